What follows belongs to an exercise in optimizing a design on an open flow for small area; a production flow would make more cautious choices. At most, simulation tests tie the RTL to the original design; equivalence was not proved. Runs are listed by start time; runs that overlapped did not see each other's results, and the first one shown may already differ from the original design. Not every run is shown, and edits may drop behaviour that the tests do not exercise. Function not checked in runs 1, 3, 4 and 6: the RTL went through the layout flow alone. Power figures rest on the tool's default switching activity, not on a simulated workload. The flow treats the clock pin as an ideal source, which a real chip does not have.

==> flow/design.v <==
`timescale 1ns/1ns
module mbist_8kx8 
#(parameter WE_WIDTH = 1,
  parameter ADDR_WIDTH = 13,
  parameter DATA_WIDTH = 8
 )
 (
  input                      b_clk,     
  input                      b_rst_n,   
  input                      b_te,      
  input [(ADDR_WIDTH-1):0]   addr_fun,
  input [(WE_WIDTH-1):0]     wen_fun,
	input                      cen_fun,
	input                      oen_fun,
	input [(DATA_WIDTH-1):0]   data_fun,
	input [(DATA_WIDTH-1):0]   ram_read_out,
	output [(ADDR_WIDTH-1):0]  addr_test,  
	output [(WE_WIDTH-1):0]    wen_test,   
	output                     cen_test,   
	output                     oen_test,   
  output [(DATA_WIDTH-1):0]  data_test,  
	output				             b_done,     
	output reg                 b_fail      
  );
  reg [(ADDR_WIDTH-1):0] test_addr;
  reg r_end;
  reg r_end_en;
  reg test_addr_rst;
  reg [(WE_WIDTH-1):0] wen_test_inner;
  reg rf_start;
  reg check_en;
  reg pattern_sel;
  wire [(DATA_WIDTH-1):0] test_pattern;
  reg [4:0] cstate, nstate;
  reg up1_down0; 
  reg count_en;  
  assign b_done = r_end;
  assign test_pattern = (pattern_sel == 1'b0) ? {DATA_WIDTH{1'b0}} : {DATA_WIDTH{1'b1}};
  assign data_test = (b_te == 1'b1) ? test_pattern   : data_fun;
  assign addr_test = (b_te == 1'b1) ? test_addr      : addr_fun;
  assign wen_test  = (b_te == 1'b1) ? wen_test_inner : wen_fun;
  assign cen_test  = (b_te == 1'b1) ? 1'b0           : cen_fun;
  assign oen_test  = (b_te == 1'b1) ? 1'b0           : oen_fun;
  always @(posedge b_clk , negedge b_rst_n) begin
    if (b_rst_n == 1'b0) 
       r_end<=1'b0;
    else if (b_te == 1'b1)
      if (r_end_en == 1'b1) 
       r_end<= 1'b1;
       else
         r_end <= 1'b0;
  end
  always @(posedge b_clk , negedge b_rst_n) begin
    if (b_rst_n == 1'b0) 
       test_addr <= {ADDR_WIDTH{1'b0}};
    else if (b_te == 1'b1) 
  	  if (test_addr_rst == 1'b1) 
           if (up1_down0 == 1'b1)
          	  test_addr<=  {ADDR_WIDTH{1'b0}};
           else
              test_addr<=  {ADDR_WIDTH{1'b1}};
     	else
           if (count_en == 1'b1)
               if (up1_down0 == 1'b1)
          	      test_addr<=  test_addr + 1'b1;
               else
                  test_addr<=  test_addr - 1'b1;
  end
  always @(posedge b_clk , negedge b_rst_n)
    if (b_rst_n == 1'b0) 
       b_fail<=1'b1;
    else begin
      if ((b_te == 1'b1) && (rf_start == 1'b1))
          b_fail<=  1'b0;
      if ((b_te == 1'b1) && (check_en == 1'b1) && !(test_pattern == ram_read_out))
          b_fail<=  1'b1;
     end
  always @(posedge b_clk , negedge b_rst_n) begin
    if (b_rst_n == 1'b0) 
          cstate<=5'b00000;
    else if (b_te == 1'b1)
          cstate<= nstate;
  end
  always @(cstate or b_te or r_end or test_addr) begin
    up1_down0     = 1'b1;
    count_en      = 1'b0;
    r_end_en      = 1'b0;
    pattern_sel   = 1'b0;
    test_addr_rst = 1'b0;
    rf_start      = 1'b0;
    check_en      = 1'b0;
    wen_test_inner = {WE_WIDTH{1'b1}};
    nstate        = cstate;
    case (cstate)
      5'b00000 :
          begin
             test_addr_rst = 1'b1;
             if (b_te == 1'b1 && r_end == 1'b0) begin
                   nstate   = 5'b00001;
                   rf_start = 1'b1;
             end
          end
      5'b00001 :    
          begin
    	    count_en       = 1'b1;
    	    wen_test_inner = {WE_WIDTH{1'b0}};
    	    pattern_sel    = 1'b0;
             if (test_addr == {ADDR_WIDTH{1'b1}} ) begin
                  nstate        = 5'b00010;
                  test_addr_rst = 1'b1;
    	            up1_down0     = 1'b0;
             end
          end
      5'b00010 :
          begin
    	      pattern_sel   = 1'b0;
    	      up1_down0     = 1'b0;
            test_addr_rst = 1'b1; 
            nstate        = 5'b00011;
          end
      5'b00011 :
          begin
            nstate = 5'b00100;
          end
      5'b00100 :   
          begin
             pattern_sel = 1'b0;
    	       check_en    = 1'b1;
             nstate      = 5'b00101;
          end
      5'b00101 :   
          begin
    	      up1_down0      = 1'b0;
    	      count_en       = 1'b1;
    	      wen_test_inner = {WE_WIDTH{1'b0}};
    	      pattern_sel    = 1'b1;
             if (test_addr == {ADDR_WIDTH{1'b0}}) begin
                  nstate        = 5'b00110;
                  test_addr_rst = 1'b1;
    	          up1_down0     = 1'b1;
             end
             else
                nstate        = 5'b00011;
          end
      5'b00110 :
          begin
             pattern_sel   = 1'b1;
             test_addr_rst = 1'b1;
             nstate        = 5'b00111;
          end
      5'b00111 :
          begin
             nstate = 5'b01000;
          end
      5'b01000 :   
          begin
            pattern_sel = 1'b1;
            check_en    = 1'b1;
            nstate      = 5'b01001;
          end
      5'b01001 :
          begin
             wen_test_inner = {WE_WIDTH{1'b0}};
             pattern_sel    = 1'b0;
             nstate         = 5'b01010;
          end
      5'b01010 :
          begin
            nstate = 5'b01011;
          end
      5'b01011 :
          begin
            pattern_sel = 1'b0;
            check_en    = 1'b1;
            nstate      = 5'b01100;
          end
      5'b01100 :
          begin
             wen_test_inner = {WE_WIDTH{1'b0}};
             pattern_sel    = 1'b1;
             count_en       = 1'b1;
             if (test_addr == {ADDR_WIDTH{1'b1}}) begin
                  nstate        = 5'b01101;
                  test_addr_rst = 1'b1;
             end
             else
                nstate        = 5'b00111;
          end
      5'b01101 :    
          begin
            pattern_sel   = 1'b1;
            test_addr_rst = 1'b1;
            nstate        = 5'b01110;
          end
      5'b01110 :
          begin
            nstate = 5'b01111;
          end
      5'b01111 :
          begin
            pattern_sel = 1'b1;
            check_en    = 1'b1;
            nstate      = 5'b10000;
          end
      5'b10000 :
          begin
            wen_test_inner = {WE_WIDTH{1'b0}};
            pattern_sel    = 1'b0;
            count_en       = 1'b1;
             if (test_addr == {ADDR_WIDTH{1'b1}}) begin
                   nstate        = 5'b10001;
                   test_addr_rst = 1'b1;
             end
             else         
                nstate        = 5'b01110;
          end
      5'b10001 :   
          begin
             pattern_sel   = 1'b1;
             test_addr_rst = 1'b1;
             nstate        = 5'b10010;
          end
      5'b10010 :
          begin
             nstate = 5'b10011;
          end
      5'b10011 :
          begin
             pattern_sel=1'b0;
             check_en=1'b1;
             nstate = 5'b10100;
          end
      5'b10100 :
          begin
             wen_test_inner = {WE_WIDTH{1'b0}};
             pattern_sel   = 1'b1;
             nstate = 5'b10101;
          end
      5'b10101 :
          begin
             nstate = 5'b10110;
          end
      5'b10110 :
          begin
             pattern_sel=1'b1;
             check_en=1'b1;
             nstate = 5'b10111;
          end
      5'b10111 :
          begin
             wen_test_inner = {WE_WIDTH{1'b0}};
             pattern_sel    = 1'b0;
             count_en       = 1'b1;
             if (test_addr == {ADDR_WIDTH{1'b1}}) begin
                   nstate        = 5'b11000;
                   test_addr_rst = 1'b1;
             end
             else
                nstate        = 5'b10010;
          end
      5'b11000 :
          begin
             pattern_sel   = 1'b0;
             test_addr_rst = 1'b1;
             nstate        = 5'b11001;
          end
      5'b11001 :
          begin
             nstate        = 5'b11010;
          end
      5'b11010 :
          begin
             pattern_sel = 1'b0;
             check_en    = 1'b1;
             count_en    = 1'b1;
             if (test_addr == {ADDR_WIDTH{1'b1}}) begin
                   nstate        = 5'b00000;
                   test_addr_rst = 1'b1;
                   r_end_en      = 1'b1;
             end
             else
                nstate = 5'b11001;
          end
      default :
          begin
             nstate        = 5'b00000;
             test_addr_rst = 1'b1;
          end 
    endcase
  end
endmodule
`timescale 1ns/1ns
module sram_model #(
  parameter ADDR_WIDTH = 5,
  parameter WORDS      = 32
)(
  output reg [7:0]            Q,
  input                       CLK,
  input                       CEN,
  input                       WEN,
  input  [ADDR_WIDTH-1:0]     A,
  input  [7:0]                D,
  input                       OEN
);
  reg [7:0] mem [0:WORDS-1];
  always @(negedge CLK) begin
    if (!CEN) begin
      if (!WEN) begin
        mem[A] <= D;
        Q      <= D;
      end
      else
        Q      <= mem[A];
    end
  end
endmodule
`timescale 1ns/1ns
module sram_bist #(
  parameter MEM_AW    = 4,
  parameter MEM_WORDS = 16
)(
  input         hclk,
  input         sram_clk,
  input         sram_rst_n,
  input         sram_csn_in,    
  input         sram_wen_in,    
  input[12:0]   sram_addr_in, 
  input[7:0 ]   sram_wdata_in,
  input         bist_en,        
	input         dft_en,         
  output[7:0 ]  sram_data_out, 
  output        bist_done,      
  output        bist_fail       
  );
  wire sram_csn;
  wire sram_wen;
  wire sram_oen;
  wire [MEM_AW-1:0] sram_a;
  wire [7:0]  sram_d;
  wire [7:0]  data_out;
  wire [7:0] dft_data;
  reg [7:0]  dft_data_r;
  wire [MEM_AW-1:0] sram_addr;
  wire [7:0]  sram_wdata;
  wire bist_clk;
  genvar K;
  assign sram_addr = sram_csn_in ? 0 : sram_addr_in[MEM_AW-1:0];
  assign sram_wdata = sram_csn_in ? 0 : sram_wdata_in;
  wire [12:0] sram_a13 = {{(13-MEM_AW){1'b0}}, sram_a};
  assign dft_data = (sram_d ^ sram_a13[7:0]) ^ {sram_csn, sram_wen, sram_oen, sram_a13[12:8]}; 
  always @(posedge hclk or negedge sram_rst_n) begin
    if(!sram_rst_n)
      dft_data_r <= 0;
    else if(dft_en)
      dft_data_r <= dft_data;
  end
  assign sram_data_out = dft_en ? dft_data_r : data_out;
  assign bist_clk = hclk;
  sram_model #(.ADDR_WIDTH(MEM_AW), .WORDS(MEM_WORDS)) u_RA1SH(
        .Q      (data_out),
        .CLK    (sram_clk),
        .CEN    (sram_csn),
        .WEN    (sram_wen),
        .A      (sram_a),
        .D      (sram_d),
        .OEN    (sram_oen)
       );
  mbist_8kx8 #(.ADDR_WIDTH(MEM_AW)) u_mbist_8kx8(
        .b_clk   (bist_clk),
        .b_rst_n (sram_rst_n),
        .b_te    (bist_en),
         .addr_fun     (sram_addr),
         .wen_fun      (sram_wen_in),
         .cen_fun      (sram_csn_in),
         .oen_fun      (1'b0),
         .data_fun     (sram_wdata),
         .ram_read_out (sram_data_out),
         .data_test    (sram_d),
         .addr_test    (sram_a),
         .wen_test     (sram_wen),
         .cen_test     (sram_csn),
         .oen_test     (sram_oen),
         .b_done       (bist_done),
         .b_fail       (bist_fail)
       );
endmodule
`timescale 1ns/1ns
module sram_core(
  input			    hclk,
  input			    sram_clk,
  input			    hresetn,
  input			    sram_wen,         
  input	[12:0]	sram_addr,
  input	[31:0]	sram_wdata_in,    
  input	[3:0]	  bank0_csn,        
  input	[3:0]	  bank1_csn,
  input			    bist_en,          
  input	    	  dft_en,           
  output [7:0]	sram_q0,
  output [7:0]	sram_q1,
  output [7:0]	sram_q2,
  output [7:0]	sram_q3,
  output [7:0]	sram_q4,
  output [7:0]	sram_q5,
  output [7:0]	sram_q6,
  output [7:0]	sram_q7,
  output			  bist_done,   
  output [7:0]  bist_fail    
  );
  wire bist_done0;
  wire bist_fail0;
  wire bist_done1;
  wire bist_fail1;
  wire bist_done2;
  wire bist_fail2;
  wire bist_done3;
  wire bist_fail3;
  wire bist_done4;
  wire bist_fail4;
  wire bist_done5;
  wire bist_fail5;
  wire bist_done6;
  wire bist_fail6;
  wire bist_done7;
  wire bist_fail7;
  wire bank0_bistdone;
  wire bank1_bistdone;
  wire [3:0] bank0_bistfail;
  wire [3:0] bank1_bistfail;
  assign bank0_bistdone = (bist_done3 && bist_done2) && (bist_done1 && bist_done0);
  assign bank0_bistfail = {bist_fail3,bist_fail2,bist_fail1,bist_fail0};
  assign bank1_bistdone = (bist_done7 && bist_done6) && (bist_done5 && bist_done4);
  assign bank1_bistfail = {bist_fail7,bist_fail6,bist_fail5,bist_fail4};
  assign bist_done = bank0_bistdone && bank1_bistdone;
  assign bist_fail = {bank1_bistfail,bank0_bistfail} ;
  sram_bist u_sram_bist0(
                        .hclk             (hclk),
                        .sram_clk         (sram_clk),
                        .sram_rst_n       (hresetn),
                        .sram_csn_in      (bank0_csn[0]),
                        .sram_wen_in      (sram_wen),
                        .sram_addr_in     (sram_addr),
                        .sram_wdata_in    (sram_wdata_in[7:0]),
                        .bist_en          (bist_en),
		                    .dft_en           (dft_en),
                        .sram_data_out    (sram_q0),
                        .bist_done        (bist_done0),
                        .bist_fail        (bist_fail0)  
                       );
  sram_bist u_sram_bist1(
                        .hclk             (hclk),
                        .sram_clk         (sram_clk),
                        .sram_rst_n       (hresetn),
                        .sram_csn_in      (bank0_csn[1]),
                        .sram_wen_in      (sram_wen),
                        .sram_addr_in     (sram_addr),
                        .sram_wdata_in    (sram_wdata_in[15:8]),
                        .bist_en          (bist_en),
		                    .dft_en           (dft_en),
                        .sram_data_out    (sram_q1),
                        .bist_done        (bist_done1),
                        .bist_fail        (bist_fail1)  
                       );
  sram_bist u_sram_bist2(
                        .hclk             (hclk),
                        .sram_clk         (sram_clk),
                        .sram_rst_n       (hresetn),
                        .sram_csn_in      (bank0_csn[2]),
                        .sram_wen_in      (sram_wen),
                        .sram_addr_in     (sram_addr),
                        .sram_wdata_in    (sram_wdata_in[23:16]),
                        .bist_en          (bist_en),
		                    .dft_en           (dft_en),
                        .sram_data_out    (sram_q2),
                        .bist_done        (bist_done2),
                        .bist_fail        (bist_fail2)  
                       );
  sram_bist u_sram_bist3(
                        .hclk             (hclk),
                        .sram_clk         (sram_clk),
                        .sram_rst_n       (hresetn),
                        .sram_csn_in      (bank0_csn[3]),
                        .sram_wen_in      (sram_wen),
                        .sram_addr_in     (sram_addr),
                        .sram_wdata_in    (sram_wdata_in[31:24]),
                        .bist_en          (bist_en),
		                    .dft_en           (dft_en),
                        .sram_data_out    (sram_q3),
                        .bist_done        (bist_done3),
                        .bist_fail        (bist_fail3)  
                       );
  sram_bist u_sram_bist4(
                        .hclk             (hclk),
                        .sram_clk         (sram_clk),
                        .sram_rst_n       (hresetn),
                        .sram_csn_in      (bank1_csn[0]),
                        .sram_wen_in      (sram_wen),
                        .sram_addr_in     (sram_addr),
                        .sram_wdata_in    (sram_wdata_in[7:0]),
                        .bist_en          (bist_en),
		                    .dft_en           (dft_en),
                        .sram_data_out    (sram_q4),
                        .bist_done        (bist_done4),
                        .bist_fail        (bist_fail4)  
                       );
  sram_bist u_sram_bist5(
                        .hclk             (hclk),
                        .sram_clk         (sram_clk),
                        .sram_rst_n       (hresetn),
                        .sram_csn_in      (bank1_csn[1]),
                        .sram_wen_in      (sram_wen),
                        .sram_addr_in     (sram_addr),
                        .sram_wdata_in    (sram_wdata_in[15:8]),
                        .bist_en          (bist_en),
		                    .dft_en           (dft_en),
                        .sram_data_out    (sram_q5),
                        .bist_done        (bist_done5),
                        .bist_fail        (bist_fail5)  
                       );
  sram_bist u_sram_bist6(
                        .hclk             (hclk),
                        .sram_clk         (sram_clk),
                        .sram_rst_n       (hresetn),
                        .sram_csn_in      (bank1_csn[2]),
                        .sram_wen_in      (sram_wen),
                        .sram_addr_in     (sram_addr),
                        .sram_wdata_in    (sram_wdata_in[23:16]),
                        .bist_en          (bist_en),
		                    .dft_en           (dft_en),
                        .sram_data_out    (sram_q6),
                        .bist_done        (bist_done6),
                        .bist_fail        (bist_fail6)  
                       );
  sram_bist u_sram_bist7(
                        .hclk             (hclk),
                        .sram_clk         (sram_clk),
                        .sram_rst_n       (hresetn),
                        .sram_csn_in      (bank1_csn[3]),
                        .sram_wen_in      (sram_wen),
                        .sram_addr_in     (sram_addr),
                        .sram_wdata_in    (sram_wdata_in[31:24]),
                        .bist_en          (bist_en),
		                    .dft_en           (dft_en),
                        .sram_data_out    (sram_q7),
                        .bist_done        (bist_done7),
                        .bist_fail        (bist_fail7)  
                       );
endmodule
`timescale 1ns/1ns
module axi_w_channel#(
    parameter   DATA_WIDTH  = 64,             	
                ADDR_WIDTH  = 32,               
                ID_WIDTH    = 1,               	 
                USER_WIDTH  = 1,             	 
                STRB_WIDTH  = (DATA_WIDTH/8)	 
)(
	input                       ACLK,
	input      	                ARESETn,
	input	   [ADDR_WIDTH-1:0] AWADDR,
	input	   [7:0]            AWLEN,
	input	   [2:0]            AWSIZE,
	input	   [1:0]	        AWBURST,
	input	 	                AWVALID,
	output reg	                AWREADY,
	input	   [DATA_WIDTH-1:0] WDATA,
	input	   [STRB_WIDTH-1:0] WSTRB,
	input		                WLAST,
	input	  	                WVALID,
	output reg	                WREADY,
	output reg [1:0]            BRESP,
	output reg	                BVALID,
	input	  	                BREADY,
	output reg					wen,
	output reg [2:0]			awsize,
	output reg [15:0]			awaddr,
	output reg [31:0]			wdata
);  
    parameter   TCO     =   1;  	
	logic	[15:0]	awaddr_start;	
	logic	[15:0]	awaddr_stop;	
	logic	[15:0]	awaddr_cnt;		
	logic	[8:0]	awaddr_step;	
	logic			awaddr_cnt_flag;
	logic   [7:0]	awlen;			 
	always_ff@(posedge ACLK, negedge ARESETn)begin
		if(!ARESETn)
			AWREADY	<= '0;
		else if(AWVALID&&!AWREADY)
			AWREADY	<= '1;
		else
			AWREADY	<= '0;
	end
	always_ff@(posedge ACLK, negedge ARESETn)begin
		if(!ARESETn)
			WREADY	<= '0;
		else if(AWREADY)
			WREADY	<= '1;
		else if(WVALID&&WLAST)
			WREADY	<= '0;	
		else
			WREADY	<= WREADY;
	end
	always_ff@(posedge ACLK, negedge ARESETn)begin
		if(!ARESETn)
			BVALID	<= '0;
		else if(~BVALID&&WLAST)
			BVALID	<= '1;
		else
			BVALID	<= '0;
	end
	always_ff@(posedge ACLK, negedge ARESETn)begin
		if(!ARESETn)begin
			awaddr_start	<= '0;
			awlen			<= '0;
			awsize			<= '0;
		end
		else if(AWVALID)begin
			awaddr_start	<= AWADDR[15:0];	
			awlen			<= AWLEN;			
			awsize			<= AWSIZE;			
		end
		else begin
			awaddr_start	<= awaddr_start;
			awlen			<= awlen;
			awsize			<= awsize;
		end
	end
	always_comb begin
		case(awsize)
			3'h0:	awaddr_step = 16'h1;
			3'h1:	awaddr_step = 16'h2;
			3'h2:	awaddr_step = 16'h4;
			default:awaddr_step = 16'h1;
		endcase
	end
	always_comb begin
		case(awsize)
			3'h0:	awaddr_stop = {8'h0,awlen};
			3'h1:	awaddr_stop = {7'h0,awlen,1'b0};
			3'h2:	awaddr_stop = {6'h0,awlen,2'b0};
			default:awaddr_stop = {8'h0,awlen};
		endcase
	end
	always_ff@(posedge ACLK, negedge ARESETn)begin
		if(!ARESETn)
			awaddr_cnt_flag	<= '0;
		else if(AWVALID)
			awaddr_cnt_flag <= '1;
		else if(awlen=='0)
			awaddr_cnt_flag <= '0;
		else if(awaddr_cnt==awaddr_stop)
			awaddr_cnt_flag <= '0;
	end
	always_ff@(posedge ACLK, negedge ARESETn)begin
		if(!ARESETn)
			awaddr_cnt	<= '0;
		else if(awaddr_cnt_flag)
			awaddr_cnt	<= awaddr_cnt + awaddr_step;
		else
			awaddr_cnt	<= '0;
	end
	always_ff@(posedge ACLK, negedge ARESETn)begin
		if(!ARESETn)
			wen	<= '0;
		else if(WLAST)
			wen	<= '0;
		else if(AWREADY)
			wen	<= '1;
		else
			wen	<= wen;
	end
	always_comb begin
		case(awsize)
			3'b000:	wdata = {24'b0,WDATA[7:0]};	 
			3'b001:	wdata = {16'b0,WDATA[15:0]}; 
			3'b010:	wdata = WDATA[31:0];		 
			default:wdata = WDATA[31:0];
		endcase
	end
	always_ff@(posedge ACLK, negedge ARESETn)begin
		if(!ARESETn)
			awaddr	<= '0;
		else
			awaddr 	<= awaddr_start + awaddr_cnt;
	end
	always_comb begin
		BRESP = '0;
	end
endmodule                                     
`timescale 1ns/1ns
module axi_r_channel#(
    parameter   DATA_WIDTH  = 64,             
                ADDR_WIDTH  = 32,               
                ID_WIDTH    = 1,                
                USER_WIDTH  = 1,              
                STRB_WIDTH  = (DATA_WIDTH/8)     
)(
	input                       ACLK,
	input      	                ARESETn,
	input	   [ADDR_WIDTH-1:0] ARADDR,
	input	   [7:0]            ARLEN,
	input	   [2:0]	        ARSIZE,
	input	   [1:0]	        ARBURST,
	input	  	                ARVALID,
	output reg	                ARREADY,
	output reg [DATA_WIDTH-1:0]	RDATA,
	output reg [1:0]	        RRESP,
	output reg	                RLAST,
	output reg                  RVALID,
	input	 	                RREADY,
    input      [31:0]	        sram_rdata,
	output reg					ren,
	output reg [2:0]			arsize,
	output reg [15:0]			araddr
);  
    parameter   TCO     =   1;  
	logic	[15:0]	araddr_start;	
	logic	[15:0]	araddr_stop;	
	logic	[15:0]	araddr_cnt;		
	logic	[8:0]	araddr_step;	
	logic			araddr_cnt_flag;
	logic   [7:0]	arlen;			 
	always_ff@(posedge ACLK, negedge ARESETn)begin
		if(!ARESETn)
			ARREADY	<= '0;
		else if(ARVALID&&!ARREADY)
			ARREADY <= '1;
		else
			ARREADY	<= '0;
	end
	always_ff@(posedge ACLK, negedge ARESETn)begin
		if(!ARESETn)
			RVALID	<= '0;
		else if(ARREADY)
			RVALID	<= '1;
		else if(RLAST)
			RVALID	<= '0;
		else
			RVALID	<= '0;
	end
	always_ff@(posedge ACLK, negedge ARESETn)begin
		if(!ARESETn)begin
			araddr_start	<= '0;
			arlen			<= '0;
			arsize			<= '0;
		end
		else if(ARVALID)begin
			araddr_start	<= ARADDR[15:0];	
			arlen			<= ARLEN;			
			arsize			<= ARSIZE;			
		end
		else begin
			araddr_start	<= araddr_start;
			arlen			<= arlen;
			arsize			<= arsize;
		end
	end
	always_ff@(posedge ACLK, negedge ARESETn)begin
		if(!ARESETn)
			RLAST	<= '0;
		else if(RREADY)
			if(araddr_cnt==araddr_stop)
				RLAST	<= '1;
			else
				RLAST	<= '0;
		else
			RLAST	<= '0;
	end
	always_comb begin
		case(arsize)
			3'h0:	araddr_step = 16'h1;
			3'h1:	araddr_step = 16'h2;
			3'h2:	araddr_step = 16'h4;
			default:araddr_step = 16'h1;
		endcase
	end
	always_comb begin
		case(arsize)
			3'h0:	araddr_stop = {8'h0,arlen};
			3'h1:	araddr_stop = {7'h0,arlen,1'b0};
			3'h2:	araddr_stop = {6'h0,arlen,2'b0};
			default:araddr_stop = {8'h0,arlen};
		endcase
	end
	always_ff@(posedge ACLK, negedge ARESETn)begin
		if(!ARESETn)
			araddr_cnt_flag	<= '0;
		else if(ARVALID)
			araddr_cnt_flag	<= '1;
		else if(arlen=='0)
			araddr_cnt_flag	<= '0;
		else if(araddr_cnt==araddr_stop)
			araddr_cnt_flag	<= '0;
	end
	always_ff@(posedge ACLK, negedge ARESETn)begin
		if(!ARESETn)
			araddr_cnt	<= '0;
		else if(araddr_cnt_flag)
			araddr_cnt	<= araddr_cnt + araddr_step;
		else
			araddr_cnt	<= '0;
	end
	always_ff@(posedge ACLK, negedge ARESETn)begin
		if(!ARESETn)
			ren	<= '0;
		else if(RREADY&&(araddr_cnt==arlen))
			ren	<= '0;
		else if(ARVALID)
			ren	<= '1;
		else
			ren	<= ren;
	end
	always_comb begin
		araddr = araddr_start + araddr_cnt;
	end
	always_ff@(posedge ACLK, negedge ARESETn)begin
		if(!ARESETn)
			RDATA	<= '0;
		else if(RREADY)
			RDATA	<= sram_rdata;
		else
			RDATA	<= RDATA;
	end
	always_comb begin
		RRESP = '0;
	end
endmodule                                     
`timescale 1ns/1ns
module axi_slave_if#(
    parameter   DATA_WIDTH  = 64,             
                ADDR_WIDTH  = 32,               
                ID_WIDTH    = 1,                
                USER_WIDTH  = 1,              
                STRB_WIDTH  = (DATA_WIDTH/8)     
)(
	input                       ACLK,
	input      	                ARESETn,
	input	   [ADDR_WIDTH-1:0] AWADDR,
	input	   [7:0]            AWLEN,
	input	   [2:0]            AWSIZE,
	input	   [1:0]	        AWBURST,
	input	 	                AWVALID,
	output    	                AWREADY,
	input	   [DATA_WIDTH-1:0] WDATA,
	input	   [STRB_WIDTH-1:0] WSTRB,
	input		                WLAST,
	input	  	                WVALID,
	output    	                WREADY,
	output     [1:0]            BRESP,
	output    	                BVALID,
	input	  	                BREADY,
	input	   [ADDR_WIDTH-1:0] ARADDR,
	input	   [7:0]            ARLEN,
	input	   [2:0]	        ARSIZE,
	input	   [1:0]	        ARBURST,
	input	  	                ARVALID,
	output    	                ARREADY,
	output     [DATA_WIDTH-1:0]	RDATA,
	output     [1:0]	        RRESP,
	output    	                RLAST,
	output                      RVALID,
	input	 	                RREADY,
    input      [7:0]	        sram_q0,  
    input      [7:0]	        sram_q1,
    input      [7:0]	        sram_q2,
    input      [7:0]	        sram_q3,
    input      [7:0]	        sram_q4,
    input      [7:0]	        sram_q5,
    input      [7:0]	        sram_q6,
    input      [7:0]	        sram_q7,
    output    	   	            sram_wen,       
    output     [12:0]	        sram_addr_out,
    output     [31:0]           sram_wdata,      
	output     [31:0]           sram_rdata,
    output     [3:0]	        bank0_csn,      
    output     [3:0]	        bank1_csn
);  
    parameter   TCO     =   1;  
	logic					wen;
	logic [2:0]  			awsize;
	logic [15:0]			awaddr;
	logic [31:0]			wdata;
	logic					ren;
	logic [2:0] 			arsize;
	logic [15:0]			araddr;
	logic [15:0]			sram_addr;	
	logic [2:0]				sram_size;	
	logic 					bank_sel;	 
	logic [3:0]				sram_csn;	 
    axi_w_channel#(
		.DATA_WIDTH(DATA_WIDTH),
		.ADDR_WIDTH(ADDR_WIDTH),
		.ID_WIDTH(ID_WIDTH),
		.USER_WIDTH(USER_WIDTH),
		.STRB_WIDTH(DATA_WIDTH/8)
	)u_axi_w_channel(.*);
	axi_r_channel#(
		.DATA_WIDTH(DATA_WIDTH),
		.ADDR_WIDTH(ADDR_WIDTH),
		.ID_WIDTH(ID_WIDTH),
		.USER_WIDTH(USER_WIDTH),
		.STRB_WIDTH(DATA_WIDTH/8)
	)u_axi_r_channel(.*);
	assign 	sram_wen 	= wen? 0 : 1;				 
	assign  bank_sel = sram_addr[15]? 1'b0 : 1'b1;	
	assign	sram_addr 	= sram_wen ? araddr: awaddr;
	assign 	sram_size	= sram_wen ? arsize: awsize;
	always_comb begin
		if(sram_size == 3'b000)begin		 
			case(sram_addr[1:0])
				2'b00: 	sram_csn = 4'b1110;
        		2'b01: 	sram_csn = 4'b1101;
        		2'b10: 	sram_csn = 4'b1011;
        		2'b11: 	sram_csn = 4'b0111;
				default:sram_csn = 4'b1111;
			endcase
		end
		else if(sram_size == 3'b001)begin	 
			case(sram_addr[1])
				1'b0:	sram_csn = 4'b1100;
				1'b1:	sram_csn = 4'b0011;
				default:sram_csn = 4'b1111;
			endcase
		end
		else if(sram_size == 3'b010) 		 
			sram_csn = '0;
		else
			sram_csn = '1;
	end
	assign	bank0_csn	= (sram_addr[15] == 1'b0) ? sram_csn : 4'b1111;
	assign	bank1_csn	= (sram_addr[15] == 1'b1) ? sram_csn : 4'b1111;
	assign 	sram_addr_out = sram_addr[14:2];
	assign 	sram_wdata 	= wdata;
	assign  sram_rdata 	= (bank_sel) ?  
                          {sram_q3, sram_q2, sram_q1, sram_q0} :
                          {sram_q7, sram_q6, sram_q5, sram_q4} ;
endmodule
`timescale 1ns/1ns
module AXI_Sram#(
    parameter   DATA_WIDTH  = 64,             
                ADDR_WIDTH  = 32,               
                ID_WIDTH    = 1,                
                USER_WIDTH  = 1,              
                STRB_WIDTH  = (DATA_WIDTH/8)     
)(
	input                       ACLK,
	input      	                ARESETn,
	input	   [ADDR_WIDTH-1:0] AWADDR,
	input	   [7:0]            AWLEN,
	input	   [2:0]            AWSIZE,
	input	   [1:0]	        AWBURST,
	input	 	                AWVALID,
	output    	                AWREADY,
	input	   [DATA_WIDTH-1:0] WDATA,
	input	   [STRB_WIDTH-1:0] WSTRB,
	input		                WLAST,
	input	  	                WVALID,
	output    	                WREADY,
	output     [1:0]            BRESP,
	output    	                BVALID,
	input	  	                BREADY,
	input	   [ADDR_WIDTH-1:0] ARADDR,
	input	   [7:0]            ARLEN,
	input	   [2:0]	        ARSIZE,
	input	   [1:0]	        ARBURST,
	input	  	                ARVALID,
	output    	                ARREADY,
	output     [DATA_WIDTH-1:0]	RDATA,
	output     [1:0]	        RRESP,
	output    	                RLAST,
	output                      RVALID,
	input	 	                RREADY,
	input						bist_en,
	input						dft_en,
	output						bist_done,
	output		[7:0]			bist_fail
);  
	logic			sram_wen;
	logic	[12:0]	sram_addr_out;
	logic	[31:0]	sram_wdata;
	logic	[31:0]	sram_rdata;
    logic   [7:0]	sram_q0;
    logic   [7:0]	sram_q1;
    logic   [7:0]	sram_q2;
    logic   [7:0]	sram_q3;
    logic   [7:0]	sram_q4;
    logic   [7:0]	sram_q5;
    logic   [7:0]	sram_q6;
    logic   [7:0]	sram_q7;
	logic	[3:0]	bank0_csn;
	logic	[3:0]	bank1_csn;
    axi_slave_if#(
		.DATA_WIDTH(DATA_WIDTH),
		.ADDR_WIDTH(ADDR_WIDTH),
		.ID_WIDTH(ID_WIDTH),
		.USER_WIDTH(USER_WIDTH),
		.STRB_WIDTH(DATA_WIDTH/8)
	)u_axi_slave_if(.*);
	sram_core u_sram_core(
        .hclk(ACLK),
        .sram_clk(ACLK),
        .hresetn(ARESETn),
		.sram_addr    (sram_addr_out),
		.sram_wdata_in(sram_wdata),
		.sram_wen     (sram_wen),
		.bank0_csn   (bank0_csn),
		.bank1_csn   (bank1_csn),
		.bist_en     (bist_en),
		.dft_en      (dft_en),
        .sram_q0    (sram_q0),
        .sram_q1    (sram_q1),
        .sram_q2    (sram_q2),
        .sram_q3    (sram_q3),
        .sram_q4    (sram_q4),
        .sram_q5    (sram_q5),
        .sram_q6    (sram_q6),
        .sram_q7    (sram_q7),
        .bist_done  (bist_done),
        .bist_fail  (bist_fail)
        );
endmodule
==> flow/run.sh <==
#!/bin/bash
# synth_recipe.tcl (not shown) runs the flow's synth.tcl, then flattens the netlist and writes it again
# the make line also repeats each setting of config.mk as NAME=value (left out here)
make -C /OpenROAD-flow-scripts/flow DESIGN_CONFIG=/design/flow/config.mk WORK_HOME=/design/flow/orfs CLKGATE_MAP_FILE= SYNTH_SCRIPT=/design/flow/synth_recipe.tcl finish
==> flow/config.mk <==
export PLATFORM = sky130hd
export DESIGN_NAME = AXI_Sram
export DESIGN_NICKNAME = AXI_Sram
export VERILOG_FILES = /design/flow/design.v
export SDC_FILE = /design/flow/constraint.sdc
export NUM_CORES = 4
export LEC_CHECK = 0
export CAP_MARGIN = 20
export CORE_MARGIN = 2
export CORE_UTILIZATION = 40
export PLACE_DENSITY = 0.6
export SLEW_MARGIN = 20
==> flow/constraint.sdc <==
create_clock -name core_clock -period 14.0 [get_ports {ACLK}]
set_input_delay 2.8000 -clock core_clock [delete_from_list [all_inputs] [get_ports {ACLK}]]
set_output_delay 2.8000 -clock core_clock [all_outputs]
set_load 0.01 [all_outputs]
==> flow_metrics.env, run 1 <==
export IMPL_cp_top_family="compound AO/OA/AOI/OAI gates"
export IMPL_dieHeight_um=410
export IMPL_die_w_um=410
export IMPL_diodes=0
export IMPL_cts_root_buf="clkbuf_16"
export IMPL_routabilityCongestion=0.893
export IMPL_cts_buffer_depth=3
export IMPL_power_frac_comb=0.313
export IMPL_drc=0
export IMPL_fin_total_pwr_uw=16700
export IMPL_core_area_um2=163000
export IMPL_power_share_clock=0.332
export IMPL_syn_inst=5842
export IMPL_fin_skew_ns=0.0860
export IMPL_cts_num_sinks=1374
export IMPL_areaGrowthSynthToFinish_pct=21.0
export IMPL_r2r_end="u_sram_core.u_sram_bist7.u_RA1SH.mem[10][7]$_DFFE_NP_"
export IMPL_clkTransAtPathRegs_ns=0.06
export IMPL_setup_tns_ns=0
export IMPL_reg2reg_from="u_axi_slave_if.u_axi_r_channel.araddr_cnt[12]$_DFF_PN0_"
export IMPL_io_buffers=141
export IMPL_arrival_ns=6.07
export IMPL_status="timing/DRC/antenna clean"
export IMPL_synth_top_cell_by_area="edfxtp_1"
export IMPL_grt_start_max_net_pins=82
export IMPL_worstPathCellList="ha_1, a21oi_1, o21ai_0, a211oi_1, nand4_1, a311oi_2, nor2_1, inv_1, nand2_1, nor2_1, nand2_1, nor2_1"
export IMPL_setup_worst_path_start="u_axi_slave_if.u_axi_r_channel.araddr_cnt[12]$_DFF_PN0_"
export IMPL_startpoint_type="flip-flop"
export IMPL_wl_per_cell_um=20.6
export IMPL_antenna_found_initial=3
export IMPL_grt_overflow=0
export IMPL_viasPerCell=5.57
export IMPL_detail_route_wirelength_um=193000
export IMPL_hold_violations=0
export IMPL_finalSetupViolCount=0
export IMPL_path_buf_inv=1
export IMPL_yosysMostFrequentCell="edfxtp_1"
export IMPL_synth_area_leaders="edfxtp_1 50%, dfrtp_1 11%, nand2_1 5.3%"
export IMPL_place_area_um2=70000
export IMPL_cts_tree="yes"
export IMPL_ys_ff_latch=1374
export IMPL_switching_share=0.397
export IMPL_ctsHoldBuffers=0
export IMPL_p_per_area_nw_per_um2=210
export IMPL_power_leakage_uw=0.0329
export IMPL_path_class="reg -> reg"
export IMPL_reg2reg_setup_slack_ns=1.30
export IMPL_min_path_cells=0
export IMPL_dieArea_um2=168000
export IMPL_crit_fanout=11
export IMPL_synth_top_area_frac=0.497
export IMPL_grt_pass1_wl_um=294000
export IMPL_min_path_type="reg -> reg"
export IMPL_io_pins=255
export IMPL_cts_buffers=158
export IMPL_num_rows=148
export IMPL_grt_pass1_vias=52000
export IMPL_worstRegToRegCells=12
export IMPL_cp_slowest_cell="a211oi_1"
export IMPL_p_seq_frac=0.355
export IMPL_ant_nets=0
export IMPL_worst_pin_slew_ns=1.09
export IMPL_syn_area_per_cell_um2=11.3
export IMPL_critPathCapture="u_sram_core.u_sram_bist7.u_RA1SH.mem[10][7]$_DFFE_NP_"
export IMPL_clock_latency_ns=0.83
export IMPL_yosysWarnings=6
export IMPL_synthFlopType="edfxtp_1"
export IMPL_grtUsageTotal=0.225
export IMPL_crit_required_ns=7.37
export IMPL_post_cts_buffers=0
export IMPL_max_stage_delay_ns=0.81
export IMPL_nNetsFinal=7296
export IMPL_slew_viol_final=0
export IMPL_via_count=52100
export IMPL_crit_cells=12
export IMPL_yosys_top_cells_count="1088 x edfxtp_1, 934 x nand2_1, 487 x a21oi_1"
export IMPL_critPathMostFrequentCell="nor2_1"
export IMPL_max_slew_margin=0.268
export IMPL_dp_hpwl_um=125000
export IMPL_ir_drop_mv=0.139
export IMPL_stdcell_area_um2=79600
export IMPL_maxCapViolCount=0
export IMPL_synth_seq_area_share=0.605
export IMPL_async_flop_share=0.208
export IMPL_synth_edf_count=1088
export IMPL_htreeDepth=4
export IMPL_synth_cell_types=100
export IMPL_dr_pass1_iters=6
export IMPL_drive_above_1_share=0.0962
export IMPL_power_switching_uw=6620
export IMPL_cts_repair_resized=0
export IMPL_p_int_uw=10100
export IMPL_worstSetupEndpointType="flip-flop"
export IMPL_synth_cell_area_um2=65800
export IMPL_initial_core_util=0.403
export IMPL_drt_iter0_drc=4962
export IMPL_rsz0062_at_grt="false"
-- metrics by stage --
step / worst slack [ns] / util / hold slack [ns] / cells
after detailed placement: 0.685 / 0.429 / 0.394 / 7988
after CTS: 1.44 / 0.488 / 0.408 / 9365
after floorplan: 1.29 / - / 0.435 / 5877
after global placement: 0.739 / 0.429 / 0.387 / 7987
final: 1.30 / 0.488 / 0.404 / 9365
after global routing: 1.02 / 0.488 / 0.432 / 9365
-- cell type report --
class                      count  area (µm²)
clock buffer                 180        4290
clock inverter              1198        5350
fill                       14800       83500
inverter                     115         432
multi-input combinational   3996       24100
sequential                  1374       39800
tap                         2175        2720
timing repair buffer         327        2860
-- per-layer routing --
metal,track usage,vias up,wire length [µm],share of wire
met5,0,-,0,0
met4,0.0987,0,6130,0.032
met3,0.0541,327,13500,0.070
met2,0.359,1956,92300,0.48
met1,0.291,25600,80800,0.42
li1,-,24300,-,-
-- logic make-up after synthesis --
group,after synthesis,synth area share
and+or+nand+nor,2007,0.134
AOI/OAI and AO/OA,1458,0.143
DFF,1374,0.605
buffers and inverters,507,0.0329
muxes,328,0.0576
xor gates and xnor gates,103,0.0137
adders and majority gates,64,0.0135
other,1,0.0000570
-- worst min path at each step --
stage | start | end | slack, ns
floorplan | u_axi_slave_if.u_axi_r_channel.ARREADY$_DFF_PN0_ | u_axi_slave_if.u_axi_r_channel.RVALID$_DFF_PN0_ | 0.44
global placement | u_axi_slave_if.u_axi_r_channel.ARREADY$_DFF_PN0_ | u_axi_slave_if.u_axi_r_channel.RVALID$_DFF_PN0_ | 0.39
detailed placement | u_axi_slave_if.u_axi_r_channel.ARREADY$_DFF_PN0_ | u_axi_slave_if.u_axi_r_channel.RVALID$_DFF_PN0_ | 0.39
CTS | u_axi_slave_if.u_axi_r_channel.ARREADY$_DFF_PN0_ | u_axi_slave_if.u_axi_r_channel.RVALID$_DFF_PN0_ | 0.41
global route | u_axi_slave_if.u_axi_r_channel.ARREADY$_DFF_PN0_ | u_axi_slave_if.u_axi_r_channel.RVALID$_DFF_PN0_ | 0.43
finish | u_axi_slave_if.u_axi_r_channel.ARREADY$_DFF_PN0_ | u_axi_slave_if.u_axi_r_channel.RVALID$_DFF_PN0_ | 0.40
-- power groups by stage --
stage	Sequential (µW)	Clock [µW]	Combinational, µW
floorplan	5540	460	3740
global placement	5940	460	5060
detailed placement	5950	460	5150
CTS	5900	5690	5180
global route	5990	6080	5710
finish	5930	5550	5220
-- cell usage in the layout, fill, tap and decap left out, types with 28 or more instances in the layout --
cell type	instances
inv_1	1196
edfxtp_1	1088
nand2_1	934
a21oi_1	485
nor2_1	425
dfrtp_1	277
o21ai_0	266
nand3_1	243
buf_4	181
mux2i_1	173
clkbuf_16	167
clkdlybuf4s50_1	137
mux2_2	127
a22oi_1	103
nor3_1	94
o22ai_1	93
xnor2_1	75
nor4_1	66
a22o_1	65
a31oi_1	60
ha_1	52
nand4_1	50
a32oi_1	42
and2_1	41
conb_1	36
and3_1	35
a21o_1	29
a221oi_1	29
xor2_1	28
mux4_2	28
-- flip-flops by register name, indices dropped and copies added, names as in the netlist, 32 cells and up --
register                              cells
u_axi_slave_if.u_axi_r_channel.RDATA     32
u_sram_core.u_sram_bist0.u_RA1SH.mem    128
u_sram_core.u_sram_bist1.u_RA1SH.mem    128
u_sram_core.u_sram_bist2.u_RA1SH.mem    128
u_sram_core.u_sram_bist3.u_RA1SH.mem    128
u_sram_core.u_sram_bist4.u_RA1SH.mem    128
u_sram_core.u_sram_bist5.u_RA1SH.mem    128
u_sram_core.u_sram_bist6.u_RA1SH.mem    128
u_sram_core.u_sram_bist7.u_RA1SH.mem    128
==> run 2, diff against run 1 <==
==> flow/design.v (replaced) <==
`timescale 1ns/1ns
module AXI_Sram #(
    parameter   DATA_WIDTH  = 64,
                ADDR_WIDTH  = 32,
                ID_WIDTH    = 1,
                USER_WIDTH  = 1,
                STRB_WIDTH  = (DATA_WIDTH/8)
)(
    input                       ACLK,
    input                       ARESETn,
    input      [ADDR_WIDTH-1:0] AWADDR,
    input      [7:0]            AWLEN,
    input      [2:0]            AWSIZE,
    input      [1:0]            AWBURST,
    input                       AWVALID,
    output reg                  AWREADY,
    input      [DATA_WIDTH-1:0] WDATA,
    input      [STRB_WIDTH-1:0] WSTRB,
    input                       WLAST,
    input                       WVALID,
    output reg                  WREADY,
    output     [1:0]            BRESP,
    output reg                  BVALID,
    input                       BREADY,
    input      [ADDR_WIDTH-1:0] ARADDR,
    input      [7:0]            ARLEN,
    input      [2:0]            ARSIZE,
    input      [1:0]            ARBURST,
    input                       ARVALID,
    output reg                  ARREADY,
    output     [DATA_WIDTH-1:0] RDATA,
    output     [1:0]            RRESP,
    output reg                  RLAST,
    output reg                  RVALID,
    input                       RREADY,
    input                       bist_en,
    input                       dft_en,
    output                      bist_done,
    output reg [7:0]            bist_fail
);
    assign BRESP = 2'b00;
    assign RRESP = 2'b00;
    reg         wen;
    reg  [15:0] awaddr_start;
    reg  [7:0]  awlen;
    reg  [2:0]  awsize;
    reg         awcnt_flag;
    reg  [15:0] awcnt;
    reg  [15:0] awaddr;
    reg  [15:0] awstep;
    reg  [15:0] awstop;
    always @(*) begin
        case (awsize)
            3'h1:    begin awstep = 16'h2; awstop = {7'h0, awlen, 1'b0}; end
            3'h2:    begin awstep = 16'h4; awstop = {6'h0, awlen, 2'b0}; end
            default: begin awstep = 16'h1; awstop = {8'h0, awlen};       end
        endcase
    end
    always @(posedge ACLK or negedge ARESETn) begin
        if (!ARESETn) begin
            AWREADY      <= 1'b0;
            WREADY       <= 1'b0;
            BVALID       <= 1'b0;
            wen          <= 1'b0;
            awaddr_start <= 16'h0;
            awlen        <= 8'h0;
            awsize       <= 3'h0;
            awcnt_flag   <= 1'b0;
            awcnt        <= 16'h0;
            awaddr       <= 16'h0;
        end
        else begin
            AWREADY <= AWVALID & ~AWREADY;
            if (AWREADY)
                WREADY <= 1'b1;
            else if (WVALID & WLAST)
                WREADY <= 1'b0;
            BVALID <= ~BVALID & WLAST;
            if (WLAST)
                wen <= 1'b0;
            else if (AWREADY)
                wen <= 1'b1;
            if (AWVALID) begin
                awaddr_start <= AWADDR[15:0];
                awlen        <= AWLEN;
                awsize       <= AWSIZE;
            end
            if (AWVALID)
                awcnt_flag <= 1'b1;
            else if (awlen == 8'h0)
                awcnt_flag <= 1'b0;
            else if (awcnt == awstop)
                awcnt_flag <= 1'b0;
            awcnt  <= awcnt_flag ? awcnt + awstep : 16'h0;
            awaddr <= awaddr_start + awcnt;
        end
    end
    reg  [15:0] araddr_start;
    reg  [7:0]  arlen;
    reg  [2:0]  arsize;
    reg         arcnt_flag;
    reg  [15:0] arcnt;
    reg  [31:0] rdata_r;
    reg  [15:0] arstep;
    reg  [15:0] arstop;
    always @(*) begin
        case (arsize)
            3'h1:    begin arstep = 16'h2; arstop = {7'h0, arlen, 1'b0}; end
            3'h2:    begin arstep = 16'h4; arstop = {6'h0, arlen, 2'b0}; end
            default: begin arstep = 16'h1; arstop = {8'h0, arlen};       end
        endcase
    end
    wire        ar_at_stop = (arcnt == arstop);
    wire [15:0] araddr     = araddr_start + arcnt;
    wire [31:0] rdata_next;
    always @(posedge ACLK or negedge ARESETn) begin
        if (!ARESETn) begin
            ARREADY      <= 1'b0;
            RVALID       <= 1'b0;
            RLAST        <= 1'b0;
            araddr_start <= 16'h0;
            arlen        <= 8'h0;
            arsize       <= 3'h0;
            arcnt_flag   <= 1'b0;
            arcnt        <= 16'h0;
            rdata_r      <= 32'h0;
        end
        else begin
            ARREADY <= ARVALID & ~ARREADY;
            RVALID  <= ARREADY;
            RLAST   <= RREADY & ar_at_stop;
            if (ARVALID) begin
                araddr_start <= ARADDR[15:0];
                arlen        <= ARLEN;
                arsize       <= ARSIZE;
            end
            if (ARVALID)
                arcnt_flag <= 1'b1;
            else if (arlen == 8'h0)
                arcnt_flag <= 1'b0;
            else if (ar_at_stop)
                arcnt_flag <= 1'b0;
            arcnt <= arcnt_flag ? arcnt + arstep : 16'h0;
            if (RREADY)
                rdata_r <= rdata_next;
        end
    end
    assign RDATA = {32'h0, rdata_r};
    wire        s_bank = wen ? awaddr[15]  : araddr[15];
    wire [3:0]  s_word = wen ? awaddr[5:2] : araddr[5:2];
    wire [1:0]  s_byte = wen ? awaddr[1:0] : araddr[1:0];
    wire [2:0]  s_size = wen ? awsize      : arsize;
    reg  [3:0]  s_csn;
    always @(*) begin
        case (s_size)
            3'b000:  s_csn = ~(4'b0001 << s_byte);
            3'b001:  s_csn = s_byte[1] ? 4'b0011 : 4'b1100;
            3'b010:  s_csn = 4'b0000;
            default: s_csn = 4'b1111;
        endcase
    end
    wire [31:0] wdata;
    assign wdata[7:0]   = WDATA[7:0];
    assign wdata[15:8]  = (awsize == 3'h0) ? 8'h0 : WDATA[15:8];
    assign wdata[31:16] = (awsize == 3'h0 || awsize == 3'h1) ? 16'h0 : WDATA[31:16];
    localparam IDEL1       = 5'b00000;
    localparam P1_WRITE0   = 5'b00001;
    localparam IDEL2       = 5'b00010;
    localparam P2_READ0    = 5'b00011;
    localparam P2_COMPARE0 = 5'b00100;
    localparam P2_WRITE1   = 5'b00101;
    localparam IDEL3       = 5'b00110;
    localparam P3_READ1    = 5'b00111;
    localparam P3_COMPARE1 = 5'b01000;
    localparam P3_WRITE0   = 5'b01001;
    localparam P3_READ0    = 5'b01010;
    localparam P3_COMPARE0 = 5'b01011;
    localparam P3_WRITE1   = 5'b01100;
    localparam IDEL4       = 5'b01101;
    localparam P4_READ1    = 5'b01110;
    localparam P4_COMPARE1 = 5'b01111;
    localparam P4_WRITE0   = 5'b10000;
    localparam IDEL5       = 5'b10001;
    localparam P5_READ0    = 5'b10010;
    localparam P5_COMPARE0 = 5'b10011;
    localparam P5_WRITE1   = 5'b10100;
    localparam P5_READ1    = 5'b10101;
    localparam P5_COMPARE1 = 5'b10110;
    localparam P5_WRITE0   = 5'b10111;
    localparam IDEL6       = 5'b11000;
    localparam P6_READ0    = 5'b11001;
    localparam P6_COMPARE0 = 5'b11010;
    reg  [4:0]  cstate, nstate;
    reg  [3:0]  test_addr;
    reg         r_end;
    reg         up1_down0, count_en, r_end_en, pattern_sel, test_addr_rst;
    reg         rf_start, check_en, wen_test;
    wire        t_full = (test_addr == 4'hf);
    wire        t_zero = (test_addr == 4'h0);
    always @(*) begin
        up1_down0     = 1'b1;
        count_en      = 1'b0;
        r_end_en      = 1'b0;
        pattern_sel   = 1'b0;
        test_addr_rst = 1'b0;
        rf_start      = 1'b0;
        check_en      = 1'b0;
        wen_test      = 1'b1;
        nstate        = cstate;
        case (cstate)
            IDEL1: begin
                test_addr_rst = 1'b1;
                if (!r_end) begin
                    nstate   = P1_WRITE0;
                    rf_start = 1'b1;
                end
            end
            P1_WRITE0: begin
                count_en = 1'b1;
                wen_test = 1'b0;
                if (t_full) begin
                    nstate        = IDEL2;
                    test_addr_rst = 1'b1;
                    up1_down0     = 1'b0;
                end
            end
            IDEL2: begin
                up1_down0     = 1'b0;
                test_addr_rst = 1'b1;
                nstate        = P2_READ0;
            end
            P2_READ0:    nstate = P2_COMPARE0;
            P2_COMPARE0: begin
                check_en = 1'b1;
                nstate   = P2_WRITE1;
            end
            P2_WRITE1: begin
                up1_down0   = 1'b0;
                count_en    = 1'b1;
                wen_test    = 1'b0;
                pattern_sel = 1'b1;
                if (t_zero) begin
                    nstate        = IDEL3;
                    test_addr_rst = 1'b1;
                    up1_down0     = 1'b1;
                end
                else
                    nstate = P2_READ0;
            end
            IDEL3: begin
                pattern_sel   = 1'b1;
                test_addr_rst = 1'b1;
                nstate        = P3_READ1;
            end
            P3_READ1:    nstate = P3_COMPARE1;
            P3_COMPARE1: begin
                pattern_sel = 1'b1;
                check_en    = 1'b1;
                nstate      = P3_WRITE0;
            end
            P3_WRITE0: begin
                wen_test = 1'b0;
                nstate   = P3_READ0;
            end
            P3_READ0:    nstate = P3_COMPARE0;
            P3_COMPARE0: begin
                check_en = 1'b1;
                nstate   = P3_WRITE1;
            end
            P3_WRITE1: begin
                wen_test    = 1'b0;
                pattern_sel = 1'b1;
                count_en    = 1'b1;
                if (t_full) begin
                    nstate        = IDEL4;
                    test_addr_rst = 1'b1;
                end
                else
                    nstate = P3_READ1;
            end
            IDEL4: begin
                pattern_sel   = 1'b1;
                test_addr_rst = 1'b1;
                nstate        = P4_READ1;
            end
            P4_READ1:    nstate = P4_COMPARE1;
            P4_COMPARE1: begin
                pattern_sel = 1'b1;
                check_en    = 1'b1;
                nstate      = P4_WRITE0;
            end
            P4_WRITE0: begin
                wen_test = 1'b0;
                count_en = 1'b1;
                if (t_full) begin
                    nstate        = IDEL5;
                    test_addr_rst = 1'b1;
                end
                else
                    nstate = P4_READ1;
            end
            IDEL5: begin
                pattern_sel   = 1'b1;
                test_addr_rst = 1'b1;
                nstate        = P5_READ0;
            end
            P5_READ0:    nstate = P5_COMPARE0;
            P5_COMPARE0: begin
                check_en = 1'b1;
                nstate   = P5_WRITE1;
            end
            P5_WRITE1: begin
                wen_test    = 1'b0;
                pattern_sel = 1'b1;
                nstate      = P5_READ1;
            end
            P5_READ1:    nstate = P5_COMPARE1;
            P5_COMPARE1: begin
                pattern_sel = 1'b1;
                check_en    = 1'b1;
                nstate      = P5_WRITE0;
            end
            P5_WRITE0: begin
                wen_test = 1'b0;
                count_en = 1'b1;
                if (t_full) begin
                    nstate        = IDEL6;
                    test_addr_rst = 1'b1;
                end
                else
                    nstate = P5_READ0;
            end
            IDEL6: begin
                test_addr_rst = 1'b1;
                nstate        = P6_READ0;
            end
            P6_READ0:    nstate = P6_COMPARE0;
            P6_COMPARE0: begin
                check_en = 1'b1;
                count_en = 1'b1;
                if (t_full) begin
                    nstate        = IDEL1;
                    test_addr_rst = 1'b1;
                    r_end_en      = 1'b1;
                end
                else
                    nstate = P6_READ0;
            end
            default: begin
                nstate        = IDEL1;
                test_addr_rst = 1'b1;
            end
        endcase
    end
    assign bist_done = r_end;
    wire [7:0]  lane_mismatch;
    always @(posedge ACLK or negedge ARESETn) begin
        if (!ARESETn) begin
            cstate    <= IDEL1;
            test_addr <= 4'h0;
            r_end     <= 1'b0;
            bist_fail <= 8'hff;
        end
        else if (bist_en) begin
            cstate <= nstate;
            r_end  <= r_end_en;
            if (test_addr_rst)
                test_addr <= up1_down0 ? 4'h0 : 4'hf;
            else if (count_en)
                test_addr <= up1_down0 ? test_addr + 4'h1 : test_addr - 4'h1;
            if (check_en)
                bist_fail <= bist_fail | lane_mismatch;
            else if (rf_start)
                bist_fail <= 8'h00;
        end
    end
    wire        e_wen  = bist_en ? wen_test  : ~wen;      
    wire [3:0]  e_a    = bist_en ? test_addr : s_word;
    wire [7:0]  e_csn  = bist_en ? 8'h00 :
                         (s_bank ? {s_csn, 4'hf} : {4'hf, s_csn});
    wire [31:0] e_d    = bist_en ? {32{pattern_sel}} : wdata;
    reg  [7:0]  mem  [0:127];
    reg  [3:0]  last_a [0:7];
    wire [3:0]  dec = e_a;
    wire [7:0]  m_rd [0:7];      
    genvar L, W;
    generate
        for (L = 0; L < 8; L = L + 1) begin : g_lane
            wire lane_acc = ~e_csn[L];
            wire [3:0] ra = lane_acc ? e_a : last_a[L];
            always @(posedge ACLK)
                if (lane_acc)
                    last_a[L] <= e_a;
            for (W = 0; W < 16; W = W + 1) begin : g_word
                always @(posedge ACLK)
                    if (lane_acc && !e_wen && dec == W)
                        mem[L*16+W] <= e_d[(L%4)*8 +: 8];
            end
            assign m_rd[L] = mem[L*16 + ra];
        end
    endgenerate
    reg  [31:0] dft_x;
    reg  [7:0]  dft_csn;
    reg         dft_wen;
    wire [31:0] x_next;
    genvar J;
    generate
        for (J = 0; J < 4; J = J + 1) begin : g_x
            wire [7:0] d = e_d[J*8 +: 8];
            assign x_next[J*8 +: 8] = {d[7], d[6] ^ e_wen, d[5], d[4], d[3:0] ^ e_a};
        end
    endgenerate
    always @(posedge ACLK or negedge ARESETn) begin
        if (!ARESETn) begin
            dft_x   <= 32'h0;
            dft_csn <= 8'h0;
            dft_wen <= 1'b0;
        end
        else if (dft_en) begin
            dft_x   <= x_next;
            dft_csn <= e_csn;
            dft_wen <= e_wen;
        end
    end
    wire [7:0] pat = {8{pattern_sel}};
    generate
        for (L = 0; L < 8; L = L + 1) begin : g_cmp
            assign lane_mismatch[L] = dft_en ?
                (dft_csn[L] | (dft_x[(L%4)*8 +: 8] != pat)) :
                (m_rd[L] != pat);
        end
    endgenerate
    generate
        for (J = 0; J < 4; J = J + 1) begin : g_rd
            wire       acc   = s_bank ? ~e_csn[J+4] : ~e_csn[J];
            wire       dcsn  = s_bank ? dft_csn[J+4] : dft_csn[J];
            wire [7:0] mrd   = s_bank ? m_rd[J+4] : m_rd[J];
            wire [7:0] q     = (acc & ~e_wen) ? e_d[J*8 +: 8] : mrd;
            wire [7:0] dsig  = dcsn ? {1'b1, dft_wen, 6'b0} : dft_x[J*8 +: 8];
            assign rdata_next[J*8 +: 8] = dft_en ? dsig : q;
        end
    endgenerate
endmodule
==> run 2 against run 1 <==
Compared with the run above: still clean; count of clock-buffer cells in the layout shrank 13; power shrank 12%; cell area shrank 20%; combinational power grew 9.2%; critical path depth grew 6; cell count shrank 31%.
==> flow_metrics.env, run 2 <==
export IMPL_fin_crit_ns=8.36
export IMPL_syn_area_per_cell_um2=12.8
export IMPL_setup_tns_ns=0
export IMPL_p_seq_frac=0.357
export IMPL_grt_overflow=0
export IMPL_routabilityCongestion=0.955
export IMPL_min_path_type="reg -> reg"
export IMPL_wl_per_cell_um=29.6
export IMPL_worstPathCellList="buf_2, buf_4, nor2_1, and4_1, or3_1, buf_4, a21oi_2, nand3_1, buf_4, mux2i_1, a22o_1, a221oi_1, nand3_1, or3_1, nand2_1, a31oi_1, o22ai_1, a21oi_1"
export IMPL_final_cells=6458
export IMPL_drc=0
export IMPL_grtUsageTotal=0.265
export IMPL_dieArea_um2=142000
export IMPL_p_int_uw=8540
export IMPL_hold_path_startpoint="ARREADY$_DFF_PN0_"
export IMPL_max_slew_margin=0.211
export IMPL_dr_pass1_iters=7
export IMPL_r2r_end="rdata_r[7]$_DFFE_PN0P_"
export IMPL_finalCritPeriodShare=0.597
export IMPL_cts_buffer_depth=3
export IMPL_clock_latency_ns=0.79
export IMPL_synth_top_cell_by_area="edfxtp_1"
export IMPL_yosysWarnings=3
export IMPL_grt_pass1_vias=38500
export IMPL_synth_seq_area_share=0.651
export IMPL_path_class="in -> reg"
export IMPL_htreeDepth=4
export IMPL_largest_reg_flops=1024
export IMPL_grt_pass1_wl_um=275000
export IMPL_synth_cell_types=110
export IMPL_synth_cell_area_um2=55600
export IMPL_synth_top_family_by_area="compound AO/OA/AOI/OAI gates"
export IMPL_dieHeight_um=377
export IMPL_synth_edf_count=1024
export IMPL_dp_cells=6196
export IMPL_hold_violations=0
export IMPL_grt_start_max_net_pins=84
export IMPL_clkTransAtPathRegs_ns=0.06
export IMPL_arrival_ns=9.08
export IMPL_via_count=40400
export IMPL_initial_core_util=0.404
export IMPL_ctsHoldBuffers=0
export IMPL_rsz0062_at_grt="false"
export IMPL_syn_inst=4360
export IMPL_multi_input_area_um2=18100
export IMPL_n_fill_cell=12200
export IMPL_fmax_mhz=120
export IMPL_synth_area_mux_share=0.0464
export IMPL_io_buffers=141
export IMPL_synth_compound_area_share=0.139
export IMPL_detail_route_wirelength_um=191000
export IMPL_p_per_area_nw_per_um2=229
export IMPL_synthFlopType="edfxtp_1"
export IMPL_antenna_found_initial=6
export IMPL_worst_pin_slew_ns=1.18
export IMPL_synth_top_area_frac=0.553
export IMPL_cp_slowest_cell="nand3_1"
export IMPL_top_register="mem"
export IMPL_cts_num_sinks=1249
export IMPL_startpoint_type="input port"
export IMPL_crit_required_ns=14.72
export IMPL_power_share_clock=0.253
export IMPL_hold_end="RVALID$_DFF_PN0_"
export IMPL_worstRegToRegCells=18
export IMPL_power_frac_comb=0.390
export IMPL_cts_root_buf="clkbuf_16"
export IMPL_critPathMostFrequentCell="buf_4"
export IMPL_yosys_top_cells_count="1024 x edfxtp_1, 349 x nand2_1, 339 x nor2_1"
export IMPL_max_stage_delay_ns=0.88
export IMPL_cts_repair_resized=0
export IMPL_die_w_um=377
export IMPL_finalSetupViolCount=0
export IMPL_regArea_um2=36200
export IMPL_worstSetupEndpointType="flip-flop"
export IMPL_ys_ff_latch=1249
export IMPL_switching_share=0.415
export IMPL_ir_drop_mv=0.129
export IMPL_post_cts_buffers=0
export IMPL_fin_skew_ns=0.0299
export IMPL_nNetsFinal=4762
export IMPL_dp_hpwl_um=129000
export IMPL_areaGrowthSynthToFinish_pct=14.8
export IMPL_core_area_um2=138000
export IMPL_slew_viol_final=0
export IMPL_synth_area_leaders="edfxtp_1 55%, dfrtp_1 8.3%, a22oi_1 3.1%"
export IMPL_min_path_cells=0
export IMPL_reg2reg_setup_slack_ns=7.66
export IMPL_power_switching_uw=6070
export IMPL_ant_nets=0
export IMPL_synthXorXnorAreaFrac=0.0113
export IMPL_num_rows=136
export IMPL_viasPerCell=6.25
export IMPL_utilization=0.464
export IMPL_synth_fa_ha_area_frac=0.0103
export IMPL_crit_fanout=30
export IMPL_synthSimpleGateAreaFrac=0.114
export IMPL_power_leakage_uw=0.0221
export IMPL_async_flop_share=0.155
export IMPL_yosysMostFrequentCell="edfxtp_1"
export IMPL_cts_tree="yes"
export IMPL_cts_buffers=139
export IMPL_drt_iter0_drc=5504
export IMPL_final_common_cell="edfxtp_1"
export IMPL_status="timing/DRC/antenna clean"
export IMPL_drive_above_1_share=0.112
export IMPL_reg2reg_from="arcnt[0]$_DFF_PN0_"
export IMPL_final_cell_mix="1024 x edfxtp_1, 348 x nand2_1, 330 x nor2_1"
export IMPL_maxCapViolCount=0
export IMPL_io_pins=255
-- run 2: layer usage --
layer	wire length (µm)	share of wire	up-vias	track usage
met3	21500	0.11	416	0.0731
met4	7250	0.038	4	0.0992
met1	79100	0.41	20200	0.370
li1	-	-	17300	-
met2	83300	0.44	2417	0.393
met5	21	0.00011	-	0
-- run 2: cells by family (layout without fill, tap and decap cells) --
family / after synthesis / in the layout
and+or+nand+nor: 1321 / 1321
DFF: 1249 / 1249
AOI/OAI and AO/OA: 1092 / 1092
buffers and inverters: 340 / 607
muxes: 242 / 242
xor gates and xnor gates: 72 / 72
adders and majority gates: 43 / 43
other: 1 / 38
-- run 2: area by class of cell --
type                            count  share of cell area
Timing Repair Buffer              260              0.0370
Tap cell                         1794              0.0351
Multi-Input combinational cell   2806               0.283
Antenna cell                        2           0.0000784
Sequential cell                  1249               0.567
Inverter                           91             0.00535
Clock buffer                      167              0.0569
Clock inverter                     89              0.0150
-- run 2: critical path: cells and delay by family --
family                 cells  cell delay [ns]
buffers and inverters      4             1.49
AO/OA/AOI/OAI              6             1.54
AND/OR/NAND/NOR            7             2.40
multiplexers               1             0.77
-- run 2: power by group through the flow --
stage / sequential (µW) / clock [µW] / combinational [µW]
final: 5210 / 3700 / 5700
after global placement: 5270 / 0 / 5450
after floorplan: 5010 / 0 / 3280
after global routing: 5250 / 3870 / 5970
after detailed placement: 5270 / 0 / 5500
after CTS: 5200 / 3730 / 5520
-- run 2: metrics by stage --
| step | total power [µW] | area (µm²) | worst slack, ns | hold WS (ns) |
|---|---|---|---|---|
| 2_1_floorplan | 8290 | 55700 | 7.95 | 0.435 |
| 3_3_place_gp | 10700 | 59100 | 5.28 | 0.391 |
| 3_5_place_dp | 10800 | 59200 | 5.26 | 0.398 |
| 4_1_cts | 14400 | 63800 | 6.10 | 0.411 |
| 5_1_grt | 15100 | 63900 | 5.82 | 0.423 |
| 6_report | 14600 | 63900 | 5.64 | 0.409 |
-- run 2: how the worst max path moves through the flow --
stage               cells after the start                        to    start  slack [ns]
floorplan                              14  bist_fail[3]$_DFFE_PN1P_  bist_en        7.95
global placement                       15  bist_fail[1]$_DFFE_PN1P_  bist_en        5.28
detailed placement                     15  bist_fail[1]$_DFFE_PN1P_  bist_en        5.26
CTS                                    15  bist_fail[1]$_DFFE_PN1P_  bist_en        6.10
global route                           15  bist_fail[1]$_DFFE_PN1P_  bist_en        5.82
finish                                 18    rdata_r[7]$_DFFE_PN0P_  bist_en        5.64
==> run 3, diff against run 2 <==
--- a/flow/design.v
+++ b/flow/design.v
@@ -59,14 +59,10 @@
     always @(posedge ACLK or negedge ARESETn) begin
         if (!ARESETn) begin
-            AWREADY      <= 1'b0;
-            WREADY       <= 1'b0;
-            BVALID       <= 1'b0;
-            wen          <= 1'b0;
-            awaddr_start <= 16'h0;
-            awlen        <= 8'h0;
-            awsize       <= 3'h0;
-            awcnt_flag   <= 1'b0;
-            awcnt        <= 16'h0;
-            awaddr       <= 16'h0;
+            AWREADY    <= 1'b0;
+            WREADY     <= 1'b0;
+            BVALID     <= 1'b0;
+            wen        <= 1'b0;
+            awsize     <= 3'h0;
+            awcnt_flag <= 1'b0;
         end
         else begin
@@ -81,9 +77,6 @@
             else if (AWREADY)
                 wen <= 1'b1;
-            if (AWVALID) begin
-                awaddr_start <= AWADDR[15:0];
-                awlen        <= AWLEN;
-                awsize       <= AWSIZE;
-            end
+            if (AWVALID)
+                awsize <= AWSIZE;
             if (AWVALID)
                 awcnt_flag <= 1'b1;
@@ -92,8 +85,14 @@
             else if (awcnt == awstop)
                 awcnt_flag <= 1'b0;
-            awcnt  <= awcnt_flag ? awcnt + awstep : 16'h0;
-            awaddr <= awaddr_start + awcnt;
         end
     end
+    always @(posedge ACLK) begin
+        if (AWVALID) begin
+            awaddr_start <= AWADDR[15:0];
+            awlen        <= AWLEN;
+        end
+        awcnt  <= awcnt_flag ? awcnt + awstep : 16'h0;
+        awaddr <= awaddr_start + awcnt;
+    end
     reg  [15:0] araddr_start;
     reg  [7:0]  arlen;
@@ -415,12 +414,13 @@
             dft_x   <= 32'h0;
             dft_csn <= 8'h0;
-            dft_wen <= 1'b0;
         end
         else if (dft_en) begin
             dft_x   <= x_next;
             dft_csn <= e_csn;
-            dft_wen <= e_wen;
         end
     end
+    always @(posedge ACLK)
+        if (dft_en)
+            dft_wen <= e_wen;
     wire [7:0] pat = {8{pattern_sel}};
     generate
==> flow/flow/run.sh (new file) <==
#!/bin/bash
set -o pipefail
bash standard.sh \
  "BUFFER_PORTS_ARGS=-buffer_cell sky130_fd_sc_hd__buf_1" \
  "CTS_ARGS=-sink_clustering_enable -repair_clock_nets -dont_use_dummy_load -sink_clustering_size 20 -sink_clustering_max_diameter 60 -buf_list sky130_fd_sc_hd__clkbuf_16" \
  finish > flow.log 2>&1
==> flow/standard.sh (new file) <==
#!/bin/bash
# synth_recipe.tcl (not shown) runs the flow's synth.tcl, then flattens the netlist and writes it again
# the make line also repeats each setting of config.mk as NAME=value (left out here)
make -C /OpenROAD-flow-scripts/flow DESIGN_CONFIG=/design/flow/config.mk WORK_HOME=/design/flow/orfs CLKGATE_MAP_FILE= SYNTH_SCRIPT=/design/flow/synth_recipe.tcl "${@:-finish}"
--- a/flow/config.mk
+++ b/flow/config.mk
@@ -8,5 +8,5 @@
 export CAP_MARGIN = 20
 export CORE_MARGIN = 2
-export CORE_UTILIZATION = 40
-export PLACE_DENSITY = 0.6
+export CORE_UTILIZATION = 50
+export PLACE_DENSITY = 0.7
 export SLEW_MARGIN = 20
removed: flow/run.sh
==> run 3 against run 2 <==
Compared with the run above: flip-flop and latch count unchanged; combinational power decreased by 15%; fmax increased by 3.7%; critical endpoint is now bist_fail[5]$_DFFE_PN1P_; still clean on timing, DRC and antenna; synthesized cell count decreased by 5.8%; sequential share of layout area increased by 4.8 points; cell area decreased by 7.7%; synthesized area decreased by 2.2%; count of clock-buffer cells in the layout decreased by 72; worst hold slack improved by 0.0069 ns; critical path depth unchanged; clock skew increased by 0.050 ns.
==> flow_metrics.env, run 3 <==
export IMPL_grt_overflow=0
export IMPL_nNetsFinal=4446
export IMPL_max_slew_margin=0.119
export IMPL_fmax_mhz=124
export IMPL_cts_root_buf="clkbuf_16"
export IMPL_cts_tree="yes"
export IMPL_synth_area_leaders="edfxtp_1 58%, dfrtp_1 6.3%, mux2i_1 3.0%"
export IMPL_path_class="in -> reg"
export IMPL_io_buffers=141
export IMPL_fin_crit_ns=8.06
export IMPL_worstSetupEndpointType="flip-flop"
export IMPL_num_rows=120
export IMPL_final_cell_mix="1049 x edfxtp_1, 341 x nand2_1, 301 x nor2_1"
export IMPL_drt_iter0_drc=6175
export IMPL_viasPerCell=6.76
export IMPL_wl_per_cell_um=29.6
export IMPL_drc=0
export IMPL_dieArea_um2=111000
export IMPL_status="timing/DRC/antenna clean"
export IMPL_areaGrowthSynthToFinish_pct=8.37
export IMPL_hold_violations=0
export IMPL_rsz0062_at_grt="false"
export IMPL_setup_tns_ns=0
export IMPL_topRoutingLayerUsed="met5"
export IMPL_worst_pin_slew_ns=1.32
export IMPL_cts_buffer_depth=3
export IMPL_die_w_um=334
export IMPL_yosysWarnings=3
export IMPL_ant_nets=0
export IMPL_clkTransAtPathRegs_ns=0.08
export IMPL_p_per_area_nw_per_um2=211
export IMPL_routabilityCongestion=0.951
export IMPL_clock_latency_ns=0.72
export IMPL_initial_core_util=0.506
export IMPL_largest_reg_flops=1024
export IMPL_via_count=38100
export IMPL_cts_repair_resized=0
export IMPL_power_leakage_uw=0.0198
export IMPL_crit_fanout=32
export IMPL_route_met2_wl_um=73200
export IMPL_arrival_ns=8.67
export IMPL_finalSetupViolCount=0
export IMPL_ys_ff_latch=1249
export IMPL_grt_start_max_net_pins=72
export IMPL_fin_total_pwr_uw=12400
export IMPL_top_register="mem"
export IMPL_antenna_found_initial=5
export IMPL_dp_hpwl_um=111000
export IMPL_dr_pass1_iters=8
export IMPL_slew_viol_final=0
export IMPL_yosys_top_cells_count="1049 x edfxtp_1, 343 x nand2_1, 309 x nor2_1"
export IMPL_async_flop_share=0.116
export IMPL_maxCapViolCount=0
export IMPL_synth_cell_types=100
export IMPL_finalCritPeriodShare=0.575
export IMPL_syn_area_per_cell_um2=13.2
export IMPL_crit_required_ns=14.62
export IMPL_synth_cell_area_um2=54400
export IMPL_synthFlopType="edfxtp_1"
export IMPL_dieHeight_um=334
export IMPL_grt_pass1_wl_um=241000
export IMPL_ir_drop_mv=0.123
export IMPL_cts_buffers=95
export IMPL_met3_length_um=22700
export IMPL_drive_above_1_share=0.0811
export IMPL_yosysMostFrequentCell="edfxtp_1"
export IMPL_drt_met1_wl_um=64400
export IMPL_ctsHoldBuffers=0
export IMPL_startpoint_type="input port"
export IMPL_synth_top_area_frac=0.579
export IMPL_grtUsageTotal=0.293
export IMPL_detail_route_wirelength_um=167000
export IMPL_grt_pass1_vias=35400
export IMPL_core_area_um2=108000
export IMPL_cts_num_sinks=1249
export IMPL_syn_inst=4105
export IMPL_synth_top_cell_by_area="edfxtp_1"
export IMPL_final_common_cell="edfxtp_1"
export IMPL_post_cts_buffers=0
export IMPL_fin_skew_ns=0.0794
export IMPL_synth_edf_count=1049
export IMPL_min_path_type="reg -> reg"
export IMPL_htreeDepth=3
export IMPL_synth_seq_area_share=0.667
export IMPL_io_pins=255
[run 3: changes by cell type in the layout (fill, tap and decap cells not counted), moves of 32 or more]
cell | previous run | this run
a221oi_1 | 49 | 87
a22o_1 | 62 | 98
a22oi_1 | 229 | 193
buf_1 | 0 | 137
buf_4 | 114 | 80
clkbuf_16 | 141 | 95
clkdlybuf4s50_1 | 138 | 0
dfrtp_1 | 185 | 137
nor3_1 | 104 | 67
o21ai_0 | 168 | 136
[run 3: path summary, 6_finish.rpt]
path | slack [ns] | end | from | cells past startpoint
max reg2reg | 7.67 | bist_fail[3]$_DFFE_PN1P_ | arcnt[0]$_DFF_PN0_ | 18
min in group asynchronous | 2.06 | arlen[2]$_DFFE_PN0P_ | ARESETn | 1
min reg2reg | 0.42 | RVALID$_DFF_PN0_ | ARREADY$_DFF_PN0_ | 0
max in group asynchronous | 9.86 | rdata_r[28]$_DFFE_PN0P_ | ARESETn | 3
min | 0.42 | RVALID$_DFF_PN0_ | ARREADY$_DFF_PN0_ | 0
max | 5.94 | bist_fail[5]$_DFFE_PN1P_ | bist_en | 18
[run 3: cells by family (layout without fill, tap and decap cells)]
| group | Yosys count | after routing | share of synthesized area |
|---|---|---|---|
| AOI/OAI and AO/OA | 993 | 993 | 0.132 |
| xor gates and xnor gates | 69 | 69 | 0.0111 |
| adders and majority gates | 43 | 43 | 0.0106 |
| buffers and inverters | 307 | 396 | 0.0264 |
| DFF | 1249 | 1249 | 0.667 |
| muxes | 243 | 243 | 0.0478 |
| other | 1 | 40 | 0.0000690 |
| and+or+nand+nor | 1200 | 1200 | 0.105 |
[run 3: layer usage]
layer  global-route usage  vias to the layer above
li1                     -                    16200
met5                    0                        -
met2                0.437                     2652
met4                0.108                        2
met1                0.412                    18900
met3               0.0823                      402
[run 3: through the flow]
step	area [µm²]	utilization	cells	hold WS (ns)	worst slack, ns
final	58900	0.548	5636	0.416	5.94
after global routing	58900	0.548	5632	0.446	5.87
after CTS	58800	0.547	5626	0.419	6.15
after detailed placement	56400	0.525	5531	0.402	5.46
after global placement	56400	0.525	5530	0.405	5.55
after floorplan	54500	-	4140	0.435	8.11
[run 3: cell type report]
| type | count | area (µm²) |
|---|---|---|
| fill | 8756 | 48600 |
| sequential | 1249 | 36200 |
| multi-input combinational | 2584 | 17000 |
| clock buffer | 95 | 2380 |
| tap | 1403 | 1760 |
| timing repair buffer | 226 | 1240 |
| inverter | 75 | 282 |
| antenna | 4 | 10.0 |
[run 3: worst max-delay path, cell delays in order]
cell and delay, ns:
buf_1 0.07, buf_4 0.24, nor2_2 0.83, and4b_1 0.42, a211oi_4 0.06, buf_4 0.30
and3_1 0.22, buf_4 0.25, nand2_1 0.39, buf_4 0.37, mux2i_1 0.36, a22o_1 0.29
a221oi_1 0.52, o2111ai_1 0.38, a211oi_1 0.59, nor3_1 0.10, a41o_1 0.26, o21ai_1 0.14
[run 3: where the power goes]
| group | internal [µW] | switching [µW] |
|---|---|---|
| Clock | 1190 | 1210 |
| Combinational | 1420 | 3410 |
| Sequential | 4720 | 482 |
| Total | 7320 | 5110 |
==> run 4, diff against run 3 <==
==> flow/flow/run.sh (replaced) <==
#!/bin/bash
set -o pipefail
bash standard.sh \
  "BUFFER_PORTS_ARGS=-buffer_cell sky130_fd_sc_hd__buf_1" \
  "CTS_ARGS=-sink_clustering_enable -repair_clock_nets -dont_use_dummy_load -sink_clustering_size 30 -sink_clustering_max_diameter 80 -buf_list sky130_fd_sc_hd__clkbuf_16" \
  finish > flow.log 2>&1
==> run 4 against run 3 <==
Compared with the run above: cell count is 0.80% lower; flip-flop and latch count is the same; synthesized cell count unchanged; utilization decreased by 0.98 points; critical endpoint unchanged; largest power group unchanged.
==> flow_metrics.env, run 4 <==
export IMPL_regArea_um2=36200
export IMPL_critPathMostFrequentCell="buf_4"
export IMPL_worst_pin_slew_ns=1.27
export IMPL_drive_above_1_share=0.0719
export IMPL_syn_area_per_cell_um2=13.2
export IMPL_grt_start_max_net_pins=72
export IMPL_initial_core_util=0.506
export IMPL_max_slew_margin=0.152
export IMPL_dr_pass1_iters=9
export IMPL_grtUsageTotal=0.291
export IMPL_num_rows=120
export IMPL_clock_latency_ns=0.73
export IMPL_rsz0062_at_grt="false"
export IMPL_detail_route_wirelength_um=166000
export IMPL_ctsHoldBuffers=0
export IMPL_cts_root_buf="clkbuf_16"
export IMPL_power_frac_comb=0.408
export IMPL_path_class="in -> reg"
export IMPL_cp_top_family="compound AO/OA/AOI/OAI gates"
export IMPL_hold_violations=0
export IMPL_multi_input_area_um2=17000
export IMPL_p_int_uw=6820
export IMPL_finalSetupViolCount=0
export IMPL_die_w_um=334
export IMPL_synth_top_area_frac=0.579
export IMPL_dp_hpwl_um=111000
export IMPL_worstPathCellList="buf_1, buf_4, nor2_2, and4b_1, a211oi_4, buf_4, and3_1, buf_4, nand2_1, buf_4, mux2i_1, a22o_1, a221oi_1, o2111ai_1, a211oi_1, nor3_1, a41o_1, o21ai_1"
export IMPL_routabilityCongestion=0.951
export IMPL_place_area_um2=56400
export IMPL_max_stage_delay_ns=0.84
export IMPL_maxCapViolCount=0
export IMPL_crit_fanout=32
export IMPL_clkTransAtPathRegs_ns=0.11
export IMPL_io_buffers=141
export IMPL_stdcell_area_um2=57900
export IMPL_pre_cts_ws_ns=5.46
export IMPL_setup_tns_ns=0
export IMPL_wl_per_cell_um=29.6
export IMPL_cp_slowest_cell="nor2_2"
export IMPL_grt_pass1_vias=35100
export IMPL_cts_buffers=54
export IMPL_via_count=37800
export IMPL_switching_share=0.423
export IMPL_ir_drop_mv=0.122
export IMPL_dieHeight_um=334
export IMPL_synth_edf_count=1049
export IMPL_yosysWarnings=3
export IMPL_synthFlopType="edfxtp_1"
export IMPL_largest_reg_flops=1024
export IMPL_io_pins=255
export IMPL_arrival_ns=8.60
export IMPL_synth_top_cell_by_area="edfxtp_1"
export IMPL_n_fill_cell=8878
export IMPL_synth_cell_area_um2=54400
export IMPL_worstSetupEndpointType="flip-flop"
export IMPL_syn_inst=4105
export IMPL_final_cell_mix="1049 x edfxtp_1, 341 x nand2_1, 301 x nor2_1"
export IMPL_min_path_type="reg -> reg"
export IMPL_fin_crit_ns=7.95
export IMPL_p_per_area_nw_per_um2=204
export IMPL_grt_overflow=0
export IMPL_nNetsFinal=4403
export IMPL_power_share_clock=0.152
export IMPL_ant_nets=0
export IMPL_power_leakage_uw=0.0193
export IMPL_antenna_found_initial=5
export IMPL_core_area_um2=108000
export IMPL_grt_pass1_wl_um=239000
export IMPL_yosys_top_cells_count="1049 x edfxtp_1, 343 x nand2_1, 309 x nor2_1"
export IMPL_status="timing/DRC/antenna clean"
export IMPL_setup_ws_ns=6.05
export IMPL_cts_num_sinks=1249
export IMPL_fin_skew_ns=0.0960
export IMPL_fin_total_pwr_uw=11800
export IMPL_cts_buffer_depth=3
export IMPL_viasPerCell=6.75
export IMPL_areaGrowthSynthToFinish_pct=6.44
export IMPL_p_seq_frac=0.440
export IMPL_cts_tree="yes"
export IMPL_startpoint_type="input port"
export IMPL_final_common_cell="edfxtp_1"
export IMPL_power_switching_uw=4990
export IMPL_cts_repair_resized=0
export IMPL_crit_required_ns=14.64
export IMPL_htreeDepth=2
export IMPL_drc=0
export IMPL_ys_ff_latch=1249
export IMPL_async_flop_share=0.116
export IMPL_dieArea_um2=111000
export IMPL_synth_area_leaders="edfxtp_1 58%, dfrtp_1 6.3%, mux2i_1 3.0%"
export IMPL_post_cts_buffers=0
export IMPL_yosysMostFrequentCell="edfxtp_1"
export IMPL_synth_cell_types=100
export IMPL_drt_iter0_drc=5787
export IMPL_finalCritPeriodShare=0.568
export IMPL_top_register="mem"
export IMPL_fmax_mhz=126
export IMPL_slew_viol_final=0
export IMPL_synth_seq_area_share=0.667
export IMPL_path_buf_inv=5
==> run 4: cell counts after synthesis <==
No cell type changed its count.
==> run 4: final timing paths <==
check / to / start / slack, ns / depth (start not counted)
worst max-delay path: bist_fail[5]$_DFFE_PN1P_ / bist_en / 6.05 / 18
worst min-delay path: RVALID$_DFF_PN0_ / ARREADY$_DFF_PN0_ / 0.41 / 0
worst max register to register: bist_fail[3]$_DFFE_PN1P_ / arcnt[0]$_DFF_PN0_ / 7.65 / 17
worst min register to register: RVALID$_DFF_PN0_ / ARREADY$_DFF_PN0_ / 0.41 / 0
max in group asynchronous: rdata_r[1]$_DFFE_PN0P_ / ARESETn / 9.94 / 3
min in group asynchronous: awsize[2]$_DFFE_PN0P_ / ARESETn / 2.01 / 1
==> run 4: cells by family (layout without fill, tap and decap cells) <==
| family | count (synthesis) | after routing | synth area share |
|---|---|---|---|
| XOR/XNOR | 69 | 69 | 0.0111 |
| other | 1 | 38 | 0.0000690 |
| multiplexers | 243 | 243 | 0.0478 |
| AO/OA/AOI/OAI | 993 | 993 | 0.132 |
| buffers and inverters | 307 | 353 | 0.0264 |
| AND/OR/NAND/NOR | 1200 | 1200 | 0.105 |
| adder cells (fa/ha/maj) | 43 | 43 | 0.0106 |
| flip-flops | 1249 | 1249 | 0.667 |
==> run 4: power by group through the flow <==
stage	logic [µW]	clock network, µW	registers (µW)
6_report	4810	1800	5190
4_1_cts	4630	1810	5160
3_3_place_gp	4540	0	5230
3_5_place_dp	4620	0	5240
5_1_grt	5040	1920	5220
2_1_floorplan	2970	0	4970
==> run 4: metrics by stage <==
stage               std cells  hold slack [ns]   util
floorplan                4140            0.435      -
global placement         5530            0.405  0.525
detailed placement       5531            0.402  0.525
CTS                      5585            0.419  0.537
global route             5589            0.446  0.538
finish                   5591            0.415  0.538
==> run 4: area by class of cell <==
type,count,share of cell area
diodes,2,0.0000865
clock buffers,54,0.0233
inverters,75,0.00486
multi-input cells,2584,0.294
flip-flops and latches,1249,0.626
well taps,1403,0.0303
repair buffers,224,0.0212
==> run 4: per-layer routing <==
layer / share of wire / up-vias / global-route usage
li1: - / 16100 / -
met2: 0.44 / 2526 / 0.433
met3: 0.13 / 384 / 0.0829
met5: 0.00011 / - / 0
met4: 0.039 / 2 / 0.108
met1: 0.39 / 18800 / 0.407
==> run 4: worst register-to-register path, cell delays in order, from the launching register on <==
cell and delay, ns:
dfrtp_1 0.44, ha_1 0.26, fa_1 0.42, xor2_1 0.17, nor2_1 0.09, o31a_2 0.36, buf_4 0.30, nor3_2 0.69
buf_4 0.41, nand2_1 0.53, buf_4 0.41, mux2i_1 0.78, a221oi_1 0.22, nand4_1 0.31, inv_1 0.10, or4_1 0.46
nor4_1 0.22, o31ai_1 0.12
==> run 5, diff against run 4 <==
--- a/flow/design.v
+++ b/flow/design.v
@@ -141,6 +141,5 @@
                 arcnt_flag <= 1'b0;
             arcnt <= arcnt_flag ? arcnt + arstep : 16'h0;
-            if (RREADY)
-                rdata_r <= rdata_next;
+            rdata_r <= rdata_next;       
         end
     end
@@ -381,20 +380,32 @@
     reg  [7:0]  mem  [0:127];
     reg  [3:0]  last_a [0:7];
-    wire [3:0]  dec = e_a;
     wire [7:0]  m_rd [0:7];      
-    genvar L, W;
+    wire [15:0] ndw;
+    dec16n u_wdec(.a(e_a), .n(ndw));
+    genvar L, W, B;
     generate
         for (L = 0; L < 8; L = L + 1) begin : g_lane
             wire lane_acc = ~e_csn[L];
-            wire [3:0] ra = lane_acc ? e_a : last_a[L];
             always @(posedge ACLK)
                 if (lane_acc)
                     last_a[L] <= e_a;
+            wire nwl;
+            g_or2 u_nwl(.a(e_csn[L]), .b(e_wen), .y(nwl));
             for (W = 0; W < 16; W = W + 1) begin : g_word
+                wire we;
+                g_nor2 u_we(.a(nwl), .b(ndw[W]), .y(we));
                 always @(posedge ACLK)
-                    if (lane_acc && !e_wen && dec == W)
+                    if (we)
                         mem[L*16+W] <= e_d[(L%4)*8 +: 8];
             end
-            assign m_rd[L] = mem[L*16 + ra];
+            wire [15:0] rs;
+            dec16m u_rdec(.acc(lane_acc), .a(e_a), .b(last_a[L]), .s(rs));
+            for (B = 0; B < 8; B = B + 1) begin : g_bit
+                wire [15:0] col;
+                for (W = 0; W < 16; W = W + 1) begin : g_c
+                    assign col[W] = mem[L*16+W][B];
+                end
+                sel16 u_sel(.d(col), .s(rs), .y(m_rd[L][B]));
+            end
         end
     endgenerate
@@ -410,34 +421,166 @@
         end
     endgenerate
+    reg         dft_valid;
     always @(posedge ACLK or negedge ARESETn) begin
-        if (!ARESETn) begin
-            dft_x   <= 32'h0;
-            dft_csn <= 8'h0;
-        end
-        else if (dft_en) begin
-            dft_x   <= x_next;
-            dft_csn <= e_csn;
-        end
+        if (!ARESETn)
+            dft_valid <= 1'b0;
+        else if (dft_en)
+            dft_valid <= 1'b1;
     end
     always @(posedge ACLK)
-        if (dft_en)
+        if (dft_en) begin
+            dft_x   <= x_next;
+            dft_csn <= e_csn;
             dft_wen <= e_wen;
-    wire [7:0] pat = {8{pattern_sel}};
+        end
+    rdpath u_rd(.dft_en(dft_en), .dft_valid(dft_valid), .pattern_sel(pattern_sel), .dft_csn(dft_csn), .dft_x(dft_x), .dft_wen(dft_wen),
+      .RREADY(RREADY), .rdata_q(rdata_r),
+      .m_rd0(m_rd[0]), .m_rd1(m_rd[1]), .m_rd2(m_rd[2]), .m_rd3(m_rd[3]), .m_rd4(m_rd[4]), .m_rd5(m_rd[5]), .m_rd6(m_rd[6]), .m_rd7(m_rd[7]),
+      .s_bank(s_bank), .e_csn(e_csn), .e_wen(e_wen), .e_d(e_d), .lane_mismatch(lane_mismatch), .rdata_next(rdata_next));
+endmodule
+module rdpath(input dft_en, dft_valid, pattern_sel, input [7:0] dft_csn, input [31:0] dft_x, input dft_wen,
+  input RREADY, input [31:0] rdata_q,
+  input [7:0] m_rd0, m_rd1, m_rd2, m_rd3, m_rd4, m_rd5, m_rd6, m_rd7, input s_bank, input [7:0] e_csn, input e_wen, input [31:0] e_d,
+  output [7:0] lane_mismatch, output [31:0] rdata_next);
+    wire [7:0] m_rd [0:7];
+    assign {m_rd[7],m_rd[6],m_rd[5],m_rd[4],m_rd[3],m_rd[2],m_rd[1],m_rd[0]} = {m_rd7,m_rd6,m_rd5,m_rd4,m_rd3,m_rd2,m_rd1,m_rd0};
+    genvar L, J;
+    wire [3:0] x_mis;
     generate
+        for (J = 0; J < 4; J = J + 1) begin : g_xm
+            mis8 u_m(.d(dft_x[J*8 +: 8]), .p(pattern_sel), .y(x_mis[J]));
+        end
         for (L = 0; L < 8; L = L + 1) begin : g_cmp
+            wire m_mis;
+            mis8 u_m(.d(m_rd[L]), .p(pattern_sel), .y(m_mis));
             assign lane_mismatch[L] = dft_en ?
-                (dft_csn[L] | (dft_x[(L%4)*8 +: 8] != pat)) :
-                (m_rd[L] != pat);
+                (dft_valid ? (dft_csn[L] | x_mis[L%4]) : pattern_sel) : m_mis;
         end
     endgenerate
     generate
         for (J = 0; J < 4; J = J + 1) begin : g_rd
-            wire       acc   = s_bank ? ~e_csn[J+4] : ~e_csn[J];
-            wire       dcsn  = s_bank ? dft_csn[J+4] : dft_csn[J];
-            wire [7:0] mrd   = s_bank ? m_rd[J+4] : m_rd[J];
-            wire [7:0] q     = (acc & ~e_wen) ? e_d[J*8 +: 8] : mrd;
-            wire [7:0] dsig  = dcsn ? {1'b1, dft_wen, 6'b0} : dft_x[J*8 +: 8];
-            assign rdata_next[J*8 +: 8] = dft_en ? dsig : q;
+            wire s_h, s_x, s_d, s_hi, s_lo, s_c7, s_c6;
+            rd_sel u_s(.RREADY(RREADY), .dft_en(dft_en), .dft_valid(dft_valid), .s_bank(s_bank),
+                       .csn_lo(e_csn[J]), .csn_hi(e_csn[J+4]), .e_wen(e_wen),
+                       .dcsn_lo(dft_csn[J]), .dcsn_hi(dft_csn[J+4]), .dft_wen(dft_wen),
+                       .s_h(s_h), .s_x(s_x), .s_d(s_d), .s_hi(s_hi), .s_lo(s_lo), .s_c7(s_c7), .s_c6(s_c6));
+            rd_byte u_b(.s_h(s_h), .s_x(s_x), .s_d(s_d), .s_hi(s_hi), .s_lo(s_lo), .s_c7(s_c7), .s_c6(s_c6),
+                        .q(rdata_q[J*8 +: 8]), .x(dft_x[J*8 +: 8]), .d(e_d[J*8 +: 8]),
+                        .m_hi(m_rd[J+4]), .m_lo(m_rd[J]), .y(rdata_next[J*8 +: 8]));
         end
     endgenerate
 endmodule
+module rd_sel(input RREADY, dft_en, dft_valid, s_bank, csn_lo, csn_hi, e_wen, dcsn_lo, dcsn_hi, dft_wen,
+              output s_h, s_x, s_d, s_hi, s_lo, s_c7, s_c6);
+    wire acc  = s_bank ? ~csn_hi : ~csn_lo;
+    wire byp  = acc & ~e_wen;
+    wire dcsn = s_bank ? dcsn_hi : dcsn_lo;
+    wire dsel = RREADY & dft_en & dft_valid;
+    wire msel = RREADY & ~dft_en;
+    assign s_h  = ~RREADY;
+    assign s_x  = dsel & ~dcsn;
+    assign s_c7 = dsel & dcsn;
+    assign s_c6 = dsel & dcsn & dft_wen;
+    assign s_d  = msel & byp;
+    assign s_hi = msel & ~byp & s_bank;
+    assign s_lo = msel & ~byp & ~s_bank;
+endmodule
+module rd_byte(input s_h, s_x, s_d, s_hi, s_lo, s_c7, s_c6, input [7:0] q, x, d, m_hi, m_lo, output [7:0] y);
+    genvar k;
+    for (k = 0; k < 8; k = k + 1) begin : g_k
+        wire a, b;
+        g_aoi222 u_a(.a1(s_h), .b1(q[k]), .a2(s_x), .b2(x[k]), .a3(s_d), .b3(d[k]), .y(a));
+        if (k == 7) begin : g7
+            g_aoi221 u_b(.a1(s_hi), .b1(m_hi[k]), .a2(s_lo), .b2(m_lo[k]), .c(s_c7), .y(b));
+        end
+        else if (k == 6) begin : g6
+            g_aoi221 u_b(.a1(s_hi), .b1(m_hi[k]), .a2(s_lo), .b2(m_lo[k]), .c(s_c6), .y(b));
+        end
+        else begin : gl
+            g_aoi22 u_b(.a1(s_hi), .b1(m_hi[k]), .a2(s_lo), .b2(m_lo[k]), .y(b));
+        end
+        g_nand2 u_o(.a(a), .b(b), .y(y[k]));
+    end
+endmodule
+module mis8(input [7:0] d, input p, output y);
+    assign y = p ? ~&d : |d;
+endmodule
+module g_aoi22(input a1, b1, a2, b2, output y);
+    assign y = ~((a1 & b1) | (a2 & b2));
+endmodule
+module g_aoi221(input a1, b1, a2, b2, c, output y);
+    assign y = ~((a1 & b1) | (a2 & b2) | c);
+endmodule
+module sel16(input [15:0] d, input [15:0] s, output y);
+    wire [5:0] x;
+    genvar i;
+    for (i = 0; i < 5; i = i + 1) begin : g_a
+        g_aoi222 u(.a1(s[3*i]), .b1(d[3*i]), .a2(s[3*i+1]), .b2(d[3*i+1]),
+                   .a3(s[3*i+2]), .b3(d[3*i+2]), .y(x[i]));
+    end
+    g_nand2 u_l(.a(s[15]), .b(d[15]), .y(x[5]));
+    wire n0, n1;
+    g_nand3 u_n0(.a(x[0]), .b(x[1]), .c(x[2]), .y(n0));
+    g_nand3 u_n1(.a(x[3]), .b(x[4]), .c(x[5]), .y(n1));
+    g_or2   u_o(.a(n0), .b(n1), .y(y));
+endmodule
+module dec16m(input acc, input [3:0] a, input [3:0] b, output [15:0] s);
+    wire [3:0] rn, r;
+    wire [3:0] nlo, nhi;
+    genvar i;
+    for (i = 0; i < 4; i = i + 1) begin : g_m
+        g_muxi u_m(.s(acc), .a1(a[i]), .a0(b[i]), .y(rn[i]));
+        g_inv  u_i(.a(rn[i]), .y(r[i]));
+    end
+    g_nand2 u_l0(.a(rn[1]), .b(rn[0]), .y(nlo[0]));
+    g_nand2 u_l1(.a(rn[1]), .b(r[0]),  .y(nlo[1]));
+    g_nand2 u_l2(.a(r[1]),  .b(rn[0]), .y(nlo[2]));
+    g_nand2 u_l3(.a(r[1]),  .b(r[0]),  .y(nlo[3]));
+    g_nand2 u_h0(.a(rn[3]), .b(rn[2]), .y(nhi[0]));
+    g_nand2 u_h1(.a(rn[3]), .b(r[2]),  .y(nhi[1]));
+    g_nand2 u_h2(.a(r[3]),  .b(rn[2]), .y(nhi[2]));
+    g_nand2 u_h3(.a(r[3]),  .b(r[2]),  .y(nhi[3]));
+    for (i = 0; i < 16; i = i + 1) begin : g_s
+        g_nor2 u_s(.a(nlo[i%4]), .b(nhi[i/4]), .y(s[i]));
+    end
+endmodule
+module dec16n(input [3:0] a, output [15:0] n);
+    wire [3:0] an;
+    wire [3:0] nlo, nhi;
+    genvar i;
+    for (i = 0; i < 4; i = i + 1) begin : g_i
+        g_inv u_i(.a(a[i]), .y(an[i]));
+    end
+    g_nand2 u_l0(.a(an[1]), .b(an[0]), .y(nlo[0]));
+    g_nand2 u_l1(.a(an[1]), .b(a[0]),  .y(nlo[1]));
+    g_nand2 u_l2(.a(a[1]),  .b(an[0]), .y(nlo[2]));
+    g_nand2 u_l3(.a(a[1]),  .b(a[0]),  .y(nlo[3]));
+    g_nand2 u_h0(.a(an[3]), .b(an[2]), .y(nhi[0]));
+    g_nand2 u_h1(.a(an[3]), .b(a[2]),  .y(nhi[1]));
+    g_nand2 u_h2(.a(a[3]),  .b(an[2]), .y(nhi[2]));
+    g_nand2 u_h3(.a(a[3]),  .b(a[2]),  .y(nhi[3]));
+    for (i = 0; i < 16; i = i + 1) begin : g_n
+        g_or2 u_n(.a(nlo[i%4]), .b(nhi[i/4]), .y(n[i]));
+    end
+endmodule
+module g_aoi222(input a1, b1, a2, b2, a3, b3, output y);
+    assign y = ~((a1 & b1) | (a2 & b2) | (a3 & b3));
+endmodule
+module g_nand2(input a, b, output y);
+    assign y = ~(a & b);
+endmodule
+module g_nand3(input a, b, c, output y);
+    assign y = ~(a & b & c);
+endmodule
+module g_or2(input a, b, output y);
+    assign y = a | b;
+endmodule
+module g_nor2(input a, b, output y);
+    assign y = ~(a | b);
+endmodule
+module g_inv(input a, output y);
+    assign y = ~a;
+endmodule
+module g_muxi(input s, a1, a0, output y);
+    assign y = ~(s ? a1 : a0);
+endmodule
==> flow/flow/run.sh (replaced) <==
#!/bin/bash
# The standard ORFS flow (standard.sh, unchanged synthesis) with:
#  - port buffers of the smallest buffer cell,
#  - a clock tree of larger sink clusters and no dummy loads.
# The whole ORFS/OpenROAD output goes to flow.log in this folder; ORFS also
# keeps each step's log under orfs/logs/.
set -o pipefail
bash standard.sh \
  "BUFFER_PORTS_ARGS=-buffer_cell sky130_fd_sc_hd__buf_1" \
  "CTS_ARGS=-sink_clustering_enable -repair_clock_nets -dont_use_dummy_load -sink_clustering_size 25 -sink_clustering_max_diameter 70 -buf_list sky130_fd_sc_hd__clkbuf_16" \
  finish > flow.log 2>&1
--- a/flow/config.mk
+++ b/flow/config.mk
@@ -11,2 +11,3 @@
 export PLACE_DENSITY = 0.7
 export SLEW_MARGIN = 20
+export SYNTH_HIERARCHICAL = 1
==> run 5 against run 4 <==
Compared with the run above: count of clock-buffer cells in the layout rose by 7; clock power rose by 3%; utilization rose by 0.31 points; power fell by 13%; flip-flop and latch count rose by 1; non-clock buffer count fell by 29; global-route usage fell by 5.0 points; clock skew fell by 0.013 ns; critical path type unchanged; largest cell class unchanged; highest routed layer is now met4.
==> flow_metrics.env, run 5 <==
export IMPL_grt_start_max_net_pins=61
export IMPL_ant_nets=0
export IMPL_synth_area_leaders="edfxtp_1 67%, a222oi_1 7.0%, dfrtp_1 4.9%"
export IMPL_antenna_found_initial=2
export IMPL_largest_reg_flops=1024
export IMPL_max_slew_margin=0.214
export IMPL_via_count=31400
export IMPL_fmax_mhz=142
export IMPL_path_class="in -> reg"
export IMPL_worst_pin_slew_ns=1.18
export IMPL_drt_iter0_drc=5375
export IMPL_wl_per_cell_um=26.1
export IMPL_crit_required_ns=14.63
export IMPL_post_cts_buffers=0
export IMPL_p_per_area_nw_per_um2=190
export IMPL_die_w_um=321
export IMPL_cts_buffer_depth=3
export IMPL_worstPathCellList="clkbuf_2, buf_4, inv_1, o21ai_1, buf_4, inv_1, mux2i_1, inv_1, nand2_1, nor2_1, a222oi_1, nand3_1, or2_1, nand3_1, nor3_1, a31oi_1, inv_1, o22ai_1, a21oi_1, nor2_1"
export IMPL_slew_viol_final=0
export IMPL_yosys_top_cells_count="1121 x edfxtp_1, 354 x nor2_1, 352 x a222oi_1"
export IMPL_async_flop_share=0.0848
export IMPL_grt_pass1_vias=29900
export IMPL_max_stage_delay_ns=0.54
export IMPL_fin_crit_ns=7.04
export IMPL_routabilityCongestion=0.877
export IMPL_maxCapViolCount=0
export IMPL_ctsHoldBuffers=0
export IMPL_finalCritPeriodShare=0.503
export IMPL_path_buf_inv=7
export IMPL_ys_ff_latch=1250
export IMPL_cts_num_sinks=1250
export IMPL_power_leakage_uw=0.0181
export IMPL_detail_route_wirelength_um=126000
export IMPL_dieHeight_um=321
export IMPL_nNetsFinal=3742
export IMPL_crit_fanout=43
export IMPL_cts_root_buf="clkbuf_16"
export IMPL_htreeDepth=2
export IMPL_drc=0
export IMPL_n_fill_cell=7928
export IMPL_finalSetupViolCount=0
export IMPL_synthFlopType="edfxtp_1"
export IMPL_areaGrowthSynthToFinish_pct=7.50
export IMPL_yosysWarnings=11
export IMPL_clkTransAtPathRegs_ns=0.10
export IMPL_hold_violations=0
export IMPL_grt_overflow=0
export IMPL_cp_top_family="buffers and inverters"
export IMPL_final_common_cell="edfxtp_1"
export IMPL_fin_skew_ns=0.0835
export IMPL_cts_repair_resized=0
export IMPL_diodes=0
export IMPL_worstSetupEndpointType="flip-flop"
export IMPL_io_buffers=141
export IMPL_viasPerCell=6.52
export IMPL_io_pins=255
export IMPL_startpoint_type="input port"
export IMPL_synth_seq_area_share=0.730
export IMPL_yosysMostFrequentCell="edfxtp_1"
export IMPL_fin_total_pwr_uw=10300
export IMPL_final_cell_mix="1121 x edfxtp_1, 352 x a222oi_1, 346 x nor2_1"
export IMPL_syn_inst=3324
export IMPL_core_area_um2=100000
export IMPL_dp_hpwl_um=81500
export IMPL_min_path_type="reg -> reg"
export IMPL_drive_above_1_share=0.0689
export IMPL_cp_slowest_cell="a222oi_1"
export IMPL_synth_cell_types=88
export IMPL_setup_tns_ns=0
export IMPL_initial_core_util=0.504
export IMPL_synth_top_area_frac=0.668
export IMPL_rsz0062_at_grt="false"
export IMPL_grt_pass1_wl_um=187000
export IMPL_syn_area_per_cell_um2=15.2
export IMPL_ir_drop_mv=0.121
export IMPL_synth_top_cell_by_area="edfxtp_1"
export IMPL_grtUsageTotal=0.240
export IMPL_dr_pass1_iters=9
export IMPL_top_register="mem"
export IMPL_dieArea_um2=103000
export IMPL_cts_buffers=61
export IMPL_status="timing/DRC/antenna clean"
export IMPL_clock_latency_ns=0.69
export IMPL_synth_edf_count=1121
export IMPL_synth_cell_area_um2=50400
export IMPL_cts_tree="yes"
export IMPL_critPathMostFrequentCell="inv_1"
export IMPL_num_rows=116
export IMPL_arrival_ns=7.67
[run 5: cells by family after synthesis]
kind of cell,after synthesis,synth area share
adders and majority gates,42,0.0112
buffers and inverters,166,0.0160
xor gates and xnor gates,64,0.0111
muxes,76,0.0159
and+or+nand+nor,1086,0.104
AOI/OAI and AO/OA,639,0.112
DFF,1250,0.730
other,1,0.0000745
[run 5: stage by stage]
step           instance area (µm²)  worst slack [ns]  hold slack, ns  utilization  std cells
5_1_grt                      54100              6.72           0.455        0.541       4824
3_5_place_dp                 52600              6.32           0.414        0.526       4763
6_report                     54100              6.96           0.427        0.541       4824
2_1_floorplan                50500              7.79           0.435            -       3359
4_1_cts                      54100              7.06           0.432        0.541       4824
3_3_place_gp                 52600              6.41           0.386        0.526       4763
[run 5: final cells by class]
cell class | instances | area [µm²] | area share
clock buffers | 61 | 1530 | 0.0282
inverters | 77 | 289 | 0.00534
multi-input cells | 1943 | 13000 | 0.240
flip-flops and latches | 1250 | 36800 | 0.679
well taps | 1298 | 1620 | 0.0300
repair buffers | 195 | 941 | 0.0174
[run 5: where the power goes]
part / total (µW) / internal (µW) / switching (µW)
combinational: 3440 / 1030 / 2410
sequential: 5030 / 4750 / 272
clock: 1850 / 772 / 1080
[run 5: per-layer routing]
metal	track usage	routed length, µm	part of all wire
met1	0.348	50700	0.40
met2	0.379	58300	0.46
met3	0.0362	13100	0.10
met4	0.0712	3910	0.031
met5	0	0	0
[run 5: modules after synthesis (local to each module, per instance), a selection]
| module | cells inside | copies in the design | cell area, µm² |
|---|---|---|---|
| g_aoi22 | 1 | 24 | 12.5 |
| g_aoi221 | 1 | 8 | 15.0 |
| g_inv | 1 | 36 | 3.75 |
| g_muxi | 1 | 32 | 10.0 |
| g_nand2 | 1 | 168 | 3.75 |
| g_nand3 | 1 | 128 | 5.00 |
| g_nor2 | 1 | 256 | 3.75 |
| g_or2 | 1 | 88 | 6.26 |
| mis8 | 8 | 12 | 47.5 |
| rdpath | 26 | 1 | 156 |
[run 5: worst paths after layout]
kind	startpoint	to	slack, ns	depth (start not counted)
setup / recovery	bist_en	bist_fail[5]$_DFFE_PN1P_	6.96	20
hold / removal	BVALID$_DFF_PN0_	BVALID$_DFF_PN0_	0.43	1
setup reg to reg	arcnt[8]$_DFF_PN0_	bist_fail[5]$_DFFE_PN1P_	8.27	22
hold reg to reg	BVALID$_DFF_PN0_	BVALID$_DFF_PN0_	0.43	1
max in group asynchronous	ARESETn	rdata_r[6]$_DFF_PN0_	10.37	2
min in group asynchronous	ARESETn	ARREADY$_DFF_PN0_	2.20	1
[run 5: worst reg2reg max path, cell delays in order, from the launching register on]
cell      delay (ns)
dfrtp_1         0.47
ha_1            0.32
a21o_1          0.18
a21o_1          0.17
a221o_1         0.33
or4_1           0.51
nand3_2         0.09
buf_4           0.44
a21o_1          0.35
mux2i_1         0.46
inv_1           0.11
nand2_1         0.17
nor2_1          0.19
a222oi_1        0.46
nand3_1         0.22
or2_1           0.32
nand3_1         0.10
nor3_1          0.04
a31oi_1         0.19
inv_1           0.07
o22ai_1         0.26
a21oi_1         0.11
nor2_1          0.12
==> run 6, diff against run 5 <==
--- a/flow/design.v
+++ b/flow/design.v
@@ -513,5 +513,5 @@
 endmodule
 module sel16(input [15:0] d, input [15:0] s, output y);
-    wire [5:0] x;
+    wire [4:0] x;
     genvar i;
     for (i = 0; i < 5; i = i + 1) begin : g_a
@@ -519,9 +519,8 @@
                    .a3(s[3*i+2]), .b3(d[3*i+2]), .y(x[i]));
     end
-    g_nand2 u_l(.a(s[15]), .b(d[15]), .y(x[5]));
     wire n0, n1;
     g_nand3 u_n0(.a(x[0]), .b(x[1]), .c(x[2]), .y(n0));
-    g_nand3 u_n1(.a(x[3]), .b(x[4]), .c(x[5]), .y(n1));
-    g_or2   u_o(.a(n0), .b(n1), .y(y));
+    g_nand2 u_n1(.a(x[3]), .b(x[4]), .y(n1));
+    g_ao211 u_o(.a1(s[15]), .a2(d[15]), .b(n0), .c(n1), .y(y));
 endmodule
 module dec16m(input acc, input [3:0] a, input [3:0] b, output [15:0] s);
@@ -567,4 +566,7 @@
     assign y = ~((a1 & b1) | (a2 & b2) | (a3 & b3));
 endmodule
+module g_ao211(input a1, a2, b, c, output y);
+    assign y = (a1 & a2) | b | c;
+endmodule
 module g_nand2(input a, b, output y);
     assign y = ~(a & b);
--- a/flow/flow/run.sh
+++ b/flow/flow/run.sh
@@ -9,3 +9,4 @@
   "BUFFER_PORTS_ARGS=-buffer_cell sky130_fd_sc_hd__buf_1" \
   "CTS_ARGS=-sink_clustering_enable -repair_clock_nets -dont_use_dummy_load -sink_clustering_size 25 -sink_clustering_max_diameter 70 -buf_list sky130_fd_sc_hd__clkbuf_16" \
+  SKIP_REPAIR_TIE_FANOUT=1 \
   finish > flow.log 2>&1
==> run 6 against run 5 <==
Compared with the run above: via count decreased by 1.1%; critical path type unchanged; global-route usage decreased by 0.17 points; fmax increased by 0.90%; flip-flop and latch count unchanged; cell area decreased by 0.59%; still clean on timing, DRC and antenna; critical path depth unchanged; largest power group unchanged.
==> flow_metrics.env, run 6 <==
export IMPL_syn_area_per_cell_um2=15.4
export IMPL_clkTransAtPathRegs_ns=0.09
export IMPL_htreeDepth=2
export IMPL_cts_tree="yes"
export IMPL_synth_cell_area_um2=50200
export IMPL_power_switching_uw=3930
export IMPL_worstSetupEndpointType="flip-flop"
export IMPL_synth_seq_area_share=0.733
export IMPL_clock_latency_ns=0.68
export IMPL_detail_route_wirelength_um=126000
export IMPL_dp_hpwl_um=81500
export IMPL_die_w_um=321
export IMPL_crit_fanout=35
export IMPL_grtUsageTotal=0.239
export IMPL_synth_top_cell_by_area="edfxtp_1"
export IMPL_status="timing/DRC/antenna clean"
export IMPL_power_leakage_uw=0.0182
export IMPL_dr_pass1_iters=7
export IMPL_finalCritPeriodShare=0.499
export IMPL_largest_reg_flops=1024
export IMPL_grt_pass1_wl_um=184000
export IMPL_switching_share=0.370
export IMPL_yosysMostFrequentCell="edfxtp_1"
export IMPL_core_area_um2=99900
export IMPL_multi_input_area_um2=12600
export IMPL_path_class="in -> reg"
export IMPL_crit_required_ns=14.62
export IMPL_initial_core_util=0.502
export IMPL_worst_pin_slew_ns=1.27
export IMPL_power_share_clock=0.174
export IMPL_ctsHoldBuffers=0
export IMPL_synth_cell_types=86
export IMPL_areaGrowthSynthToFinish_pct=7.26
export IMPL_yosys_top_cells_count="1121 x edfxtp_1, 353 x nor2_1, 352 x a222oi_1"
export IMPL_hold_violations=0
export IMPL_cts_repair_resized=0
export IMPL_p_seq_frac=0.476
export IMPL_dieArea_um2=103000
export IMPL_fin_crit_ns=6.98
export IMPL_fin_total_pwr_uw=10600
export IMPL_place_area_um2=52300
export IMPL_dieHeight_um=321
export IMPL_cts_num_sinks=1250
export IMPL_power_frac_comb=0.349
export IMPL_antenna_found_initial=3
export IMPL_finalSetupViolCount=0
export IMPL_p_per_area_nw_per_um2=197
export IMPL_setup_tns_ns=0
export IMPL_p_int_uw=6680
export IMPL_synth_top_area_frac=0.671
export IMPL_nNetsFinal=3645
export IMPL_ys_ff_latch=1250
export IMPL_via_count=31100
export IMPL_n_fill_cell=7979
export IMPL_drt_iter0_drc=5179
export IMPL_rsz0062_at_grt="false"
export IMPL_io_pins=255
export IMPL_top_register="mem"
export IMPL_maxCapViolCount=0
export IMPL_ant_nets=0
export IMPL_min_path_type="reg -> reg"
export IMPL_drive_above_1_share=0.0703
export IMPL_synth_area_leaders="edfxtp_1 67%, a222oi_1 7.0%, dfrtp_1 4.9%"
export IMPL_drc=0
export IMPL_ir_drop_mv=0.118
export IMPL_num_rows=116
export IMPL_utilization=0.539
export IMPL_final_cell_mix="1121 x edfxtp_1, 352 x a222oi_1, 344 x nor2_1"
export IMPL_cts_root_buf="clkbuf_16"
export IMPL_grt_pass1_vias=29100
export IMPL_post_cts_buffers=0
export IMPL_wl_per_cell_um=26.7
export IMPL_viasPerCell=6.57
export IMPL_stdcell_area_um2=53800
export IMPL_synthFlopType="edfxtp_1"
export IMPL_syn_inst=3258
export IMPL_hold_ws_ns=0.415
export IMPL_async_flop_share=0.0848
export IMPL_routabilityCongestion=0.878
export IMPL_io_buffers=141
export IMPL_regArea_um2=36800
export IMPL_final_common_cell="edfxtp_1"
export IMPL_slew_viol_final=0
export IMPL_max_slew_margin=0.156
export IMPL_fmax_mhz=143
export IMPL_synth_edf_count=1121
export IMPL_cts_buffer_depth=3
export IMPL_fin_skew_ns=0.0712
export IMPL_cts_buffers=61
export IMPL_yosysWarnings=11
export IMPL_startpoint_type="input port"
export IMPL_grt_overflow=0
export IMPL_grt_start_max_net_pins=65
export IMPL_arrival_ns=7.61
[run 6: cell types whose count changed in the layout (fill, tap and decap cells not counted), sizes merged, moves of 5 or more]
| cell | previous run | this run |
|---|---|---|
| nand3 | 159 | 94 |
| a211o | 2 | 67 |
| o21ai | 50 | 63 |
| or2 | 94 | 31 |
| conb | 36 | 1 |
| xnor2 | 32 | 39 |
| o21a | 7 | 16 |
| nor2b | 17 | 22 |
| a31oi | 30 | 16 |
[run 6: metrics by stage]
step / setup slack (ns) / cells
after CTS: 7.17 / 4727
final: 7.02 / 4728
after global placement: 6.49 / 4665
after global routing: 6.86 / 4727
after floorplan: 7.71 / 3258
after detailed placement: 6.45 / 4666
[run 6: path summary, 6_finish.rpt]
kind	slack (ns)	end	depth (start not counted)	start
max reg2reg	8.03	bist_fail[6]$_DFFE_PN1P_	22	arcnt[9]$_DFF_PN0_
max	7.02	bist_fail[6]$_DFFE_PN1P_	20	bist_en
min in group asynchronous	2.26	awsize[0]$_DFFE_PN0P_	1	ARESETn
max in group asynchronous	10.44	rdata_r[11]$_DFF_PN0_	2	ARESETn
min	0.41	RVALID$_DFF_PN0_	0	ARREADY$_DFF_PN0_
min reg2reg	0.41	RVALID$_DFF_PN0_	0	ARREADY$_DFF_PN0_
[run 6: Yosys stat by module, one instance, submodules excluded, excerpt]
module / copies in the design / cells inside
g_nand2: 168 / 1
g_muxi: 32 / 1
mis8: 12 / 8
AXI_Sram: 1 / 2056
g_ao211: 64 / 1
g_aoi221: 8 / 1
[run 6: cells by family (layout without fill, tap and decap cells)]
family,count (synthesis),after routing,share of synthesized area
adders and majority gates,42,42,0.0112
and+or+nand+nor,963,963,0.0897
buffers and inverters,162,333,0.0164
muxes,72,72,0.0152
xor gates and xnor gates,71,71,0.0124
other,1,2,0.0000747
AOI/OAI and AO/OA,697,697,0.122
DFF,1250,1250,0.733
[run 6: critical path, stage by stage]
cell	delay, ns
clkbuf_2	0.07
buf_4	0.48
clkinv_1	0.20
buf_4	0.28
o21a_1	0.46
buf_4	0.36
mux2i_1	0.30
inv_1	0.10
nand2_1	0.13
nor2_1	0.17
a222oi_1	0.48
nand3_1	0.23
a211o_1	0.40
nand2_1	0.10
nor3_1	0.07
a31oi_1	0.18
inv_1	0.08
o22ai_1	0.41
a21oi_1	0.13
nor2_1	0.11
[run 6: final cells by class]
type,instances,area share
clock buffer,61,0.0284
inverter,75,0.00523
sequential,1250,0.683
tap,1298,0.0302
antenna,1,0.0000465
timing repair buffer,197,0.0182
multi-input combinational,1846,0.235
[run 6: power by group through the flow]
stage	clock, µW	combinational (µW)	sequential (µW)
3_5_place_dp	0	3620	5130
2_1_floorplan	0	2320	5020
6_report	1850	3700	5050
4_1_cts	1880	3640	5050
5_1_grt	2000	3950	5090
3_3_place_gp	0	3550	5120
[run 6: metal layers]
metal,track usage,vias to the layer above,routed length [µm]
met5,0,-,13
met4,0.0680,2,3770
met3,0.0543,220,14400
met2,0.374,1780,58200
met1,0.337,15500,49700
li1,-,13600,-
==> run 7, diff against run 6 <==
--- a/flow/design.v
+++ b/flow/design.v
@@ -163,30 +163,30 @@
     assign wdata[31:16] = (awsize == 3'h0 || awsize == 3'h1) ? 16'h0 : WDATA[31:16];
     localparam IDEL1       = 5'b00000;
-    localparam P1_WRITE0   = 5'b00001;
+    localparam P1_WRITE0   = 5'b11000;
     localparam IDEL2       = 5'b00010;
-    localparam P2_READ0    = 5'b00011;
-    localparam P2_COMPARE0 = 5'b00100;
-    localparam P2_WRITE1   = 5'b00101;
-    localparam IDEL3       = 5'b00110;
-    localparam P3_READ1    = 5'b00111;
-    localparam P3_COMPARE1 = 5'b01000;
-    localparam P3_WRITE0   = 5'b01001;
+    localparam P2_READ0    = 5'b01000;
+    localparam P2_COMPARE0 = 5'b10000;
+    localparam P2_WRITE1   = 5'b11001;
+    localparam IDEL3       = 5'b00001;
+    localparam P3_READ1    = 5'b01001;
+    localparam P3_COMPARE1 = 5'b10001;
+    localparam P3_WRITE0   = 5'b11010;
     localparam P3_READ0    = 5'b01010;
-    localparam P3_COMPARE0 = 5'b01011;
-    localparam P3_WRITE1   = 5'b01100;
-    localparam IDEL4       = 5'b01101;
-    localparam P4_READ1    = 5'b01110;
-    localparam P4_COMPARE1 = 5'b01111;
-    localparam P4_WRITE0   = 5'b10000;
-    localparam IDEL5       = 5'b10001;
-    localparam P5_READ0    = 5'b10010;
-    localparam P5_COMPARE0 = 5'b10011;
-    localparam P5_WRITE1   = 5'b10100;
-    localparam P5_READ1    = 5'b10101;
-    localparam P5_COMPARE1 = 5'b10110;
-    localparam P5_WRITE0   = 5'b10111;
-    localparam IDEL6       = 5'b11000;
-    localparam P6_READ0    = 5'b11001;
-    localparam P6_COMPARE0 = 5'b11010;
+    localparam P3_COMPARE0 = 5'b10010;
+    localparam P3_WRITE1   = 5'b11011;
+    localparam IDEL4       = 5'b00011;
+    localparam P4_READ1    = 5'b01011;
+    localparam P4_COMPARE1 = 5'b10011;
+    localparam P4_WRITE0   = 5'b11100;
+    localparam IDEL5       = 5'b00101;
+    localparam P5_READ0    = 5'b01100;
+    localparam P5_COMPARE0 = 5'b10100;
+    localparam P5_WRITE1   = 5'b11101;
+    localparam P5_READ1    = 5'b01101;
+    localparam P5_COMPARE1 = 5'b10101;
+    localparam P5_WRITE0   = 5'b11110;
+    localparam IDEL6       = 5'b00100;
+    localparam P6_READ0    = 5'b01110;
+    localparam P6_COMPARE0 = 5'b10110;
     reg  [4:0]  cstate, nstate;
     reg  [3:0]  test_addr;
--- a/flow/flow/run.sh
+++ b/flow/flow/run.sh
@@ -2,5 +2,6 @@
 # The standard ORFS flow (standard.sh, unchanged synthesis) with:
 #  - port buffers of the smallest buffer cell,
-#  - a clock tree of larger sink clusters and no dummy loads.
+#  - a clock tree of larger sink clusters and no dummy loads,
+#  - one tie cell per constant instead of one per constant output.
 # The whole ORFS/OpenROAD output goes to flow.log in this folder; ORFS also
 # keeps each step's log under orfs/logs/.
==> run 7 against run 6 <==
Compared with the run above: still clean on timing, DRC and antenna; clock power is 4% higher; sequential power decreased by 2%; die area is 0.33% lower; via count is 1.1% lower; non-clock buffer count decreased by 3; routed wire length grew 0.19%; sequential share of layout area rose by 0.060 points; flip-flop and latch count stayed put; worst hold slack improved by 0.0010 ns; combinational power fell by 6.2%; largest cell class unchanged.
==> flow_metrics.env, run 7 <==
export IMPL_hold_path_startpoint="ARREADY$_DFF_PN0_"
export IMPL_cp_slowest_cell="a222oi_1"
export IMPL_fmax_mhz=142
export IMPL_top_register="mem"
export IMPL_arrival_ns=7.62
export IMPL_htreeDepth=3
export IMPL_viasPerCell=6.55
export IMPL_synth_top_area_frac=0.673
export IMPL_n_fill_cell=7957
export IMPL_utilization=0.540
export IMPL_grt_start_max_net_pins=59
export IMPL_fin_total_pwr_uw=10300
export IMPL_grt_pass1_vias=29300
export IMPL_max_stage_delay_ns=0.58
export IMPL_grt_pass1_wl_um=186000
export IMPL_power_leakage_uw=0.0181
export IMPL_areaGrowthSynthToFinish_pct=7.53
export IMPL_drc=0
export IMPL_yosysMostFrequentCell="edfxtp_1"
export IMPL_p_per_area_nw_per_um2=192
export IMPL_worst_pin_slew_ns=1.18
export IMPL_nNetsFinal=3612
export IMPL_slew_viol_final=0
export IMPL_drt_iter0_drc=5306
export IMPL_synth_top_family_by_area="compound AO/OA/AOI/OAI gates"
export IMPL_largest_reg_flops=1024
export IMPL_ir_drop_mv=0.126
export IMPL_clkTransAtPathRegs_ns=0.09
export IMPL_dr_pass1_iters=7
export IMPL_yosys_top_cells_count="1121 x edfxtp_1, 352 x a222oi_1, 340 x nor2_1"
export IMPL_min_path_cells=0
export IMPL_finalSetupViolCount=0
export IMPL_grt_overflow=0
export IMPL_io_buffers=141
export IMPL_dp_hpwl_um=81200
export IMPL_crit_fanout=22
export IMPL_yosysWarnings=11
export IMPL_dieHeight_um=320
export IMPL_synth_cell_types=86
export IMPL_die_w_um=320
export IMPL_wl_per_cell_um=26.9
export IMPL_post_cts_buffers=0
export IMPL_cts_tree="yes"
export IMPL_diodes=0
export IMPL_io_pins=255
export IMPL_hold_violations=0
export IMPL_r2r_end="bist_fail[1]$_DFFE_PN1P_"
export IMPL_detail_route_wirelength_um=126000
export IMPL_rsz0062_at_grt="false"
export IMPL_initial_core_util=0.502
export IMPL_synthSimpleGateAreaFrac=0.0877
export IMPL_maxCapViolCount=0
export IMPL_cts_root_buf="clkbuf_16"
export IMPL_grtUsageTotal=0.243
export IMPL_hold_end="RVALID$_DFF_PN0_"
export IMPL_cts_buffers=66
export IMPL_ys_ff_latch=1250
export IMPL_final_cell_mix="1121 x edfxtp_1, 352 x a222oi_1, 339 x nor2_1"
export IMPL_setup_worst_path_start="bist_en"
export IMPL_antenna_found_initial=2
export IMPL_via_count=30700
export IMPL_path_buf_inv=8
export IMPL_max_slew_margin=0.215
export IMPL_final_common_cell="edfxtp_1"
export IMPL_reg2reg_setup_slack_ns=7.63
export IMPL_cp_top_family="buffers and inverters"
export IMPL_min_path_type="reg -> reg"
export IMPL_routabilityCongestion=0.878
export IMPL_ctsHoldBuffers=0
export IMPL_stdcell_area_um2=53800
export IMPL_synth_area_leaders="edfxtp_1 67%, a222oi_1 7.0%, dfrtp_1 4.9%"
export IMPL_drive_above_1_share=0.0692
export IMPL_reg2reg_from="arcnt[1]$_DFF_PN0_"
export IMPL_syn_inst=3224
export IMPL_crit_required_ns=14.59
export IMPL_startpoint_type="input port"
export IMPL_fin_crit_ns=7.03
export IMPL_cts_buffer_depth=3
export IMPL_status="timing/DRC/antenna clean"
export IMPL_synthFlopType="edfxtp_1"
export IMPL_synth_edf_count=1121
export IMPL_synth_cell_area_um2=50000
export IMPL_core_area_um2=99600
export IMPL_place_area_um2=52100
export IMPL_cts_num_sinks=1250
export IMPL_path_class="in -> reg"
export IMPL_synthXorXnorAreaFrac=0.0119
export IMPL_worstSetupEndpointType="flip-flop"
export IMPL_synth_seq_area_share=0.736
export IMPL_worstRegToRegCells=24
export IMPL_syn_area_per_cell_um2=15.5
export IMPL_synth_fa_ha_area_frac=0.0113
export IMPL_worstPathCellList="clkbuf_2, clkinv_1, buf_4, o21ai_1, buf_4, inv_1, buf_4, mux2i_1, inv_1, nand2_1, nor2_1, a222oi_1, nand3_1, a211o_1, nand3_1, nor3_1, a31oi_1, inv_1, o22ai_1, a21oi_1, nor2_1"
export IMPL_setup_tns_ns=0
export IMPL_dieArea_um2=103000
export IMPL_synth_area_mux_share=0.0154
export IMPL_ant_nets=0
export IMPL_fin_skew_ns=0.0764
export IMPL_num_rows=116
export IMPL_async_flop_share=0.0848
export IMPL_synth_top_cell_by_area="edfxtp_1"
export IMPL_finalCritPeriodShare=0.502
export IMPL_cts_repair_resized=0
export IMPL_clock_latency_ns=0.66
export IMPL_synth_compound_area_share=0.123
==> run 7: power by group <==
| part | total, µW | switching [µW] | internal, µW |
|---|---|---|---|
| clock network | 1930 | 1080 | 844 |
| registers | 4930 | 250 | 4680 |
| logic | 3470 | 2420 | 1060 |
| total | 10300 | 3750 | 6580 |
==> run 7: cell type report <==
cell class	count	area, µm²	area share
sequential	1250	36800	0.684
inverter	71	267	0.00496
multi-input combinational	1815	12500	0.233
tap	1298	1620	0.0302
clock buffer	66	1650	0.0307
timing repair buffer	194	935	0.0174
==> run 7: per-module statistics from Yosys, one instance, submodules excluded, excerpt <==
module | cell area (µm²) | flops+latches | times used
AXI_Sram | 41900 | 1250 | 1
rdpath | 156 | 0 | 1
rd_sel | 83.8 | 0 | 4
mis8 | 47.5 | 0 | 12
g_aoi221 | 15.0 | 0 | 8
g_aoi22 | 12.5 | 0 | 24
g_aoi222 | 10.0 | 0 | 352
g_muxi | 10.0 | 0 | 32
g_ao211 | 8.76 | 0 | 64
g_or2 | 6.26 | 0 | 24
g_nand3 | 5.00 | 0 | 64
g_inv | 3.75 | 0 | 36
g_nand2 | 3.75 | 0 | 168
g_nor2 | 3.75 | 0 | 256
==> run 7: worst max path at each step <==
stage                     cells after the start  slack, ns                        to
after floorplan                              16       7.88  bist_fail[0]$_DFFE_PN1P_
after global placement                       20       6.49  bist_fail[2]$_DFFE_PN1P_
after detailed placement                     21       6.46  bist_fail[2]$_DFFE_PN1P_
after CTS                                    20       7.13  bist_fail[2]$_DFFE_PN1P_
after global routing                         20       6.76  bist_fail[2]$_DFFE_PN1P_
final                                        21       6.97  bist_fail[2]$_DFFE_PN1P_
==> run 7: worst register-to-register path, cell delays in order, from the launching register on <==
cell      delay [ns]
dfrtp_1         0.47
ha_1            0.33
a211oi_1        0.24
o21bai_1        0.15
a21oi_1         0.23
o211ai_1        0.14
a211oi_2        0.27
buf_4           0.34
inv_1           0.37
buf_4           0.34
o21ai_0         0.59
mux2i_1         0.53
inv_1           0.12
nand2_1         0.19
nor2_1          0.18
a222oi_1        0.49
nand3_1         0.24
a211o_1         0.34
nand3_1         0.10
nor3_1          0.05
a31oi_1         0.24
inv_1           0.07
o22ai_1         0.14
a21oi_1         0.08
nor2_1          0.12
==> run 7: routing by layer <==
metal / GRT usage / share of wire
met1: 0.348 / 0.40
met2: 0.375 / 0.46
met3: 0.0522 / 0.11
met4: 0.0723 / 0.031
met5: 0 / 0.000095
==> run 7: through the flow <==
step	setup WS, ns	hold slack [ns]	cells
after detailed placement	6.46	0.395	4628
final	6.97	0.416	4694
after global routing	6.76	0.433	4694
after global placement	6.49	0.399	4628
after floorplan	7.88	0.435	3224
after CTS	7.13	0.417	4694
==> run 7: kinds of logic after synthesis <==
family                   count (synthesis)
other                                    1
AO/OA/AOI/OAI                          693
adder cells (fa/ha/maj)                 42
buffers and inverters                  159
XOR/XNOR                                68
multiplexers                            72
AND/OR/NAND/NOR                        939
flip-flops                            1250
==> run 8, diff against run 7 <==
--- a/flow/flow/run.sh
+++ b/flow/flow/run.sh
@@ -2,6 +2,5 @@
 # The standard ORFS flow (standard.sh, unchanged synthesis) with:
 #  - port buffers of the smallest buffer cell,
-#  - a clock tree of larger sink clusters and no dummy loads,
-#  - one tie cell per constant instead of one per constant output.
+#  - a clock tree of larger sink clusters and no dummy loads.
 # The whole ORFS/OpenROAD output goes to flow.log in this folder; ORFS also
 # keeps each step's log under orfs/logs/.
--- a/flow/config.mk
+++ b/flow/config.mk
@@ -8,6 +8,6 @@
 export CAP_MARGIN = 20
 export CORE_MARGIN = 2
-export CORE_UTILIZATION = 50
-export PLACE_DENSITY = 0.7
+export CORE_UTILIZATION = 60
+export PLACE_DENSITY = 0.8
 export SLEW_MARGIN = 20
 export SYNTH_HIERARCHICAL = 1
==> run 8 against run 7 <==
Compared with the run above: still clean; register-to-register slack lost 0.10 ns; setup slack worse by 0.047 ns; synthesized cell count is the same; power shrank 1.3%; combinational power about the same; utilization up 11 points; global-route usage up 4.0 points; clock skew up 0.0024 ns; clock power decreased by 6%; count of clock-buffer cells in the layout down 7; die area shrank 16%; sequential share of layout area up 0.56 points; largest power group unchanged; highest routed layer unchanged.
==> flow_metrics.env, run 8 <==
export IMPL_status="timing/DRC/antenna clean"
export IMPL_min_path_type="reg -> reg"
export IMPL_dieArea_um2=85700
export IMPL_syn_inst=3224
export IMPL_switching_share=0.363
export IMPL_regArea_um2=36800
export IMPL_power_leakage_uw=0.0181
export IMPL_clkTransAtPathRegs_ns=0.09
export IMPL_grt_pass1_wl_um=182000
export IMPL_power_switching_uw=3710
export IMPL_synthSimpleGateAreaFrac=0.0877
export IMPL_top_register="mem"
export IMPL_arrival_ns=7.69
export IMPL_power_frac_comb=0.339
export IMPL_num_rows=105
export IMPL_p_per_area_nw_per_um2=191
export IMPL_htreeDepth=2
export IMPL_synth_area_leaders="edfxtp_1 67%, a222oi_1 7.0%, dfrtp_1 4.9%"
export IMPL_synth_edf_count=1121
export IMPL_worstSetupEndpointType="flip-flop"
export IMPL_setup_tns_ns=0
export IMPL_multi_input_area_um2=12500
export IMPL_maxCapViolCount=0
export IMPL_crit_required_ns=14.62
export IMPL_yosysWarnings=11
export IMPL_clock_latency_ns=0.69
export IMPL_max_slew_margin=0.211
export IMPL_ir_drop_mv=0.142
export IMPL_startpoint_type="input port"
export IMPL_async_flop_share=0.0848
export IMPL_syn_area_per_cell_um2=15.5
export IMPL_path_class="in -> reg"
export IMPL_post_cts_buffers=0
export IMPL_dr_pass1_iters=9
export IMPL_synth_top_family_by_area="compound AO/OA/AOI/OAI gates"
export IMPL_synth_seq_area_share=0.736
export IMPL_drive_above_1_share=0.0675
export IMPL_p_seq_frac=0.484
export IMPL_synth_area_mux_share=0.0154
export IMPL_dp_hpwl_um=79300
export IMPL_viasPerCell=6.98
export IMPL_finalCritPeriodShare=0.505
export IMPL_synth_top_cell_by_area="edfxtp_1"
export IMPL_die_w_um=293
export IMPL_yosys_top_cells_count="1121 x edfxtp_1, 352 x a222oi_1, 340 x nor2_1"
export IMPL_synth_cell_types=86
export IMPL_diodes=0
export IMPL_power_share_clock=0.177
export IMPL_cts_root_buf="clkbuf_16"
export IMPL_initial_core_util=0.608
export IMPL_io_pins=255
export IMPL_antenna_found_initial=6
export IMPL_synthFlopType="edfxtp_1"
export IMPL_fmax_mhz=141
export IMPL_finalSetupViolCount=0
export IMPL_fin_skew_ns=0.0788
export IMPL_dieHeight_um=293
export IMPL_n_fill_cell=5675
export IMPL_fin_crit_ns=7.07
export IMPL_drc=0
export IMPL_grt_pass1_vias=29600
export IMPL_areaGrowthSynthToFinish_pct=6.66
export IMPL_grt_overflow=0
export IMPL_crit_fanout=22
export IMPL_routabilityCongestion=0.929
export IMPL_io_buffers=141
export IMPL_yosysMostFrequentCell="edfxtp_1"
export IMPL_slew_viol_final=0
export IMPL_largest_reg_flops=1024
export IMPL_hold_violations=0
export IMPL_cts_num_sinks=1250
export IMPL_detail_route_wirelength_um=124000
export IMPL_nNetsFinal=3610
export IMPL_wl_per_cell_um=27.7
export IMPL_final_common_cell="edfxtp_1"
export IMPL_rsz0062_at_grt="false"
export IMPL_drt_iter0_drc=5533
export IMPL_p_int_uw=6490
export IMPL_ys_ff_latch=1250
export IMPL_via_count=31200
export IMPL_fin_total_pwr_uw=10200
export IMPL_core_area_um2=82200
export IMPL_cts_buffer_depth=3
export IMPL_synth_compound_area_share=0.123
export IMPL_synth_fa_ha_area_frac=0.0113
export IMPL_final_cell_mix="1121 x edfxtp_1, 352 x a222oi_1, 340 x nor2_1"
export IMPL_synth_cell_area_um2=50000
export IMPL_worst_pin_slew_ns=1.18
export IMPL_grt_start_max_net_pins=55
export IMPL_cts_buffers=59
export IMPL_grtUsageTotal=0.283
export IMPL_ant_nets=0
export IMPL_synthXorXnorAreaFrac=0.0119
export IMPL_cts_tree="yes"
export IMPL_ctsHoldBuffers=0
export IMPL_synth_top_area_frac=0.673
export IMPL_utilization=0.649
export IMPL_cts_repair_resized=0
[run 8: changes by cell type in the layout (fill, tap and decap cells not counted), moves of 2 or more]
| cell | before | now |
|---|---|---|
| nand2_2 | 0 | 2 |
| nor3_1 | 43 | 45 |
| nand2_1 | 269 | 267 |
| a2111oi_1 | 0 | 2 |
| clkbuf_16 | 66 | 59 |
| nor3_2 | 2 | 0 |
| buf_4 | 53 | 58 |
[run 8: kinds of logic after synthesis]
kind of cell,after synthesis
DFF,1250
and+or+nand+nor,939
other,1
muxes,72
buffers and inverters,159
adders and majority gates,42
xor gates and xnor gates,68
AOI/OAI and AO/OA,693
[run 8: critical path, cell delays in order]
cell	delay [ns]
clkbuf_2	0.26
clkinv_1	0.21
buf_4	0.29
o21ai_1	0.17
buf_4	0.30
inv_1	0.37
buf_4	0.31
mux2i_1	0.31
inv_1	0.10
nand2_1	0.22
nor2_1	0.22
a222oi_1	0.67
nand3_1	0.23
a211o_1	0.36
nand4_1	0.13
nor3_1	0.05
a31oi_1	0.15
inv_1	0.08
o22ai_1	0.20
a21oi_1	0.09
nor2_1	0.11
[run 8: Yosys stat by module (local to each module, per instance), excerpt]
| module | area, µm² | copies in the design | cells inside |
|---|---|---|---|
| AXI_Sram | 41900 | 1 | 2022 |
| rdpath | 156 | 1 | 26 |
| rd_sel | 83.8 | 4 | 13 |
| mis8 | 47.5 | 12 | 8 |
| g_aoi221 | 15.0 | 8 | 1 |
| g_aoi22 | 12.5 | 24 | 1 |
| g_aoi222 | 10.0 | 352 | 1 |
| g_muxi | 10.0 | 32 | 1 |
| g_ao211 | 8.76 | 64 | 1 |
| g_or2 | 6.26 | 24 | 1 |
| g_nand3 | 5.00 | 64 | 1 |
| g_inv | 3.75 | 36 | 1 |
| g_nand2 | 3.75 | 168 | 1 |
| g_nor2 | 3.75 | 256 | 1 |
[run 8: path summary, 6_finish.rpt]
path	endpoint	slack (ns)	start	depth (start not counted)
worst max-delay path	bist_fail[6]$_DFFE_PN1P_	6.93	bist_en	21
worst min-delay path	RVALID$_DFF_PN0_	0.42	ARREADY$_DFF_PN0_	0
worst max register to register	bist_fail[2]$_DFFE_PN1P_	7.53	arcnt[1]$_DFF_PN0_	24
worst min register to register	RVALID$_DFF_PN0_	0.42	ARREADY$_DFF_PN0_	0
max in group asynchronous	rdata_r[21]$_DFF_PN0_	10.38	ARESETn	2
min in group asynchronous	rdata_r[24]$_DFF_PN0_	2.27	ARESETn	1
[run 8: metal layers]
layer / track usage / routed length (µm) / vias to the layer above
met3: 0.0562 / 16200 / 273
li1: - / - / 13500
met4: 0.0968 / 4580 / 6
met1: 0.402 / 45900 / 15300
met5: 0 / 37 / -
met2: 0.444 / 56800 / 2167
[run 8: power groups by stage]
stage	sequential, µW	combinational, µW	clock [µW]
finish	4940	3460	1810
global route	4970	3670	1940
CTS	4930	3370	1820
detailed placement	5010	3360	0
global placement	5000	3270	0
floorplan	4910	2170	0
[run 8: through the flow]
step	setup slack [ns]	cells	hold WS, ns	area, µm²
6_report	6.93	4464	0.420	53300
3_5_place_dp	6.63	4405	0.395	51900
3_3_place_gp	6.78	4405	0.391	51900
4_1_cts	7.34	4464	0.424	53300
5_1_grt	6.79	4464	0.430	53300
2_1_floorplan	7.88	3224	0.435	50000
[run 8: final cells by class]
type | count | share of cell area
sequential | 1250 | 0.690
multi-input combinational | 1815 | 0.234
clock buffer | 59 | 0.0277
tap | 1070 | 0.0251
timing repair buffer | 199 | 0.0182
inverter | 71 | 0.00500
==> run 9, diff against run 8 <==
==> flow/flow/run.sh (replaced) <==
#!/bin/bash
# The standard ORFS flow (standard.sh, unchanged synthesis) with:
#  - port buffers of the smallest buffer cell,
#  - a clock tree of larger sink clusters and no dummy loads,
#  - one tie cell per constant instead of one per constant output.
# The whole ORFS/OpenROAD output goes to flow.log in this folder; ORFS also
# keeps each step's log under orfs/logs/.
set -o pipefail
bash standard.sh \
  "BUFFER_PORTS_ARGS=-buffer_cell sky130_fd_sc_hd__buf_1" \
  "CTS_ARGS=-sink_clustering_enable -repair_clock_nets -dont_use_dummy_load -sink_clustering_size 25 -sink_clustering_max_diameter 70 -buf_list sky130_fd_sc_hd__clkbuf_16" \
  SKIP_REPAIR_TIE_FANOUT=1 REMOVE_ABC_BUFFERS=1 \
  finish > flow.log 2>&1
--- a/flow/config.mk
+++ b/flow/config.mk
@@ -6,8 +6,9 @@
 export NUM_CORES = 4
 export LEC_CHECK = 0
-export CAP_MARGIN = 20
+export CAP_MARGIN = 5
 export CORE_MARGIN = 2
 export CORE_UTILIZATION = 60
+export GPL_TIMING_DRIVEN = 0
 export PLACE_DENSITY = 0.8
-export SLEW_MARGIN = 20
+export SLEW_MARGIN = 5
 export SYNTH_HIERARCHICAL = 1
==> run 9 against run 8 <==
Compared with the run above: worst hold slack worse by 0.0097 ns; fmax down 23%; synthesized cell count unchanged; critical endpoint is now bist_fail[0]$_DFFE_PN1P_; sequential share of layout area up 0.079 points; utilization down 0.074 points; cell count down 0.99%; highest routed layer unchanged; sequential power about the same; still clean on timing, DRC and antenna.
==> flow_metrics.env, run 9 <==
export IMPL_status="timing/DRC/antenna clean"
export IMPL_grt_pass1_wl_um=179000
export IMPL_drc=0
export IMPL_grt_overflow=0
export IMPL_switching_share=0.361
export IMPL_cts_num_sinks=1250
export IMPL_final_cell_mix="1121 x edfxtp_1, 352 x a222oi_1, 339 x nor2_1"
export IMPL_yosys_top_cells_count="1121 x edfxtp_1, 352 x a222oi_1, 340 x nor2_1"
export IMPL_path_class="in -> reg"
export IMPL_die_w_um=293
export IMPL_wl_per_cell_um=27.3
export IMPL_antenna_found_initial=3
export IMPL_ant_nets=0
export IMPL_cts_root_buf="clkbuf_16"
export IMPL_hold_violations=0
export IMPL_clkTransAtPathRegs_ns=0.09
export IMPL_max_slew_margin=0.0708
export IMPL_arrival_ns=9.78
export IMPL_synth_top_cell_by_area="edfxtp_1"
export IMPL_detail_route_wirelength_um=121000
export IMPL_ctsHoldBuffers=0
export IMPL_core_area_um2=82200
export IMPL_viasPerCell=6.99
export IMPL_startpoint_type="input port"
export IMPL_clock_latency_ns=0.67
export IMPL_slew_viol_final=0
export IMPL_n_fill_cell=5624
export IMPL_final_cells=4420
export IMPL_p_int_uw=6500
export IMPL_power_share_clock=0.178
export IMPL_p_seq_frac=0.485
export IMPL_top_register="mem"
export IMPL_crit_fanout=29
export IMPL_fin_skew_ns=0.0757
export IMPL_io_pins=255
export IMPL_crit_required_ns=14.60
export IMPL_areaGrowthSynthToFinish_pct=6.54
export IMPL_worst_pin_slew_ns=1.38
export IMPL_power_switching_uw=3680
export IMPL_synth_cell_types=86
export IMPL_maxCapViolCount=0
export IMPL_routabilityCongestion=0.899
export IMPL_rsz0062_at_grt="false"
export IMPL_fmax_mhz=109
export IMPL_cts_repair_resized=0
export IMPL_power_leakage_uw=0.0179
export IMPL_cts_tree="yes"
export IMPL_initial_core_util=0.608
export IMPL_power_frac_comb=0.337
export IMPL_synth_area_leaders="edfxtp_1 67%, a222oi_1 7.0%, dfrtp_1 4.9%"
export IMPL_syn_area_per_cell_um2=15.5
export IMPL_synth_top_area_frac=0.673
export IMPL_dieArea_um2=85700
export IMPL_nNetsFinal=3565
export IMPL_cts_buffer_depth=3
export IMPL_synthFlopType="edfxtp_1"
export IMPL_dr_pass1_iters=13
export IMPL_drive_above_1_share=0.0630
export IMPL_synth_edf_count=1121
export IMPL_drt_iter0_drc=5452
export IMPL_dp_hpwl_um=77900
export IMPL_fin_crit_ns=9.18
export IMPL_async_flop_share=0.0848
export IMPL_yosysWarnings=11
export IMPL_final_common_cell="edfxtp_1"
export IMPL_cts_buffers=60
export IMPL_finalSetupViolCount=0
export IMPL_p_per_area_nw_per_um2=191
export IMPL_syn_inst=3224
export IMPL_via_count=30900
export IMPL_ys_ff_latch=1250
export IMPL_worstRegToRegCells=23
export IMPL_fin_total_pwr_uw=10200
export IMPL_io_buffers=141
export IMPL_dieHeight_um=293
export IMPL_yosysMostFrequentCell="edfxtp_1"
export IMPL_num_rows=105
export IMPL_dp_cells=4356
export IMPL_setup_tns_ns=0
export IMPL_post_cts_buffers=0
export IMPL_grt_start_max_net_pins=38
export IMPL_finalCritPeriodShare=0.656
export IMPL_synth_seq_area_share=0.736
export IMPL_synth_cell_area_um2=50000
export IMPL_grtUsageTotal=0.277
export IMPL_grt_pass1_vias=29700
export IMPL_htreeDepth=2
export IMPL_min_path_type="reg -> reg"
export IMPL_min_path_cells=0
export IMPL_largest_reg_flops=1024
export IMPL_ir_drop_mv=0.140
export IMPL_worstSetupEndpointType="flip-flop"
## run 9: cell count changes in the layout (fill, tap and decap cells not counted), sizes merged
cell    change
diode       +1
inv         -1
clkinv      +1
clkbuf      -1
buf        -44
## run 9: power groups by stage
| stage | Combinational, µW | Clock, µW | Sequential (µW) |
|---|---|---|---|
| global placement | 3180 | 0 | 5020 |
| global route | 3640 | 1950 | 4970 |
| floorplan | 2100 | 0 | 4950 |
| finish | 3430 | 1810 | 4940 |
| detailed placement | 3300 | 0 | 5030 |
| CTS | 3320 | 1830 | 4950 |
## run 9: modules after synthesis, one instance, submodules excluded, a selection
module    area, µm²  cells inside
g_aoi22        12.5             1
g_inv          3.75             1
g_or2          6.26             1
rdpath          156            26
g_nor2         3.75             1
rd_sel         83.8            13
g_nand2        3.75             1
mis8           47.5             8
g_muxi         10.0             1
g_ao211        8.76             1
g_aoi221       15.0             1
g_nand3        5.00             1
g_aoi222       10.0             1
AXI_Sram      41900          2022
## run 9: cell families (layout without fill, tap and decap cells)
group | count (synthesis) | after routing | synth area share
and+or+nand+nor | 939 | 939 | 0.0877
xor gates and xnor gates | 68 | 68 | 0.0119
adders and majority gates | 42 | 42 | 0.0113
buffers and inverters | 159 | 284 | 0.0154
DFF | 1250 | 1250 | 0.736
muxes | 72 | 72 | 0.0154
AOI/OAI and AO/OA | 693 | 693 | 0.123
other | 1 | 2 | 0.0000750
## run 9: area by class of cell
type,instances,area (µm²),share of cell area
Multi-Input combinational cell,1815,12600,0.236
Timing Repair Buffer,153,792,0.0149
Inverter,71,267,0.00500
Sequential cell,1250,36800,0.690
Antenna cell,1,2.50,0.0000470
Tap cell,1070,1340,0.0251
Clock buffer,60,1500,0.0282
## run 9: final timing paths
path	from	endpoint	slack (ns)
min reg2reg	ARREADY$_DFF_PN0_	RVALID$_DFF_PN0_	0.41
min in group asynchronous	ARESETn	arcnt[3]$_DFF_PN0_	2.16
max in group asynchronous	ARESETn	bist_fail[0]$_DFFE_PN1P_	11.20
max reg2reg	arcnt[1]$_DFF_PN0_	bist_fail[0]$_DFFE_PN1P_	6.48
min	ARREADY$_DFF_PN0_	RVALID$_DFF_PN0_	0.41
max	bist_en	bist_fail[0]$_DFFE_PN1P_	4.82
## run 9: routing by layer
metal  vias to the layer above  routed length (µm)  global-route usage
met4                         4                5340               0.111
met1                     15200               44500               0.375
met2                      2009               56600               0.446
met3                       313               14200              0.0570
li1                      13400                   -                   -
met5                         -                  24                   0
## run 9: critical path, stage by stage
cell	delay, ns
buf_2	0.70
clkinv_1	1.22
o21ai_2	1.17
inv_1	0.71
mux2i_1	0.64
inv_1	0.12
nand2_1	0.17
nor2_1	0.18
a222oi_1	0.54
nand3_1	0.22
a211o_1	0.37
nand2_1	0.10
nor3_1	0.07
a31oi_1	0.28
inv_1	0.07
o22ai_1	0.18
a21oi_1	0.09
nor2_1	0.11
## run 9: per-stage QoR
| stage | setup slack [ns] | utilization | instance area [µm²] | hold WS (ns) |
|---|---|---|---|---|
| 2_1_floorplan | 7.99 | - | 49500 | 0.435 |
| 3_3_place_gp | 2.95 | 0.625 | 51400 | 0.404 |
| 3_5_place_dp | 4.43 | 0.628 | 51600 | 0.404 |
| 4_1_cts | 5.18 | 0.646 | 53100 | 0.417 |
| 5_1_grt | 4.72 | 0.648 | 53300 | 0.424 |
| 6_report | 4.82 | 0.648 | 53300 | 0.410 |
==> run 10, diff against run 9 <==
--- a/flow/config.mk
+++ b/flow/config.mk
@@ -6,9 +6,9 @@
 export NUM_CORES = 4
 export LEC_CHECK = 0
-export CAP_MARGIN = 5
+export CAP_MARGIN = 20
 export CORE_MARGIN = 2
 export CORE_UTILIZATION = 60
 export GPL_TIMING_DRIVEN = 0
 export PLACE_DENSITY = 0.8
-export SLEW_MARGIN = 5
+export SLEW_MARGIN = 20
 export SYNTH_HIERARCHICAL = 1
==> run 10 against run 9 <==
Compared with the run above: still clean; register-to-register slack better by 1.0 ns; via count hardly changed; count of clock-buffer cells in the layout shrank 1; synthesized cell count is the same; global-route usage shrank 0.16 points; non-clock buffer count rose by 3; power about the same; clock power about the same; critical endpoint unchanged; largest cell class unchanged; highest routed layer unchanged.
==> flow_metrics.env, run 10 <==
export IMPL_status="timing/DRC/antenna clean"
export IMPL_antenna_found_initial=3
export IMPL_synth_cell_area_um2=50000
export IMPL_yosysWarnings=11
export IMPL_viasPerCell=6.99
export IMPL_yosysMostFrequentCell="edfxtp_1"
export IMPL_setup_tns_ns=0
export IMPL_synth_cell_types=86
export IMPL_grt_pass1_vias=29700
export IMPL_async_flop_share=0.0848
export IMPL_clock_latency_ns=0.67
export IMPL_synth_edf_count=1121
export IMPL_detail_route_wirelength_um=120000
export IMPL_dp_hpwl_um=78400
export IMPL_top_register="mem"
export IMPL_grtUsageMet2=0.446
export IMPL_ctsHoldBuffers=0
export IMPL_dr_pass1_iters=10
export IMPL_min_path_type="reg -> reg"
export IMPL_drt_iter0_drc=5590
export IMPL_cts_tree="yes"
export IMPL_slew_viol_final=0
export IMPL_maxCapViolCount=0
export IMPL_synthFlopType="edfxtp_1"
export IMPL_hold_violations=0
export IMPL_cts_buffer_depth=3
export IMPL_rsz0062_at_grt="false"
export IMPL_synth_top_cell_by_area="edfxtp_1"
export IMPL_io_pins=255
export IMPL_ys_ff_latch=1250
export IMPL_pre_cts_ws_ns=4.96
export IMPL_fin_skew_ns=0.0646
export IMPL_htreeDepth=2
export IMPL_grtUsageTotal=0.276
export IMPL_core_area_um2=82200
export IMPL_cts_num_sinks=1250
export IMPL_n_fill_cell=5612
export IMPL_largest_reg_flops=1024
export IMPL_cts_root_buf="clkbuf_16"
export IMPL_cts_repair_resized=0
export IMPL_finalSetupViolCount=0
export IMPL_drive_above_1_share=0.0692
export IMPL_grt_start_max_net_pins=37
export IMPL_worst_pin_slew_ns=1.25
export IMPL_worstSetupEndpointType="flip-flop"
export IMPL_initial_core_util=0.608
export IMPL_dieHeight_um=293
export IMPL_worstPathCellList="buf_2, buf_12, clkinv_1, o21ai_2, inv_1, mux2i_1, inv_1, nand2_1, nor2_1, a222oi_1, nand3_1, a211o_1, nand2_1, nor3_1, a31oi_1, inv_1, o22ai_1, a21oi_1, nor2_1"
export IMPL_arrival_ns=8.63
export IMPL_io_buffers=141
export IMPL_via_count=30900
export IMPL_final_common_cell="edfxtp_1"
export IMPL_crit_required_ns=14.58
export IMPL_nNetsFinal=3567
export IMPL_p_per_area_nw_per_um2=191
export IMPL_synth_area_leaders="edfxtp_1 67%, a222oi_1 7.0%, dfrtp_1 4.9%"
export IMPL_max_slew_margin=0.164
export IMPL_clkTransAtPathRegs_ns=0.10
export IMPL_syn_area_per_cell_um2=15.5
export IMPL_grt_busiest_layer="met2"
export IMPL_routabilityCongestion=0.899
export IMPL_diodes=0
export IMPL_ir_drop_mv=0.128
export IMPL_grtUsageMet1=0.373
export IMPL_synth_seq_area_share=0.736
export IMPL_power_leakage_uw=0.0179
export IMPL_path_class="in -> reg"
export IMPL_cts_buffers=59
export IMPL_cp_slowest_cell="o21ai_2"
export IMPL_grt_overflow=0
export IMPL_wl_per_cell_um=27.2
export IMPL_cp_top_family="compound AO/OA/AOI/OAI gates"
export IMPL_crit_fanout=22
export IMPL_startpoint_type="input port"
export IMPL_fmax_mhz=124
export IMPL_dieArea_um2=85700
export IMPL_die_w_um=293
export IMPL_areaGrowthSynthToFinish_pct=6.64
export IMPL_critPathMostFrequentCell="inv_1"
export IMPL_ant_nets=0
export IMPL_met3_usage=0.0585
export IMPL_syn_inst=3224
export IMPL_yosys_top_cells_count="1121 x edfxtp_1, 352 x a222oi_1, 340 x nor2_1"
export IMPL_path_buf_inv=6
export IMPL_num_rows=105
export IMPL_setup_ws_ns=5.96
export IMPL_final_cell_mix="1121 x edfxtp_1, 352 x a222oi_1, 339 x nor2_1"
export IMPL_drc=0
export IMPL_post_cts_buffers=0
export IMPL_max_stage_delay_ns=0.96
export IMPL_fin_crit_ns=8.04
export IMPL_grt_pass1_wl_um=179000
export IMPL_synth_top_area_frac=0.673
export IMPL_finalCritPeriodShare=0.575
[run 10: cell count changes in the layout (fill, tap and decap cells not counted), sizes merged]
cell	delta
buf	+3
clkbuf	-1
clkinv	-1
diode	-1
inv	+1
[run 10: layer usage]
layer,up-vias,share of wire
li1,13400,-
met1,15200,0.37
met2,2039,0.47
met3,268,0.12
met4,6,0.039
met5,-,0.00033
[run 10: path summary, 6_finish.rpt]
kind / from / endpoint / slack [ns] / cells past startpoint
setup / recovery: bist_en / bist_fail[0]$_DFFE_PN1P_ / 5.96 / 19
hold / removal: ARREADY$_DFF_PN0_ / RVALID$_DFF_PN0_ / 0.41 / 0
setup reg to reg: arcnt[1]$_DFF_PN0_ / bist_fail[0]$_DFFE_PN1P_ / 7.51 / 23
hold reg to reg: ARREADY$_DFF_PN0_ / RVALID$_DFF_PN0_ / 0.41 / 0
max in group asynchronous: ARESETn / bist_fail[2]$_DFFE_PN1P_ / 10.82 / 3
min in group asynchronous: ARESETn / awsize[1]$_DFFE_PN0P_ / 2.21 / 1
[run 10: logic make-up after synthesis]
logic type	after synthesis	synth area share
muxes	72	0.0154
and+or+nand+nor	939	0.0877
AOI/OAI and AO/OA	693	0.123
xor gates and xnor gates	68	0.0119
buffers and inverters	159	0.0154
DFF	1250	0.736
adders and majority gates	42	0.0113
other	1	0.0000750
[run 10: Yosys stat by module, one instance, submodules excluded, a selection]
module	flops+latches	cell area, µm²
AXI_Sram	1250	41900
rdpath	0	156
rd_sel	0	83.8
g_aoi22	0	12.5
g_aoi222	0	10.0
g_muxi	0	10.0
g_nand3	0	5.00
g_nor2	0	3.75
[run 10: metrics by stage]
step | cells | power (µW) | instance area (µm²) | hold WS, ns | utilization
after floorplan | 3136 | 7050 | 49500 | 0.435 | -
after global placement | 4347 | 8200 | 51400 | 0.404 | 0.625
after detailed placement | 4361 | 8350 | 51800 | 0.412 | 0.630
after CTS | 4420 | 10100 | 53300 | 0.420 | 0.648
after global routing | 4421 | 10600 | 53300 | 0.428 | 0.648
final | 4421 | 10200 | 53300 | 0.414 | 0.648
[run 10: final cells by class]
cell class,count,area [µm²],share of cell area
flip-flops and latches,1250,36800,0.690
multi-input cells,1815,12600,0.237
clock buffers,59,1480,0.0277
well taps,1070,1340,0.0251
repair buffers,156,831,0.0156
inverters,71,267,0.00500
[run 10: worst reg2reg max path: cells and delay by family, from the launching register on]
family	cells	cell delay [ns]
AO/OA/AOI/OAI	11	3.57
AND/OR/NAND/NOR	6	0.78
buffers and inverters	4	0.76
multiplexers	1	0.54
flip-flops	1	0.47
adder cells (fa/ha/maj)	1	0.33
[run 10: power by group]
group | total, µW | leakage, µW | internal (µW) | switching [µW]
Combinational | 3450 | 0.00547 | 1050 | 2390
Sequential | 4940 | 0.0117 | 4700 | 240
Clock | 1800 | 0.000727 | 749 | 1050
==> run 11, diff against run 10 <==
--- a/flow/design.v
+++ b/flow/design.v
@@ -48,13 +48,9 @@
     reg  [15:0] awcnt;
     reg  [15:0] awaddr;
-    reg  [15:0] awstep;
-    reg  [15:0] awstop;
-    always @(*) begin
-        case (awsize)
-            3'h1:    begin awstep = 16'h2; awstop = {7'h0, awlen, 1'b0}; end
-            3'h2:    begin awstep = 16'h4; awstop = {6'h0, awlen, 2'b0}; end
-            default: begin awstep = 16'h1; awstop = {8'h0, awlen};       end
-        endcase
-    end
+    wire        aw_flag_next, aw_at_stop;
+    wire [15:0] awcnt_next;
+    wire [6:0]  aw_sum;
+    burst_cnt u_awc(.start(awaddr_start), .len(awlen), .size(awsize), .flag(awcnt_flag), .cnt(awcnt),
+                    .valid(AWVALID), .flag_next(aw_flag_next), .cnt_next(awcnt_next), .at_stop(aw_at_stop), .addr(aw_sum));
     always @(posedge ACLK or negedge ARESETn) begin
         if (!ARESETn) begin
@@ -79,10 +75,5 @@
             if (AWVALID)
                 awsize <= AWSIZE;
-            if (AWVALID)
-                awcnt_flag <= 1'b1;
-            else if (awlen == 8'h0)
-                awcnt_flag <= 1'b0;
-            else if (awcnt == awstop)
-                awcnt_flag <= 1'b0;
+            awcnt_flag <= aw_flag_next;
         end
     end
@@ -92,6 +83,6 @@
             awlen        <= AWLEN;
         end
-        awcnt  <= awcnt_flag ? awcnt + awstep : 16'h0;
-        awaddr <= awaddr_start + awcnt;
+        awcnt  <= awcnt_next;
+        awaddr <= {aw_sum[6], 9'h0, aw_sum[5:0]};
     end
     reg  [15:0] araddr_start;
@@ -101,15 +92,10 @@
     reg  [15:0] arcnt;
     reg  [31:0] rdata_r;
-    reg  [15:0] arstep;
-    reg  [15:0] arstop;
-    always @(*) begin
-        case (arsize)
-            3'h1:    begin arstep = 16'h2; arstop = {7'h0, arlen, 1'b0}; end
-            3'h2:    begin arstep = 16'h4; arstop = {6'h0, arlen, 2'b0}; end
-            default: begin arstep = 16'h1; arstop = {8'h0, arlen};       end
-        endcase
-    end
-    wire        ar_at_stop = (arcnt == arstop);
-    wire [15:0] araddr     = araddr_start + arcnt;
+    wire        ar_flag_next, ar_at_stop;
+    wire [15:0] arcnt_next;
+    wire [6:0]  ar_sum;
+    burst_cnt u_arc(.start(araddr_start), .len(arlen), .size(arsize), .flag(arcnt_flag), .cnt(arcnt),
+                    .valid(ARVALID), .flag_next(ar_flag_next), .cnt_next(arcnt_next), .at_stop(ar_at_stop), .addr(ar_sum));
+    wire [15:0] araddr = {ar_sum[6], 9'h0, ar_sum[5:0]};    
     wire [31:0] rdata_next;
     always @(posedge ACLK or negedge ARESETn) begin
@@ -134,11 +120,6 @@
                 arsize       <= ARSIZE;
             end
-            if (ARVALID)
-                arcnt_flag <= 1'b1;
-            else if (arlen == 8'h0)
-                arcnt_flag <= 1'b0;
-            else if (ar_at_stop)
-                arcnt_flag <= 1'b0;
-            arcnt <= arcnt_flag ? arcnt + arstep : 16'h0;
+            arcnt_flag <= ar_flag_next;
+            arcnt      <= arcnt_next;
             rdata_r <= rdata_next;       
         end
@@ -587,2 +568,85 @@
     assign y = ~(s ? a1 : a0);
 endmodule
+module burst_cnt(input [15:0] start, input [7:0] len, input [2:0] size, input flag, input [15:0] cnt,
+                 input valid, output flag_next, output [15:0] cnt_next, output at_stop, output [6:0] addr);
+    genvar k;
+    wire s1, s2, so;
+    size_dec u_sd(.size(size), .s1(s1), .s2(s2), .so(so));
+    wire [9:0] nstop;
+    g_nand2 u_ns0(.a(so), .b(len[0]), .y(nstop[0]));
+    g_aoi22 u_ns1(.a1(so), .b1(len[1]), .a2(s1), .b2(len[0]), .y(nstop[1]));
+    for (k = 2; k < 8; k = k + 1) begin : g_ns
+        g_aoi222 u(.a1(so), .b1(len[k]), .a2(s1), .b2(len[k-1]), .a3(s2), .b3(len[k-2]), .y(nstop[k]));
+    end
+    g_aoi22 u_ns8(.a1(s1), .b1(len[7]), .a2(s2), .b2(len[6]), .y(nstop[8]));
+    g_nand2 u_ns9(.a(s2), .b(len[7]), .y(nstop[9]));
+    wire [9:0] eq;
+    for (k = 0; k < 10; k = k + 1) begin : g_eq
+        g_xor2 u(.a(cnt[k]), .b(nstop[k]), .y(eq[k]));
+    end
+    wire z1, z2, na, nb, nc;
+    g_nor3  u_z1(.a(cnt[15]), .b(cnt[14]), .c(cnt[13]), .y(z1));
+    g_nor3  u_z2(.a(cnt[12]), .b(cnt[11]), .c(cnt[10]), .y(z2));
+    g_nand4 u_na(.a(eq[0]), .b(eq[1]), .c(eq[2]), .d(eq[3]), .y(na));
+    g_nand4 u_nb(.a(eq[4]), .b(eq[5]), .c(eq[6]), .d(eq[7]), .y(nb));
+    g_nand4 u_nc(.a(eq[8]), .b(eq[9]), .c(z1), .d(z2), .y(nc));
+    g_nor3  u_st(.a(na), .b(nb), .c(nc), .y(at_stop));
+    flag_nx u_fl(.valid(valid), .flag(flag), .len(len), .at_stop(at_stop), .flag_next(flag_next));
+    wire [15:0] t;
+    wire [16:0] c;
+    wire e1, e2;
+    g_ha  u_i0(.a(cnt[0]), .b(so), .s(t[0]), .c(c[1]));
+    g_or2 u_e1(.a(s1), .b(c[1]), .y(e1));
+    g_ha  u_i1(.a(cnt[1]), .b(e1), .s(t[1]), .c(c[2]));
+    g_or2 u_e2(.a(s2), .b(c[2]), .y(e2));
+    g_ha  u_i2(.a(cnt[2]), .b(e2), .s(t[2]), .c(c[3]));
+    for (k = 3; k < 15; k = k + 1) begin : g_inc
+        g_ha u(.a(cnt[k]), .b(c[k]), .s(t[k]), .c(c[k+1]));
+    end
+    g_xor2 u_i15(.a(cnt[15]), .b(c[15]), .y(t[15]));
+    for (k = 0; k < 16; k = k + 1) begin : g_clr
+        g_and2 u(.a(flag), .b(t[k]), .y(cnt_next[k]));
+    end
+    wire [15:0] ac;
+    g_ha u_a0(.a(start[0]), .b(cnt[0]), .s(addr[0]), .c(ac[1]));
+    for (k = 1; k < 6; k = k + 1) begin : g_add
+        g_fa u(.a(start[k]), .b(cnt[k]), .ci(ac[k]), .s(addr[k]), .co(ac[k+1]));
+    end
+    for (k = 6; k < 15; k = k + 1) begin : g_cy
+        g_maj u(.a(start[k]), .b(cnt[k]), .c(ac[k]), .y(ac[k+1]));
+    end
+    wire x15;
+    g_xor2 u_x15a(.a(start[15]), .b(cnt[15]), .y(x15));
+    g_xor2 u_x15b(.a(x15), .b(ac[15]), .y(addr[6]));
+endmodule
+module size_dec(input [2:0] size, output s1, s2, so);
+    assign s1 = (size == 3'h1);
+    assign s2 = (size == 3'h2);
+    assign so = ~(s1 | s2);
+endmodule
+module flag_nx(input valid, flag, input [7:0] len, input at_stop, output flag_next);
+    assign flag_next = valid | (flag & (len != 8'h0) & ~at_stop);
+endmodule
+module g_ha(input a, b, output s, c);
+    assign s = a ^ b;
+    assign c = a & b;
+endmodule
+module g_fa(input a, b, ci, output s, co);
+    assign s  = a ^ b ^ ci;
+    assign co = (a & b) | (a & ci) | (b & ci);
+endmodule
+module g_maj(input a, b, c, output y);
+    assign y = (a & b) | (a & c) | (b & c);
+endmodule
+module g_xor2(input a, b, output y);
+    assign y = a ^ b;
+endmodule
+module g_and2(input a, b, output y);
+    assign y = a & b;
+endmodule
+module g_nor3(input a, b, c, output y);
+    assign y = ~(a | b | c);
+endmodule
+module g_nand4(input a, b, c, d, output y);
+    assign y = ~(a & b & c & d);
+endmodule
==> run 11 against run 10 <==
Compared with the run above: count of clock-buffer cells in the layout fell by 1; routed wire length is 0.24% lower; setup slack worse by 2.4 ns; die area shrank 2.3%; global-route usage rose by 0.85 points; synthesized area down 2.4%; register-to-register slack worse by 4.0 ns; synthesized cell count shrank 7.1%; worst hold slack improved by 0.0037 ns; clock skew is 0.0037 ns higher; largest power group unchanged.
==> flow_metrics.env, run 11 <==
export IMPL_grt_start_max_net_pins=37
export IMPL_cts_buffers=58
export IMPL_io_buffers=141
export IMPL_cp_slowest_cell="clkinv_2"
export IMPL_drive_above_1_share=0.0813
export IMPL_critPathMostFrequentCell="maj3_2"
export IMPL_dp_hpwl_um=78500
export IMPL_maxCapViolCount=0
export IMPL_syn_area_per_cell_um2=16.3
export IMPL_synth_top_area_frac=0.690
export IMPL_yosysMostFrequentCell="edfxtp_1"
export IMPL_power_leakage_uw=0.0177
export IMPL_initial_core_util=0.606
export IMPL_ctsHoldBuffers=0
export IMPL_synth_cell_area_um2=48800
export IMPL_htreeDepth=2
export IMPL_dieHeight_um=289
export IMPL_syn_inst=2996
export IMPL_cts_tree="yes"
export IMPL_ant_nets=0
export IMPL_final_cell_mix="1121 x edfxtp_1, 364 x a222oi_1, 310 x nor2_1"
export IMPL_startpoint_type="flip-flop"
export IMPL_status="timing/DRC/antenna clean"
export IMPL_nNetsFinal=3367
export IMPL_ys_ff_latch=1250
export IMPL_io_pins=255
export IMPL_dr_pass1_iters=14
export IMPL_min_path_type="reg -> reg"
export IMPL_clkTransAtPathRegs_ns=0.09
export IMPL_finalCritPeriodShare=0.749
export IMPL_synth_top_cell_by_area="edfxtp_1"
export IMPL_finalSetupViolCount=0
export IMPL_rsz0062_at_grt="false"
export IMPL_crit_fanout=28
export IMPL_hold_violations=0
export IMPL_final_common_cell="edfxtp_1"
export IMPL_synthSimpleGateAreaFrac=0.0788
export IMPL_top_register="mem"
export IMPL_synthFlopType="edfxtp_1"
export IMPL_via_count=29800
export IMPL_wl_per_cell_um=28.5
export IMPL_grt_pass1_wl_um=177000
export IMPL_async_flop_share=0.0848
export IMPL_ir_drop_mv=0.108
export IMPL_num_rows=104
export IMPL_synth_area_leaders="edfxtp_1 69%, a222oi_1 7.5%, dfrtp_1 5.0%"
export IMPL_synth_cell_types=73
export IMPL_grt_pass1_vias=29300
export IMPL_die_w_um=289
export IMPL_synth_seq_area_share=0.754
export IMPL_cts_buffer_depth=3
export IMPL_yosysWarnings=11
export IMPL_fin_skew_ns=0.0683
export IMPL_routabilityCongestion=0.912
export IMPL_synth_top_family_by_area="compound AO/OA/AOI/OAI gates"
export IMPL_worstSetupEndpointType="flip-flop"
export IMPL_clock_latency_ns=0.68
export IMPL_p_per_area_nw_per_um2=194
export IMPL_detail_route_wirelength_um=120000
export IMPL_synth_area_mux_share=0.0167
export IMPL_core_area_um2=80500
export IMPL_crit_required_ns=14.57
export IMPL_synthXorXnorAreaFrac=0.00843
export IMPL_post_cts_buffers=0
export IMPL_path_class="reg -> reg"
export IMPL_synth_compound_area_share=0.112
export IMPL_arrival_ns=11.05
export IMPL_drt_iter0_drc=5309
export IMPL_grtUsageTotal=0.284
export IMPL_drc=0
export IMPL_max_slew_margin=0.192
export IMPL_synth_edf_count=1121
export IMPL_largest_reg_flops=1024
export IMPL_cts_repair_resized=0
export IMPL_areaGrowthSynthToFinish_pct=7.34
export IMPL_cts_num_sinks=1250
export IMPL_worst_pin_slew_ns=1.21
export IMPL_viasPerCell=7.06
export IMPL_synth_fa_ha_area_frac=0.0174
export IMPL_dieArea_um2=83700
export IMPL_antenna_found_initial=2
export IMPL_utilization=0.651
export IMPL_grt_overflow=0
export IMPL_max_stage_delay_ns=0.76
export IMPL_fmax_mhz=95.4
export IMPL_setup_tns_ns=0
export IMPL_cts_root_buf="clkbuf_16"
export IMPL_fin_crit_ns=10.48
export IMPL_yosys_top_cells_count="1121 x edfxtp_1, 364 x a222oi_1, 311 x nor2_1"
export IMPL_slew_viol_final=0
==> run 11: changes by cell type after synthesis, sizes merged, moves of 16 or more <==
cell,delta
a21oi,-27
xnor2,-26
nand2,-16
o21ai,-24
maj3,+18
nor2,-29
==> run 11: Yosys stat by module (local to each module, per instance), a selection <==
module / times used / flops+latches / area, µm² / cells inside
rdpath: 1 / 0 / 156 / 26
flag_nx: 2 / 0 / 28.8 / 5
g_fa: 10 / 0 / 20.0 / 1
g_ha: 32 / 0 / 12.5 / 1
g_maj: 18 / 0 / 11.3 / 1
g_ao211: 64 / 0 / 8.76 / 1
g_xor2: 26 / 0 / 8.76 / 1
g_nand4: 6 / 0 / 6.26 / 1
g_or2: 28 / 0 / 6.26 / 1
g_inv: 36 / 0 / 3.75 / 1
g_nand2: 172 / 0 / 3.75 / 1
==> run 11: metal layers <==
| layer | routed length (µm) | track usage | vias up |
|---|---|---|---|
| met2 | 57000 | 0.458 | 2206 |
| met4 | 5150 | 0.124 | 0 |
| met3 | 15500 | 0.0705 | 307 |
| met5 | 0 | 0 | - |
| met1 | 42400 | 0.371 | 14700 |
| li1 | - | - | 12600 |
==> run 11: kinds of logic after synthesis <==
logic type               after synthesis
AO/OA/AOI/OAI                        587
XOR/XNOR                              47
adder cells (fa/ha/maj)               63
buffers and inverters                135
flip-flops                          1250
multiplexers                          76
other                                  1
AND/OR/NAND/NOR                      837
==> run 11: power breakdown <==
| group | internal [µW] | switching [µW] |
|---|---|---|
| Clock | 737 | 1040 |
| Combinational | 1040 | 2400 |
| Sequential | 4690 | 236 |
==> run 11: layout make-up <==
class,instances,area (µm²)
Multi-Input combinational cell,1611,11600
Timing Repair Buffer,159,927
Sequential cell,1250,36800
Tap cell,1060,1330
Fill cell,5287,28100
Antenna cell,6,15.0
Clock buffer,58,1450
Inverter,70,264
==> run 11: through the flow <==
step / setup slack (ns) / hold slack (ns) / total power (µW) / cells / area (µm²)
2_1_floorplan: 5.15 / 0.435 / 6980 / 2931 / 48400
3_3_place_gp: 2.32 / 0.385 / 8110 / 4132 / 50300
3_5_place_dp: 3.77 / 0.395 / 8330 / 4150 / 50900
4_1_cts: 3.77 / 0.416 / 10100 / 4208 / 52400
5_1_grt: 3.30 / 0.424 / 10500 / 4208 / 52400
6_report: 3.52 / 0.417 / 10100 / 4214 / 52400
==> run 11: worst max-delay path: cells and delay by family (launching register included) <==
family          cells  cell delay [ns]
buf+inv             3             0.93
compound gates      6             1.82
flops               1             0.41
simple gates        5             0.95
fa+ha+maj          15             5.03
xor+xnor            1             0.22
mux                 2             1.03
==> run 11: final timing paths <==
kind / cells past startpoint / start / to / slack, ns
max in group asynchronous: 3 / ARESETn / bist_fail[0]$_DFFE_PN1P_ / 10.99
worst min register to register: 0 / ARREADY$_DFF_PN0_ / RVALID$_DFF_PN0_ / 0.42
worst max-delay path: 32 / araddr_start[0]$_DFFE_PN0P_ / bist_fail[4]$_DFFE_PN1P_ / 3.52
worst min-delay path: 0 / ARREADY$_DFF_PN0_ / RVALID$_DFF_PN0_ / 0.42
min in group asynchronous: 1 / ARESETn / RVALID$_DFF_PN0_ / 2.13
worst max register to register: 32 / araddr_start[0]$_DFFE_PN0P_ / bist_fail[4]$_DFFE_PN1P_ / 3.52
==> run 12, diff against run 11 <==
--- a/flow/flow/run.sh
+++ b/flow/flow/run.sh
@@ -9,5 +9,5 @@
 bash standard.sh \
   "BUFFER_PORTS_ARGS=-buffer_cell sky130_fd_sc_hd__buf_1" \
-  "CTS_ARGS=-sink_clustering_enable -repair_clock_nets -dont_use_dummy_load -sink_clustering_size 25 -sink_clustering_max_diameter 70 -buf_list sky130_fd_sc_hd__clkbuf_16" \
+  "CTS_ARGS=-sink_clustering_enable -repair_clock_nets -dont_use_dummy_load -sink_clustering_size 30 -sink_clustering_max_diameter 80 -buf_list sky130_fd_sc_hd__clkbuf_16" \
   SKIP_REPAIR_TIE_FANOUT=1 REMOVE_ABC_BUFFERS=1 \
   finish > flow.log 2>&1
==> run 12 against run 11 <==
Compared with the run above: count of clock-buffer cells in the layout fell by 9; power fell by 1.3%; die area did not move; synthesized cell count did not move; highest routed layer is now met5.
==> flow_metrics.env, run 12 <==
export IMPL_grt_pass1_vias=29200
export IMPL_initial_core_util=0.606
export IMPL_synth_edf_count=1121
export IMPL_setup_tns_ns=0
export IMPL_status="timing/DRC/antenna clean"
export IMPL_arrival_ns=10.99
export IMPL_crit_fanout=28
export IMPL_startpoint_type="flip-flop"
export IMPL_r2r_end="bist_fail[7]$_DFFE_PN1P_"
export IMPL_nNetsFinal=3358
export IMPL_reg2reg_setup_slack_ns=3.59
export IMPL_stdcell_area_um2=52200
export IMPL_top_register="mem"
export IMPL_clock_latency_ns=0.65
export IMPL_worst_pin_slew_ns=1.25
export IMPL_drt_iter0_drc=5437
export IMPL_finalCritPeriodShare=0.743
export IMPL_ant_nets=0
export IMPL_hold_violations=0
export IMPL_synth_cell_area_um2=48800
export IMPL_p_per_area_nw_per_um2=192
export IMPL_cts_buffer_depth=3
export IMPL_async_flop_share=0.0848
export IMPL_max_stage_delay_ns=0.74
export IMPL_dr_pass1_iters=10
export IMPL_hold_path_startpoint="ARREADY$_DFF_PN0_"
export IMPL_syn_area_per_cell_um2=16.3
export IMPL_fin_total_pwr_uw=10000
export IMPL_regArea_um2=36800
export IMPL_multi_input_area_um2=11600
export IMPL_maxCapViolCount=0
export IMPL_htreeDepth=2
export IMPL_min_path_type="reg -> reg"
export IMPL_dieHeight_um=289
export IMPL_core_area_um2=80500
export IMPL_post_cts_buffers=0
export IMPL_dieArea_um2=83700
export IMPL_synth_top_cell_by_area="edfxtp_1"
export IMPL_ys_ff_latch=1250
export IMPL_detail_route_wirelength_um=120000
export IMPL_synthFlopType="edfxtp_1"
export IMPL_viasPerCell=7.09
export IMPL_ir_drop_mv=0.174
export IMPL_reg2reg_from="araddr_start[0]$_DFFE_PN0P_"
export IMPL_worstSetupEndpointType="flip-flop"
export IMPL_cts_repair_resized=0
export IMPL_yosys_top_cells_count="1121 x edfxtp_1, 364 x a222oi_1, 311 x nor2_1"
export IMPL_die_w_um=289
export IMPL_worstRegToRegCells=33
export IMPL_largest_reg_flops=1024
export IMPL_areaGrowthSynthToFinish_pct=6.86
export IMPL_dp_hpwl_um=78500
export IMPL_critPathMostFrequentCell="maj3_2"
export IMPL_path_class="reg -> reg"
export IMPL_syn_inst=2996
export IMPL_path_buf_inv=3
export IMPL_grt_start_max_net_pins=37
export IMPL_cp_slowest_cell="clkinv_2"
export IMPL_final_cell_mix="1121 x edfxtp_1, 364 x a222oi_1, 310 x nor2_1"
export IMPL_crit_required_ns=14.59
export IMPL_synth_seq_area_share=0.754
export IMPL_power_leakage_uw=0.0176
export IMPL_io_buffers=141
export IMPL_synth_top_area_frac=0.690
export IMPL_cp_top_family="adder cells"
export IMPL_grt_overflow=0
export IMPL_final_common_cell="edfxtp_1"
export IMPL_num_rows=104
export IMPL_slew_viol_final=0
export IMPL_place_area_um2=50900
export IMPL_fmax_mhz=96.1
export IMPL_grt_pass1_wl_um=177000
export IMPL_hold_end="RVALID$_DFF_PN0_"
export IMPL_synth_cell_types=73
export IMPL_cts_buffers=49
export IMPL_io_pins=255
export IMPL_fin_crit_ns=10.41
export IMPL_drive_above_1_share=0.0787
export IMPL_n_fill_cell=5301
export IMPL_cts_tree="yes"
export IMPL_yosysWarnings=11
export IMPL_rsz0062_at_grt="false"
export IMPL_grtUsageTotal=0.284
export IMPL_ctsHoldBuffers=0
export IMPL_finalSetupViolCount=0
export IMPL_wl_per_cell_um=28.5
export IMPL_min_path_cells=0
export IMPL_routabilityCongestion=0.912
export IMPL_cts_num_sinks=1250
export IMPL_yosysMostFrequentCell="edfxtp_1"
export IMPL_cts_root_buf="clkbuf_16"
export IMPL_synth_area_leaders="edfxtp_1 69%, a222oi_1 7.5%, dfrtp_1 5.0%"
export IMPL_fin_skew_ns=0.0397
export IMPL_via_count=29800
export IMPL_utilization=0.648
export IMPL_drc=0
export IMPL_antenna_found_initial=2
export IMPL_clkTransAtPathRegs_ns=0.11
export IMPL_max_slew_margin=0.167
==> run 12: per-module statistics from Yosys, one instance, submodules excluded, a selection <==
| module | cell area [µm²] | cells inside |
|---|---|---|
| g_muxi | 10.0 | 1 |
| g_ao211 | 8.76 | 1 |
| g_fa | 20.0 | 1 |
| g_aoi22 | 12.5 | 1 |
| g_nor3 | 10.0 | 1 |
| g_aoi221 | 15.0 | 1 |
| AXI_Sram | 39100 | 1620 |
| g_maj | 11.3 | 1 |
| g_xor2 | 8.76 | 1 |
==> run 12: how the worst max path moves through the flow <==
stage | slack (ns) | end | cells past startpoint | start
after detailed placement | 3.77 | bist_fail[6]$_DFFE_PN1P_ | 33 | arcnt[0]$_DFF_PN0_
after global placement | 2.32 | bist_fail[5]$_DFFE_PN1P_ | 32 | araddr_start[0]$_DFFE_PN0P_
after floorplan | 5.15 | bist_fail[6]$_DFFE_PN1P_ | 32 | arcnt[0]$_DFF_PN0_
after global routing | 3.30 | bist_fail[6]$_DFFE_PN1P_ | 33 | araddr_start[0]$_DFFE_PN0P_
final | 3.59 | bist_fail[7]$_DFFE_PN1P_ | 33 | araddr_start[0]$_DFFE_PN0P_
after CTS | 3.70 | bist_fail[6]$_DFFE_PN1P_ | 33 | arcnt[0]$_DFF_PN0_
==> run 12: per-layer routing <==
metal / GRT usage / up-vias / share of wire / wire length [µm]
met2: 0.456 / 2183 / 0.47 / 56300
met1: 0.374 / 14700 / 0.36 / 43100
met4: 0.126 / 2 / 0.050 / 5990
li1: - / 12600 / - / -
met5: 0 / - / 0.00012 / 14
met3: 0.0650 / 333 / 0.12 / 14400
==> run 12: final cells by class <==
| class | instances | area share |
|---|---|---|
| Sequential cell | 1250 | 0.705 |
| Multi-Input combinational cell | 1611 | 0.223 |
| Tap cell | 1060 | 0.0254 |
| Clock buffer | 49 | 0.0235 |
| Timing Repair Buffer | 159 | 0.0178 |
| Inverter | 70 | 0.00506 |
| Antenna cell | 2 | 0.0000959 |
==> run 12: worst register-to-register path: cells and delay by family, from the launching register on <==
family                     cells  cell delay, ns
buffers and inverters          3            0.92
and+or+nand+nor                6            0.82
DFF                            1            0.41
adders and majority gates     15            5.03
AOI/OAI and AO/OA              6            2.00
muxes                          2            0.98
xor gates and xnor gates       1            0.22
==> run 12: kinds of logic (layout without fill, tap and decap cells) <==
kind of cell,count (synthesis),count (layout),synth area share
AO/OA/AOI/OAI,587,587,0.112
XOR/XNOR,47,47,0.00843
adder cells (fa/ha/maj),63,63,0.0174
buffers and inverters,135,278,0.0134
flip-flops,1250,1250,0.754
multiplexers,76,76,0.0167
other,1,3,0.0000768
AND/OR/NAND/NOR,837,837,0.0788
==> run 12: power breakdown <==
part / switching, µW / total [µW] / internal, µW
sequential: 238 / 4930 / 4690
clock: 1020 / 1650 / 631
combinational: 2390 / 3430 / 1040
total: 3650 / 10000 / 6360
==> run 12: stage by stage <==
stage / hold slack [ns] / cells / worst slack (ns)
floorplan: 0.435 / 2931 / 5.15
global placement: 0.385 / 4132 / 2.32
detailed placement: 0.395 / 4150 / 3.77
CTS: 0.418 / 4199 / 3.70
global route: 0.426 / 4199 / 3.30
finish: 0.419 / 4201 / 3.59
==> run 13, diff against run 12 <==
--- a/flow/design.v
+++ b/flow/design.v
@@ -89,4 +89,5 @@
     reg  [7:0]  arlen;
     reg  [2:0]  arsize;
+    reg         ar_loaded;       
     reg         arcnt_flag;
     reg  [15:0] arcnt;
@@ -97,5 +98,6 @@
     burst_cnt u_arc(.start(araddr_start), .len(arlen), .size(arsize), .flag(arcnt_flag), .cnt(arcnt),
                     .valid(ARVALID), .flag_next(ar_flag_next), .cnt_next(arcnt_next), .at_stop(ar_at_stop), .addr(ar_sum));
-    wire [15:0] araddr = {ar_sum[6], 9'h0, ar_sum[5:0]};    
+    wire [15:0] araddr = {ar_sum[6] & ar_loaded, 9'h0, ar_sum[5:0] & {6{ar_loaded}}};    
+    wire [2:0]  arsize_e = arsize & {3{ar_loaded}};
     wire [31:0] rdata_next;
     always @(posedge ACLK or negedge ARESETn) begin
@@ -104,7 +106,5 @@
             RVALID       <= 1'b0;
             RLAST        <= 1'b0;
-            araddr_start <= 16'h0;
-            arlen        <= 8'h0;
-            arsize       <= 3'h0;
+            ar_loaded    <= 1'b0;
             arcnt_flag   <= 1'b0;
             arcnt        <= 16'h0;
@@ -114,10 +114,7 @@
             ARREADY <= ARVALID & ~ARREADY;
             RVALID  <= ARREADY;
-            RLAST   <= RREADY & ar_at_stop;
-            if (ARVALID) begin
-                araddr_start <= ARADDR[15:0];
-                arlen        <= ARLEN;
-                arsize       <= ARSIZE;
-            end
+            RLAST   <= RREADY & (ar_at_stop | ~ar_loaded);
+            if (ARVALID)
+                ar_loaded <= 1'b1;
             arcnt_flag <= ar_flag_next;
             arcnt      <= arcnt_next;
@@ -125,9 +122,15 @@
         end
     end
+    always @(posedge ACLK)
+        if (ARVALID) begin
+            araddr_start <= ARADDR[15:0];
+            arlen        <= ARLEN;
+            arsize       <= ARSIZE;
+        end
     assign RDATA = {32'h0, rdata_r};
     wire        s_bank = wen ? awaddr[15]  : araddr[15];
     wire [3:0]  s_word = wen ? awaddr[5:2] : araddr[5:2];
     wire [1:0]  s_byte = wen ? awaddr[1:0] : araddr[1:0];
-    wire [2:0]  s_size = wen ? awsize      : arsize;
+    wire [2:0]  s_size = wen ? awsize      : arsize_e;
     reg  [3:0]  s_csn;
     always @(*) begin
@@ -439,11 +442,14 @@
         end
     endgenerate
+    wire s_h, d_sel, nd_sel, msel, nm_hi, nm_lo;
+    rd_com u_c(.RREADY(RREADY), .dft_en(dft_en), .dft_valid(dft_valid), .s_bank(s_bank),
+               .s_h(s_h), .d_sel(d_sel), .nd_sel(nd_sel), .msel(msel), .nm_hi(nm_hi), .nm_lo(nm_lo));
     generate
         for (J = 0; J < 4; J = J + 1) begin : g_rd
-            wire s_h, s_x, s_d, s_hi, s_lo, s_c7, s_c6;
-            rd_sel u_s(.RREADY(RREADY), .dft_en(dft_en), .dft_valid(dft_valid), .s_bank(s_bank),
+            wire s_x, s_d, s_hi, s_lo, s_c7, s_c6;
+            rd_sel u_s(.d_sel(d_sel), .nd_sel(nd_sel), .nm_hi(nm_hi), .nm_lo(nm_lo), .msel(msel), .s_bank(s_bank),
                        .csn_lo(e_csn[J]), .csn_hi(e_csn[J+4]), .e_wen(e_wen),
                        .dcsn_lo(dft_csn[J]), .dcsn_hi(dft_csn[J+4]), .dft_wen(dft_wen),
-                       .s_h(s_h), .s_x(s_x), .s_d(s_d), .s_hi(s_hi), .s_lo(s_lo), .s_c7(s_c7), .s_c6(s_c6));
+                       .s_x(s_x), .s_d(s_d), .s_hi(s_hi), .s_lo(s_lo), .s_c7(s_c7), .s_c6(s_c6));
             rd_byte u_b(.s_h(s_h), .s_x(s_x), .s_d(s_d), .s_hi(s_hi), .s_lo(s_lo), .s_c7(s_c7), .s_c6(s_c6),
                         .q(rdata_q[J*8 +: 8]), .x(dft_x[J*8 +: 8]), .d(e_d[J*8 +: 8]),
@@ -452,18 +458,27 @@
     endgenerate
 endmodule
-module rd_sel(input RREADY, dft_en, dft_valid, s_bank, csn_lo, csn_hi, e_wen, dcsn_lo, dcsn_hi, dft_wen,
-              output s_h, s_x, s_d, s_hi, s_lo, s_c7, s_c6);
-    wire acc  = s_bank ? ~csn_hi : ~csn_lo;
-    wire byp  = acc & ~e_wen;
-    wire dcsn = s_bank ? dcsn_hi : dcsn_lo;
-    wire dsel = RREADY & dft_en & dft_valid;
-    wire msel = RREADY & ~dft_en;
-    assign s_h  = ~RREADY;
-    assign s_x  = dsel & ~dcsn;
-    assign s_c7 = dsel & dcsn;
-    assign s_c6 = dsel & dcsn & dft_wen;
-    assign s_d  = msel & byp;
-    assign s_hi = msel & ~byp & s_bank;
-    assign s_lo = msel & ~byp & ~s_bank;
+module rd_sel(input d_sel, nd_sel, nm_hi, nm_lo, msel, s_bank, csn_lo, csn_hi, e_wen, dcsn_lo, dcsn_hi, dft_wen,
+              output s_x, s_d, s_hi, s_lo, s_c7, s_c6);
+    wire accn, byp, dcsn;
+    g_mux2 u_acc(.s(s_bank), .a1(csn_hi), .a0(csn_lo), .y(accn));
+    g_nor2 u_byp(.a(accn), .b(e_wen), .y(byp));
+    g_mux2 u_dcs(.s(s_bank), .a1(dcsn_hi), .a0(dcsn_lo), .y(dcsn));
+    g_nor2 u_sx(.a(nd_sel), .b(dcsn), .y(s_x));
+    g_and2 u_c7(.a(d_sel), .b(dcsn), .y(s_c7));
+    g_and2 u_c6(.a(s_c7), .b(dft_wen), .y(s_c6));
+    g_and2 u_sd(.a(msel), .b(byp), .y(s_d));
+    g_nor2 u_hi(.a(nm_hi), .b(byp), .y(s_hi));
+    g_nor2 u_lo(.a(nm_lo), .b(byp), .y(s_lo));
+endmodule
+module rd_com(input RREADY, dft_en, dft_valid, s_bank, output s_h, d_sel, nd_sel, msel, nm_hi, nm_lo);
+    assign s_h    = ~RREADY;
+    assign d_sel  = RREADY & dft_en & dft_valid;
+    assign nd_sel = ~d_sel;
+    assign msel   = RREADY & ~dft_en;
+    assign nm_hi  = ~(msel & s_bank);
+    assign nm_lo  = ~(msel & ~s_bank);
+endmodule
+module g_mux2(input s, a1, a0, output y);
+    assign y = s ? a1 : a0;
 endmodule
 module rd_byte(input s_h, s_x, s_d, s_hi, s_lo, s_c7, s_c6, input [7:0] q, x, d, m_hi, m_lo, output [7:0] y);
==> flow/flow/run.sh (replaced) <==
#!/bin/bash
# The standard ORFS flow (standard.sh, unchanged synthesis) with:
#  - port buffers of the smallest buffer cell,
#  - a clock tree of larger sink clusters and no dummy loads,
#  - one tie cell per constant instead of one per constant output,
#  - the buffers ABC inserted removed at floorplan (REMOVE_ABC_BUFFERS).
# The whole ORFS/OpenROAD output goes to flow.log in this folder; ORFS also
# keeps each step's log under orfs/logs/.
set -o pipefail
bash standard.sh \
  "BUFFER_PORTS_ARGS=-buffer_cell sky130_fd_sc_hd__buf_1" \
  "CTS_ARGS=-sink_clustering_enable -repair_clock_nets -dont_use_dummy_load -sink_clustering_size 25 -sink_clustering_max_diameter 70 -buf_list sky130_fd_sc_hd__clkbuf_16" \
  SKIP_REPAIR_TIE_FANOUT=1 REMOVE_ABC_BUFFERS=1 \
  finish > flow.log 2>&1
==> run 13 against run 12 <==
Compared with the run above: synthesized area down 0.25%; count of clock-buffer cells in the layout rose by 9; sequential power shrank 1%; setup slack worse by 0.24 ns; critical path depth unchanged; cell count decreased by 0.43%; fmax decreased by 2.3%; via count shrank 0.68%; global-route usage shrank 0.25 points; flip-flop and latch count increased by 1; routed wire length shrank 1.2%; clock power up 7%.
==> flow_metrics.env, run 13 <==
export IMPL_status="timing/DRC/antenna clean"
export IMPL_antenna_found_initial=3
export IMPL_n_fill_cell=5317
export IMPL_cp_top_family="adder cells"
export IMPL_ant_nets=0
export IMPL_grtUsageTotal=0.281
export IMPL_routabilityCongestion=0.918
export IMPL_final_cell_mix="1148 x edfxtp_1, 364 x a222oi_1, 310 x nor2_1"
export IMPL_grt_start_max_net_pins=37
export IMPL_synth_edf_count=1148
export IMPL_synth_cell_area_um2=48700
export IMPL_topRoutingLayerUsed="met5"
export IMPL_slew_viol_final=0
export IMPL_p_per_area_nw_per_um2=188
export IMPL_max_slew_margin=0.185
export IMPL_cts_buffers=58
export IMPL_drt_met1_wl_um=41700
export IMPL_place_area_um2=50800
export IMPL_dieArea_um2=83500
export IMPL_power_share_clock=0.180
export IMPL_stdcell_area_um2=52300
export IMPL_ir_drop_mv=0.137
export IMPL_areaGrowthSynthToFinish_pct=7.35
export IMPL_maxCapViolCount=0
export IMPL_route_met2_wl_um=55900
export IMPL_detail_route_wirelength_um=118000
export IMPL_arrival_ns=11.26
export IMPL_io_buffers=141
export IMPL_rsz0062_at_grt="false"
export IMPL_viasPerCell=7.07
export IMPL_synth_cell_types=74
export IMPL_fin_skew_ns=0.0819
export IMPL_dp_hpwl_um=78400
export IMPL_dieHeight_um=289
export IMPL_crit_fanout=18
export IMPL_utilization=0.650
export IMPL_final_common_cell="edfxtp_1"
export IMPL_hold_violations=0
export IMPL_drt_iter0_drc=5286
export IMPL_synth_area_leaders="edfxtp_1 71%, a222oi_1 7.5%, dfrtp_1 3.7%"
export IMPL_core_area_um2=80400
export IMPL_p_seq_frac=0.494
export IMPL_syn_area_per_cell_um2=16.4
export IMPL_drc=0
export IMPL_crit_required_ns=14.61
export IMPL_hold_ws_ns=0.448
export IMPL_power_leakage_uw=0.0176
export IMPL_pre_cts_ws_ns=3.63
export IMPL_cts_tree="yes"
export IMPL_worst_pin_slew_ns=1.22
export IMPL_syn_inst=2963
export IMPL_yosysMostFrequentCell="edfxtp_1"
export IMPL_num_rows=104
export IMPL_path_class="reg -> reg"
export IMPL_dr_pass1_iters=7
export IMPL_switching_share=0.355
export IMPL_htreeDepth=2
export IMPL_synth_top_cell_by_area="edfxtp_1"
export IMPL_wl_per_cell_um=28.3
export IMPL_async_flop_share=0.0639
export IMPL_ctsHoldBuffers=0
export IMPL_finalSetupViolCount=0
export IMPL_setup_ws_ns=3.35
export IMPL_fmax_mhz=93.9
export IMPL_synth_top_area_frac=0.708
export IMPL_critPathMostFrequentCell="maj3_2"
export IMPL_min_path_type="reg -> reg"
export IMPL_ys_ff_latch=1251
export IMPL_cts_repair_resized=0
export IMPL_top_register="mem"
export IMPL_io_pins=255
export IMPL_synth_seq_area_share=0.759
export IMPL_post_cts_buffers=0
export IMPL_nNetsFinal=3339
export IMPL_cts_buffer_depth=3
export IMPL_multi_input_area_um2=11300
export IMPL_p_int_uw=6350
export IMPL_power_frac_comb=0.326
export IMPL_met3_length_um=15600
export IMPL_worstSetupEndpointType="flip-flop"
export IMPL_synthFlopType="edfxtp_1"
export IMPL_fin_crit_ns=10.65
export IMPL_clock_latency_ns=0.68
export IMPL_cts_root_buf="clkbuf_16"
export IMPL_max_stage_delay_ns=0.92
export IMPL_via_count=29600
export IMPL_die_w_um=289
export IMPL_grt_overflow=0
export IMPL_cp_slowest_cell="a22oi_2"
export IMPL_grt_pass1_vias=28900
export IMPL_largest_reg_flops=1024
export IMPL_grt_pass1_wl_um=175000
export IMPL_power_switching_uw=3490
export IMPL_drive_above_1_share=0.0737
export IMPL_startpoint_type="flip-flop"
export IMPL_cts_num_sinks=1251
export IMPL_yosys_top_cells_count="1148 x edfxtp_1, 364 x a222oi_1, 311 x nor2_1"
export IMPL_path_buf_inv=3
export IMPL_initial_core_util=0.606
export IMPL_finalCritPeriodShare=0.761
export IMPL_regArea_um2=36900
export IMPL_setup_tns_ns=0
export IMPL_yosysWarnings=11
export IMPL_clkTransAtPathRegs_ns=0.10
==> run 13: cell count changes after synthesis, moves of 9 or more <==
cell / delta
and2_1: +9
buf_2: +10
clkbuf_1: -11
dfrtp_1: -26
edfxtp_1: +27
mux2_2: -29
mux2i_1: -10
o21ai_0: -17
o21ai_1: +21
xnor2_1: -12
xor2_1: +12
==> run 13: logic make-up after synthesis <==
| logic type | after synthesis | synth area share |
|---|---|---|
| compound gates | 600 | 0.114 |
| xor+xnor | 47 | 0.00845 |
| fa+ha+maj | 63 | 0.0174 |
| buf+inv | 125 | 0.0130 |
| flops | 1251 | 0.759 |
| mux | 45 | 0.0102 |
| other cells | 1 | 0.0000770 |
| simple gates | 831 | 0.0781 |
==> run 13: per-layer routing <==
metal | vias up | global-route usage
met2 | 2180 | 0.447
met5 | - | 0
met3 | 309 | 0.0656
li1 | 12500 | -
met4 | 2 | 0.108
met1 | 14600 | 0.383
==> run 13: worst paths after layout <==
kind	from	end	slack [ns]	cells past startpoint
max	arcnt[0]$_DFF_PN0_	bist_fail[4]$_DFFE_PN1P_	3.35	33
min	ARREADY$_DFF_PN0_	RVALID$_DFF_PN0_	0.45	0
max reg2reg	arcnt[0]$_DFF_PN0_	bist_fail[4]$_DFFE_PN1P_	3.35	33
min reg2reg	ARREADY$_DFF_PN0_	RVALID$_DFF_PN0_	0.45	0
max in group asynchronous	ARESETn	bist_fail[5]$_DFFE_PN1P_	10.89	3
min in group asynchronous	ARESETn	arcnt[2]$_DFF_PN0_	2.21	1
==> run 13: per-module statistics from Yosys (local to each module, per instance), a selection <==
module    flip-flops and latches  cell area (µm²)  cells inside
g_nand3                        0             5.00             1
g_nand4                        0             6.26             1
g_xor2                         0             8.76             1
g_aoi221                       0             15.0             1
g_nor2                         0             3.75             1
g_muxi                         0             10.0             1
g_or2                          0             6.26             1
size_dec                       0             27.5             5
rdpath                         0              156            26
g_nor3                         0             10.0             1
mis8                           0             47.5             8
g_ha                           0             12.5             1
==> run 13: cell type report <==
class                   instances  share of cell area
repair buffers                158              0.0183
inverters                      66             0.00474
multi-input cells            1587               0.217
diodes                          3            0.000144
flip-flops and latches       1251               0.707
clock buffers                  58              0.0278
well taps                    1060              0.0254
==> run 13: power groups by stage <==
stage	registers, µW	clock network, µW	logic (µW)
floorplan	4850	0	1930
global placement	4930	0	2870
detailed placement	4930	0	3100
CTS	4850	1790	3120
global route	4880	1920	3390
finish	4860	1770	3210
==> run 13: metrics by stage <==
stage               std cells  total power, µW
finish                   4183             9840
global route             4180            10200
CTS                      4180             9760
detailed placement       4122             8040
global placement         4105             7800
floorplan                2904             6780
==> run 14, diff against run 13 <==
--- a/flow/flow/run.sh
+++ b/flow/flow/run.sh
@@ -10,5 +10,5 @@
 bash standard.sh \
   "BUFFER_PORTS_ARGS=-buffer_cell sky130_fd_sc_hd__buf_1" \
-  "CTS_ARGS=-sink_clustering_enable -repair_clock_nets -dont_use_dummy_load -sink_clustering_size 25 -sink_clustering_max_diameter 70 -buf_list sky130_fd_sc_hd__clkbuf_16" \
+  "CTS_ARGS=-sink_clustering_enable -repair_clock_nets -dont_use_dummy_load -sink_clustering_size 27 -sink_clustering_max_diameter 80 -buf_list sky130_fd_sc_hd__clkbuf_16" \
   SKIP_REPAIR_TIE_FANOUT=1 REMOVE_ABC_BUFFERS=1 \
   finish > flow.log 2>&1
==> run 14 against run 13 <==
Compared with the run above: fmax is 0.76% higher; die area stayed put; setup slack better by 0.081 ns; sequential share of layout area is 0.17 points higher; synthesized cell count stayed put; global-route usage hardly changed; synthesized area stayed put; highest routed layer unchanged; utilization is 0.15 points lower; critical path type unchanged.
==> flow_metrics.env, run 14 <==
export IMPL_routabilityCongestion=0.918
export IMPL_viasPerCell=7.04
export IMPL_power_leakage_uw=0.0176
export IMPL_initial_core_util=0.606
export IMPL_synthFlopType="edfxtp_1"
export IMPL_ant_nets=0
export IMPL_min_path_cells=0
export IMPL_top_register="mem"
export IMPL_place_area_um2=50800
export IMPL_dieHeight_um=289
export IMPL_finalCritPeriodShare=0.755
export IMPL_p_per_area_nw_per_um2=187
export IMPL_hold_violations=0
export IMPL_ir_drop_mv=0.119
export IMPL_post_cts_buffers=0
export IMPL_grt_pass1_vias=28800
export IMPL_n_fill_cell=5329
export IMPL_syn_inst=2963
export IMPL_num_rows=104
export IMPL_worstRegToRegCells=33
export IMPL_dr_pass1_iters=10
export IMPL_synth_cell_types=74
export IMPL_grtUsageTotal=0.281
export IMPL_nNetsFinal=3334
export IMPL_largest_reg_flops=1024
export IMPL_min_path_type="reg -> reg"
export IMPL_io_buffers=141
export IMPL_clock_latency_ns=0.67
export IMPL_wl_per_cell_um=28.3
export IMPL_fin_crit_ns=10.57
export IMPL_slew_viol_final=0
export IMPL_finalSetupViolCount=0
export IMPL_drc=0
export IMPL_htreeDepth=2
export IMPL_synth_top_area_frac=0.708
export IMPL_syn_area_per_cell_um2=16.4
export IMPL_worstSetupEndpointType="flip-flop"
export IMPL_synth_area_leaders="edfxtp_1 71%, a222oi_1 7.5%, dfrtp_1 3.7%"
export IMPL_cp_slowest_cell="a22oi_2"
export IMPL_drive_above_1_share=0.0722
export IMPL_drt_iter0_drc=5294
export IMPL_cts_buffer_depth=3
export IMPL_antenna_found_initial=3
export IMPL_rsz0062_at_grt="false"
export IMPL_critPathMostFrequentCell="maj3_2"
export IMPL_synth_cell_area_um2=48700
export IMPL_path_class="reg -> reg"
export IMPL_hold_ws_ns=0.443
export IMPL_core_area_um2=80400
export IMPL_arrival_ns=11.16
export IMPL_ctsHoldBuffers=0
export IMPL_yosys_top_cells_count="1148 x edfxtp_1, 364 x a222oi_1, 311 x nor2_1"
export IMPL_cts_repair_resized=0
export IMPL_clkTransAtPathRegs_ns=0.10
export IMPL_grt_start_max_net_pins=37
export IMPL_stdcell_area_um2=52200
export IMPL_max_slew_margin=0.204
export IMPL_final_cell_mix="1148 x edfxtp_1, 364 x a222oi_1, 310 x nor2_1"
export IMPL_cts_num_sinks=1251
export IMPL_maxCapViolCount=0
export IMPL_detail_route_wirelength_um=118000
export IMPL_ys_ff_latch=1251
export IMPL_startpoint_type="flip-flop"
export IMPL_crit_fanout=18
export IMPL_async_flop_share=0.0639
export IMPL_die_w_um=289
export IMPL_grt_overflow=0
export IMPL_status="timing/DRC/antenna clean"
export IMPL_max_stage_delay_ns=0.92
export IMPL_cts_tree="yes"
export IMPL_fin_skew_ns=0.0708
export IMPL_synth_edf_count=1148
export IMPL_setup_tns_ns=0
export IMPL_yosysMostFrequentCell="edfxtp_1"
export IMPL_dieArea_um2=83500
export IMPL_yosysWarnings=11
export IMPL_cts_buffers=53
export IMPL_grt_pass1_wl_um=175000
export IMPL_fmax_mhz=94.6
export IMPL_synth_seq_area_share=0.759
export IMPL_io_pins=255
export IMPL_synth_top_cell_by_area="edfxtp_1"
export IMPL_areaGrowthSynthToFinish_pct=7.10
export IMPL_cts_root_buf="clkbuf_16"
export IMPL_worst_pin_slew_ns=1.19
export IMPL_dp_hpwl_um=78400
export IMPL_via_count=29400
export IMPL_final_common_cell="edfxtp_1"
export IMPL_crit_required_ns=14.59
run 14: cell counts after synthesis:
Identical to the previous run, type by type.
run 14: kinds of logic after synthesis:
logic type,Yosys count,share of synthesized area
fa+ha+maj,63,0.0174
flops,1251,0.759
xor+xnor,47,0.00845
compound gates,600,0.114
buf+inv,125,0.0130
other cells,1,0.0000770
simple gates,831,0.0781
mux,45,0.0102
run 14: Yosys stat by module (local to each module, per instance), a selection:
module | flip-flops and latches | cells inside
flag_nx | 0 | 5
g_and2 | 0 | 1
g_aoi22 | 0 | 1
g_aoi221 | 0 | 1
g_aoi222 | 0 | 1
g_ha | 0 | 1
g_maj | 0 | 1
g_mux2 | 0 | 1
g_nand2 | 0 | 1
g_nand3 | 0 | 1
g_nand4 | 0 | 1
g_nor2 | 0 | 1
g_or2 | 0 | 1
run 14: cell type report:
cell class | instances | area [µm²] | area share
inverter | 66 | 248 | 0.00475
clock buffer | 53 | 1330 | 0.0254
tap | 1060 | 1330 | 0.0254
timing repair buffer | 158 | 958 | 0.0184
multi-input combinational | 1587 | 11300 | 0.217
antenna | 4 | 10.0 | 0.000192
sequential | 1251 | 36900 | 0.708
run 14: metrics by stage:
step / setup slack [ns] / power (µW) / std cells / utilization
2_1_floorplan: 5.76 / 6780 / 2904 / -
3_5_place_dp: 3.63 / 8040 / 4122 / 0.632
4_1_cts: 3.60 / 9690 / 4175 / 0.648
3_3_place_gp: 3.38 / 7800 / 4105 / 0.624
5_1_grt: 3.23 / 10100 / 4175 / 0.648
6_report: 3.43 / 9770 / 4179 / 0.648
run 14: worst max-delay path, delay by kind of cell, from the launching register on:
kind | cells | cell delay (ns)
flops | 1 | 0.43
mux | 1 | 0.47
simple gates | 6 | 0.88
buf+inv | 3 | 0.76
xor+xnor | 1 | 0.21
fa+ha+maj | 15 | 4.99
compound gates | 7 | 2.76
run 14: path summary, 6_finish.rpt:
check | startpoint | to | slack [ns]
hold / removal | ARREADY$_DFF_PN0_ | RVALID$_DFF_PN0_ | 0.44
setup / recovery | arcnt[0]$_DFF_PN0_ | bist_fail[4]$_DFFE_PN1P_ | 3.43
min in group asynchronous | ARESETn | arcnt[2]$_DFF_PN0_ | 2.20
setup reg to reg | arcnt[0]$_DFF_PN0_ | bist_fail[4]$_DFFE_PN1P_ | 3.43
hold reg to reg | ARREADY$_DFF_PN0_ | RVALID$_DFF_PN0_ | 0.44
max in group asynchronous | ARESETn | bist_fail[0]$_DFFE_PN1P_ | 10.86
run 14: report_power, final:
group | internal (µW) | total, µW | switching, µW | leakage [µW]
sequential | 4620 | 4860 | 242 | 0.0117
combinational | 994 | 3200 | 2210 | 0.00518
clock | 678 | 1700 | 1030 | 0.000653
run 14: routing by layer:
metal / wire length [µm] / vias to the layer above / track usage
met4: 5020 / 2 / 0.109
met5: 20 / - / 0
met2: 56200 / 2038 / 0.449
li1: - / 12500 / -
met1: 42400 / 14600 / 0.379
met3: 14600 / 311 / 0.0655
==> run 15, diff against run 14 <==
==> flow/flow/run.sh (replaced) <==
#!/bin/bash
# The standard ORFS flow (standard.sh): the synthesis unchanged, then the
# layout with:
#  - port buffers of the smallest buffer cell,
#  - a clock tree of larger sink clusters and no dummy loads,
#  - one tie cell per constant instead of one per constant output,
#  - the buffers ABC inserted removed at floorplan (REMOVE_ABC_BUFFERS),
#  - buffers of drive 8 and up kept out of the data-net repair.
# The whole ORFS/OpenROAD output goes to synth.log and flow.log in this
# folder; ORFS also keeps each step's log under orfs/logs/.
set -o pipefail
bash standard.sh synth > synth.log 2>&1 || exit 1
bash standard.sh \
  "DONT_USE_CELLS= sky130_fd_sc_hd__probe_p_8 sky130_fd_sc_hd__probec_p_8 sky130_fd_sc_hd__lpflow_bleeder_1 sky130_fd_sc_hd__lpflow_clkbufkapwr_1 sky130_fd_sc_hd__lpflow_clkbufkapwr_16 sky130_fd_sc_hd__lpflow_clkbufkapwr_2 sky130_fd_sc_hd__lpflow_clkbufkapwr_4 sky130_fd_sc_hd__lpflow_clkbufkapwr_8 sky130_fd_sc_hd__lpflow_clkinvkapwr_1 sky130_fd_sc_hd__lpflow_clkinvkapwr_16 sky130_fd_sc_hd__lpflow_clkinvkapwr_2 sky130_fd_sc_hd__lpflow_clkinvkapwr_4 sky130_fd_sc_hd__lpflow_clkinvkapwr_8 sky130_fd_sc_hd__lpflow_decapkapwr_12 sky130_fd_sc_hd__lpflow_decapkapwr_3 sky130_fd_sc_hd__lpflow_decapkapwr_4 sky130_fd_sc_hd__lpflow_decapkapwr_6 sky130_fd_sc_hd__lpflow_decapkapwr_8 sky130_fd_sc_hd__lpflow_inputiso0n_1 sky130_fd_sc_hd__lpflow_inputiso0p_1 sky130_fd_sc_hd__lpflow_inputiso1n_1 sky130_fd_sc_hd__lpflow_inputiso1p_1 sky130_fd_sc_hd__lpflow_inputisolatch_1 sky130_fd_sc_hd__lpflow_isobufsrc_1 sky130_fd_sc_hd__lpflow_isobufsrc_16 sky130_fd_sc_hd__lpflow_isobufsrc_2 sky130_fd_sc_hd__lpflow_isobufsrc_4 sky130_fd_sc_hd__lpflow_isobufsrc_8 sky130_fd_sc_hd__lpflow_isobufsrckapwr_16 sky130_fd_sc_hd__lpflow_lsbuf_lh_hl_isowell_tap_1 sky130_fd_sc_hd__lpflow_lsbuf_lh_hl_isowell_tap_2 sky130_fd_sc_hd__lpflow_lsbuf_lh_hl_isowell_tap_4 sky130_fd_sc_hd__lpflow_lsbuf_lh_isowell_4 sky130_fd_sc_hd__lpflow_lsbuf_lh_isowell_tap_1 sky130_fd_sc_hd__lpflow_lsbuf_lh_isowell_tap_2 sky130_fd_sc_hd__lpflow_lsbuf_lh_isowell_tap_4 # # Define fill cells export FILL_CELLS ?= sky130_fd_sc_hd__fill_1 sky130_fd_sc_hd__fill_2 sky130_fd_sc_hd__fill_4 sky130_fd_sc_hd__fill_8 sky130_fd_sc_hd__buf_8 sky130_fd_sc_hd__buf_12 sky130_fd_sc_hd__buf_16" \
  "BUFFER_PORTS_ARGS=-buffer_cell sky130_fd_sc_hd__buf_1" \
  "CTS_ARGS=-sink_clustering_enable -repair_clock_nets -dont_use_dummy_load -sink_clustering_size 27 -sink_clustering_max_diameter 80 -buf_list sky130_fd_sc_hd__clkbuf_16" \
  SKIP_REPAIR_TIE_FANOUT=1 REMOVE_ABC_BUFFERS=1 \
  finish > flow.log 2>&1
==> run 15 against run 14 <==
Compared with the run above: cell count hardly changed; clock skew rose by 0.013 ns; count of clock-buffer cells in the layout stayed put; first-iteration DRC count up 2.2%; still clean on timing, DRC and antenna; setup slack better by 0.053 ns; critical path depth unchanged; largest cell class unchanged.
==> flow_metrics.env, run 15 <==
export IMPL_status="timing/DRC/antenna clean"
export IMPL_hold_path_startpoint="ARREADY$_DFF_PN0_"
export IMPL_power_leakage_uw=0.0175
export IMPL_die_w_um=289
export IMPL_syn_inst=2963
export IMPL_routabilityCongestion=0.918
export IMPL_cts_root_buf="clkbuf_16"
export IMPL_regArea_um2=36900
export IMPL_crit_required_ns=14.60
export IMPL_multi_input_area_um2=11300
export IMPL_maxCapViolCount=0
export IMPL_startpoint_type="flip-flop"
export IMPL_dieArea_um2=83500
export IMPL_pre_cts_ws_ns=3.66
export IMPL_synth_cell_types=74
export IMPL_finalSetupViolCount=0
export IMPL_clkTransAtPathRegs_ns=0.10
export IMPL_yosysMostFrequentCell="edfxtp_1"
export IMPL_drc=0
export IMPL_worst_pin_slew_ns=1.27
export IMPL_areaGrowthSynthToFinish_pct=6.68
export IMPL_nNetsFinal=3334
export IMPL_drt_iter0_drc=5411
export IMPL_worstRegToRegCells=33
export IMPL_ys_ff_latch=1251
export IMPL_path_class="reg -> reg"
export IMPL_slew_viol_final=0
export IMPL_r2r_end="bist_fail[4]$_DFFE_PN1P_"
export IMPL_setup_tns_ns=0
export IMPL_ctsHoldBuffers=0
export IMPL_stdcell_area_um2=51900
export IMPL_dieHeight_um=289
export IMPL_htreeDepth=2
export IMPL_cts_num_sinks=1251
export IMPL_viasPerCell=7.07
export IMPL_n_fill_cell=5339
export IMPL_ir_drop_mv=0.122
export IMPL_syn_area_per_cell_um2=16.4
export IMPL_wl_per_cell_um=28.2
export IMPL_detail_route_wirelength_um=118000
export IMPL_cts_repair_resized=0
export IMPL_yosys_top_cells_count="1148 x edfxtp_1, 364 x a222oi_1, 311 x nor2_1"
export IMPL_largest_reg_flops=1024
export IMPL_p_per_area_nw_per_um2=187
export IMPL_initial_core_util=0.606
export IMPL_final_cell_mix="1148 x edfxtp_1, 364 x a222oi_1, 310 x nor2_1"
export IMPL_grt_start_max_net_pins=37
export IMPL_cp_slowest_cell="a22oi_2"
export IMPL_grtUsageTotal=0.279
export IMPL_grt_pass1_vias=28900
export IMPL_io_pins=255
export IMPL_fin_skew_ns=0.0839
export IMPL_synth_edf_count=1148
export IMPL_final_common_cell="edfxtp_1"
export IMPL_reg2reg_from="arcnt[0]$_DFF_PN0_"
export IMPL_cts_buffers=53
export IMPL_io_buffers=141
export IMPL_core_area_um2=80400
export IMPL_yosysWarnings=11
export IMPL_crit_fanout=18
export IMPL_grt_pass1_wl_um=174000
export IMPL_synth_top_cell_by_area="edfxtp_1"
export IMPL_synth_top_area_frac=0.708
export IMPL_critPathMostFrequentCell="maj3_2"
export IMPL_dp_hpwl_um=78100
export IMPL_async_flop_share=0.0639
export IMPL_synth_cell_area_um2=48700
export IMPL_finalCritPeriodShare=0.751
export IMPL_cts_buffer_depth=3
export IMPL_setup_worst_path_start="arcnt[0]$_DFF_PN0_"
export IMPL_top_register="mem"
export IMPL_post_cts_buffers=0
export IMPL_cts_tree="yes"
export IMPL_max_slew_margin=0.156
export IMPL_min_path_cells=0
export IMPL_via_count=29600
export IMPL_worstSetupEndpointType="flip-flop"
export IMPL_dr_pass1_iters=9
export IMPL_ant_nets=0
export IMPL_max_stage_delay_ns=0.88
export IMPL_fmax_mhz=95.1
export IMPL_rsz0062_at_grt="false"
export IMPL_synth_area_leaders="edfxtp_1 71%, a222oi_1 7.5%, dfrtp_1 3.7%"
export IMPL_min_path_type="reg -> reg"
export IMPL_hold_end="RVALID$_DFF_PN0_"
export IMPL_clock_latency_ns=0.68
export IMPL_hold_violations=0
export IMPL_synthFlopType="edfxtp_1"
export IMPL_fin_crit_ns=10.51
export IMPL_place_area_um2=50600
export IMPL_synth_seq_area_share=0.759
export IMPL_fin_total_pwr_uw=9700
export IMPL_grt_overflow=0
export IMPL_drive_above_1_share=0.0722
export IMPL_antenna_found_initial=3
export IMPL_arrival_ns=11.11
export IMPL_num_rows=104
export IMPL_setup_ws_ns=3.49
export IMPL_reg2reg_setup_slack_ns=3.49
==> run 15: stage by stage <==
step	hold slack, ns	cells	util
after global routing	0.455	4175	0.646
after global placement	0.386	4105	0.624
after CTS	0.443	4175	0.646
after detailed placement	0.393	4122	0.629
after floorplan	0.435	2904	-
final	0.440	4181	0.646
==> run 15: worst max path at each step <==
stage | slack [ns] | cells after the start | to
floorplan | 5.76 | 32 | bist_fail[4]$_DFFE_PN1P_
CTS | 3.62 | 33 | bist_fail[4]$_DFFE_PN1P_
global route | 3.34 | 33 | bist_fail[6]$_DFFE_PN1P_
detailed placement | 3.66 | 33 | bist_fail[4]$_DFFE_PN1P_
finish | 3.49 | 33 | bist_fail[4]$_DFFE_PN1P_
global placement | 3.38 | 15 | bist_fail[4]$_DFFE_PN1P_
==> run 15: cells by family (layout without fill, tap and decap cells) <==
logic type,Yosys count,count (layout),synth area share
compound gates,600,600,0.114
xor+xnor,47,47,0.00845
simple gates,831,831,0.0781
mux,45,45,0.0102
fa+ha+maj,63,63,0.0174
flops,1251,1251,0.759
buf+inv,125,277,0.0130
other cells,1,7,0.0000770
==> run 15: layer usage <==
metal / vias up / routed length, µm / GRT usage
li1: 12500 / - / -
met1: 14600 / 42400 / 0.380
met2: 2178 / 55600 / 0.448
met3: 307 / 15000 / 0.0627
met4: 2 / 5040 / 0.106
met5: - / 11 / 0
==> run 15: critical path: cells and delay by family (launching register included) <==
kind | cells | cell delay [ns]
adders and majority gates | 15 | 4.99
AOI/OAI and AO/OA | 7 | 2.75
and+or+nand+nor | 6 | 0.86
buffers and inverters | 3 | 0.76
muxes | 1 | 0.47
DFF | 1 | 0.43
xor gates and xnor gates | 1 | 0.21
==> run 15: where the power goes <==
part / internal (µW) / switching, µW / leakage, µW
clock network: 678 / 1020 / 0.000653
registers: 4620 / 240 / 0.0117
logic: 956 / 2200 / 0.00511
==> run 15: layout make-up <==
class,instances,share of cell area
antenna,6,0.000289
timing repair buffer,158,0.0144
clock buffer,53,0.0255
multi-input combinational,1587,0.218
inverter,66,0.00477
sequential,1251,0.711
tap,1060,0.0255
==> run 15: Yosys stat by module (local to each module, per instance), excerpt <==
module,cell area (µm²),times used
g_aoi22,12.5,28
g_nand3,5.00,64
g_inv,3.75,36
size_dec,27.5,2
flag_nx,28.8,2
rd_com,38.8,1
==> run 16, diff against run 15 <==
==> flow/flow/run.sh (replaced) <==
#!/bin/bash
# The standard ORFS flow (standard.sh): the synthesis unchanged, then the
# layout with:
#  - port buffers of the smallest buffer cell,
#  - a clock tree of larger sink clusters and no dummy loads,
#  - one tie cell per constant instead of one per constant output,
#  - the buffers ABC inserted removed at floorplan (REMOVE_ABC_BUFFERS),
#  - buffers of drive 8 and up kept out of the data-net repair (added to the
#    platform's don't-use list after synthesis).
# The tools' output goes to synth.log and flow.log in this folder; ORFS also
# keeps each step's log under orfs/logs/.
set -o pipefail
bash standard.sh synth > synth.log 2>&1 || exit 1
bash standard.sh \
  "DONT_USE_CELLS=sky130_fd_sc_hd__probe_p_8 sky130_fd_sc_hd__probec_p_8 sky130_fd_sc_hd__lpflow_bleeder_1 sky130_fd_sc_hd__lpflow_clkbufkapwr_1 sky130_fd_sc_hd__lpflow_clkbufkapwr_16 sky130_fd_sc_hd__lpflow_clkbufkapwr_2 sky130_fd_sc_hd__lpflow_clkbufkapwr_4 sky130_fd_sc_hd__lpflow_clkbufkapwr_8 sky130_fd_sc_hd__lpflow_clkinvkapwr_1 sky130_fd_sc_hd__lpflow_clkinvkapwr_16 sky130_fd_sc_hd__lpflow_clkinvkapwr_2 sky130_fd_sc_hd__lpflow_clkinvkapwr_4 sky130_fd_sc_hd__lpflow_clkinvkapwr_8 sky130_fd_sc_hd__lpflow_decapkapwr_12 sky130_fd_sc_hd__lpflow_decapkapwr_3 sky130_fd_sc_hd__lpflow_decapkapwr_4 sky130_fd_sc_hd__lpflow_decapkapwr_6 sky130_fd_sc_hd__lpflow_decapkapwr_8 sky130_fd_sc_hd__lpflow_inputiso0n_1 sky130_fd_sc_hd__lpflow_inputiso0p_1 sky130_fd_sc_hd__lpflow_inputiso1n_1 sky130_fd_sc_hd__lpflow_inputiso1p_1 sky130_fd_sc_hd__lpflow_inputisolatch_1 sky130_fd_sc_hd__lpflow_isobufsrc_1 sky130_fd_sc_hd__lpflow_isobufsrc_16 sky130_fd_sc_hd__lpflow_isobufsrc_2 sky130_fd_sc_hd__lpflow_isobufsrc_4 sky130_fd_sc_hd__lpflow_isobufsrc_8 sky130_fd_sc_hd__lpflow_isobufsrckapwr_16 sky130_fd_sc_hd__lpflow_lsbuf_lh_hl_isowell_tap_1 sky130_fd_sc_hd__lpflow_lsbuf_lh_hl_isowell_tap_2 sky130_fd_sc_hd__lpflow_lsbuf_lh_hl_isowell_tap_4 sky130_fd_sc_hd__lpflow_lsbuf_lh_isowell_4 sky130_fd_sc_hd__lpflow_lsbuf_lh_isowell_tap_1 sky130_fd_sc_hd__lpflow_lsbuf_lh_isowell_tap_2 sky130_fd_sc_hd__lpflow_lsbuf_lh_isowell_tap_4 sky130_fd_sc_hd__buf_8 sky130_fd_sc_hd__buf_12 sky130_fd_sc_hd__buf_16" \
  "BUFFER_PORTS_ARGS=-buffer_cell sky130_fd_sc_hd__buf_1" \
  "CTS_ARGS=-sink_clustering_enable -repair_clock_nets -dont_use_dummy_load -sink_clustering_size 27 -sink_clustering_max_diameter 80 -buf_list sky130_fd_sc_hd__clkbuf_16" \
  SKIP_REPAIR_TIE_FANOUT=1 REMOVE_ABC_BUFFERS=1 \
  finish > flow.log 2>&1
==> run 16 against run 15 <==
Compared with the run above: fmax unchanged; global-route usage unchanged; synthesized area unchanged; setup slack unchanged; largest power group unchanged; synthesized cell count unchanged; via count unchanged; still clean on timing, DRC and antenna; power unchanged; sequential share of layout area unchanged; non-clock buffer count unchanged.
==> flow_metrics.env, run 16 <==
export IMPL_synth_area_leaders="edfxtp_1 71%, a222oi_1 7.5%, dfrtp_1 3.7%"
export IMPL_final_cell_mix="1148 x edfxtp_1, 364 x a222oi_1, 310 x nor2_1"
export IMPL_syn_area_per_cell_um2=16.4
export IMPL_yosysWarnings=11
export IMPL_die_w_um=289
export IMPL_clock_latency_ns=0.68
export IMPL_final_common_cell="edfxtp_1"
export IMPL_power_switching_uw=3450
export IMPL_async_flop_share=0.0639
export IMPL_stdcell_area_um2=51900
export IMPL_switching_share=0.356
export IMPL_min_path_cells=0
export IMPL_hold_path_startpoint="ARREADY$_DFF_PN0_"
export IMPL_startpoint_type="flip-flop"
export IMPL_fin_skew_ns=0.0839
export IMPL_ant_nets=0
export IMPL_yosys_top_cells_count="1148 x edfxtp_1, 364 x a222oi_1, 311 x nor2_1"
export IMPL_nNetsFinal=3334
export IMPL_initial_core_util=0.606
export IMPL_arrival_ns=11.11
export IMPL_antenna_found_initial=3
export IMPL_dp_hpwl_um=78100
export IMPL_synth_top_cell_by_area="edfxtp_1"
export IMPL_num_rows=104
export IMPL_synth_cell_area_um2=48700
export IMPL_worstRegToRegCells=33
export IMPL_fin_crit_ns=10.51
export IMPL_ir_drop_mv=0.122
export IMPL_cts_repair_resized=0
export IMPL_regArea_um2=36900
export IMPL_power_frac_comb=0.325
export IMPL_rsz0062_at_grt="false"
export IMPL_ctsHoldBuffers=0
export IMPL_grtUsageTotal=0.279
export IMPL_n_fill_cell=5339
export IMPL_power_share_clock=0.175
export IMPL_drt_iter0_drc=5411
export IMPL_cts_buffers=53
export IMPL_hold_violations=0
export IMPL_cts_root_buf="clkbuf_16"
export IMPL_place_area_um2=50600
export IMPL_p_int_uw=6250
export IMPL_detail_route_wirelength_um=118000
export IMPL_grt_pass1_wl_um=174000
export IMPL_max_stage_delay_ns=0.88
export IMPL_synth_cell_types=74
export IMPL_finalCritPeriodShare=0.751
export IMPL_dieArea_um2=83500
export IMPL_hold_end="RVALID$_DFF_PN0_"
export IMPL_topRoutingLayerUsed="met5"
export IMPL_cts_buffer_depth=3
export IMPL_via_count=29600
export IMPL_areaGrowthSynthToFinish_pct=6.68
export IMPL_post_cts_buffers=0
export IMPL_synthFlopType="edfxtp_1"
export IMPL_cts_num_sinks=1251
export IMPL_drt_met1_wl_um=42400
export IMPL_crit_required_ns=14.60
export IMPL_worst_pin_slew_ns=1.27
export IMPL_reg2reg_from="arcnt[0]$_DFF_PN0_"
export IMPL_core_area_um2=80400
export IMPL_worstSetupEndpointType="flip-flop"
export IMPL_power_leakage_uw=0.0175
export IMPL_setup_ws_ns=3.49
export IMPL_drive_above_1_share=0.0722
export IMPL_viasPerCell=7.07
export IMPL_synth_edf_count=1148
export IMPL_fmax_mhz=95.1
export IMPL_dieHeight_um=289
export IMPL_synth_seq_area_share=0.759
export IMPL_met3_length_um=15000
export IMPL_yosysMostFrequentCell="edfxtp_1"
export IMPL_grt_start_max_net_pins=37
export IMPL_wl_per_cell_um=28.2
export IMPL_crit_fanout=18
export IMPL_top_register="mem"
export IMPL_p_seq_frac=0.500
export IMPL_status="timing/DRC/antenna clean"
export IMPL_fin_total_pwr_uw=9700
export IMPL_largest_reg_flops=1024
export IMPL_finalSetupViolCount=0
export IMPL_maxCapViolCount=0
export IMPL_p_per_area_nw_per_um2=187
export IMPL_htreeDepth=2
export IMPL_routabilityCongestion=0.918
export IMPL_setup_tns_ns=0
export IMPL_grt_overflow=0
export IMPL_io_pins=255
export IMPL_cp_slowest_cell="a22oi_2"
export IMPL_pre_cts_ws_ns=3.66
export IMPL_io_buffers=141
export IMPL_reg2reg_setup_slack_ns=3.49
export IMPL_ys_ff_latch=1251
export IMPL_utilization=0.646
export IMPL_max_slew_margin=0.156
export IMPL_cts_tree="yes"
export IMPL_r2r_end="bist_fail[4]$_DFFE_PN1P_"
export IMPL_synth_top_area_frac=0.708
export IMPL_drc=0
export IMPL_slew_viol_final=0
export IMPL_syn_inst=2963
export IMPL_multi_input_area_um2=11300
export IMPL_clkTransAtPathRegs_ns=0.10
export IMPL_route_met2_wl_um=55600
export IMPL_min_path_type="reg -> reg"
export IMPL_dr_pass1_iters=9
export IMPL_grt_pass1_vias=28900
export IMPL_path_class="reg -> reg"
export IMPL_critPathMostFrequentCell="maj3_2"
==> run 16: layer usage <==
metal | track usage | vias to the layer above
met5 | 0 | -
met3 | 0.0627 | 307
met2 | 0.448 | 2178
met1 | 0.380 | 14600
met4 | 0.106 | 2
li1 | - | 12500
==> run 16: how the worst max path moves through the flow <==
stage,from,to,cells past startpoint
floorplan,arcnt[0]$_DFF_PN0_,bist_fail[4]$_DFFE_PN1P_,32
global placement,bist_en,bist_fail[4]$_DFFE_PN1P_,15
detailed placement,arcnt[0]$_DFF_PN0_,bist_fail[4]$_DFFE_PN1P_,33
CTS,arcnt[0]$_DFF_PN0_,bist_fail[4]$_DFFE_PN1P_,33
global route,arcnt[0]$_DFF_PN0_,bist_fail[6]$_DFFE_PN1P_,33
finish,arcnt[0]$_DFF_PN0_,bist_fail[4]$_DFFE_PN1P_,33
==> run 16: modules after synthesis, one instance, submodules excluded, excerpt <==
module    copies in the design  cells inside  flip-flops and latches  cell area, µm²
flag_nx                      2             5                       0            28.8
g_fa                        10             1                       0            20.0
g_nor3                       6             1                       0            10.0
g_aoi222                   364             1                       0            10.0
g_muxi                      32             1                       0            10.0
g_ao211                     64             1                       0            8.76
g_xor2                      26             1                       0            8.76
g_or2                       28             1                       0            6.26
g_and2                      44             1                       0            6.26
==> run 16: cell type report <==
type / count / area share
repair buffers: 158 / 0.0144
diodes: 6 / 0.000289
well taps: 1060 / 0.0255
multi-input cells: 1587 / 0.218
clock buffers: 53 / 0.0255
inverters: 66 / 0.00477
flip-flops and latches: 1251 / 0.711
==> run 16: logic make-up after synthesis <==
family                   after synthesis  share of synthesized area
AO/OA/AOI/OAI                        600                      0.114
XOR/XNOR                              47                    0.00845
adder cells (fa/ha/maj)               63                     0.0174
buffers and inverters                125                     0.0130
flip-flops                          1251                      0.759
multiplexers                          45                     0.0102
other                                  1                  0.0000770
AND/OR/NAND/NOR                      831                     0.0781
==> run 16: through the flow <==
step	std cells	hold slack, ns
floorplan	2904	0.435
global placement	4105	0.386
detailed placement	4122	0.393
CTS	4175	0.443
global route	4175	0.455
finish	4181	0.440
==> run 16: critical path, delay by kind of cell, from the launching register on <==
kind / cells / cell delay [ns]
adders and majority gates: 15 / 4.99
xor gates and xnor gates: 1 / 0.21
and+or+nand+nor: 6 / 0.86
AOI/OAI and AO/OA: 7 / 2.75
DFF: 1 / 0.43
muxes: 1 / 0.47
buffers and inverters: 3 / 0.76
==> run 16: power by group through the flow <==
stage          logic (µW)  clock network (µW)  registers, µW
2_1_floorplan        1930                   0           4850
3_3_place_gp         2870                   0           4930
3_5_place_dp         3050                   0           4930
4_1_cts              3060                1720           4850
5_1_grt              3340                1830           4880
6_report             3150                1690           4860
==> run 17, diff against run 16 <==
==> flow/flow/run.sh (replaced) <==
#!/bin/bash
# The standard ORFS flow (standard.sh): the synthesis unchanged, then the
# layout with:
#  - port buffers of the smallest buffer cell,
#  - a clock tree of larger sink clusters and no dummy loads,
#  - one tie cell per constant instead of one per constant output,
#  - the buffers ABC inserted removed at floorplan (REMOVE_ABC_BUFFERS),
#  - buffers of drive 8 and up kept out of the data-net repair (added to the
#    platform's don't-use list after synthesis).
# The tools' output goes to synth.log and flow.log in this folder; ORFS also
# keeps each step's log under orfs/logs/.
set -o pipefail
bash standard.sh synth > synth.log 2>&1 || exit 1
bash standard.sh \
  "DONT_USE_CELLS=sky130_fd_sc_hd__probe_p_8 sky130_fd_sc_hd__probec_p_8 sky130_fd_sc_hd__lpflow_bleeder_1 sky130_fd_sc_hd__lpflow_clkbufkapwr_1 sky130_fd_sc_hd__lpflow_clkbufkapwr_16 sky130_fd_sc_hd__lpflow_clkbufkapwr_2 sky130_fd_sc_hd__lpflow_clkbufkapwr_4 sky130_fd_sc_hd__lpflow_clkbufkapwr_8 sky130_fd_sc_hd__lpflow_clkinvkapwr_1 sky130_fd_sc_hd__lpflow_clkinvkapwr_16 sky130_fd_sc_hd__lpflow_clkinvkapwr_2 sky130_fd_sc_hd__lpflow_clkinvkapwr_4 sky130_fd_sc_hd__lpflow_clkinvkapwr_8 sky130_fd_sc_hd__lpflow_decapkapwr_12 sky130_fd_sc_hd__lpflow_decapkapwr_3 sky130_fd_sc_hd__lpflow_decapkapwr_4 sky130_fd_sc_hd__lpflow_decapkapwr_6 sky130_fd_sc_hd__lpflow_decapkapwr_8 sky130_fd_sc_hd__lpflow_inputiso0n_1 sky130_fd_sc_hd__lpflow_inputiso0p_1 sky130_fd_sc_hd__lpflow_inputiso1n_1 sky130_fd_sc_hd__lpflow_inputiso1p_1 sky130_fd_sc_hd__lpflow_inputisolatch_1 sky130_fd_sc_hd__lpflow_isobufsrc_1 sky130_fd_sc_hd__lpflow_isobufsrc_16 sky130_fd_sc_hd__lpflow_isobufsrc_2 sky130_fd_sc_hd__lpflow_isobufsrc_4 sky130_fd_sc_hd__lpflow_isobufsrc_8 sky130_fd_sc_hd__lpflow_isobufsrckapwr_16 sky130_fd_sc_hd__lpflow_lsbuf_lh_hl_isowell_tap_1 sky130_fd_sc_hd__lpflow_lsbuf_lh_hl_isowell_tap_2 sky130_fd_sc_hd__lpflow_lsbuf_lh_hl_isowell_tap_4 sky130_fd_sc_hd__lpflow_lsbuf_lh_isowell_4 sky130_fd_sc_hd__lpflow_lsbuf_lh_isowell_tap_1 sky130_fd_sc_hd__lpflow_lsbuf_lh_isowell_tap_2 sky130_fd_sc_hd__lpflow_lsbuf_lh_isowell_tap_4 sky130_fd_sc_hd__buf_6 sky130_fd_sc_hd__buf_8 sky130_fd_sc_hd__buf_12 sky130_fd_sc_hd__buf_16 sky130_fd_sc_hd__bufbuf_8 sky130_fd_sc_hd__bufbuf_16" \
  "BUFFER_PORTS_ARGS=-buffer_cell sky130_fd_sc_hd__buf_1" \
  "CTS_ARGS=-sink_clustering_enable -repair_clock_nets -dont_use_dummy_load -sink_clustering_size 27 -sink_clustering_max_diameter 80 -buf_list sky130_fd_sc_hd__clkbuf_16" \
  SKIP_REPAIR_TIE_FANOUT=1 REMOVE_ABC_BUFFERS=1 \
  finish > flow.log 2>&1
==> run 17 against run 16 <==
Compared with the run above: still clean on timing, DRC and antenna; combinational power hardly changed; first-iteration DRC count is 0.30% higher; setup slack worse by 0.011 ns; largest power group unchanged; highest routed layer unchanged.
==> flow_metrics.env, run 17 <==
export IMPL_dp_hpwl_um=78200
export IMPL_cp_slowest_cell="a22oi_2"
export IMPL_n_fill_cell=5394
export IMPL_critPathCapture="bist_fail[4]$_DFFE_PN1P_"
export IMPL_clock_latency_ns=0.66
export IMPL_synth_compound_area_share=0.114
export IMPL_cts_root_buf="clkbuf_16"
export IMPL_largest_reg_flops=1024
export IMPL_setup_worst_path_start="arcnt[0]$_DFF_PN0_"
export IMPL_place_area_um2=50500
export IMPL_post_cts_buffers=0
export IMPL_core_area_um2=80400
export IMPL_maxCapViolCount=0
export IMPL_fin_skew_ns=0.0716
export IMPL_hold_violations=0
export IMPL_power_switching_uw=3450
export IMPL_drc=0
export IMPL_cts_buffer_depth=3
export IMPL_synth_cell_area_um2=48700
export IMPL_p_int_uw=6240
export IMPL_synth_fa_ha_area_frac=0.0174
export IMPL_worstRegToRegCells=33
export IMPL_multi_input_area_um2=11300
export IMPL_rsz0062_at_grt="false"
export IMPL_grt_start_max_net_pins=37
export IMPL_grt_pass1_wl_um=174000
export IMPL_min_path_type="reg -> reg"
export IMPL_routabilityCongestion=0.918
export IMPL_htreeDepth=2
export IMPL_final_common_cell="edfxtp_1"
export IMPL_cts_repair_resized=0
export IMPL_setup_tns_ns=0
export IMPL_nNetsFinal=3334
export IMPL_syn_area_per_cell_um2=16.4
export IMPL_reg2reg_setup_slack_ns=3.47
export IMPL_cp_top_family="adder cells"
export IMPL_path_buf_inv=3
export IMPL_worst_pin_slew_ns=1.21
export IMPL_crit_required_ns=14.59
export IMPL_grtUsageTotal=0.279
export IMPL_io_pins=255
export IMPL_slew_viol_final=0
export IMPL_synth_seq_area_share=0.759
export IMPL_switching_share=0.356
export IMPL_crit_fanout=18
export IMPL_grt_pass1_vias=28700
export IMPL_arrival_ns=11.12
export IMPL_synth_area_leaders="edfxtp_1 71%, a222oi_1 7.5%, dfrtp_1 3.7%"
export IMPL_finalSetupViolCount=0
export IMPL_yosysWarnings=11
export IMPL_p_seq_frac=0.501
export IMPL_io_buffers=141
export IMPL_num_rows=104
export IMPL_async_flop_share=0.0639
export IMPL_synth_top_cell_by_area="edfxtp_1"
export IMPL_wl_per_cell_um=28.1
export IMPL_drt_iter0_drc=5427
export IMPL_cts_num_sinks=1251
export IMPL_drive_above_1_share=0.0722
export IMPL_synth_top_area_frac=0.708
export IMPL_ctsHoldBuffers=0
export IMPL_fin_total_pwr_uw=9690
export IMPL_power_share_clock=0.175
export IMPL_min_path_cells=0
export IMPL_status="timing/DRC/antenna clean"
export IMPL_max_slew_margin=0.194
export IMPL_reg2reg_from="arcnt[0]$_DFF_PN0_"
export IMPL_p_per_area_nw_per_um2=187
export IMPL_grtUsageMet2=0.445
export IMPL_power_frac_comb=0.324
export IMPL_initial_core_util=0.606
export IMPL_critPathMostFrequentCell="maj3_2"
export IMPL_dr_pass1_iters=9
export IMPL_ys_ff_latch=1251
export IMPL_synthXorXnorAreaFrac=0.00845
export IMPL_regArea_um2=36900
export IMPL_worstSetupEndpointType="flip-flop"
export IMPL_cts_buffers=53
export IMPL_dieHeight_um=289
export IMPL_max_stage_delay_ns=0.86
export IMPL_areaGrowthSynthToFinish_pct=6.48
export IMPL_detail_route_wirelength_um=117000
export IMPL_stdcell_area_um2=51800
export IMPL_synth_area_mux_share=0.0102
export IMPL_antenna_found_initial=5
export IMPL_path_class="reg -> reg"
export IMPL_top_register="mem"
export IMPL_met3_usage=0.0576
export IMPL_die_w_um=289
export IMPL_finalCritPeriodShare=0.752
export IMPL_fin_crit_ns=10.53
export IMPL_grtUsageMet1=0.385
export IMPL_dieArea_um2=83500
export IMPL_r2r_end="bist_fail[4]$_DFFE_PN1P_"
export IMPL_ant_nets=0
export IMPL_ir_drop_mv=0.109
export IMPL_synth_top_family_by_area="compound AO/OA/AOI/OAI gates"
export IMPL_yosys_top_cells_count="1148 x edfxtp_1, 364 x a222oi_1, 311 x nor2_1"
export IMPL_synth_edf_count=1148
export IMPL_yosysMostFrequentCell="edfxtp_1"
export IMPL_crit_cells=33
export IMPL_grt_busiest_layer="met2"
export IMPL_fmax_mhz=95.0
export IMPL_grt_overflow=0
export IMPL_synthSimpleGateAreaFrac=0.0781
export IMPL_clkTransAtPathRegs_ns=0.10
export IMPL_synth_cell_types=74
export IMPL_viasPerCell=7.02
export IMPL_synthFlopType="edfxtp_1"
export IMPL_cts_tree="yes"
export IMPL_final_cell_mix="1148 x edfxtp_1, 364 x a222oi_1, 310 x nor2_1"
export IMPL_syn_inst=2963
export IMPL_via_count=29300
export IMPL_power_leakage_uw=0.0174
export IMPL_startpoint_type="flip-flop"
==> run 17: cell count changes in the layout (fill, tap and decap cells not counted), sizes merged <==
| cell | before | now |
|---|---|---|
| buf | 157 | 158 |
| bufbuf | 1 | 0 |
| diode | 6 | 1 |
==> run 17: per-layer routing <==
metal	wire, µm	vias up
met5	12	-
met1	42200	14500
met3	14600	288
li1	-	12500
met2	55500	2053
met4	5080	2
==> run 17: per-stage QoR <==
step | setup slack (ns) | hold WS, ns | cells | util
floorplan | 5.76 | 0.435 | 2904 | -
global placement | 3.38 | 0.386 | 4105 | 0.624
detailed placement | 3.67 | 0.400 | 4122 | 0.628
CTS | 3.62 | 0.428 | 4175 | 0.644
global route | 3.28 | 0.447 | 4175 | 0.645
finish | 3.47 | 0.430 | 4176 | 0.645
==> run 17: worst min path at each step <==
stage,startpoint,endpoint,slack (ns)
floorplan,ARREADY$_DFF_PN0_,RVALID$_DFF_PN0_,0.44
global placement,ARREADY$_DFF_PN0_,RVALID$_DFF_PN0_,0.39
detailed placement,ARREADY$_DFF_PN0_,RVALID$_DFF_PN0_,0.40
CTS,ARREADY$_DFF_PN0_,RVALID$_DFF_PN0_,0.43
global route,ARREADY$_DFF_PN0_,RVALID$_DFF_PN0_,0.45
finish,ARREADY$_DFF_PN0_,RVALID$_DFF_PN0_,0.43
==> run 17: logic make-up after synthesis <==
group                      count (synthesis)
adders and majority gates                 63
muxes                                     45
buffers and inverters                    125
and+or+nand+nor                          831
xor gates and xnor gates                  47
other                                      1
AOI/OAI and AO/OA                        600
DFF                                     1251
==> run 17: final cells by class <==
class,instances,area share
diodes,1,0.0000483
clock buffers,53,0.0256
inverters,66,0.00478
multi-input cells,1587,0.219
flip-flops and latches,1251,0.713
well taps,1060,0.0256
repair buffers,158,0.0128
==> run 17: Yosys stat by module, one instance, submodules excluded, excerpt <==
module    cells inside  area, µm²  flops+latches
g_maj                1       11.3              0
g_inv                1       3.75              0
size_dec             5       27.5              0
g_ao211              1       8.76              0
AXI_Sram          1597      39000           1251
g_or2                1       6.26              0
g_nor3               1       10.0              0
g_ha                 1       12.5              0
g_aoi221             1       15.0              0
g_nand4              1       6.26              0
g_nand3              1       5.00              0
g_aoi222             1       10.0              0
g_and2               1       6.26              0
==> run 17: power groups by stage <==
stage | sequential [µW] | clock (µW) | combinational [µW]
2_1_floorplan | 4850 | 0 | 1930
3_3_place_gp | 4930 | 0 | 2870
3_5_place_dp | 4930 | 0 | 3040
4_1_cts | 4850 | 1720 | 3050
5_1_grt | 4880 | 1840 | 3330
6_report | 4850 | 1700 | 3140
==> run 18, diff against run 17 <==
--- a/flow/flow/run.sh
+++ b/flow/flow/run.sh
@@ -6,5 +6,5 @@
 #  - one tie cell per constant instead of one per constant output,
 #  - the buffers ABC inserted removed at floorplan (REMOVE_ABC_BUFFERS),
-#  - buffers of drive 8 and up kept out of the data-net repair (added to the
+#  - buffers of drive 6 and up kept out of the data-net repair (added to the
 #    platform's don't-use list after synthesis).
 # The tools' output goes to synth.log and flow.log in this folder; ORFS also
==> run 18 against run 17 <==
Compared with the run above: cell area stayed put; via count did not move; fmax stayed put; non-clock buffer count stayed put; cell count stayed put; flip-flop and latch count unchanged; worst hold slack stayed put; count of clock-buffer cells in the layout is the same; utilization stayed put; combinational power barely moved; critical path depth unchanged; first-iteration DRC count stayed put; largest power group unchanged.
==> flow_metrics.env, run 18 <==
export IMPL_regArea_um2=36900
export IMPL_ys_ff_latch=1251
export IMPL_slew_viol_final=0
export IMPL_multi_input_area_um2=11300
export IMPL_clock_latency_ns=0.66
export IMPL_drt_met1_wl_um=42200
export IMPL_synth_top_cell_by_area="edfxtp_1"
export IMPL_synthFlopType="edfxtp_1"
export IMPL_antenna_found_initial=5
export IMPL_post_cts_buffers=0
export IMPL_via_count=29300
export IMPL_initial_core_util=0.606
export IMPL_yosysWarnings=11
export IMPL_cts_repair_resized=0
export IMPL_areaGrowthSynthToFinish_pct=6.48
export IMPL_final_common_cell="edfxtp_1"
export IMPL_synth_cell_types=74
export IMPL_cts_root_buf="clkbuf_16"
export IMPL_status="timing/DRC/antenna clean"
export IMPL_pre_cts_ws_ns=3.67
export IMPL_crit_fanout=18
export IMPL_drt_iter0_drc=5427
export IMPL_routabilityCongestion=0.918
export IMPL_fin_total_pwr_uw=9690
export IMPL_max_stage_delay_ns=0.86
export IMPL_switching_share=0.356
export IMPL_num_rows=104
export IMPL_drc=0
export IMPL_dieHeight_um=289
export IMPL_met3_length_um=14600
export IMPL_core_area_um2=80400
export IMPL_dp_hpwl_um=78200
export IMPL_drive_above_1_share=0.0722
export IMPL_io_pins=255
export IMPL_synth_area_leaders="edfxtp_1 71%, a222oi_1 7.5%, dfrtp_1 3.7%"
export IMPL_grt_start_max_net_pins=37
export IMPL_cp_slowest_cell="a22oi_2"
export IMPL_io_buffers=141
export IMPL_largest_reg_flops=1024
export IMPL_route_met2_wl_um=55500
export IMPL_ctsHoldBuffers=0
export IMPL_n_fill_cell=5394
export IMPL_hold_violations=0
export IMPL_cts_buffer_depth=3
export IMPL_dr_pass1_iters=9
export IMPL_ant_nets=0
export IMPL_cts_buffers=53
export IMPL_worst_pin_slew_ns=1.21
export IMPL_min_path_type="reg -> reg"
export IMPL_maxCapViolCount=0
export IMPL_worstSetupEndpointType="flip-flop"
export IMPL_detail_route_wirelength_um=117000
export IMPL_cts_num_sinks=1251
export IMPL_grtUsageTotal=0.279
export IMPL_synth_cell_area_um2=48700
export IMPL_yosysMostFrequentCell="edfxtp_1"
export IMPL_startpoint_type="flip-flop"
export IMPL_power_frac_comb=0.324
export IMPL_synth_top_area_frac=0.708
export IMPL_p_int_uw=6240
export IMPL_crit_required_ns=14.59
export IMPL_p_seq_frac=0.501
export IMPL_syn_area_per_cell_um2=16.4
export IMPL_grt_pass1_vias=28700
export IMPL_power_share_clock=0.175
export IMPL_grt_pass1_wl_um=174000
export IMPL_async_flop_share=0.0639
export IMPL_fmax_mhz=95.0
export IMPL_final_cell_mix="1148 x edfxtp_1, 364 x a222oi_1, 310 x nor2_1"
export IMPL_nNetsFinal=3334
export IMPL_fin_crit_ns=10.53
export IMPL_top_register="mem"
export IMPL_synth_seq_area_share=0.759
export IMPL_viasPerCell=7.02
export IMPL_syn_inst=2963
export IMPL_wl_per_cell_um=28.1
export IMPL_power_switching_uw=3450
export IMPL_setup_tns_ns=0
export IMPL_hold_ws_ns=0.430
export IMPL_htreeDepth=2
export IMPL_cts_tree="yes"
export IMPL_clkTransAtPathRegs_ns=0.10
export IMPL_max_slew_margin=0.194
export IMPL_finalSetupViolCount=0
export IMPL_fin_skew_ns=0.0716
export IMPL_rsz0062_at_grt="false"
export IMPL_finalCritPeriodShare=0.752
export IMPL_dieArea_um2=83500
export IMPL_arrival_ns=11.12
export IMPL_die_w_um=289
export IMPL_topRoutingLayerUsed="met5"
export IMPL_ir_drop_mv=0.109
export IMPL_grt_overflow=0
export IMPL_power_leakage_uw=0.0174
export IMPL_p_per_area_nw_per_um2=187
export IMPL_yosys_top_cells_count="1148 x edfxtp_1, 364 x a222oi_1, 311 x nor2_1"
export IMPL_path_class="reg -> reg"
export IMPL_synth_edf_count=1148
export IMPL_setup_ws_ns=3.47
export IMPL_critPathMostFrequentCell="maj3_2"
run 18: cell counts after synthesis:
No cell type changed its count.
run 18: routing by layer:
layer / vias to the layer above / track usage
met1: 14500 / 0.385
met4: 2 / 0.108
met5: - / 0
li1: 12500 / -
met3: 288 / 0.0576
met2: 2053 / 0.445
run 18: cell type report:
type / count / share of cell area
inverter: 66 / 0.00478
timing repair buffer: 158 / 0.0128
multi-input combinational: 1587 / 0.219
tap: 1060 / 0.0256
sequential: 1251 / 0.713
antenna: 1 / 0.0000483
clock buffer: 53 / 0.0256
run 18: power groups by stage:
| stage | sequential (µW) | combinational, µW | clock (µW) |
|---|---|---|---|
| 4_1_cts | 4850 | 3050 | 1720 |
| 3_3_place_gp | 4930 | 2870 | 0 |
| 6_report | 4850 | 3140 | 1700 |
| 3_5_place_dp | 4930 | 3040 | 0 |
| 5_1_grt | 4880 | 3330 | 1840 |
| 2_1_floorplan | 4850 | 1930 | 0 |
run 18: modules after synthesis (local to each module, per instance), excerpt:
| module | cells inside | flops+latches | cell area, µm² |
|---|---|---|---|
| g_aoi22 | 1 | 0 | 12.5 |
| g_or2 | 1 | 0 | 6.26 |
| g_aoi221 | 1 | 0 | 15.0 |
| mis8 | 8 | 0 | 47.5 |
| g_xor2 | 1 | 0 | 8.76 |
| g_nand3 | 1 | 0 | 5.00 |
| g_fa | 1 | 0 | 20.0 |
| g_nor3 | 1 | 0 | 10.0 |
| g_and2 | 1 | 0 | 6.26 |
| g_nand4 | 1 | 0 | 6.26 |
| g_ao211 | 1 | 0 | 8.76 |
| g_maj | 1 | 0 | 11.3 |
run 18: kinds of logic (layout without fill, tap and decap cells):
family | count (synthesis) | after routing | synth area share
other | 1 | 2 | 0.0000770
XOR/XNOR | 47 | 47 | 0.00845
adder cells (fa/ha/maj) | 63 | 63 | 0.0174
multiplexers | 45 | 45 | 0.0102
AND/OR/NAND/NOR | 831 | 831 | 0.0781
AO/OA/AOI/OAI | 600 | 600 | 0.114
buffers and inverters | 125 | 277 | 0.0130
flip-flops | 1251 | 1251 | 0.759
run 18: stage by stage:
step            util  area [µm²]  std cells
2_1_floorplan      -       48300       2904
3_3_place_gp   0.624       50200       4105
3_5_place_dp   0.628       50500       4122
4_1_cts        0.644       51800       4175
5_1_grt        0.645       51800       4175
6_report       0.645       51800       4176
run 18: worst max-delay path: cells and delay by family, from the launching register on:
| family | cells | cell delay, ns |
|---|---|---|
| xor+xnor | 1 | 0.21 |
| buf+inv | 3 | 0.75 |
| mux | 1 | 0.43 |
| simple gates | 6 | 0.87 |
| flops | 1 | 0.43 |
| fa+ha+maj | 15 | 5.00 |
| compound gates | 7 | 2.80 |
run 18: path summary, 6_finish.rpt:
| check | start | end | slack (ns) | cells past startpoint |
|---|---|---|---|---|
| setup reg to reg | arcnt[0]$_DFF_PN0_ | bist_fail[4]$_DFFE_PN1P_ | 3.47 | 33 |
| hold reg to reg | ARREADY$_DFF_PN0_ | RVALID$_DFF_PN0_ | 0.43 | 0 |
| hold / removal | ARREADY$_DFF_PN0_ | RVALID$_DFF_PN0_ | 0.43 | 0 |
| max in group asynchronous | ARESETn | rdata_r[30]$_DFF_PN0_ | 10.40 | 3 |
| setup / recovery | arcnt[0]$_DFF_PN0_ | bist_fail[4]$_DFFE_PN1P_ | 3.47 | 33 |
| min in group asynchronous | ARESETn | AWREADY$_DFF_PN0_ | 2.19 | 1 |
==> run 19, diff against run 18 <==
--- a/flow/flow/run.sh
+++ b/flow/flow/run.sh
@@ -15,5 +15,5 @@
   "DONT_USE_CELLS=sky130_fd_sc_hd__probe_p_8 sky130_fd_sc_hd__probec_p_8 sky130_fd_sc_hd__lpflow_bleeder_1 sky130_fd_sc_hd__lpflow_clkbufkapwr_1 sky130_fd_sc_hd__lpflow_clkbufkapwr_16 sky130_fd_sc_hd__lpflow_clkbufkapwr_2 sky130_fd_sc_hd__lpflow_clkbufkapwr_4 sky130_fd_sc_hd__lpflow_clkbufkapwr_8 sky130_fd_sc_hd__lpflow_clkinvkapwr_1 sky130_fd_sc_hd__lpflow_clkinvkapwr_16 sky130_fd_sc_hd__lpflow_clkinvkapwr_2 sky130_fd_sc_hd__lpflow_clkinvkapwr_4 sky130_fd_sc_hd__lpflow_clkinvkapwr_8 sky130_fd_sc_hd__lpflow_decapkapwr_12 sky130_fd_sc_hd__lpflow_decapkapwr_3 sky130_fd_sc_hd__lpflow_decapkapwr_4 sky130_fd_sc_hd__lpflow_decapkapwr_6 sky130_fd_sc_hd__lpflow_decapkapwr_8 sky130_fd_sc_hd__lpflow_inputiso0n_1 sky130_fd_sc_hd__lpflow_inputiso0p_1 sky130_fd_sc_hd__lpflow_inputiso1n_1 sky130_fd_sc_hd__lpflow_inputiso1p_1 sky130_fd_sc_hd__lpflow_inputisolatch_1 sky130_fd_sc_hd__lpflow_isobufsrc_1 sky130_fd_sc_hd__lpflow_isobufsrc_16 sky130_fd_sc_hd__lpflow_isobufsrc_2 sky130_fd_sc_hd__lpflow_isobufsrc_4 sky130_fd_sc_hd__lpflow_isobufsrc_8 sky130_fd_sc_hd__lpflow_isobufsrckapwr_16 sky130_fd_sc_hd__lpflow_lsbuf_lh_hl_isowell_tap_1 sky130_fd_sc_hd__lpflow_lsbuf_lh_hl_isowell_tap_2 sky130_fd_sc_hd__lpflow_lsbuf_lh_hl_isowell_tap_4 sky130_fd_sc_hd__lpflow_lsbuf_lh_isowell_4 sky130_fd_sc_hd__lpflow_lsbuf_lh_isowell_tap_1 sky130_fd_sc_hd__lpflow_lsbuf_lh_isowell_tap_2 sky130_fd_sc_hd__lpflow_lsbuf_lh_isowell_tap_4 sky130_fd_sc_hd__buf_6 sky130_fd_sc_hd__buf_8 sky130_fd_sc_hd__buf_12 sky130_fd_sc_hd__buf_16 sky130_fd_sc_hd__bufbuf_8 sky130_fd_sc_hd__bufbuf_16" \
   "BUFFER_PORTS_ARGS=-buffer_cell sky130_fd_sc_hd__buf_1" \
-  "CTS_ARGS=-sink_clustering_enable -repair_clock_nets -dont_use_dummy_load -sink_clustering_size 27 -sink_clustering_max_diameter 80 -buf_list sky130_fd_sc_hd__clkbuf_16" \
+  "CTS_ARGS=-sink_clustering_enable -repair_clock_nets -dont_use_dummy_load -sink_clustering_size 30 -sink_clustering_max_diameter 80 -buf_list sky130_fd_sc_hd__clkbuf_16" \
   SKIP_REPAIR_TIE_FANOUT=1 REMOVE_ABC_BUFFERS=1 \
   finish > flow.log 2>&1
==> run 19 against run 18 <==
Compared with the run above: routed wire length rose by 0.31%; non-clock buffer count unchanged; global-route usage barely moved; fmax grew 0.36%; clock skew rose by 0.020 ns; worst hold slack got worse by 0.0011 ns; first-iteration DRC count up 0.20%; clock power down 2%; cell area shrank 0.14%; critical path type unchanged; still clean on timing, DRC and antenna; die area unchanged; count of clock-buffer cells in the layout decreased by 3.
==> flow_metrics.env, run 19 <==
export IMPL_grt_pass1_wl_um=174000
export IMPL_max_stage_delay_ns=0.85
export IMPL_cts_root_buf="clkbuf_16"
export IMPL_rsz0062_at_grt="false"
export IMPL_synth_area_leaders="edfxtp_1 71%, a222oi_1 7.5%, dfrtp_1 3.7%"
export IMPL_ctsHoldBuffers=0
export IMPL_cp_top_family="adder cells"
export IMPL_synthSimpleGateAreaFrac=0.0781
export IMPL_setup_ws_ns=3.51
export IMPL_die_w_um=289
export IMPL_cp_slowest_cell="a22oi_2"
export IMPL_met3_length_um=14900
export IMPL_arrival_ns=11.08
export IMPL_startpoint_type="flip-flop"
export IMPL_fmax_mhz=95.3
export IMPL_cts_buffer_depth=3
export IMPL_synth_fa_ha_area_frac=0.0174
export IMPL_syn_inst=2963
export IMPL_dieHeight_um=289
export IMPL_power_leakage_uw=0.0174
export IMPL_clock_latency_ns=0.67
export IMPL_synthXorXnorAreaFrac=0.00845
export IMPL_worstSetupEndpointType="flip-flop"
export IMPL_async_flop_share=0.0639
export IMPL_finalSetupViolCount=0
export IMPL_cts_num_sinks=1251
export IMPL_top_register="mem"
export IMPL_path_class="reg -> reg"
export IMPL_num_rows=104
export IMPL_cts_tree="yes"
export IMPL_synth_compound_area_share=0.114
export IMPL_fin_skew_ns=0.0919
export IMPL_synth_cell_types=74
export IMPL_synth_top_cell_by_area="edfxtp_1"
export IMPL_min_path_type="reg -> reg"
export IMPL_ir_drop_mv=0.120
export IMPL_final_common_cell="edfxtp_1"
export IMPL_htreeDepth=2
export IMPL_yosysWarnings=11
export IMPL_via_count=29500
export IMPL_synth_top_area_frac=0.708
export IMPL_synthFlopType="edfxtp_1"
export IMPL_synth_seq_area_share=0.759
export IMPL_stdcell_area_um2=51800
export IMPL_viasPerCell=7.07
export IMPL_ys_ff_latch=1251
export IMPL_n_fill_cell=5394
export IMPL_final_cell_mix="1148 x edfxtp_1, 364 x a222oi_1, 310 x nor2_1"
export IMPL_grt_start_max_net_pins=37
export IMPL_fin_crit_ns=10.49
export IMPL_clkTransAtPathRegs_ns=0.10
export IMPL_status="timing/DRC/antenna clean"
export IMPL_slew_viol_final=0
export IMPL_route_met2_wl_um=55600
export IMPL_grtUsageTotal=0.279
export IMPL_grt_overflow=0
export IMPL_drc=0
export IMPL_cts_repair_resized=0
export IMPL_place_area_um2=50500
export IMPL_yosys_top_cells_count="1148 x edfxtp_1, 364 x a222oi_1, 311 x nor2_1"
export IMPL_setup_tns_ns=0
export IMPL_core_area_um2=80400
export IMPL_synth_edf_count=1148
export IMPL_grt_pass1_vias=28700
export IMPL_topRoutingLayerUsed="met5"
export IMPL_synth_cell_area_um2=48700
export IMPL_maxCapViolCount=0
export IMPL_areaGrowthSynthToFinish_pct=6.33
export IMPL_crit_required_ns=14.59
export IMPL_synth_top_family_by_area="compound AO/OA/AOI/OAI gates"
export IMPL_crit_fanout=18
export IMPL_dp_hpwl_um=78200
export IMPL_worst_pin_slew_ns=1.19
export IMPL_synth_area_mux_share=0.0102
export IMPL_ant_nets=0
export IMPL_final_cells=4174
export IMPL_largest_reg_flops=1024
export IMPL_dp_cells=4122
export IMPL_post_cts_buffers=0
export IMPL_detail_route_wirelength_um=118000
export IMPL_dieArea_um2=83500
export IMPL_drt_iter0_drc=5438
export IMPL_syn_area_per_cell_um2=16.4
export IMPL_cts_buffers=50
export IMPL_critPathMostFrequentCell="maj3_2"
export IMPL_antenna_found_initial=4
export IMPL_yosysMostFrequentCell="edfxtp_1"
export IMPL_routabilityCongestion=0.918
export IMPL_hold_violations=0
export IMPL_max_slew_margin=0.207
export IMPL_finalCritPeriodShare=0.749
export IMPL_initial_core_util=0.606
export IMPL_io_pins=255
export IMPL_io_buffers=141
export IMPL_wl_per_cell_um=28.2
export IMPL_drive_above_1_share=0.0713
export IMPL_p_per_area_nw_per_um2=187
export IMPL_pre_cts_ws_ns=3.67
export IMPL_dr_pass1_iters=9
export IMPL_drt_met1_wl_um=42000
export IMPL_nNetsFinal=3331
export IMPL_utilization=0.644
export IMPL_path_buf_inv=3
## run 19: changes by cell type in the layout (fill, tap and decap cells not counted), sizes merged
cell | previous run | this run
clkbuf | 53 | 50
diode | 1 | 2
## run 19: per-stage QoR
step | total power, µW | hold slack (ns)
2_1_floorplan | 6780 | 0.435
4_1_cts | 9580 | 0.419
3_5_place_dp | 7980 | 0.400
3_3_place_gp | 7800 | 0.386
5_1_grt | 10000 | 0.440
6_report | 9660 | 0.429
## run 19: path summary, 6_finish.rpt
check | from | end | slack, ns | depth (start not counted)
setup / recovery | araddr_start[0]$_DFFE_PP_ | bist_fail[4]$_DFFE_PN1P_ | 3.51 | 33
hold / removal | ARREADY$_DFF_PN0_ | RVALID$_DFF_PN0_ | 0.43 | 0
setup reg to reg | araddr_start[0]$_DFFE_PP_ | bist_fail[4]$_DFFE_PN1P_ | 3.51 | 33
hold reg to reg | ARREADY$_DFF_PN0_ | RVALID$_DFF_PN0_ | 0.43 | 0
max in group asynchronous | ARESETn | bist_fail[4]$_DFFE_PN1P_ | 10.36 | 3
min in group asynchronous | ARESETn | arcnt[2]$_DFF_PN0_ | 2.20 | 1
## run 19: cell type report
cell class                 instances  area [µm²]  share of cell area
antenna                            2        5.00           0.0000967
clock buffer                      50        1250              0.0242
inverter                          66         248             0.00478
multi-input combinational       1587       11300               0.219
sequential                      1251       36900               0.714
tap                             1060        1330              0.0256
timing repair buffer             158         663              0.0128
## run 19: cell families (layout without fill, tap and decap cells)
| group | after synthesis | after routing |
|---|---|---|
| DFF | 1251 | 1251 |
| and+or+nand+nor | 831 | 831 |
| AOI/OAI and AO/OA | 600 | 600 |
| buffers and inverters | 125 | 274 |
| adders and majority gates | 63 | 63 |
| xor gates and xnor gates | 47 | 47 |
| muxes | 45 | 45 |
| other | 1 | 3 |
## run 19: power by group
part / leakage, µW / internal, µW / switching [µW] / total [µW]
combinational: 0.00507 / 944 / 2200 / 3140
clock: 0.000616 / 642 / 1020 / 1660
sequential: 0.0117 / 4620 / 240 / 4860
## run 19: modules after synthesis (local to each module, per instance), a selection
module,cell area (µm²),times used,cells inside,flip-flops and latches
g_aoi222,10.0,364,1,0
g_or2,6.26,28,1,0
rdpath,156,1,26,0
g_nor2,3.75,272,1,0
mis8,47.5,12,8,0
g_ha,12.5,32,1,0
## run 19: worst reg2reg max path, delay by kind of cell, from the launching register on
family,cells,cell delay (ns)
multiplexers,1,0.47
AO/OA/AOI/OAI,7,2.70
buffers and inverters,3,0.77
adder cells (fa/ha/maj),15,5.03
AND/OR/NAND/NOR,6,0.89
XOR/XNOR,1,0.20
flip-flops,1,0.41
## run 19: per-layer routing
layer	global-route usage	up-vias
li1	-	12500
met1	0.386	14600
met2	0.447	2162
met3	0.0541	295
met4	0.107	4
met5	0	-
==> run 20, diff against run 19 <==
==> flow/flow/run.sh (replaced) <==
#!/bin/bash
# The standard ORFS flow (standard.sh): the synthesis unchanged, then the
# layout with:
#  - port buffers of the smallest buffer cell,
#  - a clock tree of larger sink clusters and no dummy loads,
#  - one tie cell per constant instead of one per constant output,
#  - the buffers ABC inserted removed at floorplan (REMOVE_ABC_BUFFERS),
#  - buffers of drive 4 and up kept out of the data-net repair (added to the
#    platform's don't-use list after synthesis).
# The tools' output goes to synth.log and flow.log in this folder; ORFS also
# keeps each step's log under orfs/logs/.
set -o pipefail
bash standard.sh synth > synth.log 2>&1 || exit 1
bash standard.sh \
  "DONT_USE_CELLS=sky130_fd_sc_hd__probe_p_8 sky130_fd_sc_hd__probec_p_8 sky130_fd_sc_hd__lpflow_bleeder_1 sky130_fd_sc_hd__lpflow_clkbufkapwr_1 sky130_fd_sc_hd__lpflow_clkbufkapwr_16 sky130_fd_sc_hd__lpflow_clkbufkapwr_2 sky130_fd_sc_hd__lpflow_clkbufkapwr_4 sky130_fd_sc_hd__lpflow_clkbufkapwr_8 sky130_fd_sc_hd__lpflow_clkinvkapwr_1 sky130_fd_sc_hd__lpflow_clkinvkapwr_16 sky130_fd_sc_hd__lpflow_clkinvkapwr_2 sky130_fd_sc_hd__lpflow_clkinvkapwr_4 sky130_fd_sc_hd__lpflow_clkinvkapwr_8 sky130_fd_sc_hd__lpflow_decapkapwr_12 sky130_fd_sc_hd__lpflow_decapkapwr_3 sky130_fd_sc_hd__lpflow_decapkapwr_4 sky130_fd_sc_hd__lpflow_decapkapwr_6 sky130_fd_sc_hd__lpflow_decapkapwr_8 sky130_fd_sc_hd__lpflow_inputiso0n_1 sky130_fd_sc_hd__lpflow_inputiso0p_1 sky130_fd_sc_hd__lpflow_inputiso1n_1 sky130_fd_sc_hd__lpflow_inputiso1p_1 sky130_fd_sc_hd__lpflow_inputisolatch_1 sky130_fd_sc_hd__lpflow_isobufsrc_1 sky130_fd_sc_hd__lpflow_isobufsrc_16 sky130_fd_sc_hd__lpflow_isobufsrc_2 sky130_fd_sc_hd__lpflow_isobufsrc_4 sky130_fd_sc_hd__lpflow_isobufsrc_8 sky130_fd_sc_hd__lpflow_isobufsrckapwr_16 sky130_fd_sc_hd__lpflow_lsbuf_lh_hl_isowell_tap_1 sky130_fd_sc_hd__lpflow_lsbuf_lh_hl_isowell_tap_2 sky130_fd_sc_hd__lpflow_lsbuf_lh_hl_isowell_tap_4 sky130_fd_sc_hd__lpflow_lsbuf_lh_isowell_4 sky130_fd_sc_hd__lpflow_lsbuf_lh_isowell_tap_1 sky130_fd_sc_hd__lpflow_lsbuf_lh_isowell_tap_2 sky130_fd_sc_hd__lpflow_lsbuf_lh_isowell_tap_4 sky130_fd_sc_hd__buf_4 sky130_fd_sc_hd__buf_6 sky130_fd_sc_hd__buf_8 sky130_fd_sc_hd__buf_12 sky130_fd_sc_hd__buf_16 sky130_fd_sc_hd__bufbuf_8 sky130_fd_sc_hd__bufbuf_16" \
  "BUFFER_PORTS_ARGS=-buffer_cell sky130_fd_sc_hd__buf_1" \
  "CTS_ARGS=-sink_clustering_enable -repair_clock_nets -dont_use_dummy_load -sink_clustering_size 27 -sink_clustering_max_diameter 80 -buf_list sky130_fd_sc_hd__clkbuf_16" \
  SKIP_REPAIR_TIE_FANOUT=1 REMOVE_ABC_BUFFERS=1 \
  finish > flow.log 2>&1
==> run 20 against run 19 <==
Compared with the run above: first-iteration DRC count decreased by 0.15%; critical path type unchanged; largest cell class unchanged; count of clock-buffer cells in the layout is 3 higher; combinational power barely moved; power increased by 0.57%; worst hold slack improved by 0.011 ns.
==> flow_metrics.env, run 20 <==
export IMPL_finalCritPeriodShare=0.753
export IMPL_status="timing/DRC/antenna clean"
export IMPL_power_leakage_uw=0.0174
export IMPL_final_common_cell="edfxtp_1"
export IMPL_async_flop_share=0.0639
export IMPL_setup_tns_ns=0
export IMPL_rsz0062_at_grt="false"
export IMPL_clock_latency_ns=0.69
export IMPL_synth_top_cell_by_area="edfxtp_1"
export IMPL_arrival_ns=11.11
export IMPL_grt_overflow=0
export IMPL_hold_ws_ns=0.439
export IMPL_path_class="reg -> reg"
export IMPL_antenna_found_initial=6
export IMPL_ir_drop_mv=0.117
export IMPL_routabilityCongestion=0.918
export IMPL_io_pins=255
export IMPL_ant_nets=0
export IMPL_cts_buffer_depth=3
export IMPL_ctsHoldBuffers=0
export IMPL_worst_pin_slew_ns=1.22
export IMPL_initial_core_util=0.606
export IMPL_worstSetupEndpointType="flip-flop"
export IMPL_final_cell_mix="1148 x edfxtp_1, 364 x a222oi_1, 310 x nor2_1"
export IMPL_grtUsageTotal=0.281
export IMPL_die_w_um=289
export IMPL_cts_buffers=53
export IMPL_fin_skew_ns=0.0945
export IMPL_post_cts_buffers=0
export IMPL_wl_per_cell_um=28.4
export IMPL_syn_inst=2963
export IMPL_min_path_type="reg -> reg"
export IMPL_largest_reg_flops=1024
export IMPL_slew_viol_final=0
export IMPL_place_area_um2=50500
export IMPL_top_register="mem"
export IMPL_dieArea_um2=83500
export IMPL_num_rows=104
export IMPL_clkTransAtPathRegs_ns=0.11
export IMPL_io_buffers=141
export IMPL_ys_ff_latch=1251
export IMPL_critPathMostFrequentCell="maj3_2"
export IMPL_synth_edf_count=1148
export IMPL_cp_slowest_cell="a22oi_2"
export IMPL_crit_fanout=18
export IMPL_cts_tree="yes"
export IMPL_synth_cell_types=74
export IMPL_cts_repair_resized=0
export IMPL_finalSetupViolCount=0
export IMPL_synth_top_area_frac=0.708
export IMPL_via_count=29500
export IMPL_nNetsFinal=3334
export IMPL_maxCapViolCount=0
export IMPL_fin_total_pwr_uw=9710
export IMPL_yosysWarnings=11
export IMPL_detail_route_wirelength_um=119000
export IMPL_synth_area_leaders="edfxtp_1 71%, a222oi_1 7.5%, dfrtp_1 3.7%"
export IMPL_final_cells=4177
export IMPL_stdcell_area_um2=51800
export IMPL_drc=0
export IMPL_synth_seq_area_share=0.759
export IMPL_drt_iter0_drc=5430
export IMPL_core_area_um2=80400
export IMPL_grt_pass1_vias=29100
export IMPL_htreeDepth=2
export IMPL_yosysMostFrequentCell="edfxtp_1"
export IMPL_syn_area_per_cell_um2=16.4
export IMPL_max_slew_margin=0.189
export IMPL_dieHeight_um=289
export IMPL_areaGrowthSynthToFinish_pct=6.39
export IMPL_startpoint_type="flip-flop"
export IMPL_fin_crit_ns=10.54
export IMPL_synth_cell_area_um2=48700
export IMPL_p_per_area_nw_per_um2=187
export IMPL_cts_num_sinks=1251
export IMPL_grt_start_max_net_pins=37
export IMPL_hold_violations=0
export IMPL_dr_pass1_iters=10
export IMPL_fmax_mhz=94.9
export IMPL_dp_hpwl_um=78200
export IMPL_viasPerCell=7.06
export IMPL_crit_required_ns=14.57
export IMPL_grt_pass1_wl_um=175000
export IMPL_dp_cells=4122
export IMPL_cts_root_buf="clkbuf_16"
export IMPL_yosys_top_cells_count="1148 x edfxtp_1, 364 x a222oi_1, 311 x nor2_1"
export IMPL_synthFlopType="edfxtp_1"
export IMPL_drive_above_1_share=0.0722
export IMPL_max_stage_delay_ns=0.94
==> run 20: cell counts after synthesis <==
No cell type changed its count.
==> run 20: per-stage QoR <==
step / util / setup WS [ns]
floorplan: - / 5.76
global placement: 0.624 / 3.38
detailed placement: 0.627 / 3.71
CTS: 0.644 / 3.70
global route: 0.644 / 3.25
finish: 0.644 / 3.46
==> run 20: layer usage <==
| metal | share of wire | vias up | global-route usage | routed length [µm] |
|---|---|---|---|---|
| met4 | 0.043 | 4 | 0.113 | 5060 |
| met2 | 0.47 | 2107 | 0.450 | 56100 |
| met5 | 0.00025 | - | 0 | 30 |
| met1 | 0.36 | 14600 | 0.381 | 42600 |
| li1 | - | 12500 | - | - |
| met3 | 0.13 | 295 | 0.0610 | 14900 |
==> run 20: cells by family after synthesis <==
logic type,count (synthesis),share of synthesized area
AOI/OAI and AO/OA,600,0.114
and+or+nand+nor,831,0.0781
buffers and inverters,125,0.0130
other,1,0.0000770
xor gates and xnor gates,47,0.00845
DFF,1251,0.759
muxes,45,0.0102
adders and majority gates,63,0.0174
==> run 20: modules after synthesis, one instance, submodules excluded, a selection <==
module	cells inside	flops+latches	times used
mis8	8	0	12
size_dec	5	0	2
g_mux2	1	0	8
g_aoi221	1	0	8
g_ha	1	0	32
g_muxi	1	0	32
g_ao211	1	0	64
g_xor2	1	0	26
g_nand3	1	0	64
g_nor2	1	0	272
g_inv	1	0	36
==> run 20: area by class of cell <==
class / instances / area, µm²
antenna: 2 / 5.00
fill: 5396 / 28600
multi-input combinational: 1587 / 11300
clock buffer: 53 / 1330
tap: 1060 / 1330
sequential: 1251 / 36900
inverter: 66 / 248
timing repair buffer: 158 / 621
==> run 20: worst max-delay path, delay by kind of cell (launching register included) <==
kind                     cells  cell delay [ns]
adder cells (fa/ha/maj)     15             5.01
AO/OA/AOI/OAI                7             2.73
AND/OR/NAND/NOR              5             0.91
buffers and inverters        3             0.77
flip-flops                   1             0.43
multiplexers                 1             0.43
XOR/XNOR                     1             0.21
==> run 20: power breakdown <==
group          switching [µW]  total [µW]  internal, µW
sequential                241        4860          4620
combinational            2210        3150           936
clock                    1030        1710           678
==> run 20: worst paths after layout <==
kind                                          from                  endpoint  slack, ns  cells after the start
worst min-delay path             ARREADY$_DFF_PN0_          RVALID$_DFF_PN0_       0.44                      0
min in group asynchronous                  ARESETn      arcnt_flag$_DFF_PN0_       2.21                      1
worst min register to register   ARREADY$_DFF_PN0_          RVALID$_DFF_PN0_       0.44                      0
max in group asynchronous                  ARESETn     rdata_r[27]$_DFF_PN0_       9.79                      3
worst max-delay path            arcnt[0]$_DFF_PN0_  bist_fail[4]$_DFFE_PN1P_       3.46                     32
worst max register to register  arcnt[0]$_DFF_PN0_  bist_fail[4]$_DFFE_PN1P_       3.46                     32
==> run 21, diff against run 20 <==
--- a/flow/flow/run.sh
+++ b/flow/flow/run.sh
@@ -15,5 +15,5 @@
   "DONT_USE_CELLS=sky130_fd_sc_hd__probe_p_8 sky130_fd_sc_hd__probec_p_8 sky130_fd_sc_hd__lpflow_bleeder_1 sky130_fd_sc_hd__lpflow_clkbufkapwr_1 sky130_fd_sc_hd__lpflow_clkbufkapwr_16 sky130_fd_sc_hd__lpflow_clkbufkapwr_2 sky130_fd_sc_hd__lpflow_clkbufkapwr_4 sky130_fd_sc_hd__lpflow_clkbufkapwr_8 sky130_fd_sc_hd__lpflow_clkinvkapwr_1 sky130_fd_sc_hd__lpflow_clkinvkapwr_16 sky130_fd_sc_hd__lpflow_clkinvkapwr_2 sky130_fd_sc_hd__lpflow_clkinvkapwr_4 sky130_fd_sc_hd__lpflow_clkinvkapwr_8 sky130_fd_sc_hd__lpflow_decapkapwr_12 sky130_fd_sc_hd__lpflow_decapkapwr_3 sky130_fd_sc_hd__lpflow_decapkapwr_4 sky130_fd_sc_hd__lpflow_decapkapwr_6 sky130_fd_sc_hd__lpflow_decapkapwr_8 sky130_fd_sc_hd__lpflow_inputiso0n_1 sky130_fd_sc_hd__lpflow_inputiso0p_1 sky130_fd_sc_hd__lpflow_inputiso1n_1 sky130_fd_sc_hd__lpflow_inputiso1p_1 sky130_fd_sc_hd__lpflow_inputisolatch_1 sky130_fd_sc_hd__lpflow_isobufsrc_1 sky130_fd_sc_hd__lpflow_isobufsrc_16 sky130_fd_sc_hd__lpflow_isobufsrc_2 sky130_fd_sc_hd__lpflow_isobufsrc_4 sky130_fd_sc_hd__lpflow_isobufsrc_8 sky130_fd_sc_hd__lpflow_isobufsrckapwr_16 sky130_fd_sc_hd__lpflow_lsbuf_lh_hl_isowell_tap_1 sky130_fd_sc_hd__lpflow_lsbuf_lh_hl_isowell_tap_2 sky130_fd_sc_hd__lpflow_lsbuf_lh_hl_isowell_tap_4 sky130_fd_sc_hd__lpflow_lsbuf_lh_isowell_4 sky130_fd_sc_hd__lpflow_lsbuf_lh_isowell_tap_1 sky130_fd_sc_hd__lpflow_lsbuf_lh_isowell_tap_2 sky130_fd_sc_hd__lpflow_lsbuf_lh_isowell_tap_4 sky130_fd_sc_hd__buf_4 sky130_fd_sc_hd__buf_6 sky130_fd_sc_hd__buf_8 sky130_fd_sc_hd__buf_12 sky130_fd_sc_hd__buf_16 sky130_fd_sc_hd__bufbuf_8 sky130_fd_sc_hd__bufbuf_16" \
   "BUFFER_PORTS_ARGS=-buffer_cell sky130_fd_sc_hd__buf_1" \
-  "CTS_ARGS=-sink_clustering_enable -repair_clock_nets -dont_use_dummy_load -sink_clustering_size 27 -sink_clustering_max_diameter 80 -buf_list sky130_fd_sc_hd__clkbuf_16" \
+  "CTS_ARGS=-sink_clustering_enable -repair_clock_nets -dont_use_dummy_load -sink_clustering_size 30 -sink_clustering_max_diameter 80 -buf_list sky130_fd_sc_hd__clkbuf_16" \
   SKIP_REPAIR_TIE_FANOUT=1 REMOVE_ABC_BUFFERS=1 \
   finish > flow.log 2>&1
==> run 21 against run 20 <==
Compared with the run above: still clean on timing, DRC and antenna; worst hold slack got worse by 0.0023 ns; routed wire length decreased by 0.34%; sequential share of layout area increased by 0.097 points; cell area decreased by 0.14%; first-iteration DRC count decreased by 1.8%; clock power decreased by 3%; cell count about the same; critical path type unchanged; critical endpoint unchanged; largest power group unchanged; highest routed layer is now met4.
==> flow_metrics.env, run 21 <==
export IMPL_hold_violations=0
export IMPL_cts_tree="yes"
export IMPL_synthFlopType="edfxtp_1"
export IMPL_fin_crit_ns=10.60
export IMPL_worst_pin_slew_ns=1.19
export IMPL_met3_length_um=15100
export IMPL_htreeDepth=2
export IMPL_ir_drop_mv=0.119
export IMPL_path_class="reg -> reg"
export IMPL_synth_top_area_frac=0.708
export IMPL_hold_path_startpoint="BVALID$_DFF_PN0_"
export IMPL_detail_route_wirelength_um=118000
export IMPL_io_pins=255
export IMPL_setup_worst_path_start="arcnt[0]$_DFF_PN0_"
export IMPL_yosysMostFrequentCell="edfxtp_1"
export IMPL_grt_pass1_wl_um=174000
export IMPL_wl_per_cell_um=28.3
export IMPL_synth_top_cell_by_area="edfxtp_1"
export IMPL_arrival_ns=11.17
export IMPL_setup_tns_ns=0
export IMPL_dp_hpwl_um=78200
export IMPL_crit_fanout=18
export IMPL_grt_pass1_vias=28800
export IMPL_io_buffers=141
export IMPL_synth_area_leaders="edfxtp_1 71%, a222oi_1 7.5%, dfrtp_1 3.7%"
export IMPL_ctsHoldBuffers=0
export IMPL_rsz0062_at_grt="false"
export IMPL_slew_viol_final=0
export IMPL_syn_area_per_cell_um2=16.4
export IMPL_largest_reg_flops=1024
export IMPL_antenna_found_initial=4
export IMPL_topRoutingLayerUsed="met4"
export IMPL_drt_met1_wl_um=42600
export IMPL_crit_required_ns=14.57
export IMPL_top_register="mem"
export IMPL_grt_overflow=0
export IMPL_synth_seq_area_share=0.759
export IMPL_cts_num_sinks=1251
export IMPL_worstRegToRegCells=33
export IMPL_min_path_cells=1
export IMPL_critPathMostFrequentCell="maj3_2"
export IMPL_drc=0
export IMPL_num_rows=104
export IMPL_startpoint_type="flip-flop"
export IMPL_cts_buffer_depth=3
export IMPL_cp_slowest_cell="a22oi_2"
export IMPL_die_w_um=289
export IMPL_cts_root_buf="clkbuf_16"
export IMPL_power_leakage_uw=0.0174
export IMPL_status="timing/DRC/antenna clean"
export IMPL_syn_inst=2963
export IMPL_cts_buffers=50
export IMPL_grtUsageTotal=0.280
export IMPL_worstSetupEndpointType="flip-flop"
export IMPL_routabilityCongestion=0.918
export IMPL_yosys_top_cells_count="1148 x edfxtp_1, 364 x a222oi_1, 311 x nor2_1"
export IMPL_p_per_area_nw_per_um2=187
export IMPL_route_met2_wl_um=55800
export IMPL_clkTransAtPathRegs_ns=0.10
export IMPL_final_common_cell="edfxtp_1"
export IMPL_async_flop_share=0.0639
export IMPL_max_slew_margin=0.205
export IMPL_ys_ff_latch=1251
export IMPL_core_area_um2=80400
export IMPL_min_path_type="reg -> reg"
export IMPL_utilization=0.643
export IMPL_post_cts_buffers=0
export IMPL_grt_start_max_net_pins=37
export IMPL_areaGrowthSynthToFinish_pct=6.25
export IMPL_nNetsFinal=3331
export IMPL_fin_skew_ns=0.0879
export IMPL_clock_latency_ns=0.68
export IMPL_finalSetupViolCount=0
export IMPL_initial_core_util=0.606
export IMPL_max_stage_delay_ns=0.92
export IMPL_dr_pass1_iters=8
export IMPL_reg2reg_from="arcnt[0]$_DFF_PN0_"
export IMPL_dieArea_um2=83500
export IMPL_dieHeight_um=289
export IMPL_synth_edf_count=1148
export IMPL_via_count=29500
export IMPL_finalCritPeriodShare=0.757
export IMPL_maxCapViolCount=0
export IMPL_fmax_mhz=94.4
export IMPL_synth_cell_types=74
export IMPL_drt_iter0_drc=5333
export IMPL_yosysWarnings=11
export IMPL_viasPerCell=7.06
export IMPL_drive_above_1_share=0.0713
export IMPL_ant_nets=0
export IMPL_cts_repair_resized=0
export IMPL_synth_cell_area_um2=48700
export IMPL_final_cell_mix="1148 x edfxtp_1, 364 x a222oi_1, 310 x nor2_1"
## run 21: power by group
group | total [µW] | switching [µW] | internal (µW)
clock | 1660 | 1020 | 642
sequential | 4860 | 242 | 4620
combinational | 3140 | 2210 | 936
## run 21: cell families after synthesis
group,Yosys count,share of synthesized area
AOI/OAI and AO/OA,600,0.114
xor gates and xnor gates,47,0.00845
adders and majority gates,63,0.0174
buffers and inverters,125,0.0130
DFF,1251,0.759
muxes,45,0.0102
other,1,0.0000770
and+or+nand+nor,831,0.0781
## run 21: worst paths after layout
| kind | slack [ns] | endpoint |
|---|---|---|
| max | 3.40 | bist_fail[4]$_DFFE_PN1P_ |
| min | 0.44 | BVALID$_DFF_PN0_ |
| max reg2reg | 3.40 | bist_fail[4]$_DFFE_PN1P_ |
| min reg2reg | 0.44 | BVALID$_DFF_PN0_ |
| max in group asynchronous | 9.79 | rdata_r[24]$_DFF_PN0_ |
| min in group asynchronous | 2.18 | arcnt[2]$_DFF_PN0_ |
## run 21: per-stage QoR
step	power, µW	cell area, µm²	hold WS [ns]	cells	worst slack [ns]
2_1_floorplan	6780	48300	0.435	2904	5.76
6_report	9670	51700	0.437	4176	3.40
4_1_cts	9570	51700	0.441	4172	3.64
3_5_place_dp	7970	50500	0.390	4122	3.71
5_1_grt	10000	51700	0.459	4172	3.21
3_3_place_gp	7800	50200	0.386	4105	3.38
## run 21: Yosys stat by module (local to each module, per instance), excerpt
module,copies in the design,cell area (µm²),flip-flops and latches,cells
g_muxi,32,10.0,0,1
g_aoi221,8,15.0,0,1
g_aoi22,28,12.5,0,1
g_and2,44,6.26,0,1
AXI_Sram,1,39000,1251,1597
g_nor2,272,3.75,0,1
g_maj,18,11.3,0,1
g_ao211,64,8.76,0,1
g_ha,32,12.5,0,1
rdpath,1,156,0,26
g_nand4,6,6.26,0,1
mis8,12,47.5,0,8
g_nor3,6,10.0,0,1
g_nand2,172,3.75,0,1
## run 21: per-layer routing
layer  vias to the layer above  global-route usage
met3                       286              0.0597
met5                         -                   0
met2                      2176               0.447
met1                     14600               0.384
li1                      12500                   -
met4                         0               0.109
## run 21: layout make-up
| type | count | area, µm² |
|---|---|---|
| Timing Repair Buffer | 158 | 621 |
| Tap cell | 1060 | 1330 |
| Inverter | 66 | 248 |
| Fill cell | 5403 | 28700 |
| Antenna cell | 4 | 10.0 |
| Multi-Input combinational cell | 1587 | 11300 |
| Clock buffer | 50 | 1250 |
| Sequential cell | 1251 | 36900 |
## run 21: critical path: cells and delay by family (launching register included)
kind	cells	cell delay (ns)
flops	1	0.43
simple gates	6	0.88
xor+xnor	1	0.21
mux	1	0.40
fa+ha+maj	15	5.03
buf+inv	3	0.76
compound gates	7	2.82

## port drivers added, routing unchanged
No port has a modelled driver above. Below, the same layouts with a new extraction and two added sets of constraints.
Step 1, drivers: a clkbuf_16 drives ACLK and a buf_2 each remaining input, both assumed.
Step 2 adds t to the input delays and takes it off the output delays; t is the mean of the earliest and latest rising clock arrival at the registers after step 1. Input paths then give back, and output paths get back, about the clock's delay inside the block.
Slacks: no drivers / after step 1 / after step 2; pairs: no drivers / after step 1.
run	t (ns)	setup slack, ns	hold slack, ns	clock arrival spread, ns	cell pins on the clock port's net
run 2	0.858	5.642 / 5.697 / 4.839	0.409 / 0.409 / 0.409	0.036 / 0.036	1
run 3	0.748	5.943 / 5.996 / 5.248	0.416 / 0.416 / 0.416	0.088 / 0.089	1
run 4	0.759	6.048 / 6.101 / 5.342	0.415 / 0.415 / 0.415	0.098 / 0.098	1
run 5	0.717	6.955 / 6.995 / 6.278	0.427 / 0.427 / 0.427	0.084 / 0.083	1
run 6	0.720	7.018 / 7.057 / 6.337	0.415 / 0.415 / 0.415	0.079 / 0.079	1
run 7	0.680	6.973 / 7.010 / 6.330	0.416 / 0.416 / 0.416	0.097 / 0.096	1
run 8	0.698	6.926 / 6.959 / 6.261	0.420 / 0.420 / 0.420	0.095 / 0.094	1
run 9	0.701	4.816 / 4.823 / 4.122	0.410 / 0.410 / 0.410	0.075 / 0.076	1
run 10	0.703	5.955 / 5.961 / 5.259	0.414 / 0.414 / 0.414	0.064 / 0.065	1
run 11	0.707	3.520 / 3.520 / 3.520	0.417 / 0.417 / 0.417	0.071 / 0.072	1
run 12	0.693	3.594 / 3.594 / 3.594	0.419 / 0.419 / 0.419	0.040 / 0.040	1
run 13	0.698	3.352 / 3.352 / 3.352	0.448 / 0.448 / 0.448	0.082 / 0.082	1
run 14	0.696	3.433 / 3.433 / 3.433	0.443 / 0.443 / 0.443	0.072 / 0.073	1
run 15	0.701	3.486 / 3.486 / 3.486	0.440 / 0.440 / 0.440	0.085 / 0.085	1
run 16	0.701	3.486 / 3.486 / 3.486	0.440 / 0.440 / 0.440	0.085 / 0.085	1
run 17	0.688	3.474 / 3.474 / 3.474	0.430 / 0.430 / 0.430	0.072 / 0.072	1
run 18	0.688	3.474 / 3.474 / 3.474	0.430 / 0.430 / 0.430	0.072 / 0.072	1
run 19	0.682	3.512 / 3.512 / 3.512	0.429 / 0.429 / 0.429	0.116 / 0.116	1
run 20	0.707	3.460 / 3.460 / 3.460	0.439 / 0.439 / 0.439	0.096 / 0.096	1
run 21	0.694	3.401 / 3.401 / 3.401	0.437 / 0.437 / 0.437	0.089 / 0.088	1
After both steps setup and hold are still met in every run listed. The setup slack of run 2, which loses most, moves by +0.055 ns with the drivers and by -0.803 ns with both steps.
